This design comes from an exercise in tuning for small area on the open sky130 flow, not from production work. RTL that was checked went through simulation tests only; none was proved equivalent to the original. The runs stand in the order in which they began. Some may have run side by side, so a run need not build on the results above it, and the first need not be the original design. Not every run is shown, and edits may drop behaviour that the tests do not exercise. Function not checked in run 3: the RTL went through the layout flow alone. Power and IR drop assume default switching activity.

## flow/design.v

```verilog
module font_rom (
    input      [5:0] code,
    input      [2:0] row,
    input      [2:0] col,
    output           bit_out
);
    reg [63:0] bitmap;
    assign bit_out = bitmap[{row, col}];
    always @(*) begin
        case (code)
            6'd1: bitmap = 64'h0033333F33331E0C;
            6'd2: bitmap = 64'h003F66663E66663F;
            6'd3: bitmap = 64'h003C66030303663C;
            6'd4: bitmap = 64'h001F36666666361F;
            6'd5: bitmap = 64'h007F46161E16467F;
            6'd6: bitmap = 64'h000F06161E16467F;
            6'd7: bitmap = 64'h007C66730303663C;
            6'd8: bitmap = 64'h003333333F333333;
            6'd9: bitmap = 64'h001E0C0C0C0C0C1E;
            6'd10: bitmap = 64'h001E333330303078;
            6'd11: bitmap = 64'h006766361E366667;
            6'd12: bitmap = 64'h007F66460606060F;
            6'd13: bitmap = 64'h0063636B7F7F7763;
            6'd14: bitmap = 64'h006363737B6F6763;
            6'd15: bitmap = 64'h001C36636363361C;
            6'd16: bitmap = 64'h000F06063E66663F;
            6'd17: bitmap = 64'h00381E3B3333331E;
            6'd18: bitmap = 64'h006766363E66663F;
            6'd19: bitmap = 64'h001E33380E07331E;
            6'd20: bitmap = 64'h001E0C0C0C0C2D3F;
            6'd21: bitmap = 64'h003F333333333333;
            6'd22: bitmap = 64'h000C1E3333333333;
            6'd23: bitmap = 64'h0063777F6B636363;
            6'd24: bitmap = 64'h0063361C1C366363;
            6'd25: bitmap = 64'h001E0C0C1E333333;
            6'd26: bitmap = 64'h007F664C1831637F;
            6'd27: bitmap = 64'h003E676F7B73633E;
            6'd28: bitmap = 64'h003F0C0C0C0C0E0C;
            6'd29: bitmap = 64'h003F33061C30331E;
            6'd30: bitmap = 64'h001E33301C30331E;
            6'd31: bitmap = 64'h0078307F33363C38;
            6'd32: bitmap = 64'h001E3330301F033F;
            6'd33: bitmap = 64'h001E33331F03061C;
            6'd34: bitmap = 64'h000C0C0C1830333F;
            6'd35: bitmap = 64'h001E33331E33331E;
            6'd36: bitmap = 64'h000E18303E33331E;
            6'd37: bitmap = 64'h000C0C0000000000;
            6'd38: bitmap = 64'h060C0C0000000000;
            6'd39: bitmap = 64'h000C000C1830331E;
            6'd40: bitmap = 64'h00180018183C3C18;
            6'd41: bitmap = 64'h000103060C183060;
            6'd42: bitmap = 64'h00406030180C0603;
            6'd43: bitmap = 64'h00FF000000000000;
            6'd44: bitmap = 64'h000000003F000000;
            6'd45: bitmap = 64'h0018181818181818;
            6'd46: bitmap = 64'h0000001E3333331E;
            6'd47: bitmap = 64'h000C0C00000C0C00;
            6'd48: bitmap = 64'h0000000000030606;
            default: bitmap = 64'h0;
        endcase
    end
endmodule
module svo_tmds (
	input clk, resetn, de,
	input [1:0] ctrl,
	input din,
	output reg [9:0] dout0,
	output reg [9:0] dout12
);
	reg signed [3:0] cnt;
	reg [3:0] q_out, dout_buf2, dout_code;
	wire neg = cnt[3];
	always @(posedge clk) begin
		if (!resetn) begin
			cnt <= 0;
			q_out <= 0;
		end else if (!de) begin
			cnt <= 0;
			q_out <= {2'b01, ctrl};
		end else begin
			cnt <= neg ? cnt + (din ? 4'sd3 : 4'sd5) : cnt - 4'sd4;
			q_out <= {2'b10, neg, din};
		end
		dout_buf2 <= q_out;
		dout_code <= dout_buf2;
	end
	reg [9:0] data_word;
	always @(*) begin
		case (dout_code[1:0])
			2'b00: data_word = 10'h100;
			2'b01: data_word = 10'h200;
			2'b10: data_word = 10'h3ff;
			2'b11: data_word = 10'h0ff;
		endcase
		if (dout_code[3]) begin
			dout0 = data_word;
			dout12 = data_word;
		end else if (dout_code[2]) begin
			case (dout_code[1:0])
				2'b00: dout0 = 10'b1101010100;
				2'b01: dout0 = 10'b0010101011;
				2'b10: dout0 = 10'b0101010100;
				2'b11: dout0 = 10'b1010101011;
			endcase
			dout12 = 10'b1101010100;
		end else begin
			dout0 = 10'b0;
			dout12 = 10'b0;
		end
	end
endmodule
`timescale 1ns / 1ps
module svo_enc (
	input clk, resetn,
	input in_axis_tvalid,
	output reg in_axis_tready,
	input in_axis_tdata,
	input in_axis_tuser,
	output reg out_axis_tdata,
	output reg [3:0] out_axis_tuser
);
	reg [10:0] hcursor;
	reg [9:0] vcursor;
	reg [3:0] ctrl_fifo [0:3];
	reg [1:0] ctrl_fifo_wraddr, ctrl_fifo_rdaddr;
	reg [1:0] pixel_fifo [0:7];
	reg [2:0] pixel_fifo_wraddr, pixel_fifo_rdaddr;
	reg [4:0] out_fifo [0:3];
	reg [1:0] out_fifo_wraddr, out_fifo_rdaddr;
	wire [1:0]  ctrl_fifo_fill =  ctrl_fifo_wraddr -  ctrl_fifo_rdaddr;
	wire [2:0] pixel_fifo_fill = pixel_fifo_wraddr - pixel_fifo_rdaddr;
	wire [1:0]   out_fifo_fill =   out_fifo_wraddr -   out_fifo_rdaddr;
	reg is_hsync, is_vsync, is_blank;
	always @(posedge clk) begin
		if (!resetn) begin
			ctrl_fifo_wraddr <= 0;
			hcursor = 0;
			vcursor = 0;
		end else if (ctrl_fifo_wraddr + 2'd1 != ctrl_fifo_rdaddr) begin
			is_blank = 0;
			is_hsync = 0;
			is_vsync = 0;
			if (hcursor < 64) begin
				is_blank = 1;
			end else if (hcursor < 64 + 128) begin
				is_blank = 1;
				is_hsync = 1;
			end else if (hcursor < 64 + 128 + 192) begin
				is_blank = 1;
			end
			if (vcursor < 3) begin
				is_blank = 1;
			end else if (vcursor < 3 + 5) begin
				is_blank = 1;
				is_vsync = 1;
			end else if (vcursor < 3 + 5 + 20) begin
				is_blank = 1;
			end
			ctrl_fifo[ctrl_fifo_wraddr] <= {is_blank, is_vsync, is_hsync, !hcursor && !vcursor};
			ctrl_fifo_wraddr <= ctrl_fifo_wraddr + 1;
			if (hcursor == 1664-1) begin
				hcursor = 0;
				vcursor = vcursor == 748-1 ? 0 : vcursor + 1;
			end else begin
				hcursor = hcursor + 1;
			end
		end
	end
	always @(posedge clk) begin
		if (!resetn) begin
			pixel_fifo_wraddr <= 0;
			in_axis_tready <= 0;
		end else begin
			if (in_axis_tvalid && in_axis_tready) begin
				pixel_fifo[pixel_fifo_wraddr] <= {in_axis_tuser, in_axis_tdata};
				pixel_fifo_wraddr <= pixel_fifo_wraddr + 1;
			end
			in_axis_tready <= pixel_fifo_wraddr + 3'd2 != pixel_fifo_rdaddr && pixel_fifo_wraddr + 3'd1 != pixel_fifo_rdaddr;
		end
	end
	always @(posedge clk) begin
		if (!resetn) begin
			ctrl_fifo_rdaddr <= 0;
			pixel_fifo_rdaddr <= 0;
			out_fifo_wraddr <= 0;
		end else begin
			if (ctrl_fifo_rdaddr != ctrl_fifo_wraddr && pixel_fifo_rdaddr != pixel_fifo_wraddr && out_fifo_wraddr + 2'd1 != out_fifo_rdaddr) begin
				if (ctrl_fifo[ctrl_fifo_rdaddr][0] && !pixel_fifo[pixel_fifo_rdaddr][1]) begin
					pixel_fifo_rdaddr <= pixel_fifo_rdaddr + 1;
				end else
				if (ctrl_fifo[ctrl_fifo_rdaddr][3]) begin
					out_fifo[out_fifo_wraddr] <= {ctrl_fifo[ctrl_fifo_rdaddr], 1'b0};
					out_fifo_wraddr <= out_fifo_wraddr + 1;
					ctrl_fifo_rdaddr <= ctrl_fifo_rdaddr + 1;
				end else begin
					out_fifo[out_fifo_wraddr] <= {ctrl_fifo[ctrl_fifo_rdaddr], pixel_fifo[pixel_fifo_rdaddr][0]};
					out_fifo_wraddr <= out_fifo_wraddr + 1;
					ctrl_fifo_rdaddr <= ctrl_fifo_rdaddr + 1;
					pixel_fifo_rdaddr <= pixel_fifo_rdaddr + 1;
				end
			end
		end
	end
	reg out_axis_tvalid;
	reg [1:0] next_out_fifo_rdaddr;
	reg [1:0] wait_for_fifos;
	always @(posedge clk) begin
		if (!resetn) begin
			wait_for_fifos <= 0;
			out_fifo_rdaddr <= 0;
			out_axis_tvalid <= 0;
			out_axis_tdata <= 0;
			out_axis_tuser <= 0;
		end else if (wait_for_fifos < 3 || out_fifo_fill == 0) begin
			if (ctrl_fifo_fill < 3 || pixel_fifo_fill < 6 || out_fifo_fill < 3)
				wait_for_fifos <= 0;
			else
				wait_for_fifos <= wait_for_fifos + 1;
		end else begin
			next_out_fifo_rdaddr = out_fifo_rdaddr;
			if (out_axis_tvalid)
				next_out_fifo_rdaddr = next_out_fifo_rdaddr + 1;
			out_axis_tvalid <= next_out_fifo_rdaddr != out_fifo_wraddr;
			{out_axis_tuser, out_axis_tdata} <= out_fifo[next_out_fifo_rdaddr];
			out_fifo_rdaddr <= next_out_fifo_rdaddr;
		end
	end
endmodule
`timescale 1ns / 1ps
module svo_canvas (
    input            clk,
    input            resetn,
    input            user_clk,
    input      [2:0] user_data_3,
    input            out_axis_tready,
    output reg       out_axis_tvalid,
    output reg       out_axis_tdata,
    output reg       out_axis_tuser
);
    localparam LEFT  = 64;
    localparam RIGHT = 64 + 1024;
    localparam BOT   = 512;
    reg [2:0] user_clk_q;
    wire user_clk_rise = user_clk_q[1] && !user_clk_q[2];
    wire user_clk_fall = !user_clk_q[1] && user_clk_q[2];
    reg       write_clk;
    reg       load_upper;
    reg [5:0] user_data_6;
    reg [6:0] last_pos;
    reg       any_wr;
    reg       two_wr;
    reg       enable_read_offset;
    reg [2:0] read_offset;
    wire       do_write = user_clk_rise && !write_clk;
    wire [6:0] wr_pos   = two_wr ? last_pos + 7'd1 : 7'd0;
    always @(posedge clk) begin
        if (!resetn) begin
            user_clk_q <= 0;
            write_clk <= 0;
            load_upper <= 0;
            user_data_6 <= 0;
            last_pos <= 0;
            any_wr <= 0;
            two_wr <= 0;
            enable_read_offset <= 0;
            read_offset <= 0;
        end else begin
            user_clk_q <= { user_clk_q[1:0], user_clk };
            if (user_clk_rise)
                write_clk <= !write_clk;
            if (user_clk_fall) begin
                load_upper <= !load_upper;
                if (load_upper)
                    user_data_6[5:3] <= user_data_3;
                else
                    user_data_6[2:0] <= user_data_3;
            end
            if (do_write) begin
                last_pos <= wr_pos;
                any_wr <= 1;
                two_wr <= any_wr;
                if (wr_pos == 7'd127)
                    enable_read_offset <= 1;
                if (enable_read_offset && wr_pos[3:0] == 0)
                    read_offset <= read_offset + 1;
            end
        end
    end
    reg [5:0] char_mem [0:127];
    always @(posedge clk) begin
        if (resetn && do_write)
            char_mem[wr_pos] <= user_data_6;
    end
    reg [10:0] screen_x;
    reg [9:0]  screen_y;
    reg [9:0]  display_x;
    reg [8:0]  display_y;
    reg [10:0] next_screen_x;
    reg [9:0]  next_screen_y;
    reg [9:0]  next_display_x;
    reg [8:0]  next_display_y;
    wire advance = !out_axis_tvalid || out_axis_tready;
    wire in_x = screen_x >= LEFT && screen_x < RIGHT;
    wire in_y = screen_y < BOT;
    always @(*) begin
        next_screen_x = screen_x;
        next_screen_y = screen_y;
        if (advance) begin
            if (screen_x == 1279) begin
                next_screen_x = 0;
                next_screen_y = (screen_y == 719) ? 10'd0 : screen_y + 10'd1;
            end else begin
                next_screen_x = screen_x + 11'd1;
            end
        end
    end
    always @(*) begin
        next_display_x = display_x;
        next_display_y = display_y;
        if (screen_x == RIGHT-1) begin
            next_display_x = 0;
            if (screen_y == BOT-1)
                next_display_y = 0;
            else if (in_y)
                next_display_y = display_y + 9'd1;
        end else if (in_x) begin
            next_display_x = display_x + 10'd1;
        end
    end
    wire [3:0] rd_col = next_display_x[9:6];
    wire [2:0] rd_row = next_display_y[8:6] + read_offset;
    wire [6:0] rd_pos = { rd_row, rd_col };
    wire [2:0] lw_row = last_pos[6:4];
    wire [3:0] lw_col = last_pos[3:0];
    wire rd_valid = any_wr && ((rd_row < lw_row) ||
                               (rd_row == lw_row && rd_col <= lw_col) ||
                               (enable_read_offset && rd_row > lw_row));
    reg  [5:0] char_code_q;
    reg        pix_q;
    wire       font_bit;
    font_rom font_bitmaps (
        .code(char_code_q),
        .row(display_y[5:3]),
        .col(display_x[5:3]),
        .bit_out(font_bit)
    );
    always @(posedge clk) begin
        if (!resetn) begin
            char_code_q <= 0;
            pix_q <= 0;
        end else begin
            char_code_q <= rd_valid ? char_mem[rd_pos] : 6'd0;
            pix_q <= font_bit;
        end
    end
    always @(posedge clk) begin
        if (!resetn) begin
            screen_x <= 0;
            screen_y <= 0;
            display_x <= 0;
            display_y <= 0;
            out_axis_tvalid <= 0;
            out_axis_tdata <= 0;
            out_axis_tuser <= 0;
        end else begin
            screen_x <= next_screen_x;
            screen_y <= next_screen_y;
            display_x <= next_display_x;
            display_y <= next_display_y;
            if (advance) begin
                out_axis_tvalid <= 1;
                out_axis_tdata <= pix_q && in_x && in_y;
                out_axis_tuser <= (screen_x == 0) && (screen_y == 0);
            end
        end
    end
endmodule
`timescale 1ns / 1ps
module hdmi_text_top (
	input clk,
	input resetn,
	input user_clk,
	input [2:0] user_data_3,
	output [9:0] tmds_ch0,
	output [9:0] tmds_ch1,
	output [9:0] tmds_ch2
);
	wire vdma_tvalid, vdma_tready, vdma_tdata, vdma_tuser;
	wire video_enc_tdata;
	wire [3:0] video_enc_tuser;
	reg [3:0] resetn_clk_pixel_q;
	always @(posedge clk)
		resetn_clk_pixel_q <= {resetn_clk_pixel_q, resetn};
	wire clk_pixel_resetn = resetn_clk_pixel_q[3];
	svo_canvas svo_canvas (
		.clk(clk),
		.resetn(resetn),
		.user_clk(user_clk),
		.user_data_3(user_data_3),
		.out_axis_tready(vdma_tready),
		.out_axis_tvalid(vdma_tvalid),
		.out_axis_tdata(vdma_tdata),
		.out_axis_tuser(vdma_tuser)
	);
	svo_enc svo_enc (
		.clk(clk),
		.resetn(clk_pixel_resetn),
		.in_axis_tvalid(vdma_tvalid),
		.in_axis_tready(vdma_tready),
		.in_axis_tdata(vdma_tdata),
		.in_axis_tuser(vdma_tuser),
		.out_axis_tdata(video_enc_tdata),
		.out_axis_tuser(video_enc_tuser)
	);
	wire [9:0] tmds_ch12;
	svo_tmds svo_tmds (
		.clk(clk),
		.resetn(clk_pixel_resetn),
		.de(!video_enc_tuser[3]),
		.ctrl(video_enc_tuser[2:1]),
		.din(video_enc_tdata),
		.dout0(tmds_ch0),
		.dout12(tmds_ch12)
	);
	assign tmds_ch1 = tmds_ch12;
	assign tmds_ch2 = tmds_ch12;
endmodule
```

## flow/run.sh

```bash
#!/bin/bash
# synth_recipe.tcl (not shown) runs the flow's synth.tcl, then flattens the netlist and writes it again
# the make line also repeats each setting of config.mk as NAME=value (left out here)
make -C /OpenROAD-flow-scripts/flow DESIGN_CONFIG=/design/flow/config.mk WORK_HOME=/design/flow/orfs CLKGATE_MAP_FILE= SYNTH_SCRIPT=/design/flow/synth_recipe.tcl finish
```

## flow/config.mk

```make
export PLATFORM = sky130hd
export DESIGN_NAME = hdmi_text_top
export DESIGN_NICKNAME = hdmi_text_top
export VERILOG_FILES = /design/flow/design.v
export SDC_FILE = /design/flow/constraint.sdc
export NUM_CORES = 4
export LEC_CHECK = 0
export CAP_MARGIN = 20
export CORE_MARGIN = 2
export CORE_UTILIZATION = 40
export SLEW_MARGIN = 20
```

## flow/constraint.sdc

```tcl
create_clock -name core_clock -period 10.0 [get_ports {clk}]
set_input_delay 2.0000 -clock core_clock [delete_from_list [all_inputs] [get_ports {clk}]]
set_output_delay 2.0000 -clock core_clock [all_outputs]
set_load 0.01 [all_outputs]
```

==> out/metrics.yaml, run 1 <==
outcome: "no timing/DRC/antenna violations"
synth-edff-count: 816
nNetsFinal: 3688
clkLatencyLatePin_ns: 0.70
max_freq_mhz: 168
hold_ws_ns: 0.324
seqPwrFrac_pct: 52.8
drive_gt1_share_pct: 6.60
area_growth_syn_to_layout_pct: 10.3
via_count: 29700
crit_arrival_ns: 6.57
yosys_warnings: 5
final_cell_mix: "816 x edfxtp_1, 663 x nand2_1, 266 x nor2_1, 212 x nand3_1, 164 x a21oi_1"
grt_usage_pct: 21.1
dpl.hpwl_um: 71600
core_um2: 107000
power_density_nw_per_um2: 174
start_util_pct: 40.2
die_h_um: 332
first_pass_iters: 6
cap_violations: 0
synth.area.top_cells: "edfxtp_1 57%, dfxtp_1 6.6%, nand2_1 5.8%"
p_switching_uw: 1770
ant_nets: 0
cts_made_buffers: 99
yosysTopAreaCell: "edfxtp_1"
synth-main-ff-cell: "edfxtp_1"
yosys.cell_types.count: 88
grt_pass1_wl_um: 179000
die-area_um2: 110000
antenna_cells: 0
finalCritPeriodShare_pct: 59.6
internal-power_uw: 6500
p_total_uw: 8270
post_cts_buffers: 0
fin_skew_ns: 0.0525
ir_drop_mv: 0.149
switching_share_pct: 21.3
tritoncts: "yes"
period_needed_ns: 5.96
post_drt_wl_per_cell_um: 23.3
ys_async_sr_fraction_pct: 0
ctsRootBufferMaster: "clkbuf_16"
clkTransAtPathRegs_ns: 0.06
drc_errors: 0
hold_buffers: 0
setup_violations: 0
cp_max_fo: 98
required_ns: 10.61
ioPinCount: 36
combPwrFrac_pct: 3.3
place_congestion: 0.937
cts.sinks: 958
chipWidth_um: 332
port_buffers: 35
placed_cells: 4919
worst_pin_slew_ns: 1.09
drtIter0Drc: 3868
std_cell_rows: 120
final_common_cell: "edfxtp_1"
end_kind: "register"
synth_top_area_share_pct: 57.0
yosysSeqAreaShare_pct: 63.6
synth_nets: 3757
synth_seq_cells: 958
tns_ns: 0
htreeDepth: 3
power.leakage_uw: 0.0158
final_cell_count_no_fill: 5100
cts_resized: 0
slew_headroom_pct: 26.8
rsz0062_at_grt: "false"
syn_area_um2: 43000
critical_path_class: "register to register"
antenna_found_initial: 0
vias_per_cell: 5.82
cts_buffer_depth: 3
netlist_instances: 3686
grt_pass1_vias: 28200
start_kind: "register"
synth.avg_cell_area_um2: 11.7
hold_viol: 0
routed_wl_um: 119000
grt_max_degree: 140
slew_viol_final: 0
grt-ovfl-total: 0
min_path_type: "register to register"
power.share.clock_pct: 43.9
sequential cells by signal, summed over array words and instances, names as in the netlist, 4 cells and up, named ones only:
register / cells
resetn_clk_pixel_q: 4
svo_canvas.char_code_q: 6
svo_canvas.char_mem: 768
svo_canvas.display_x: 10
svo_canvas.display_y: 9
svo_canvas.last_pos: 7
svo_canvas.screen_x: 11
svo_canvas.screen_y: 10
svo_canvas.user_data_6: 6
svo_enc.ctrl_fifo: 16
svo_enc.hcursor: 11
svo_enc.out_fifo: 16
svo_enc.pixel_fifo: 16
svo_enc.vcursor: 10
svo_tmds.cnt: 4
svo_tmds.dout_buf2: 4
svo_tmds.dout_code: 4
svo_tmds.q_out: 4
metal layers:
metal	share of wire (%)	up-vias	track usage, %
met3	8.5	235	3.44
met4	3.3	0	7.59
met1	44	14600	30.4
met5	0	-	0
li1	-	13400	-
met2	45	1391	32.1
critical path, stage by stage (launching register included):
cell,delay [ns]
dfxtp_1,0.50
nor4bb_2,0.51
nand3_1,0.33
o211ai_4,0.14
buf_4,0.54
nand2_8,0.58
inv_8,0.70
ha_1,0.26
nor2b_1,0.05
o21a_1,0.16
o21a_1,0.16
o21a_1,0.15
o21ai_0,0.28
nand4_1,0.40
a211oi_1,0.63
a21boi_1,0.20
a22oi_2,0.22
power groups by stage:
| stage | Combinational (µW) | Sequential (µW) | Clock, µW |
|---|---|---|---|
| final | 273 | 4370 | 3630 |
| after floorplan | 199 | 4450 | 0 |
| after global placement | 267 | 4450 | 0 |
| after global routing | 307 | 4370 | 3840 |
| after detailed placement | 272 | 4450 | 0 |
| after CTS | 273 | 4370 | 3680 |
logic make-up after synthesis:
logic type / count (synthesis) / synth area share [%]
xor+xnor: 81 / 1.67
buf+inv: 310 / 3.66
fa+ha+maj: 65 / 1.94
mux: 123 / 3.34
simple gates: 1502 / 15.9
compound gates: 647 / 9.89
flops: 958 / 63.6
synth_stat cells, drive strengths merged, types with 19 or more instances:
master and n:
xnor2 46, a21boi 20, mux2i 106, and2 57
edfxtp 816, nor2 271, and3 94, dfxtp 142
a22oi 26, a21oi 164, nand2 665, o21ai 109
a211oi 63, buf 149, nor3 41, a311oi 19
a31oi 82, ha 62, nor2b 34, o211ai 27
nand3 212, nand2b 25, inv 53, clkbuf 108
a221oi 20, nand4 37, xor2 35
worst paths after layout:
kind / start / to / slack, ns / cells after the start
min reg2reg: svo_tmds.q_out[2] / svo_tmds.dout_buf2[2] / 0.32 / 0
max: svo_canvas.screen_x[10] / svo_canvas.char_code_q[3] / 4.04 / 16
max reg2reg: svo_canvas.screen_x[10] / svo_canvas.char_code_q[3] / 4.04 / 16
min: svo_tmds.q_out[2] / svo_tmds.dout_buf2[2] / 0.32 / 0
layout make-up:
cell class | instances | area (µm²)
tap | 1403 | 1760
sequential | 958 | 27400
clock buffer | 137 | 2670
fill | 9795 | 59500
timing repair buffer | 87 | 761
clock inverter | 44 | 507
inverter | 53 | 211
multi-input combinational | 2418 | 14200
stage by stage:
step           worst slack (ns)  util, %  cell area, µm²
4_1_cts                    4.24     44.4           47400
3_3_place_gp               4.29     41.4           44300
3_5_place_dp               4.22     41.4           44300
6_report                   4.04     44.4           47400
5_1_grt                    3.71     44.4           47400
2_1_floorplan              5.54        -           43000
==> run 2: changes to the inputs <==
--- a/flow/design.v
+++ b/flow/design.v
@@ -286,11 +286,6 @@
             end
         end
     end
-    reg [5:0] char_mem [0:127];
-    always @(posedge clk) begin
-        if (resetn && do_write)
-            char_mem[wr_pos] <= user_data_6;
-    end
     reg [10:0] screen_x;
     reg [9:0]  screen_y;
     reg [9:0]  display_x;
@@ -332,9 +327,76 @@
     wire [6:0] rd_pos = { rd_row, rd_col };
     wire [2:0] lw_row = last_pos[6:4];
     wire [3:0] lw_col = last_pos[3:0];
-    wire rd_valid = any_wr && ((rd_row < lw_row) ||
+    wire rd_valid = two_wr && ((rd_row < lw_row) ||
                                (rd_row == lw_row && rd_col <= lw_col) ||
                                (enable_read_offset && rd_row > lw_row));
+    reg [3:0]  ph;
+    reg [95:0] ring [0:7];
+    reg        pa_v, pb_v;
+    reg [5:0]  pa_d, pb_d;
+    wire [6:0] pa_pos = last_pos;
+    wire [6:0] pb_pos = last_pos - 7'd1;
+    wire commit_a = pa_v && pa_pos[3:0] == ph;
+    wire commit_b = pb_v && pb_pos[3:0] == ph;
+    wire mem_write = do_write && any_wr;    
+    reg [5:0] ring_in [0:7];
+    integer r;
+    always @(*) begin
+        for (r = 0; r < 8; r = r + 1) begin
+            if (commit_a && pa_pos[6:4] == r)
+                ring_in[r] = pa_d;
+            else if (commit_b && pb_pos[6:4] == r)
+                ring_in[r] = pb_d;
+            else
+                ring_in[r] = ring[r][5:0];
+        end
+    end
+    always @(posedge clk) begin
+        for (r = 0; r < 8; r = r + 1)
+            ring[r] <= { ring_in[r], ring[r][95:6] };
+    end
+    always @(posedge clk) begin
+        if (!resetn) begin
+            ph <= 0;
+            pa_v <= 0;
+            pb_v <= 0;
+        end else begin
+            ph <= ph + 4'd1;
+            if (mem_write) begin
+                pa_v <= 1;
+                pa_d <= user_data_6;
+                pb_v <= pa_v && !commit_a;
+                pb_d <= pa_d;
+            end else begin
+                if (commit_a) pa_v <= 0;
+                if (commit_b) pb_v <= 0;
+            end
+        end
+    end
+    wire [3:0] c  = display_x[9:6];
+    wire [2:0] g  = display_y[8:6];
+    wire at_c  = ph == c;
+    wire at_c1 = ph == c + 4'd1;
+    wire [2:0] row_a = g + read_offset;
+    wire [2:0] row_b = row_a + 3'd1;
+    wire [5:0] tap_a = ring_in[row_a];
+    wire [5:0] tap_b = ring_in[row_b];
+    reg  [5:0] x00, x10, x01, x11;
+    wire [5:0] f00 = at_c  ? tap_a : x00;
+    wire [5:0] f10 = at_c  ? tap_b : x10;
+    wire [5:0] f01 = at_c1 ? tap_a : x01;
+    wire [5:0] f11 = at_c1 ? tap_b : x11;
+    wire colchg = rd_col != c;
+    wire scroll = do_write && enable_read_offset && wr_pos[3:0] == 0;
+    always @(posedge clk) begin
+        x00 <= scroll ? (colchg ? f11 : f10) : (colchg ? f01 : f00);
+        x10 <= colchg ? f11 : f10;
+        x01 <= scroll ? f11 : f01;
+        x11 <= f11;
+    end
+    wire [5:0] rd_data = (pa_v && rd_pos == pa_pos) ? pa_d :
+                         (pb_v && rd_pos == pb_pos) ? pb_d :
+                         colchg ? f01 : f00;
     reg  [5:0] char_code_q;
     reg        pix_q;
     wire       font_bit;
@@ -349,7 +411,7 @@
             char_code_q <= 0;
             pix_q <= 0;
         end else begin
-            char_code_q <= rd_valid ? char_mem[rd_pos] : 6'd0;
+            char_code_q <= rd_valid ? rd_data : 6'd0;
             pix_q <= font_bit;
         end
     end
==> out/metrics.yaml, run 2 <==
outcome: "no timing/DRC/antenna violations"
cts_buffer_depth: 3
required_ns: 10.54
yosys_warnings: 7
die_h_um: 291
yosysMostFrequentCell: "dfxtp_1"
post_cts_buffers: 0
area_growth_syn_to_layout_pct: 14.0
grt_usage_pct: 18.1
combPwrFrac_pct: 3.1
critical_path_class: "register to register"
grt-ovfl-total: 0
end_kind: "register"
ys_async_sr_fraction_pct: 0
synth.avg_cell_area_um2: 11.7
hold_buffers: 0
cts.sinks: 1045
vias_per_cell: 5.19
utilization_pct: 45.8
place_congestion: 1.00
internal-power_uw: 6560
tritoncts: "yes"
nNetsFinal: 2883
cp_max_fo: 23
final_cell_count_no_fill: 3964
routed_wl_um: 77600
synth-main-ff-cell: "dfxtp_1"
ioPinCount: 36
fin_area_um2: 37400
final_common_cell: "dfxtp_1"
max_freq_mhz: 128
slowest_stage: "ha_1"
cts_made_buffers: 98
synth_seq_cells: 1045
ir_drop_mv: 0.129
yosys.cell_types.count: 97
drive_gt1_share_pct: 9.33
p_switching_uw: 1770
seqPwrFrac_pct: 51.6
clkTransAtPathRegs_ns: 0.06
largest_register_ff_count: 768
grt_pass1_wl_um: 119000
slew_viol_final: 0
antenna_found_initial: 6
setup_violations: 0
finalCritPeriodShare_pct: 78.1
period_needed_ns: 7.81
rsz0062_at_grt: "false"
power.leakage_uw: 0.0144
start_kind: "register"
die-area_um2: 84400
worst_pin_slew_ns: 1.15
hold_viol: 0
path_common_cell: "nor3_1"
placed_cells: 3781
ctsRootBufferMaster: "clkbuf_16"
regMostFlops: "svo_canvas.ring"
min_path_type: "register to register"
htreeDepth: 3
yosysSeqAreaShare_pct: 65.5
tns_ns: 0
ant_nets: 0
drc_errors: 0
cap_violations: 0
yosys-top-cells-count: "985 x dfxtp_1, 240 x nor2_1, 180 x nand2_1, 139 x a21oi_1, 104 x o21ai_0"
via_count: 20600
std_cell_rows: 105
synth-edff-count: 60
fin_skew_ns: 0.0769
slew_headroom_pct: 23.1
chipWidth_um: 291
core_um2: 81700
start_util_pct: 40.2
final_cell_mix: "985 x dfxtp_1, 239 x nor2_1, 180 x nand2_1, 139 x a21oi_1, 104 x o21ai_0"
drtIter0Drc: 1593
crit_arrival_ns: 8.35
syn_area_um2: 32900
cts_resized: 0
synth.area.top_cells: "dfxtp_1 60%, edfxtp_1 5.5%, nor2_1 2.7%"
slowest_delay_ns: 0.92
grt_pass1_vias: 20000
dpl.hpwl_um: 52100
netlist_instances: 2809
power_density_nw_per_um2: 223
port_buffers: 35
grt_max_degree: 58
clkLatencyLatePin_ns: 0.67
hold_ws_ns: 0.305
first_pass_iters: 5
placed_area_um2: 34000
synth_nets: 2881
power.share.clock_pct: 45.3
post_drt_wl_per_cell_um: 19.6
synth_top_area_share_pct: 60.0
yosysTopAreaCell: "dfxtp_1"
switching_share_pct: 21.2
==> run 2: power groups by stage <==
stage | clock network (µW) | registers [µW] | logic, µW
detailed placement | 0 | 4400 | 259
global route | 4050 | 4310 | 289
global placement | 0 | 4390 | 249
finish | 3770 | 4300 | 258
floorplan | 0 | 4380 | 200
CTS | 3870 | 4300 | 261
==> run 2: through the flow <==
stage / total power, µW / setup WS, ns
CTS: 8440 / 2.28
detailed placement: 4650 / 2.32
finish: 8330 / 2.19
global placement: 4640 / 2.38
floorplan: 4580 / 3.65
global route: 8640 / 1.56
==> run 2: layer usage <==
metal,vias to the layer above,wire length [µm],global-route usage (%)
li1,9718,-,-
met1,9938,35600,25.2
met2,753,34300,28.3
met3,166,5070,3.06
met4,0,2550,6.99
met5,-,0,0
==> run 2: layout make-up <==
cell class                 count  area, µm²
fill                        7367      44300
clock inverter                38        508
multi-input combinational   1546      10400
clock buffer                 144       2930
antenna                        1       2.50
tap                         1070       1340
sequential                  1045      21500
inverter                      59        221
timing repair buffer          61        546
==> run 2: cells by family after synthesis <==
logic type | count (synthesis) | synth area share (%)
simple gates | 754 | 11.2
flops | 1045 | 65.5
fa+ha+maj | 66 | 2.60
compound gates | 482 | 9.33
buf+inv | 218 | 3.03
mux | 128 | 5.09
xor+xnor | 116 | 3.22
==> run 2: path summary, 6_finish.rpt <==
path,from,to,slack (ns),cells past startpoint
worst max-delay path,svo_canvas.screen_x[6],svo_canvas.font_bitmaps.bitmap[3],2.19,26
worst min-delay path,svo_canvas.ring[7][46],svo_canvas.ring[7][40],0.30,0
worst max register to register,svo_canvas.screen_x[6],svo_canvas.font_bitmaps.bitmap[3],2.19,26
worst min register to register,svo_canvas.ring[7][46],svo_canvas.ring[7][40],0.30,0
==> run 2: worst max-delay path, delay by kind of cell, from the launching register on <==
family / cells / cell delay [ns]
and+or+nand+nor: 13 / 3.24
xor gates and xnor gates: 2 / 0.41
DFF: 1 / 0.38
AOI/OAI and AO/OA: 4 / 1.01
muxes: 1 / 0.14
adders and majority gates: 3 / 1.72
buffers and inverters: 3 / 0.77
==> run 3: changes to the inputs <==
--- a/flow/design.v
+++ b/flow/design.v
@@ -1,64 +1,59 @@
 module font_rom (
-    input      [5:0] code,
-    input      [2:0] row,
-    input      [2:0] col,
-    output           bit_out
+    input  [5:0] code,
+    input  [2:0] row,
+    input  [2:0] col,
+    output       bit_out
 );
-    reg [63:0] bitmap;
+    wire [63:0] bitmap =
+        ({64{code == 6'd1}} & 64'h0033333F33331E0C) |
+        ({64{code == 6'd2}} & 64'h003F66663E66663F) |
+        ({64{code == 6'd3}} & 64'h003C66030303663C) |
+        ({64{code == 6'd4}} & 64'h001F36666666361F) |
+        ({64{code == 6'd5}} & 64'h007F46161E16467F) |
+        ({64{code == 6'd6}} & 64'h000F06161E16467F) |
+        ({64{code == 6'd7}} & 64'h007C66730303663C) |
+        ({64{code == 6'd8}} & 64'h003333333F333333) |
+        ({64{code == 6'd9}} & 64'h001E0C0C0C0C0C1E) |
+        ({64{code == 6'd10}} & 64'h001E333330303078) |
+        ({64{code == 6'd11}} & 64'h006766361E366667) |
+        ({64{code == 6'd12}} & 64'h007F66460606060F) |
+        ({64{code == 6'd13}} & 64'h0063636B7F7F7763) |
+        ({64{code == 6'd14}} & 64'h006363737B6F6763) |
+        ({64{code == 6'd15}} & 64'h001C36636363361C) |
+        ({64{code == 6'd16}} & 64'h000F06063E66663F) |
+        ({64{code == 6'd17}} & 64'h00381E3B3333331E) |
+        ({64{code == 6'd18}} & 64'h006766363E66663F) |
+        ({64{code == 6'd19}} & 64'h001E33380E07331E) |
+        ({64{code == 6'd20}} & 64'h001E0C0C0C0C2D3F) |
+        ({64{code == 6'd21}} & 64'h003F333333333333) |
+        ({64{code == 6'd22}} & 64'h000C1E3333333333) |
+        ({64{code == 6'd23}} & 64'h0063777F6B636363) |
+        ({64{code == 6'd24}} & 64'h0063361C1C366363) |
+        ({64{code == 6'd25}} & 64'h001E0C0C1E333333) |
+        ({64{code == 6'd26}} & 64'h007F664C1831637F) |
+        ({64{code == 6'd27}} & 64'h003E676F7B73633E) |
+        ({64{code == 6'd28}} & 64'h003F0C0C0C0C0E0C) |
+        ({64{code == 6'd29}} & 64'h003F33061C30331E) |
+        ({64{code == 6'd30}} & 64'h001E33301C30331E) |
+        ({64{code == 6'd31}} & 64'h0078307F33363C38) |
+        ({64{code == 6'd32}} & 64'h001E3330301F033F) |
+        ({64{code == 6'd33}} & 64'h001E33331F03061C) |
+        ({64{code == 6'd34}} & 64'h000C0C0C1830333F) |
+        ({64{code == 6'd35}} & 64'h001E33331E33331E) |
+        ({64{code == 6'd36}} & 64'h000E18303E33331E) |
+        ({64{code == 6'd37}} & 64'h000C0C0000000000) |
+        ({64{code == 6'd38}} & 64'h060C0C0000000000) |
+        ({64{code == 6'd39}} & 64'h000C000C1830331E) |
+        ({64{code == 6'd40}} & 64'h00180018183C3C18) |
+        ({64{code == 6'd41}} & 64'h000103060C183060) |
+        ({64{code == 6'd42}} & 64'h00406030180C0603) |
+        ({64{code == 6'd43}} & 64'h00FF000000000000) |
+        ({64{code == 6'd44}} & 64'h000000003F000000) |
+        ({64{code == 6'd45}} & 64'h0018181818181818) |
+        ({64{code == 6'd46}} & 64'h0000001E3333331E) |
+        ({64{code == 6'd47}} & 64'h000C0C00000C0C00) |
+        ({64{code == 6'd48}} & 64'h0000000000030606);
     assign bit_out = bitmap[{row, col}];
-    always @(*) begin
-        case (code)
-            6'd1: bitmap = 64'h0033333F33331E0C;
-            6'd2: bitmap = 64'h003F66663E66663F;
-            6'd3: bitmap = 64'h003C66030303663C;
-            6'd4: bitmap = 64'h001F36666666361F;
-            6'd5: bitmap = 64'h007F46161E16467F;
-            6'd6: bitmap = 64'h000F06161E16467F;
-            6'd7: bitmap = 64'h007C66730303663C;
-            6'd8: bitmap = 64'h003333333F333333;
-            6'd9: bitmap = 64'h001E0C0C0C0C0C1E;
-            6'd10: bitmap = 64'h001E333330303078;
-            6'd11: bitmap = 64'h006766361E366667;
-            6'd12: bitmap = 64'h007F66460606060F;
-            6'd13: bitmap = 64'h0063636B7F7F7763;
-            6'd14: bitmap = 64'h006363737B6F6763;
-            6'd15: bitmap = 64'h001C36636363361C;
-            6'd16: bitmap = 64'h000F06063E66663F;
-            6'd17: bitmap = 64'h00381E3B3333331E;
-            6'd18: bitmap = 64'h006766363E66663F;
-            6'd19: bitmap = 64'h001E33380E07331E;
-            6'd20: bitmap = 64'h001E0C0C0C0C2D3F;
-            6'd21: bitmap = 64'h003F333333333333;
-            6'd22: bitmap = 64'h000C1E3333333333;
-            6'd23: bitmap = 64'h0063777F6B636363;
-            6'd24: bitmap = 64'h0063361C1C366363;
-            6'd25: bitmap = 64'h001E0C0C1E333333;
-            6'd26: bitmap = 64'h007F664C1831637F;
-            6'd27: bitmap = 64'h003E676F7B73633E;
-            6'd28: bitmap = 64'h003F0C0C0C0C0E0C;
-            6'd29: bitmap = 64'h003F33061C30331E;
-            6'd30: bitmap = 64'h001E33301C30331E;
-            6'd31: bitmap = 64'h0078307F33363C38;
-            6'd32: bitmap = 64'h001E3330301F033F;
-            6'd33: bitmap = 64'h001E33331F03061C;
-            6'd34: bitmap = 64'h000C0C0C1830333F;
-            6'd35: bitmap = 64'h001E33331E33331E;
-            6'd36: bitmap = 64'h000E18303E33331E;
-            6'd37: bitmap = 64'h000C0C0000000000;
-            6'd38: bitmap = 64'h060C0C0000000000;
-            6'd39: bitmap = 64'h000C000C1830331E;
-            6'd40: bitmap = 64'h00180018183C3C18;
-            6'd41: bitmap = 64'h000103060C183060;
-            6'd42: bitmap = 64'h00406030180C0603;
-            6'd43: bitmap = 64'h00FF000000000000;
-            6'd44: bitmap = 64'h000000003F000000;
-            6'd45: bitmap = 64'h0018181818181818;
-            6'd46: bitmap = 64'h0000001E3333331E;
-            6'd47: bitmap = 64'h000C0C00000C0C00;
-            6'd48: bitmap = 64'h0000000000030606;
-            default: bitmap = 64'h0;
-        endcase
-    end
 endmodule
 module svo_tmds (
 	input clk, resetn, de,
--- a/flow/config.mk
+++ b/flow/config.mk
@@ -5,7 +5,9 @@
 export SDC_FILE = /design/flow/constraint.sdc
 export NUM_CORES = 4
 export LEC_CHECK = 0
+export ABC_AREA = 1
 export CAP_MARGIN = 20
 export CORE_MARGIN = 2
 export CORE_UTILIZATION = 40
+export CTS_BUF_LIST = sky130_fd_sc_hd__clkbuf_4
 export SLEW_MARGIN = 20
==> out/metrics.yaml, run 3 <==
outcome: "no timing/DRC/antenna violations"
end_kind: "output port"
clkTransAtPathRegs_ns: 0.06
chipWidth_um: 284
max_freq_mhz: 211
p_switching_uw: 1850
vias_per_cell: 4.78
ys_async_sr_fraction_pct: 0
drc_errors: 0
cap_violations: 0
ir_drop_mv: 0.152
critical_path_class: "register to output port"
grt-ovfl-total: 0
netlist_instances: 3148
cts_buffer_depth: 3
rsz0062_at_grt: "false"
placed_area_um2: 32600
hold_viol: 0
largest_register_ff_count: 768
power.share.clock_pct: 41.1
yosys_warnings: 6
syn_area_um2: 31300
synth_nets: 3207
period_needed_ns: 4.73
yosys-top-cells-count: "940 x dfxtp_1, 548 x nand2_1, 300 x inv_1, 284 x nor2_1, 242 x nand3_1"
place_congestion: 1.04
p_total_uw: 7790
grt.busiest_layer: "met2"
tns_ns: 0
synth_top_area_share_pct: 60.1
post_drt_wl_per_cell_um: 15.8
cts_made_buffers: 227
tritoncts: "yes"
core_um2: 77500
slowest_delay_ns: 0.55
die-area_um2: 80500
drive_gt1_share_pct: 13.9
cp_max_fo: 5
synth.avg_cell_area_um2: 9.95
antenna_found_initial: 1
required_ns: 8.00
dpl.hpwl_um: 51400
yosys.cell_types.count: 68
ioPinCount: 36
post_cts_buffers: 0
power.leakage_uw: 0.0158
synth-edff-count: 60
synth-main-ff-cell: "dfxtp_1"
seqPwrFrac_pct: 53.5
htreeDepth: 4
whs_path_depth: 0
slew_headroom_pct: 46.0
grt_max_degree: 38
crit_chain: "inv_1, ha_1, o21ai_0, o21ai_0, clkdlybuf4s50_1"
yosysSeqAreaShare_pct: 65.8
grt_pass1_vias: 21400
setup_violations: 0
nNetsFinal: 3413
fin_area_um2: 35700
first_pass_iters: 7
clkLatencyLatePin_ns: 1.04
internal-power_uw: 5940
via_count: 21900
slowest_stage: "clkdlybuf4s50_1"
final_common_cell: "dfxtp_1"
min_path_type: "register to register"
crit_arrival_ns: 2.73
utilization_pct: 46.1
combPwrFrac_pct: 5.4
grt_pass1_wl_um: 114000
synth_seq_cells: 1000
yosysTopAreaCell: "dfxtp_1"
r2r.worst_path.cells: 21
std_cell_rows: 102
ant_nets: 0
hold_buffers: 0
worst_pin_slew_ns: 0.803
gr-usage-met3_pct: 4.36
path_common_cell: "o21ai_0"
grt_use_met1_pct: 22.6
drtIter0Drc: 1476
ctsRootBufferMaster: "clkbuf_4"
start_kind: "register"
fin_skew_ns: 0.0931
grt_use_met2_pct: 28.5
final_cell_mix: "940 x dfxtp_1, 548 x nand2_1, 348 x clkbuf_4, 300 x inv_1, 283 x nor2_1"
start_util_pct: 40.4
slew_viol_final: 0
synth.area.top_cells: "dfxtp_1 60%, nand2_1 6.6%, edfxtp_1 5.8%"
switching_share_pct: 23.7
regMostFlops: "svo_canvas.ring"
power_density_nw_per_um2: 218
yosysMostFrequentCell: "dfxtp_1"
die_h_um: 284
area_growth_syn_to_layout_pct: 14.1
routed_wl_um: 72300
cts.sinks: 1000
finalCritPeriodShare_pct: 47.3
port_buffers: 35
cts_resized: 0
grt_usage_pct: 18.0
run 3: worst max-delay path, delay by kind of cell (launching register included):
kind | cells | cell delay (ns)
compound gates | 2 | 0.59
buf+inv | 2 | 0.62
flops | 1 | 0.39
fa+ha+maj | 1 | 0.18
run 3: cells by family after synthesis:
family	synth area share, %
AOI/OAI and AO/OA	5.83
xor gates and xnor gates	1.14
adders and majority gates	2.21
buffers and inverters	5.23
DFF	65.8
and+or+nand+nor	19.7
run 3: power by group through the flow:
stage,Combinational (µW),Clock [µW],Sequential (µW)
CTS,425,3350,4160
detailed placement,424,0,4250
finish,421,3200,4160
global route,487,3550,4170
global placement,420,0,4250
floorplan,329,0,4230
run 3: final cells by class:
class                      instances  area (µm²)
antenna                            2        5.00
sequential                      1000       20600
inverter                         321        1220
clock buffer                     348        2610
tap                             1040        1300
timing repair buffer              44         418
multi-input combinational       1760        9070
fill                            7393       41700
clock inverter                    63         472
run 3: routing by layer:
layer / part of all wire (%) / wire length (µm) / vias up
met5: 0 / 0 / -
met4: 4.1 / 2940 / 0
met3: 6.7 / 4840 / 192
met2: 45 / 32900 / 748
met1: 44 / 31700 / 10100
li1: - / - / 10800
run 3: final timing paths:
check        slack (ns)                   endpoint                   start
max                5.27                tmds_ch0[7]   svo_tmds.dout_code[0]
min                0.28     svo_canvas.ring[5][15]  svo_canvas.ring[5][21]
max reg2reg        5.37  svo_canvas.char_code_q[0]  svo_canvas.screen_x[0]
min reg2reg        0.28     svo_canvas.ring[5][15]  svo_canvas.ring[5][21]
run 3: through the flow:
stage	std cells	setup slack, ns	hold slack, ns
2_1_floorplan	3148	5.97	0.310
3_3_place_gp	4165	5.53	0.310
3_5_place_dp	4165	5.34	0.312
4_1_cts	4576	5.06	0.287
5_1_grt	4577	4.78	0.284
6_report	4578	5.27	0.278
==> run 4: changes to the inputs <==
--- a/flow/design.v
+++ b/flow/design.v
@@ -107,119 +107,42 @@
 `timescale 1ns / 1ps
 module svo_enc (
 	input clk, resetn,
-	input in_axis_tvalid,
-	output reg in_axis_tready,
-	input in_axis_tdata,
-	input in_axis_tuser,
-	output reg out_axis_tdata,
-	output reg [3:0] out_axis_tuser
+	output [9:0] disp_x,
+	output [8:0] disp_y,
+	output [3:0] rd_col,
+	output [2:0] rd_grid_y,
+	output de,
+	output [1:0] ctrl,    
+	output text           
 );
-	reg [10:0] hcursor;
-	reg [9:0] vcursor;
-	reg [3:0] ctrl_fifo [0:3];
-	reg [1:0] ctrl_fifo_wraddr, ctrl_fifo_rdaddr;
-	reg [1:0] pixel_fifo [0:7];
-	reg [2:0] pixel_fifo_wraddr, pixel_fifo_rdaddr;
-	reg [4:0] out_fifo [0:3];
-	reg [1:0] out_fifo_wraddr, out_fifo_rdaddr;
-	wire [1:0]  ctrl_fifo_fill =  ctrl_fifo_wraddr -  ctrl_fifo_rdaddr;
-	wire [2:0] pixel_fifo_fill = pixel_fifo_wraddr - pixel_fifo_rdaddr;
-	wire [1:0]   out_fifo_fill =   out_fifo_wraddr -   out_fifo_rdaddr;
-	reg is_hsync, is_vsync, is_blank;
+	reg [10:0] hx;
+	reg [9:0] ln;
 	always @(posedge clk) begin
 		if (!resetn) begin
-			ctrl_fifo_wraddr <= 0;
-			hcursor = 0;
-			vcursor = 0;
-		end else if (ctrl_fifo_wraddr + 2'd1 != ctrl_fifo_rdaddr) begin
-			is_blank = 0;
-			is_hsync = 0;
-			is_vsync = 0;
-			if (hcursor < 64) begin
-				is_blank = 1;
-			end else if (hcursor < 64 + 128) begin
-				is_blank = 1;
-				is_hsync = 1;
-			end else if (hcursor < 64 + 128 + 192) begin
-				is_blank = 1;
-			end
-			if (vcursor < 3) begin
-				is_blank = 1;
-			end else if (vcursor < 3 + 5) begin
-				is_blank = 1;
-				is_vsync = 1;
-			end else if (vcursor < 3 + 5 + 20) begin
-				is_blank = 1;
-			end
-			ctrl_fifo[ctrl_fifo_wraddr] <= {is_blank, is_vsync, is_hsync, !hcursor && !vcursor};
-			ctrl_fifo_wraddr <= ctrl_fifo_wraddr + 1;
-			if (hcursor == 1664-1) begin
-				hcursor = 0;
-				vcursor = vcursor == 748-1 ? 0 : vcursor + 1;
-			end else begin
-				hcursor = hcursor + 1;
-			end
-		end
-	end
-	always @(posedge clk) begin
-		if (!resetn) begin
-			pixel_fifo_wraddr <= 0;
-			in_axis_tready <= 0;
-		end else begin
-			if (in_axis_tvalid && in_axis_tready) begin
-				pixel_fifo[pixel_fifo_wraddr] <= {in_axis_tuser, in_axis_tdata};
-				pixel_fifo_wraddr <= pixel_fifo_wraddr + 1;
-			end
-			in_axis_tready <= pixel_fifo_wraddr + 3'd2 != pixel_fifo_rdaddr && pixel_fifo_wraddr + 3'd1 != pixel_fifo_rdaddr;
-		end
-	end
-	always @(posedge clk) begin
-		if (!resetn) begin
-			ctrl_fifo_rdaddr <= 0;
-			pixel_fifo_rdaddr <= 0;
-			out_fifo_wraddr <= 0;
+			hx <= 11'd1212;
+			ln <= 10'd720;
 		end else begin
-			if (ctrl_fifo_rdaddr != ctrl_fifo_wraddr && pixel_fifo_rdaddr != pixel_fifo_wraddr && out_fifo_wraddr + 2'd1 != out_fifo_rdaddr) begin
-				if (ctrl_fifo[ctrl_fifo_rdaddr][0] && !pixel_fifo[pixel_fifo_rdaddr][1]) begin
-					pixel_fifo_rdaddr <= pixel_fifo_rdaddr + 1;
-				end else
-				if (ctrl_fifo[ctrl_fifo_rdaddr][3]) begin
-					out_fifo[out_fifo_wraddr] <= {ctrl_fifo[ctrl_fifo_rdaddr], 1'b0};
-					out_fifo_wraddr <= out_fifo_wraddr + 1;
-					ctrl_fifo_rdaddr <= ctrl_fifo_rdaddr + 1;
-				end else begin
-					out_fifo[out_fifo_wraddr] <= {ctrl_fifo[ctrl_fifo_rdaddr], pixel_fifo[pixel_fifo_rdaddr][0]};
-					out_fifo_wraddr <= out_fifo_wraddr + 1;
-					ctrl_fifo_rdaddr <= ctrl_fifo_rdaddr + 1;
-					pixel_fifo_rdaddr <= pixel_fifo_rdaddr + 1;
-				end
-			end
-		end
-	end
-	reg out_axis_tvalid;
-	reg [1:0] next_out_fifo_rdaddr;
-	reg [1:0] wait_for_fifos;
-	always @(posedge clk) begin
-		if (!resetn) begin
-			wait_for_fifos <= 0;
-			out_fifo_rdaddr <= 0;
-			out_axis_tvalid <= 0;
-			out_axis_tdata <= 0;
-			out_axis_tuser <= 0;
-		end else if (wait_for_fifos < 3 || out_fifo_fill == 0) begin
-			if (ctrl_fifo_fill < 3 || pixel_fifo_fill < 6 || out_fifo_fill < 3)
-				wait_for_fifos <= 0;
-			else
-				wait_for_fifos <= wait_for_fifos + 1;
-		end else begin
-			next_out_fifo_rdaddr = out_fifo_rdaddr;
-			if (out_axis_tvalid)
-				next_out_fifo_rdaddr = next_out_fifo_rdaddr + 1;
-			out_axis_tvalid <= next_out_fifo_rdaddr != out_fifo_wraddr;
-			{out_axis_tuser, out_axis_tdata} <= out_fifo[next_out_fifo_rdaddr];
-			out_fifo_rdaddr <= next_out_fifo_rdaddr;
+			hx <= (hx == 11'd1663) ? 11'd0 : hx + 11'd1;
+			if (hx == 11'd1023)
+				ln <= (ln == 10'd747) ? 10'd0 : ln + 10'd1;
 		end
 	end
+	assign disp_x = hx[10] ? 10'd0 : hx[9:0];
+	assign disp_y = ln[9] ? 9'd0 : ln[8:0];
+	wire [10:0] hx_inc = hx + 11'd1;
+	assign rd_col = hx_inc[10] ? 4'd0 : hx_inc[9:6];
+	wire [9:0] ln_next = (hx == 11'd1023) ? ((ln == 10'd747) ? 10'd0 : ln + 10'd1) : ln;
+	assign rd_grid_y = ln_next[9] ? 3'd0 : ln_next[8:6];
+	wire late    = hx >= 11'd1024 && hx < 11'd1223;    
+	wire blank_h = hx >= 11'd1223 && hx < 11'd1607;
+	wire hsync   = hx >= 11'd1287 && hx < 11'd1415;
+	wire text_h  = hx >= 11'd7 && hx < 11'd1031;
+	wire blank_v = late ? (ln >= 10'd721 || ln == 10'd0) : (ln >= 10'd720);
+	wire vsync   = late ? (ln >= 10'd724 && ln < 10'd729) : (ln >= 10'd723 && ln < 10'd728);
+	wire text_v  = late ? (ln >= 10'd1 && ln < 10'd513) : (ln < 10'd512);
+	assign de = !(blank_h || blank_v);
+	assign ctrl = {vsync, hsync};
+	assign text = text_h && text_v;
 endmodule
 `timescale 1ns / 1ps
 module svo_canvas (
@@ -227,14 +150,12 @@
     input            resetn,
     input            user_clk,
     input      [2:0] user_data_3,
-    input            out_axis_tready,
-    output reg       out_axis_tvalid,
-    output reg       out_axis_tdata,
-    output reg       out_axis_tuser
+    input      [9:0] display_x,
+    input      [8:0] display_y,
+    input      [3:0] rd_col,
+    input      [2:0] rd_grid_y,
+    output           pixel
 );
-    localparam LEFT  = 64;
-    localparam RIGHT = 64 + 1024;
-    localparam BOT   = 512;
     reg [2:0] user_clk_q;
     wire user_clk_rise = user_clk_q[1] && !user_clk_q[2];
     wire user_clk_fall = !user_clk_q[1] && user_clk_q[2];
@@ -281,44 +202,7 @@
             end
         end
     end
-    reg [10:0] screen_x;
-    reg [9:0]  screen_y;
-    reg [9:0]  display_x;
-    reg [8:0]  display_y;
-    reg [10:0] next_screen_x;
-    reg [9:0]  next_screen_y;
-    reg [9:0]  next_display_x;
-    reg [8:0]  next_display_y;
-    wire advance = !out_axis_tvalid || out_axis_tready;
-    wire in_x = screen_x >= LEFT && screen_x < RIGHT;
-    wire in_y = screen_y < BOT;
-    always @(*) begin
-        next_screen_x = screen_x;
-        next_screen_y = screen_y;
-        if (advance) begin
-            if (screen_x == 1279) begin
-                next_screen_x = 0;
-                next_screen_y = (screen_y == 719) ? 10'd0 : screen_y + 10'd1;
-            end else begin
-                next_screen_x = screen_x + 11'd1;
-            end
-        end
-    end
-    always @(*) begin
-        next_display_x = display_x;
-        next_display_y = display_y;
-        if (screen_x == RIGHT-1) begin
-            next_display_x = 0;
-            if (screen_y == BOT-1)
-                next_display_y = 0;
-            else if (in_y)
-                next_display_y = display_y + 9'd1;
-        end else if (in_x) begin
-            next_display_x = display_x + 10'd1;
-        end
-    end
-    wire [3:0] rd_col = next_display_x[9:6];
-    wire [2:0] rd_row = next_display_y[8:6] + read_offset;
+    wire [2:0] rd_row = rd_grid_y + read_offset;
     wire [6:0] rd_pos = { rd_row, rd_col };
     wire [2:0] lw_row = last_pos[6:4];
     wire [3:0] lw_col = last_pos[3:0];
@@ -410,27 +294,10 @@
             pix_q <= font_bit;
         end
     end
-    always @(posedge clk) begin
-        if (!resetn) begin
-            screen_x <= 0;
-            screen_y <= 0;
-            display_x <= 0;
-            display_y <= 0;
-            out_axis_tvalid <= 0;
-            out_axis_tdata <= 0;
-            out_axis_tuser <= 0;
-        end else begin
-            screen_x <= next_screen_x;
-            screen_y <= next_screen_y;
-            display_x <= next_display_x;
-            display_y <= next_display_y;
-            if (advance) begin
-                out_axis_tvalid <= 1;
-                out_axis_tdata <= pix_q && in_x && in_y;
-                out_axis_tuser <= (screen_x == 0) && (screen_y == 0);
-            end
-        end
-    end
+    reg [6:0] pix_d;
+    always @(posedge clk)
+        pix_d <= { pix_d[5:0], pix_q };
+    assign pixel = pix_d[6];
 endmodule
 `timescale 1ns / 1ps
 module hdmi_text_top (
@@ -442,40 +309,45 @@
 	output [9:0] tmds_ch1,
 	output [9:0] tmds_ch2
 );
-	wire vdma_tvalid, vdma_tready, vdma_tdata, vdma_tuser;
-	wire video_enc_tdata;
-	wire [3:0] video_enc_tuser;
 	reg [3:0] resetn_clk_pixel_q;
 	always @(posedge clk)
 		resetn_clk_pixel_q <= {resetn_clk_pixel_q, resetn};
 	wire clk_pixel_resetn = resetn_clk_pixel_q[3];
+	wire [9:0] display_x;
+	wire [8:0] display_y;
+	wire [3:0] rd_col;
+	wire [2:0] rd_grid_y;
+	wire de, text, pixel;
+	wire [1:0] ctrl;
+	svo_enc svo_enc (
+		.clk(clk),
+		.resetn(clk_pixel_resetn),
+		.disp_x(display_x),
+		.disp_y(display_y),
+		.rd_col(rd_col),
+		.rd_grid_y(rd_grid_y),
+		.de(de),
+		.ctrl(ctrl),
+		.text(text)
+	);
 	svo_canvas svo_canvas (
 		.clk(clk),
 		.resetn(resetn),
 		.user_clk(user_clk),
 		.user_data_3(user_data_3),
-		.out_axis_tready(vdma_tready),
-		.out_axis_tvalid(vdma_tvalid),
-		.out_axis_tdata(vdma_tdata),
-		.out_axis_tuser(vdma_tuser)
-	);
-	svo_enc svo_enc (
-		.clk(clk),
-		.resetn(clk_pixel_resetn),
-		.in_axis_tvalid(vdma_tvalid),
-		.in_axis_tready(vdma_tready),
-		.in_axis_tdata(vdma_tdata),
-		.in_axis_tuser(vdma_tuser),
-		.out_axis_tdata(video_enc_tdata),
-		.out_axis_tuser(video_enc_tuser)
+		.display_x(display_x),
+		.display_y(display_y),
+		.rd_col(rd_col),
+		.rd_grid_y(rd_grid_y),
+		.pixel(pixel)
 	);
 	wire [9:0] tmds_ch12;
 	svo_tmds svo_tmds (
 		.clk(clk),
 		.resetn(clk_pixel_resetn),
-		.de(!video_enc_tuser[3]),
-		.ctrl(video_enc_tuser[2:1]),
-		.din(video_enc_tdata),
+		.de(de),
+		.ctrl(ctrl),
+		.din(text && pixel),
 		.dout0(tmds_ch0),
 		.dout12(tmds_ch12)
 	);
==> out/metrics.yaml, run 4 <==
nFillCells: 6232
ant_nets: 0
ctsRootBufferMaster: "clkbuf_4"
synth.avg_cell_area_um2: 9.98
yosysMostFrequentCell: "dfxtp_1"
ys_async_sr_fraction_pct: 0
htreeDepth: 4
post_cts_buffers: 0
period_needed_ns: 4.83
critical_path_class: "register to output port"
netlist_instances: 2642
via_count: 18600
switching_share_pct: 22.2
seqPwrFrac_pct: 55.5
synth-edff-count: 12
syn_area_um2: 26400
slowest_delay_ns: 0.65
synth_seq_cells: 889
synth-simple-area-share_pct: 20.7
area_growth_syn_to_layout_pct: 14.3
crit_arrival_ns: 2.83
synth-main-ff-cell: "dfxtp_1"
largest_register_ff_count: 768
synth.mux.area_fraction_pct: 0.0379
synth_top_family_by_area: "simple AND/OR/NAND/NOR gates"
drive_gt1_share_pct: 13.7
max_freq_mhz: 207
regMostFlops: "svo_canvas.ring"
p_switching_uw: 1440
finalCritPeriodShare_pct: 48.3
nNetsFinal: 2867
core_um2: 65500
synth_nets: 2678
post_drt_wl_per_cell_um: 17.8
p_total_uw: 6480
final_common_cell: "dfxtp_1"
synth_top_area_share_pct: 66.6
ir_drop_mv: 0.149
die-area_um2: 68000
internal-power_uw: 5050
grt-ovfl-total: 0
power_density_nw_per_um2: 215
synth_compound_area_share_pct: 4.34
slowest_stage: "clkdlybuf4s50_1"
clkTransAtPathRegs_ns: 0.06
worst_pin_slew_ns: 0.930
cts_resized: 0
yosysSeqAreaShare_pct: 67.9
synth.area.top_cells: "dfxtp_1 67%, nand2_1 7.8%, nand3_1 4.9%"
fin_ws_ns: 5.17
drtIter0Drc: 1445
outcome: "no timing/DRC/antenna violations"
start_kind: "register"
clkLatencyLatePin_ns: 0.99
crit_chain: "inv_1, ha_1, o31ai_1, clkdlybuf4s50_1"
tritoncts: "yes"
seq_area_um2: 17900
slew_headroom_pct: 37.4
yosys-top-cells-count: "877 x dfxtp_1, 550 x nand2_1, 256 x nand3_1, 228 x inv_1, 202 x nor2_1"
grt_pass1_vias: 17700
min_path_type: "register to register"
power.share.clock_pct: 41.5
chipWidth_um: 261
cts.sinks: 889
first_pass_iters: 5
hold_ws_ns: 0.291
cts_buffer_depth: 3
dpl.hpwl_um: 50100
synthAdderAreaFrac_pct: 1.51
grt_pass1_wl_um: 103000
grt_usage_pct: 20.3
std_cell_rows: 94
place_congestion: 0.972
die_h_um: 261
final_cell_mix: "877 x dfxtp_1, 550 x nand2_1, 300 x clkbuf_4, 256 x nand3_1, 228 x inv_1"
synth-xor-area-share_pct: 0.730
yosys.cell_types.count: 56
ioPinCount: 36
combPwrFrac_pct: 3.0
yosys_warnings: 6
power.leakage_uw: 0.0138
place_ws_ns: 5.24
cts_made_buffers: 203
fin_skew_ns: 0.0599
vias_per_cell: 4.82
routed_wl_um: 68500
setup_violations: 0
port_buffers: 35
start_util_pct: 40.3
end_kind: "output port"
hold_viol: 0
antenna_found_initial: 2
drc_errors: 0
slew_viol_final: 0
multi_input_area_um2: 7210
cp_max_fo: 5
yosysTopAreaCell: "dfxtp_1"
cap_violations: 0
grt_max_degree: 25
tns_ns: 0
required_ns: 8.00
hold_buffers: 0
rsz0062_at_grt: "false"
==> run 4: cell count changes after synthesis, sizes merged, moves of 10 or more <==
cell and change:
dfxtp -63, a21oi -49, xnor2 -11, inv -72, nand2 -10, nor3b -11, ha -22, edfxtp -48
o21ai -45, nand4 -15, nor2 -82, nor3 -34
==> run 4: cells by family after synthesis <==
kind of cell / Yosys count
DFF: 889
AOI/OAI and AO/OA: 198
xor gates and xnor gates: 22
adders and majority gates: 30
buffers and inverters: 303
and+or+nand+nor: 1199
muxes: 1
==> run 4: critical path, delay by kind of cell, from the launching register on <==
family	cells	cell delay, ns
buffers and inverters	2	0.73
adder cells (fa/ha/maj)	1	0.21
AO/OA/AOI/OAI	1	0.53
flip-flops	1	0.37
==> run 4: layout make-up <==
cell class | instances | area share (%)
diodes | 5 | 0.0415
inverters | 244 | 3.06
clock inverters | 55 | 1.11
flip-flops and latches | 889 | 59.4
well taps | 864 | 3.59
clock buffers | 300 | 7.47
repair buffers | 43 | 1.37
multi-input cells | 1450 | 23.9
==> run 4: final timing paths <==
path | from | to | slack (ns) | depth (start not counted)
worst max-delay path | svo_tmds.dout_code[0] | tmds_ch0[1] | 5.17 | 4
worst min-delay path | svo_canvas.ring[4][52] | svo_canvas.ring[4][46] | 0.29 | 0
worst min register to register | svo_canvas.ring[4][52] | svo_canvas.ring[4][46] | 0.29 | 0
worst max register to register | svo_enc.hx[0] | svo_canvas.char_code_q[5] | 5.19 | 23
==> run 4: per-layer routing <==
| layer | vias up | global-route usage (%) | part of all wire, % |
|---|---|---|---|
| met1 | 8638 | 28.5 | 47 |
| met3 | 127 | 4.85 | 7.1 |
| met5 | - | 0 | 0 |
| li1 | 9076 | - | - |
| met4 | 0 | 9.25 | 3.3 |
| met2 | 724 | 29.5 | 42 |
==> run 4: power groups by stage <==
stage | Clock, µW | Sequential (µW) | Combinational, µW
4_1_cts | 2810 | 3600 | 197
6_report | 2690 | 3600 | 196
3_5_place_dp | 0 | 3680 | 196
3_3_place_gp | 0 | 3670 | 189
5_1_grt | 3010 | 3600 | 215
2_1_floorplan | 0 | 3670 | 141
==> run 4: metrics by stage <==
stage | area (µm²) | utilization [%] | std cells
global route | 30100 | 46.0 | 3848
detailed placement | 27500 | 42.0 | 3489
finish | 30100 | 46.0 | 3850
global placement | 27500 | 42.0 | 3488
CTS | 30100 | 46.0 | 3844
floorplan | 26400 | - | 2642
==> run 5: changes to the inputs <==
==> flow/flow/run.sh (new file) <==
#!/bin/bash
set -euo pipefail
export CTS_ARGS="-sink_clustering_enable -repair_clock_nets -sink_clustering_size 18 -sink_clustering_max_diameter 50 -buf_list sky130_fd_sc_hd__clkbuf_8 -dont_use_dummy_load"
bash standard.sh > standard.log 2>&1
==> flow/standard.sh (new file) <==
#!/bin/bash
# synth_recipe.tcl (not shown) runs the flow's synth.tcl, then flattens the netlist and writes it again
# the make line also repeats each setting of config.mk as NAME=value (left out here)
make -C /OpenROAD-flow-scripts/flow DESIGN_CONFIG=/design/flow/config.mk WORK_HOME=/design/flow/orfs CLKGATE_MAP_FILE= SYNTH_SCRIPT=/design/flow/synth_recipe.tcl "${@:-finish}"
--- a/flow/config.mk
+++ b/flow/config.mk
@@ -9,5 +9,4 @@
 export CAP_MARGIN = 20
 export CORE_MARGIN = 2
 export CORE_UTILIZATION = 40
-export CTS_BUF_LIST = sky130_fd_sc_hd__clkbuf_4
 export SLEW_MARGIN = 20
removed: flow/run.sh
==> out/metrics.yaml, run 5 <==
cts_resized: 0
grt-ovfl-total: 0
cap_violations: 0
nFillCells: 6279
critPathBufInv: 2
start_kind: "register"
synth.area.top_cells: "dfxtp_1 67%, nand2_1 7.8%, nand3_1 4.9%"
placed_cells: 3489
hold_buffers: 0
netlist_instances: 2642
critical_path_class: "register to register"
final_cell_mix: "877 x dfxtp_1, 550 x nand2_1, 256 x nand3_1, 228 x inv_1, 200 x nor2_1"
required_ns: 10.50
worst_pin_slew_ns: 0.936
end_kind: "register"
htreeDepth: 3
grt_max_degree: 25
die-area_um2: 68000
fin_area_um2: 28500
slew_headroom_pct: 37.0
cts_buffer_depth: 3
internal-power_uw: 4270
seq_area_um2: 17900
r2r-end: "svo_canvas.char_code_q[5]"
routed_wl_um: 67100
cts_made_buffers: 69
drive_gt1_share_pct: 5.83
via_count: 17600
crit_cells: 22
drc_errors: 0
grt_pass1_vias: 16400
cts.sinks: 889
post_cts_buffers: 0
synth-edff-count: 12
switching_share_pct: 20.8
post_drt_wl_per_cell_um: 18.8
crit_chain: "ha_1, nand2_1, nor2_4, nand3_2, nor2_4, nand4_4, clkinv_2, nand4_1, nor2_1, nand2_1, o211ai_1, nor2_1, fa_1, xor2_1, nand3b_1, nand2_1, ha_1, nand3_1, nor3_1, inv_1, o21ai_0, a21oi_1"
power.leakage_uw: 0.0128
finalCritPeriodShare_pct: 47.6
largest_register_ff_count: 768
setup_violations: 0
whs_path_depth: 0
synth_top_area_share_pct: 66.6
antenna_found_initial: 1
yosysSeqAreaShare_pct: 67.9
power.share.clock_pct: 29.6
rsz0062_at_grt: "false"
slew_viol_final: 0
area_growth_syn_to_layout_pct: 8.01
cp_max_fo: 8
std_cell_rows: 94
yosysTopAreaCell: "dfxtp_1"
regMostFlops: "svo_canvas.ring"
hold_viol: 0
tritoncts: "yes"
ioPinCount: 36
placed_area_um2: 27500
vias_per_cell: 4.96
min_path_type: "register to register"
r2r.worst_path.cells: 22
final_common_cell: "dfxtp_1"
fin_skew_ns: 0.0886
ant_nets: 0
p_total_uw: 5380
slowest_delay_ns: 0.67
multi_input_area_um2: 7210
grt_pass1_wl_um: 99300
reg2reg_from: "svo_enc.hx[0]"
ir_drop_mv: 0.155
drtIter0Drc: 1542
start_util_pct: 40.3
crit_family: "simple AND/OR/NAND/NOR gates"
dpl.hpwl_um: 50100
yosys-top-cells-count: "877 x dfxtp_1, 550 x nand2_1, 256 x nand3_1, 228 x inv_1, 202 x nor2_1"
chipWidth_um: 261
final_cell_count_no_fill: 3560
holdCritStartpoint: "svo_canvas.ring[6][85]"
outcome: "no timing/DRC/antenna violations"
first_pass_iters: 6
yosys.cell_types.count: 56
tns_ns: 0
syn_area_um2: 26400
synth_seq_cells: 889
combPwrFrac_pct: 3.6
max_freq_mhz: 210
synth.avg_cell_area_um2: 9.98
holdPathEnd: "svo_canvas.ring[6][79]"
path_common_cell: "nand2_1"
yosysMostFrequentCell: "dfxtp_1"
clkTransAtPathRegs_ns: 0.10
reg2reg_slack_ns: 5.24
power_density_nw_per_um2: 189
nNetsFinal: 2733
synth-main-ff-cell: "dfxtp_1"
period_needed_ns: 4.76
synth_nets: 2678
yosys_warnings: 6
grt_usage_pct: 19.6
ys_async_sr_fraction_pct: 0
place_congestion: 0.972
seqPwrFrac_pct: 66.8
ctsRootBufferMaster: "clkbuf_8"
port_buffers: 35
core_um2: 65500
slowest_stage: "nor3_1"
crit_arrival_ns: 5.25
clkLatencyLatePin_ns: 0.67
die_h_um: 261
p_switching_uw: 1120
==> run 5: cell counts after synthesis <==
No cell type changed its count.
==> run 5: cells by family (layout without fill, tap and decap cells) <==
family | count (synthesis) | count (layout) | share of synthesized area, %
adders and majority gates | 30 | 30 | 1.51
xor gates and xnor gates | 22 | 22 | 0.730
buffers and inverters | 303 | 356 | 4.80
other | 0 | 1 | 0
AOI/OAI and AO/OA | 198 | 198 | 4.34
and+or+nand+nor | 1199 | 1199 | 20.7
muxes | 1 | 1 | 0.0379
DFF | 889 | 889 | 67.9
==> run 5: power by group through the flow <==
stage               combinational (µW)  sequential, µW  clock, µW
floorplan                          141            3670          0
global placement                   189            3670          0
detailed placement                 196            3680          0
CTS                                197            3590       1670
global route                       215            3600       1800
finish                             197            3590       1590
==> run 5: cell type report <==
cell class | count | area share (%)
clock buffers | 69 | 3.33
multi-input cells | 1450 | 25.3
repair buffers | 43 | 1.44
inverters | 244 | 3.24
diodes | 1 | 0.00878
flip-flops and latches | 889 | 62.9
well taps | 864 | 3.79
==> run 5: how the worst max path moves through the flow <==
stage	start	endpoint	slack (ns)
after floorplan	svo_enc.hx[0]	svo_canvas.char_code_q[0]	6.02
after global placement	svo_enc.hx[0]	svo_canvas.char_code_q[5]	5.40
after detailed placement	svo_enc.hx[0]	svo_canvas.char_code_q[5]	5.24
after CTS	svo_enc.hx[0]	svo_canvas.char_code_q[5]	5.24
after global routing	svo_enc.hx[0]	svo_canvas.char_code_q[5]	4.68
final	svo_enc.hx[0]	svo_canvas.char_code_q[5]	5.24
==> run 5: routing by layer <==
metal  global-route usage (%)  up-vias  routed length, µm
met1                     28.6     8287              32200
met5                        0        -                  0
met2                     28.6      655              27900
met3                     3.52      150               4630
li1                         -     8553                  -
met4                     7.73        0               2390
==> run 5: metrics by stage <==
| step | setup WS (ns) | hold slack (ns) | utilization (%) |
|---|---|---|---|
| after floorplan | 6.02 | 0.310 | - |
| after global placement | 5.40 | 0.310 | 42.0 |
| after detailed placement | 5.24 | 0.312 | 42.0 |
| after global routing | 4.68 | 0.283 | 43.5 |
| after CTS | 5.24 | 0.288 | 43.5 |
| final | 5.24 | 0.288 | 43.5 |
==> run 5: worst reg2reg max path, cell delays in order (launching register included) <==
cell	delay [ns]
dfxtp_1	0.37
ha_1	0.18
nand2_1	0.18
nor2_4	0.16
nand3_2	0.11
nor2_4	0.19
nand4_4	0.19
clkinv_2	0.15
nand4_1	0.12
nor2_1	0.15
nand2_1	0.11
o211ai_1	0.22
nor2_1	0.09
fa_1	0.41
xor2_1	0.17
nand3b_1	0.16
nand2_1	0.09
ha_1	0.32
nand3_1	0.13
nor3_1	0.67
inv_1	0.21
o21ai_0	0.22
a21oi_1	0.07
==> run 6: changes to the inputs <==
--- a/flow/design.v
+++ b/flow/design.v
@@ -4,56 +4,1115 @@
     input  [2:0] col,
     output       bit_out
 );
-    wire [63:0] bitmap =
-        ({64{code == 6'd1}} & 64'h0033333F33331E0C) |
-        ({64{code == 6'd2}} & 64'h003F66663E66663F) |
-        ({64{code == 6'd3}} & 64'h003C66030303663C) |
-        ({64{code == 6'd4}} & 64'h001F36666666361F) |
-        ({64{code == 6'd5}} & 64'h007F46161E16467F) |
-        ({64{code == 6'd6}} & 64'h000F06161E16467F) |
-        ({64{code == 6'd7}} & 64'h007C66730303663C) |
-        ({64{code == 6'd8}} & 64'h003333333F333333) |
-        ({64{code == 6'd9}} & 64'h001E0C0C0C0C0C1E) |
-        ({64{code == 6'd10}} & 64'h001E333330303078) |
-        ({64{code == 6'd11}} & 64'h006766361E366667) |
-        ({64{code == 6'd12}} & 64'h007F66460606060F) |
-        ({64{code == 6'd13}} & 64'h0063636B7F7F7763) |
-        ({64{code == 6'd14}} & 64'h006363737B6F6763) |
-        ({64{code == 6'd15}} & 64'h001C36636363361C) |
-        ({64{code == 6'd16}} & 64'h000F06063E66663F) |
-        ({64{code == 6'd17}} & 64'h00381E3B3333331E) |
-        ({64{code == 6'd18}} & 64'h006766363E66663F) |
-        ({64{code == 6'd19}} & 64'h001E33380E07331E) |
-        ({64{code == 6'd20}} & 64'h001E0C0C0C0C2D3F) |
-        ({64{code == 6'd21}} & 64'h003F333333333333) |
-        ({64{code == 6'd22}} & 64'h000C1E3333333333) |
-        ({64{code == 6'd23}} & 64'h0063777F6B636363) |
-        ({64{code == 6'd24}} & 64'h0063361C1C366363) |
-        ({64{code == 6'd25}} & 64'h001E0C0C1E333333) |
-        ({64{code == 6'd26}} & 64'h007F664C1831637F) |
-        ({64{code == 6'd27}} & 64'h003E676F7B73633E) |
-        ({64{code == 6'd28}} & 64'h003F0C0C0C0C0E0C) |
-        ({64{code == 6'd29}} & 64'h003F33061C30331E) |
-        ({64{code == 6'd30}} & 64'h001E33301C30331E) |
-        ({64{code == 6'd31}} & 64'h0078307F33363C38) |
-        ({64{code == 6'd32}} & 64'h001E3330301F033F) |
-        ({64{code == 6'd33}} & 64'h001E33331F03061C) |
-        ({64{code == 6'd34}} & 64'h000C0C0C1830333F) |
-        ({64{code == 6'd35}} & 64'h001E33331E33331E) |
-        ({64{code == 6'd36}} & 64'h000E18303E33331E) |
-        ({64{code == 6'd37}} & 64'h000C0C0000000000) |
-        ({64{code == 6'd38}} & 64'h060C0C0000000000) |
-        ({64{code == 6'd39}} & 64'h000C000C1830331E) |
-        ({64{code == 6'd40}} & 64'h00180018183C3C18) |
-        ({64{code == 6'd41}} & 64'h000103060C183060) |
-        ({64{code == 6'd42}} & 64'h00406030180C0603) |
-        ({64{code == 6'd43}} & 64'h00FF000000000000) |
-        ({64{code == 6'd44}} & 64'h000000003F000000) |
-        ({64{code == 6'd45}} & 64'h0018181818181818) |
-        ({64{code == 6'd46}} & 64'h0000001E3333331E) |
-        ({64{code == 6'd47}} & 64'h000C0C00000C0C00) |
-        ({64{code == 6'd48}} & 64'h0000000000030606);
-    assign bit_out = bitmap[{row, col}];
+    reg b;
+    always @(*) begin
+        case ({code, row, col})
+            12'd66: b = 1'b1;
+            12'd67: b = 1'b1;
+            12'd73: b = 1'b1;
+            12'd74: b = 1'b1;
+            12'd75: b = 1'b1;
+            12'd76: b = 1'b1;
+            12'd80: b = 1'b1;
+            12'd81: b = 1'b1;
+            12'd84: b = 1'b1;
+            12'd85: b = 1'b1;
+            12'd88: b = 1'b1;
+            12'd89: b = 1'b1;
+            12'd92: b = 1'b1;
+            12'd93: b = 1'b1;
+            12'd96: b = 1'b1;
+            12'd97: b = 1'b1;
+            12'd98: b = 1'b1;
+            12'd99: b = 1'b1;
+            12'd100: b = 1'b1;
+            12'd101: b = 1'b1;
+            12'd104: b = 1'b1;
+            12'd105: b = 1'b1;
+            12'd108: b = 1'b1;
+            12'd109: b = 1'b1;
+            12'd112: b = 1'b1;
+            12'd113: b = 1'b1;
+            12'd116: b = 1'b1;
+            12'd117: b = 1'b1;
+            12'd128: b = 1'b1;
+            12'd129: b = 1'b1;
+            12'd130: b = 1'b1;
+            12'd131: b = 1'b1;
+            12'd132: b = 1'b1;
+            12'd133: b = 1'b1;
+            12'd137: b = 1'b1;
+            12'd138: b = 1'b1;
+            12'd141: b = 1'b1;
+            12'd142: b = 1'b1;
+            12'd145: b = 1'b1;
+            12'd146: b = 1'b1;
+            12'd149: b = 1'b1;
+            12'd150: b = 1'b1;
+            12'd153: b = 1'b1;
+            12'd154: b = 1'b1;
+            12'd155: b = 1'b1;
+            12'd156: b = 1'b1;
+            12'd157: b = 1'b1;
+            12'd161: b = 1'b1;
+            12'd162: b = 1'b1;
+            12'd165: b = 1'b1;
+            12'd166: b = 1'b1;
+            12'd169: b = 1'b1;
+            12'd170: b = 1'b1;
+            12'd173: b = 1'b1;
+            12'd174: b = 1'b1;
+            12'd176: b = 1'b1;
+            12'd177: b = 1'b1;
+            12'd178: b = 1'b1;
+            12'd179: b = 1'b1;
+            12'd180: b = 1'b1;
+            12'd181: b = 1'b1;
+            12'd194: b = 1'b1;
+            12'd195: b = 1'b1;
+            12'd196: b = 1'b1;
+            12'd197: b = 1'b1;
+            12'd201: b = 1'b1;
+            12'd202: b = 1'b1;
+            12'd205: b = 1'b1;
+            12'd206: b = 1'b1;
+            12'd208: b = 1'b1;
+            12'd209: b = 1'b1;
+            12'd216: b = 1'b1;
+            12'd217: b = 1'b1;
+            12'd224: b = 1'b1;
+            12'd225: b = 1'b1;
+            12'd233: b = 1'b1;
+            12'd234: b = 1'b1;
+            12'd237: b = 1'b1;
+            12'd238: b = 1'b1;
+            12'd242: b = 1'b1;
+            12'd243: b = 1'b1;
+            12'd244: b = 1'b1;
+            12'd245: b = 1'b1;
+            12'd256: b = 1'b1;
+            12'd257: b = 1'b1;
+            12'd258: b = 1'b1;
+            12'd259: b = 1'b1;
+            12'd260: b = 1'b1;
+            12'd265: b = 1'b1;
+            12'd266: b = 1'b1;
+            12'd268: b = 1'b1;
+            12'd269: b = 1'b1;
+            12'd273: b = 1'b1;
+            12'd274: b = 1'b1;
+            12'd277: b = 1'b1;
+            12'd278: b = 1'b1;
+            12'd281: b = 1'b1;
+            12'd282: b = 1'b1;
+            12'd285: b = 1'b1;
+            12'd286: b = 1'b1;
+            12'd289: b = 1'b1;
+            12'd290: b = 1'b1;
+            12'd293: b = 1'b1;
+            12'd294: b = 1'b1;
+            12'd297: b = 1'b1;
+            12'd298: b = 1'b1;
+            12'd300: b = 1'b1;
+            12'd301: b = 1'b1;
+            12'd304: b = 1'b1;
+            12'd305: b = 1'b1;
+            12'd306: b = 1'b1;
+            12'd307: b = 1'b1;
+            12'd308: b = 1'b1;
+            12'd320: b = 1'b1;
+            12'd321: b = 1'b1;
+            12'd322: b = 1'b1;
+            12'd323: b = 1'b1;
+            12'd324: b = 1'b1;
+            12'd325: b = 1'b1;
+            12'd326: b = 1'b1;
+            12'd329: b = 1'b1;
+            12'd330: b = 1'b1;
+            12'd334: b = 1'b1;
+            12'd337: b = 1'b1;
+            12'd338: b = 1'b1;
+            12'd340: b = 1'b1;
+            12'd345: b = 1'b1;
+            12'd346: b = 1'b1;
+            12'd347: b = 1'b1;
+            12'd348: b = 1'b1;
+            12'd353: b = 1'b1;
+            12'd354: b = 1'b1;
+            12'd356: b = 1'b1;
+            12'd361: b = 1'b1;
+            12'd362: b = 1'b1;
+            12'd366: b = 1'b1;
+            12'd368: b = 1'b1;
+            12'd369: b = 1'b1;
+            12'd370: b = 1'b1;
+            12'd371: b = 1'b1;
+            12'd372: b = 1'b1;
+            12'd373: b = 1'b1;
+            12'd374: b = 1'b1;
+            12'd384: b = 1'b1;
+            12'd385: b = 1'b1;
+            12'd386: b = 1'b1;
+            12'd387: b = 1'b1;
+            12'd388: b = 1'b1;
+            12'd389: b = 1'b1;
+            12'd390: b = 1'b1;
+            12'd393: b = 1'b1;
+            12'd394: b = 1'b1;
+            12'd398: b = 1'b1;
+            12'd401: b = 1'b1;
+            12'd402: b = 1'b1;
+            12'd404: b = 1'b1;
+            12'd409: b = 1'b1;
+            12'd410: b = 1'b1;
+            12'd411: b = 1'b1;
+            12'd412: b = 1'b1;
+            12'd417: b = 1'b1;
+            12'd418: b = 1'b1;
+            12'd420: b = 1'b1;
+            12'd425: b = 1'b1;
+            12'd426: b = 1'b1;
+            12'd432: b = 1'b1;
+            12'd433: b = 1'b1;
+            12'd434: b = 1'b1;
+            12'd435: b = 1'b1;
+            12'd450: b = 1'b1;
+            12'd451: b = 1'b1;
+            12'd452: b = 1'b1;
+            12'd453: b = 1'b1;
+            12'd457: b = 1'b1;
+            12'd458: b = 1'b1;
+            12'd461: b = 1'b1;
+            12'd462: b = 1'b1;
+            12'd464: b = 1'b1;
+            12'd465: b = 1'b1;
+            12'd472: b = 1'b1;
+            12'd473: b = 1'b1;
+            12'd480: b = 1'b1;
+            12'd481: b = 1'b1;
+            12'd484: b = 1'b1;
+            12'd485: b = 1'b1;
+            12'd486: b = 1'b1;
+            12'd489: b = 1'b1;
+            12'd490: b = 1'b1;
+            12'd493: b = 1'b1;
+            12'd494: b = 1'b1;
+            12'd498: b = 1'b1;
+            12'd499: b = 1'b1;
+            12'd500: b = 1'b1;
+            12'd501: b = 1'b1;
+            12'd502: b = 1'b1;
+            12'd512: b = 1'b1;
+            12'd513: b = 1'b1;
+            12'd516: b = 1'b1;
+            12'd517: b = 1'b1;
+            12'd520: b = 1'b1;
+            12'd521: b = 1'b1;
+            12'd524: b = 1'b1;
+            12'd525: b = 1'b1;
+            12'd528: b = 1'b1;
+            12'd529: b = 1'b1;
+            12'd532: b = 1'b1;
+            12'd533: b = 1'b1;
+            12'd536: b = 1'b1;
+            12'd537: b = 1'b1;
+            12'd538: b = 1'b1;
+            12'd539: b = 1'b1;
+            12'd540: b = 1'b1;
+            12'd541: b = 1'b1;
+            12'd544: b = 1'b1;
+            12'd545: b = 1'b1;
+            12'd548: b = 1'b1;
+            12'd549: b = 1'b1;
+            12'd552: b = 1'b1;
+            12'd553: b = 1'b1;
+            12'd556: b = 1'b1;
+            12'd557: b = 1'b1;
+            12'd560: b = 1'b1;
+            12'd561: b = 1'b1;
+            12'd564: b = 1'b1;
+            12'd565: b = 1'b1;
+            12'd577: b = 1'b1;
+            12'd578: b = 1'b1;
+            12'd579: b = 1'b1;
+            12'd580: b = 1'b1;
+            12'd586: b = 1'b1;
+            12'd587: b = 1'b1;
+            12'd594: b = 1'b1;
+            12'd595: b = 1'b1;
+            12'd602: b = 1'b1;
+            12'd603: b = 1'b1;
+            12'd610: b = 1'b1;
+            12'd611: b = 1'b1;
+            12'd618: b = 1'b1;
+            12'd619: b = 1'b1;
+            12'd625: b = 1'b1;
+            12'd626: b = 1'b1;
+            12'd627: b = 1'b1;
+            12'd628: b = 1'b1;
+            12'd643: b = 1'b1;
+            12'd644: b = 1'b1;
+            12'd645: b = 1'b1;
+            12'd646: b = 1'b1;
+            12'd652: b = 1'b1;
+            12'd653: b = 1'b1;
+            12'd660: b = 1'b1;
+            12'd661: b = 1'b1;
+            12'd668: b = 1'b1;
+            12'd669: b = 1'b1;
+            12'd672: b = 1'b1;
+            12'd673: b = 1'b1;
+            12'd676: b = 1'b1;
+            12'd677: b = 1'b1;
+            12'd680: b = 1'b1;
+            12'd681: b = 1'b1;
+            12'd684: b = 1'b1;
+            12'd685: b = 1'b1;
+            12'd689: b = 1'b1;
+            12'd690: b = 1'b1;
+            12'd691: b = 1'b1;
+            12'd692: b = 1'b1;
+            12'd704: b = 1'b1;
+            12'd705: b = 1'b1;
+            12'd706: b = 1'b1;
+            12'd709: b = 1'b1;
+            12'd710: b = 1'b1;
+            12'd713: b = 1'b1;
+            12'd714: b = 1'b1;
+            12'd717: b = 1'b1;
+            12'd718: b = 1'b1;
+            12'd721: b = 1'b1;
+            12'd722: b = 1'b1;
+            12'd724: b = 1'b1;
+            12'd725: b = 1'b1;
+            12'd729: b = 1'b1;
+            12'd730: b = 1'b1;
+            12'd731: b = 1'b1;
+            12'd732: b = 1'b1;
+            12'd737: b = 1'b1;
+            12'd738: b = 1'b1;
+            12'd740: b = 1'b1;
+            12'd741: b = 1'b1;
+            12'd745: b = 1'b1;
+            12'd746: b = 1'b1;
+            12'd749: b = 1'b1;
+            12'd750: b = 1'b1;
+            12'd752: b = 1'b1;
+            12'd753: b = 1'b1;
+            12'd754: b = 1'b1;
+            12'd757: b = 1'b1;
+            12'd758: b = 1'b1;
+            12'd768: b = 1'b1;
+            12'd769: b = 1'b1;
+            12'd770: b = 1'b1;
+            12'd771: b = 1'b1;
+            12'd777: b = 1'b1;
+            12'd778: b = 1'b1;
+            12'd785: b = 1'b1;
+            12'd786: b = 1'b1;
+            12'd793: b = 1'b1;
+            12'd794: b = 1'b1;
+            12'd801: b = 1'b1;
+            12'd802: b = 1'b1;
+            12'd806: b = 1'b1;
+            12'd809: b = 1'b1;
+            12'd810: b = 1'b1;
+            12'd813: b = 1'b1;
+            12'd814: b = 1'b1;
+            12'd816: b = 1'b1;
+            12'd817: b = 1'b1;
+            12'd818: b = 1'b1;
+            12'd819: b = 1'b1;
+            12'd820: b = 1'b1;
+            12'd821: b = 1'b1;
+            12'd822: b = 1'b1;
+            12'd832: b = 1'b1;
+            12'd833: b = 1'b1;
+            12'd837: b = 1'b1;
+            12'd838: b = 1'b1;
+            12'd840: b = 1'b1;
+            12'd841: b = 1'b1;
+            12'd842: b = 1'b1;
+            12'd844: b = 1'b1;
+            12'd845: b = 1'b1;
+            12'd846: b = 1'b1;
+            12'd848: b = 1'b1;
+            12'd849: b = 1'b1;
+            12'd850: b = 1'b1;
+            12'd851: b = 1'b1;
+            12'd852: b = 1'b1;
+            12'd853: b = 1'b1;
+            12'd854: b = 1'b1;
+            12'd856: b = 1'b1;
+            12'd857: b = 1'b1;
+            12'd858: b = 1'b1;
+            12'd859: b = 1'b1;
+            12'd860: b = 1'b1;
+            12'd861: b = 1'b1;
+            12'd862: b = 1'b1;
+            12'd864: b = 1'b1;
+            12'd865: b = 1'b1;
+            12'd867: b = 1'b1;
+            12'd869: b = 1'b1;
+            12'd870: b = 1'b1;
+            12'd872: b = 1'b1;
+            12'd873: b = 1'b1;
+            12'd877: b = 1'b1;
+            12'd878: b = 1'b1;
+            12'd880: b = 1'b1;
+            12'd881: b = 1'b1;
+            12'd885: b = 1'b1;
+            12'd886: b = 1'b1;
+            12'd896: b = 1'b1;
+            12'd897: b = 1'b1;
+            12'd901: b = 1'b1;
+            12'd902: b = 1'b1;
+            12'd904: b = 1'b1;
+            12'd905: b = 1'b1;
+            12'd906: b = 1'b1;
+            12'd909: b = 1'b1;
+            12'd910: b = 1'b1;
+            12'd912: b = 1'b1;
+            12'd913: b = 1'b1;
+            12'd914: b = 1'b1;
+            12'd915: b = 1'b1;
+            12'd917: b = 1'b1;
+            12'd918: b = 1'b1;
+            12'd920: b = 1'b1;
+            12'd921: b = 1'b1;
+            12'd923: b = 1'b1;
+            12'd924: b = 1'b1;
+            12'd925: b = 1'b1;
+            12'd926: b = 1'b1;
+            12'd928: b = 1'b1;
+            12'd929: b = 1'b1;
+            12'd932: b = 1'b1;
+            12'd933: b = 1'b1;
+            12'd934: b = 1'b1;
+            12'd936: b = 1'b1;
+            12'd937: b = 1'b1;
+            12'd941: b = 1'b1;
+            12'd942: b = 1'b1;
+            12'd944: b = 1'b1;
+            12'd945: b = 1'b1;
+            12'd949: b = 1'b1;
+            12'd950: b = 1'b1;
+            12'd962: b = 1'b1;
+            12'd963: b = 1'b1;
+            12'd964: b = 1'b1;
+            12'd969: b = 1'b1;
+            12'd970: b = 1'b1;
+            12'd972: b = 1'b1;
+            12'd973: b = 1'b1;
+            12'd976: b = 1'b1;
+            12'd977: b = 1'b1;
+            12'd981: b = 1'b1;
+            12'd982: b = 1'b1;
+            12'd984: b = 1'b1;
+            12'd985: b = 1'b1;
+            12'd989: b = 1'b1;
+            12'd990: b = 1'b1;
+            12'd992: b = 1'b1;
+            12'd993: b = 1'b1;
+            12'd997: b = 1'b1;
+            12'd998: b = 1'b1;
+            12'd1001: b = 1'b1;
+            12'd1002: b = 1'b1;
+            12'd1004: b = 1'b1;
+            12'd1005: b = 1'b1;
+            12'd1010: b = 1'b1;
+            12'd1011: b = 1'b1;
+            12'd1012: b = 1'b1;
+            12'd1024: b = 1'b1;
+            12'd1025: b = 1'b1;
+            12'd1026: b = 1'b1;
+            12'd1027: b = 1'b1;
+            12'd1028: b = 1'b1;
+            12'd1029: b = 1'b1;
+            12'd1033: b = 1'b1;
+            12'd1034: b = 1'b1;
+            12'd1037: b = 1'b1;
+            12'd1038: b = 1'b1;
+            12'd1041: b = 1'b1;
+            12'd1042: b = 1'b1;
+            12'd1045: b = 1'b1;
+            12'd1046: b = 1'b1;
+            12'd1049: b = 1'b1;
+            12'd1050: b = 1'b1;
+            12'd1051: b = 1'b1;
+            12'd1052: b = 1'b1;
+            12'd1053: b = 1'b1;
+            12'd1057: b = 1'b1;
+            12'd1058: b = 1'b1;
+            12'd1065: b = 1'b1;
+            12'd1066: b = 1'b1;
+            12'd1072: b = 1'b1;
+            12'd1073: b = 1'b1;
+            12'd1074: b = 1'b1;
+            12'd1075: b = 1'b1;
+            12'd1089: b = 1'b1;
+            12'd1090: b = 1'b1;
+            12'd1091: b = 1'b1;
+            12'd1092: b = 1'b1;
+            12'd1096: b = 1'b1;
+            12'd1097: b = 1'b1;
+            12'd1100: b = 1'b1;
+            12'd1101: b = 1'b1;
+            12'd1104: b = 1'b1;
+            12'd1105: b = 1'b1;
+            12'd1108: b = 1'b1;
+            12'd1109: b = 1'b1;
+            12'd1112: b = 1'b1;
+            12'd1113: b = 1'b1;
+            12'd1116: b = 1'b1;
+            12'd1117: b = 1'b1;
+            12'd1120: b = 1'b1;
+            12'd1121: b = 1'b1;
+            12'd1123: b = 1'b1;
+            12'd1124: b = 1'b1;
+            12'd1125: b = 1'b1;
+            12'd1129: b = 1'b1;
+            12'd1130: b = 1'b1;
+            12'd1131: b = 1'b1;
+            12'd1132: b = 1'b1;
+            12'd1139: b = 1'b1;
+            12'd1140: b = 1'b1;
+            12'd1141: b = 1'b1;
+            12'd1152: b = 1'b1;
+            12'd1153: b = 1'b1;
+            12'd1154: b = 1'b1;
+            12'd1155: b = 1'b1;
+            12'd1156: b = 1'b1;
+            12'd1157: b = 1'b1;
+            12'd1161: b = 1'b1;
+            12'd1162: b = 1'b1;
+            12'd1165: b = 1'b1;
+            12'd1166: b = 1'b1;
+            12'd1169: b = 1'b1;
+            12'd1170: b = 1'b1;
+            12'd1173: b = 1'b1;
+            12'd1174: b = 1'b1;
+            12'd1177: b = 1'b1;
+            12'd1178: b = 1'b1;
+            12'd1179: b = 1'b1;
+            12'd1180: b = 1'b1;
+            12'd1181: b = 1'b1;
+            12'd1185: b = 1'b1;
+            12'd1186: b = 1'b1;
+            12'd1188: b = 1'b1;
+            12'd1189: b = 1'b1;
+            12'd1193: b = 1'b1;
+            12'd1194: b = 1'b1;
+            12'd1197: b = 1'b1;
+            12'd1198: b = 1'b1;
+            12'd1200: b = 1'b1;
+            12'd1201: b = 1'b1;
+            12'd1202: b = 1'b1;
+            12'd1205: b = 1'b1;
+            12'd1206: b = 1'b1;
+            12'd1217: b = 1'b1;
+            12'd1218: b = 1'b1;
+            12'd1219: b = 1'b1;
+            12'd1220: b = 1'b1;
+            12'd1224: b = 1'b1;
+            12'd1225: b = 1'b1;
+            12'd1228: b = 1'b1;
+            12'd1229: b = 1'b1;
+            12'd1232: b = 1'b1;
+            12'd1233: b = 1'b1;
+            12'd1234: b = 1'b1;
+            12'd1241: b = 1'b1;
+            12'd1242: b = 1'b1;
+            12'd1243: b = 1'b1;
+            12'd1251: b = 1'b1;
+            12'd1252: b = 1'b1;
+            12'd1253: b = 1'b1;
+            12'd1256: b = 1'b1;
+            12'd1257: b = 1'b1;
+            12'd1260: b = 1'b1;
+            12'd1261: b = 1'b1;
+            12'd1265: b = 1'b1;
+            12'd1266: b = 1'b1;
+            12'd1267: b = 1'b1;
+            12'd1268: b = 1'b1;
+            12'd1280: b = 1'b1;
+            12'd1281: b = 1'b1;
+            12'd1282: b = 1'b1;
+            12'd1283: b = 1'b1;
+            12'd1284: b = 1'b1;
+            12'd1285: b = 1'b1;
+            12'd1288: b = 1'b1;
+            12'd1290: b = 1'b1;
+            12'd1291: b = 1'b1;
+            12'd1293: b = 1'b1;
+            12'd1298: b = 1'b1;
+            12'd1299: b = 1'b1;
+            12'd1306: b = 1'b1;
+            12'd1307: b = 1'b1;
+            12'd1314: b = 1'b1;
+            12'd1315: b = 1'b1;
+            12'd1322: b = 1'b1;
+            12'd1323: b = 1'b1;
+            12'd1329: b = 1'b1;
+            12'd1330: b = 1'b1;
+            12'd1331: b = 1'b1;
+            12'd1332: b = 1'b1;
+            12'd1344: b = 1'b1;
+            12'd1345: b = 1'b1;
+            12'd1348: b = 1'b1;
+            12'd1349: b = 1'b1;
+            12'd1352: b = 1'b1;
+            12'd1353: b = 1'b1;
+            12'd1356: b = 1'b1;
+            12'd1357: b = 1'b1;
+            12'd1360: b = 1'b1;
+            12'd1361: b = 1'b1;
+            12'd1364: b = 1'b1;
+            12'd1365: b = 1'b1;
+            12'd1368: b = 1'b1;
+            12'd1369: b = 1'b1;
+            12'd1372: b = 1'b1;
+            12'd1373: b = 1'b1;
+            12'd1376: b = 1'b1;
+            12'd1377: b = 1'b1;
+            12'd1380: b = 1'b1;
+            12'd1381: b = 1'b1;
+            12'd1384: b = 1'b1;
+            12'd1385: b = 1'b1;
+            12'd1388: b = 1'b1;
+            12'd1389: b = 1'b1;
+            12'd1392: b = 1'b1;
+            12'd1393: b = 1'b1;
+            12'd1394: b = 1'b1;
+            12'd1395: b = 1'b1;
+            12'd1396: b = 1'b1;
+            12'd1397: b = 1'b1;
+            12'd1408: b = 1'b1;
+            12'd1409: b = 1'b1;
+            12'd1412: b = 1'b1;
+            12'd1413: b = 1'b1;
+            12'd1416: b = 1'b1;
+            12'd1417: b = 1'b1;
+            12'd1420: b = 1'b1;
+            12'd1421: b = 1'b1;
+            12'd1424: b = 1'b1;
+            12'd1425: b = 1'b1;
+            12'd1428: b = 1'b1;
+            12'd1429: b = 1'b1;
+            12'd1432: b = 1'b1;
+            12'd1433: b = 1'b1;
+            12'd1436: b = 1'b1;
+            12'd1437: b = 1'b1;
+            12'd1440: b = 1'b1;
+            12'd1441: b = 1'b1;
+            12'd1444: b = 1'b1;
+            12'd1445: b = 1'b1;
+            12'd1449: b = 1'b1;
+            12'd1450: b = 1'b1;
+            12'd1451: b = 1'b1;
+            12'd1452: b = 1'b1;
+            12'd1458: b = 1'b1;
+            12'd1459: b = 1'b1;
+            12'd1472: b = 1'b1;
+            12'd1473: b = 1'b1;
+            12'd1477: b = 1'b1;
+            12'd1478: b = 1'b1;
+            12'd1480: b = 1'b1;
+            12'd1481: b = 1'b1;
+            12'd1485: b = 1'b1;
+            12'd1486: b = 1'b1;
+            12'd1488: b = 1'b1;
+            12'd1489: b = 1'b1;
+            12'd1493: b = 1'b1;
+            12'd1494: b = 1'b1;
+            12'd1496: b = 1'b1;
+            12'd1497: b = 1'b1;
+            12'd1499: b = 1'b1;
+            12'd1501: b = 1'b1;
+            12'd1502: b = 1'b1;
+            12'd1504: b = 1'b1;
+            12'd1505: b = 1'b1;
+            12'd1506: b = 1'b1;
+            12'd1507: b = 1'b1;
+            12'd1508: b = 1'b1;
+            12'd1509: b = 1'b1;
+            12'd1510: b = 1'b1;
+            12'd1512: b = 1'b1;
+            12'd1513: b = 1'b1;
+            12'd1514: b = 1'b1;
+            12'd1516: b = 1'b1;
+            12'd1517: b = 1'b1;
+            12'd1518: b = 1'b1;
+            12'd1520: b = 1'b1;
+            12'd1521: b = 1'b1;
+            12'd1525: b = 1'b1;
+            12'd1526: b = 1'b1;
+            12'd1536: b = 1'b1;
+            12'd1537: b = 1'b1;
+            12'd1541: b = 1'b1;
+            12'd1542: b = 1'b1;
+            12'd1544: b = 1'b1;
+            12'd1545: b = 1'b1;
+            12'd1549: b = 1'b1;
+            12'd1550: b = 1'b1;
+            12'd1553: b = 1'b1;
+            12'd1554: b = 1'b1;
+            12'd1556: b = 1'b1;
+            12'd1557: b = 1'b1;
+            12'd1562: b = 1'b1;
+            12'd1563: b = 1'b1;
+            12'd1564: b = 1'b1;
+            12'd1570: b = 1'b1;
+            12'd1571: b = 1'b1;
+            12'd1572: b = 1'b1;
+            12'd1577: b = 1'b1;
+            12'd1578: b = 1'b1;
+            12'd1580: b = 1'b1;
+            12'd1581: b = 1'b1;
+            12'd1584: b = 1'b1;
+            12'd1585: b = 1'b1;
+            12'd1589: b = 1'b1;
+            12'd1590: b = 1'b1;
+            12'd1600: b = 1'b1;
+            12'd1601: b = 1'b1;
+            12'd1604: b = 1'b1;
+            12'd1605: b = 1'b1;
+            12'd1608: b = 1'b1;
+            12'd1609: b = 1'b1;
+            12'd1612: b = 1'b1;
+            12'd1613: b = 1'b1;
+            12'd1616: b = 1'b1;
+            12'd1617: b = 1'b1;
+            12'd1620: b = 1'b1;
+            12'd1621: b = 1'b1;
+            12'd1625: b = 1'b1;
+            12'd1626: b = 1'b1;
+            12'd1627: b = 1'b1;
+            12'd1628: b = 1'b1;
+            12'd1634: b = 1'b1;
+            12'd1635: b = 1'b1;
+            12'd1642: b = 1'b1;
+            12'd1643: b = 1'b1;
+            12'd1649: b = 1'b1;
+            12'd1650: b = 1'b1;
+            12'd1651: b = 1'b1;
+            12'd1652: b = 1'b1;
+            12'd1664: b = 1'b1;
+            12'd1665: b = 1'b1;
+            12'd1666: b = 1'b1;
+            12'd1667: b = 1'b1;
+            12'd1668: b = 1'b1;
+            12'd1669: b = 1'b1;
+            12'd1670: b = 1'b1;
+            12'd1672: b = 1'b1;
+            12'd1673: b = 1'b1;
+            12'd1677: b = 1'b1;
+            12'd1678: b = 1'b1;
+            12'd1680: b = 1'b1;
+            12'd1684: b = 1'b1;
+            12'd1685: b = 1'b1;
+            12'd1691: b = 1'b1;
+            12'd1692: b = 1'b1;
+            12'd1698: b = 1'b1;
+            12'd1699: b = 1'b1;
+            12'd1702: b = 1'b1;
+            12'd1705: b = 1'b1;
+            12'd1706: b = 1'b1;
+            12'd1709: b = 1'b1;
+            12'd1710: b = 1'b1;
+            12'd1712: b = 1'b1;
+            12'd1713: b = 1'b1;
+            12'd1714: b = 1'b1;
+            12'd1715: b = 1'b1;
+            12'd1716: b = 1'b1;
+            12'd1717: b = 1'b1;
+            12'd1718: b = 1'b1;
+            12'd1729: b = 1'b1;
+            12'd1730: b = 1'b1;
+            12'd1731: b = 1'b1;
+            12'd1732: b = 1'b1;
+            12'd1733: b = 1'b1;
+            12'd1736: b = 1'b1;
+            12'd1737: b = 1'b1;
+            12'd1741: b = 1'b1;
+            12'd1742: b = 1'b1;
+            12'd1744: b = 1'b1;
+            12'd1745: b = 1'b1;
+            12'd1748: b = 1'b1;
+            12'd1749: b = 1'b1;
+            12'd1750: b = 1'b1;
+            12'd1752: b = 1'b1;
+            12'd1753: b = 1'b1;
+            12'd1755: b = 1'b1;
+            12'd1756: b = 1'b1;
+            12'd1757: b = 1'b1;
+            12'd1758: b = 1'b1;
+            12'd1760: b = 1'b1;
+            12'd1761: b = 1'b1;
+            12'd1762: b = 1'b1;
+            12'd1763: b = 1'b1;
+            12'd1765: b = 1'b1;
+            12'd1766: b = 1'b1;
+            12'd1768: b = 1'b1;
+            12'd1769: b = 1'b1;
+            12'd1770: b = 1'b1;
+            12'd1773: b = 1'b1;
+            12'd1774: b = 1'b1;
+            12'd1777: b = 1'b1;
+            12'd1778: b = 1'b1;
+            12'd1779: b = 1'b1;
+            12'd1780: b = 1'b1;
+            12'd1781: b = 1'b1;
+            12'd1794: b = 1'b1;
+            12'd1795: b = 1'b1;
+            12'd1801: b = 1'b1;
+            12'd1802: b = 1'b1;
+            12'd1803: b = 1'b1;
+            12'd1810: b = 1'b1;
+            12'd1811: b = 1'b1;
+            12'd1818: b = 1'b1;
+            12'd1819: b = 1'b1;
+            12'd1826: b = 1'b1;
+            12'd1827: b = 1'b1;
+            12'd1834: b = 1'b1;
+            12'd1835: b = 1'b1;
+            12'd1840: b = 1'b1;
+            12'd1841: b = 1'b1;
+            12'd1842: b = 1'b1;
+            12'd1843: b = 1'b1;
+            12'd1844: b = 1'b1;
+            12'd1845: b = 1'b1;
+            12'd1857: b = 1'b1;
+            12'd1858: b = 1'b1;
+            12'd1859: b = 1'b1;
+            12'd1860: b = 1'b1;
+            12'd1864: b = 1'b1;
+            12'd1865: b = 1'b1;
+            12'd1868: b = 1'b1;
+            12'd1869: b = 1'b1;
+            12'd1876: b = 1'b1;
+            12'd1877: b = 1'b1;
+            12'd1882: b = 1'b1;
+            12'd1883: b = 1'b1;
+            12'd1884: b = 1'b1;
+            12'd1889: b = 1'b1;
+            12'd1890: b = 1'b1;
+            12'd1896: b = 1'b1;
+            12'd1897: b = 1'b1;
+            12'd1900: b = 1'b1;
+            12'd1901: b = 1'b1;
+            12'd1904: b = 1'b1;
+            12'd1905: b = 1'b1;
+            12'd1906: b = 1'b1;
+            12'd1907: b = 1'b1;
+            12'd1908: b = 1'b1;
+            12'd1909: b = 1'b1;
+            12'd1921: b = 1'b1;
+            12'd1922: b = 1'b1;
+            12'd1923: b = 1'b1;
+            12'd1924: b = 1'b1;
+            12'd1928: b = 1'b1;
+            12'd1929: b = 1'b1;
+            12'd1932: b = 1'b1;
+            12'd1933: b = 1'b1;
+            12'd1940: b = 1'b1;
+            12'd1941: b = 1'b1;
+            12'd1946: b = 1'b1;
+            12'd1947: b = 1'b1;
+            12'd1948: b = 1'b1;
+            12'd1956: b = 1'b1;
+            12'd1957: b = 1'b1;
+            12'd1960: b = 1'b1;
+            12'd1961: b = 1'b1;
+            12'd1964: b = 1'b1;
+            12'd1965: b = 1'b1;
+            12'd1969: b = 1'b1;
+            12'd1970: b = 1'b1;
+            12'd1971: b = 1'b1;
+            12'd1972: b = 1'b1;
+            12'd1987: b = 1'b1;
+            12'd1988: b = 1'b1;
+            12'd1989: b = 1'b1;
+            12'd1994: b = 1'b1;
+            12'd1995: b = 1'b1;
+            12'd1996: b = 1'b1;
+            12'd1997: b = 1'b1;
+            12'd2001: b = 1'b1;
+            12'd2002: b = 1'b1;
+            12'd2004: b = 1'b1;
+            12'd2005: b = 1'b1;
+            12'd2008: b = 1'b1;
+            12'd2009: b = 1'b1;
+            12'd2012: b = 1'b1;
+            12'd2013: b = 1'b1;
+            12'd2016: b = 1'b1;
+            12'd2017: b = 1'b1;
+            12'd2018: b = 1'b1;
+            12'd2019: b = 1'b1;
+            12'd2020: b = 1'b1;
+            12'd2021: b = 1'b1;
+            12'd2022: b = 1'b1;
+            12'd2028: b = 1'b1;
+            12'd2029: b = 1'b1;
+            12'd2035: b = 1'b1;
+            12'd2036: b = 1'b1;
+            12'd2037: b = 1'b1;
+            12'd2038: b = 1'b1;
+            12'd2048: b = 1'b1;
+            12'd2049: b = 1'b1;
+            12'd2050: b = 1'b1;
+            12'd2051: b = 1'b1;
+            12'd2052: b = 1'b1;
+            12'd2053: b = 1'b1;
+            12'd2056: b = 1'b1;
+            12'd2057: b = 1'b1;
+            12'd2064: b = 1'b1;
+            12'd2065: b = 1'b1;
+            12'd2066: b = 1'b1;
+            12'd2067: b = 1'b1;
+            12'd2068: b = 1'b1;
+            12'd2076: b = 1'b1;
+            12'd2077: b = 1'b1;
+            12'd2084: b = 1'b1;
+            12'd2085: b = 1'b1;
+            12'd2088: b = 1'b1;
+            12'd2089: b = 1'b1;
+            12'd2092: b = 1'b1;
+            12'd2093: b = 1'b1;
+            12'd2097: b = 1'b1;
+            12'd2098: b = 1'b1;
+            12'd2099: b = 1'b1;
+            12'd2100: b = 1'b1;
+            12'd2114: b = 1'b1;
+            12'd2115: b = 1'b1;
+            12'd2116: b = 1'b1;
+            12'd2121: b = 1'b1;
+            12'd2122: b = 1'b1;
+            12'd2128: b = 1'b1;
+            12'd2129: b = 1'b1;
+            12'd2136: b = 1'b1;
+            12'd2137: b = 1'b1;
+            12'd2138: b = 1'b1;
+            12'd2139: b = 1'b1;
+            12'd2140: b = 1'b1;
+            12'd2144: b = 1'b1;
+            12'd2145: b = 1'b1;
+            12'd2148: b = 1'b1;
+            12'd2149: b = 1'b1;
+            12'd2152: b = 1'b1;
+            12'd2153: b = 1'b1;
+            12'd2156: b = 1'b1;
+            12'd2157: b = 1'b1;
+            12'd2161: b = 1'b1;
+            12'd2162: b = 1'b1;
+            12'd2163: b = 1'b1;
+            12'd2164: b = 1'b1;
+            12'd2176: b = 1'b1;
+            12'd2177: b = 1'b1;
+            12'd2178: b = 1'b1;
+            12'd2179: b = 1'b1;
+            12'd2180: b = 1'b1;
+            12'd2181: b = 1'b1;
+            12'd2184: b = 1'b1;
+            12'd2185: b = 1'b1;
+            12'd2188: b = 1'b1;
+            12'd2189: b = 1'b1;
+            12'd2196: b = 1'b1;
+            12'd2197: b = 1'b1;
+            12'd2203: b = 1'b1;
+            12'd2204: b = 1'b1;
+            12'd2210: b = 1'b1;
+            12'd2211: b = 1'b1;
+            12'd2218: b = 1'b1;
+            12'd2219: b = 1'b1;
+            12'd2226: b = 1'b1;
+            12'd2227: b = 1'b1;
+            12'd2241: b = 1'b1;
+            12'd2242: b = 1'b1;
+            12'd2243: b = 1'b1;
+            12'd2244: b = 1'b1;
+            12'd2248: b = 1'b1;
+            12'd2249: b = 1'b1;
+            12'd2252: b = 1'b1;
+            12'd2253: b = 1'b1;
+            12'd2256: b = 1'b1;
+            12'd2257: b = 1'b1;
+            12'd2260: b = 1'b1;
+            12'd2261: b = 1'b1;
+            12'd2265: b = 1'b1;
+            12'd2266: b = 1'b1;
+            12'd2267: b = 1'b1;
+            12'd2268: b = 1'b1;
+            12'd2272: b = 1'b1;
+            12'd2273: b = 1'b1;
+            12'd2276: b = 1'b1;
+            12'd2277: b = 1'b1;
+            12'd2280: b = 1'b1;
+            12'd2281: b = 1'b1;
+            12'd2284: b = 1'b1;
+            12'd2285: b = 1'b1;
+            12'd2289: b = 1'b1;
+            12'd2290: b = 1'b1;
+            12'd2291: b = 1'b1;
+            12'd2292: b = 1'b1;
+            12'd2305: b = 1'b1;
+            12'd2306: b = 1'b1;
+            12'd2307: b = 1'b1;
+            12'd2308: b = 1'b1;
+            12'd2312: b = 1'b1;
+            12'd2313: b = 1'b1;
+            12'd2316: b = 1'b1;
+            12'd2317: b = 1'b1;
+            12'd2320: b = 1'b1;
+            12'd2321: b = 1'b1;
+            12'd2324: b = 1'b1;
+            12'd2325: b = 1'b1;
+            12'd2329: b = 1'b1;
+            12'd2330: b = 1'b1;
+            12'd2331: b = 1'b1;
+            12'd2332: b = 1'b1;
+            12'd2333: b = 1'b1;
+            12'd2340: b = 1'b1;
+            12'd2341: b = 1'b1;
+            12'd2347: b = 1'b1;
+            12'd2348: b = 1'b1;
+            12'd2353: b = 1'b1;
+            12'd2354: b = 1'b1;
+            12'd2355: b = 1'b1;
+            12'd2410: b = 1'b1;
+            12'd2411: b = 1'b1;
+            12'd2418: b = 1'b1;
+            12'd2419: b = 1'b1;
+            12'd2474: b = 1'b1;
+            12'd2475: b = 1'b1;
+            12'd2482: b = 1'b1;
+            12'd2483: b = 1'b1;
+            12'd2489: b = 1'b1;
+            12'd2490: b = 1'b1;
+            12'd2497: b = 1'b1;
+            12'd2498: b = 1'b1;
+            12'd2499: b = 1'b1;
+            12'd2500: b = 1'b1;
+            12'd2504: b = 1'b1;
+            12'd2505: b = 1'b1;
+            12'd2508: b = 1'b1;
+            12'd2509: b = 1'b1;
+            12'd2516: b = 1'b1;
+            12'd2517: b = 1'b1;
+            12'd2523: b = 1'b1;
+            12'd2524: b = 1'b1;
+            12'd2530: b = 1'b1;
+            12'd2531: b = 1'b1;
+            12'd2546: b = 1'b1;
+            12'd2547: b = 1'b1;
+            12'd2563: b = 1'b1;
+            12'd2564: b = 1'b1;
+            12'd2570: b = 1'b1;
+            12'd2571: b = 1'b1;
+            12'd2572: b = 1'b1;
+            12'd2573: b = 1'b1;
+            12'd2578: b = 1'b1;
+            12'd2579: b = 1'b1;
+            12'd2580: b = 1'b1;
+            12'd2581: b = 1'b1;
+            12'd2587: b = 1'b1;
+            12'd2588: b = 1'b1;
+            12'd2595: b = 1'b1;
+            12'd2596: b = 1'b1;
+            12'd2611: b = 1'b1;
+            12'd2612: b = 1'b1;
+            12'd2629: b = 1'b1;
+            12'd2630: b = 1'b1;
+            12'd2636: b = 1'b1;
+            12'd2637: b = 1'b1;
+            12'd2643: b = 1'b1;
+            12'd2644: b = 1'b1;
+            12'd2650: b = 1'b1;
+            12'd2651: b = 1'b1;
+            12'd2657: b = 1'b1;
+            12'd2658: b = 1'b1;
+            12'd2664: b = 1'b1;
+            12'd2665: b = 1'b1;
+            12'd2672: b = 1'b1;
+            12'd2688: b = 1'b1;
+            12'd2689: b = 1'b1;
+            12'd2697: b = 1'b1;
+            12'd2698: b = 1'b1;
+            12'd2706: b = 1'b1;
+            12'd2707: b = 1'b1;
+            12'd2715: b = 1'b1;
+            12'd2716: b = 1'b1;
+            12'd2724: b = 1'b1;
+            12'd2725: b = 1'b1;
+            12'd2733: b = 1'b1;
+            12'd2734: b = 1'b1;
+            12'd2742: b = 1'b1;
+            12'd2800: b = 1'b1;
+            12'd2801: b = 1'b1;
+            12'd2802: b = 1'b1;
+            12'd2803: b = 1'b1;
+            12'd2804: b = 1'b1;
+            12'd2805: b = 1'b1;
+            12'd2806: b = 1'b1;
+            12'd2807: b = 1'b1;
+            12'd2840: b = 1'b1;
+            12'd2841: b = 1'b1;
+            12'd2842: b = 1'b1;
+            12'd2843: b = 1'b1;
+            12'd2844: b = 1'b1;
+            12'd2845: b = 1'b1;
+            12'd2883: b = 1'b1;
+            12'd2884: b = 1'b1;
+            12'd2891: b = 1'b1;
+            12'd2892: b = 1'b1;
+            12'd2899: b = 1'b1;
+            12'd2900: b = 1'b1;
+            12'd2907: b = 1'b1;
+            12'd2908: b = 1'b1;
+            12'd2915: b = 1'b1;
+            12'd2916: b = 1'b1;
+            12'd2923: b = 1'b1;
+            12'd2924: b = 1'b1;
+            12'd2931: b = 1'b1;
+            12'd2932: b = 1'b1;
+            12'd2945: b = 1'b1;
+            12'd2946: b = 1'b1;
+            12'd2947: b = 1'b1;
+            12'd2948: b = 1'b1;
+            12'd2952: b = 1'b1;
+            12'd2953: b = 1'b1;
+            12'd2956: b = 1'b1;
+            12'd2957: b = 1'b1;
+            12'd2960: b = 1'b1;
+            12'd2961: b = 1'b1;
+            12'd2964: b = 1'b1;
+            12'd2965: b = 1'b1;
+            12'd2968: b = 1'b1;
+            12'd2969: b = 1'b1;
+            12'd2972: b = 1'b1;
+            12'd2973: b = 1'b1;
+            12'd2977: b = 1'b1;
+            12'd2978: b = 1'b1;
+            12'd2979: b = 1'b1;
+            12'd2980: b = 1'b1;
+            12'd3018: b = 1'b1;
+            12'd3019: b = 1'b1;
+            12'd3026: b = 1'b1;
+            12'd3027: b = 1'b1;
+            12'd3050: b = 1'b1;
+            12'd3051: b = 1'b1;
+            12'd3058: b = 1'b1;
+            12'd3059: b = 1'b1;
+            12'd3073: b = 1'b1;
+            12'd3074: b = 1'b1;
+            12'd3081: b = 1'b1;
+            12'd3082: b = 1'b1;
+            12'd3088: b = 1'b1;
+            12'd3089: b = 1'b1;
+            default: b = 1'b0;
+        endcase
+    end
+    assign bit_out = b;
 endmodule
 module svo_tmds (
 	input clk, resetn, de,
@@ -63,7 +1122,7 @@
 	output reg [9:0] dout12
 );
 	reg signed [3:0] cnt;
-	reg [3:0] q_out, dout_buf2, dout_code;
+	reg [3:0] q_out;
 	wire neg = cnt[3];
 	always @(posedge clk) begin
 		if (!resetn) begin
@@ -76,22 +1135,20 @@
 			cnt <= neg ? cnt + (din ? 4'sd3 : 4'sd5) : cnt - 4'sd4;
 			q_out <= {2'b10, neg, din};
 		end
-		dout_buf2 <= q_out;
-		dout_code <= dout_buf2;
 	end
 	reg [9:0] data_word;
 	always @(*) begin
-		case (dout_code[1:0])
+		case (q_out[1:0])
 			2'b00: data_word = 10'h100;
 			2'b01: data_word = 10'h200;
 			2'b10: data_word = 10'h3ff;
 			2'b11: data_word = 10'h0ff;
 		endcase
-		if (dout_code[3]) begin
+		if (q_out[3]) begin
 			dout0 = data_word;
 			dout12 = data_word;
-		end else if (dout_code[2]) begin
-			case (dout_code[1:0])
+		end else if (q_out[2]) begin
+			case (q_out[1:0])
 				2'b00: dout0 = 10'b1101010100;
 				2'b01: dout0 = 10'b0010101011;
 				2'b10: dout0 = 10'b0101010100;
@@ -119,7 +1176,7 @@
 	reg [9:0] ln;
 	always @(posedge clk) begin
 		if (!resetn) begin
-			hx <= 11'd1212;
+			hx <= 11'd1214;
 			ln <= 10'd720;
 		end else begin
 			hx <= (hx == 11'd1663) ? 11'd0 : hx + 11'd1;
@@ -133,10 +1190,10 @@
 	assign rd_col = hx_inc[10] ? 4'd0 : hx_inc[9:6];
 	wire [9:0] ln_next = (hx == 11'd1023) ? ((ln == 10'd747) ? 10'd0 : ln + 10'd1) : ln;
 	assign rd_grid_y = ln_next[9] ? 3'd0 : ln_next[8:6];
-	wire late    = hx >= 11'd1024 && hx < 11'd1223;    
-	wire blank_h = hx >= 11'd1223 && hx < 11'd1607;
-	wire hsync   = hx >= 11'd1287 && hx < 11'd1415;
-	wire text_h  = hx >= 11'd7 && hx < 11'd1031;
+	wire late    = hx >= 11'd1024 && hx < 11'd1225;
+	wire blank_h = hx >= 11'd1225 && hx < 11'd1609;
+	wire hsync   = hx >= 11'd1289 && hx < 11'd1417;
+	wire text_h  = hx >= 11'd9 && hx < 11'd1033;
 	wire blank_v = late ? (ln >= 10'd721 || ln == 10'd0) : (ln >= 10'd720);
 	wire vsync   = late ? (ln >= 10'd724 && ln < 10'd729) : (ln >= 10'd723 && ln < 10'd728);
 	wire text_v  = late ? (ln >= 10'd1 && ln < 10'd513) : (ln < 10'd512);
@@ -215,8 +1272,8 @@
     reg [5:0]  pa_d, pb_d;
     wire [6:0] pa_pos = last_pos;
     wire [6:0] pb_pos = last_pos - 7'd1;
-    wire commit_a = pa_v && pa_pos[3:0] == ph;
-    wire commit_b = pb_v && pb_pos[3:0] == ph;
+    wire commit_a = pa_v && (pa_pos[3:0] ^ {pa_pos[4], 3'b000}) == ph;
+    wire commit_b = pb_v && (pb_pos[3:0] ^ {pb_pos[4], 3'b000}) == ph;
     wire mem_write = do_write && any_wr;    
     reg [5:0] ring_in [0:7];
     integer r;
@@ -254,17 +1311,20 @@
     end
     wire [3:0] c  = display_x[9:6];
     wire [2:0] g  = display_y[8:6];
-    wire at_c  = ph == c;
-    wire at_c1 = ph == c + 4'd1;
-    wire [2:0] row_a = g + read_offset;
-    wire [2:0] row_b = row_a + 3'd1;
-    wire [5:0] tap_a = ring_in[row_a];
-    wire [5:0] tap_b = ring_in[row_b];
+    wire [2:0] r0 = g + read_offset;
+    wire [3:0] c1 = c + 4'd1;
+    wire odd = r0[0];
+    wire at_c   = ph == c;
+    wire at_c8  = ph == (c ^ 4'd8);
+    wire at_c1  = ph == c1;
+    wire at_c18 = ph == (c1 ^ 4'd8);
+    wire [2:0] row_sel = (odd == (at_c8 || at_c18)) ? r0 : r0 + 3'd1;
+    wire [5:0] tap = ring_in[row_sel];
     reg  [5:0] x00, x10, x01, x11;
-    wire [5:0] f00 = at_c  ? tap_a : x00;
-    wire [5:0] f10 = at_c  ? tap_b : x10;
-    wire [5:0] f01 = at_c1 ? tap_a : x01;
-    wire [5:0] f11 = at_c1 ? tap_b : x11;
+    wire [5:0] f00 = (odd ? at_c8  : at_c ) ? tap : x00;
+    wire [5:0] f10 = (odd ? at_c   : at_c8) ? tap : x10;
+    wire [5:0] f01 = (odd ? at_c18 : at_c1) ? tap : x01;
+    wire [5:0] f11 = (odd ? at_c1 : at_c18) ? tap : x11;
     wire colchg = rd_col != c;
     wire scroll = do_write && enable_read_offset && wr_pos[3:0] == 0;
     always @(posedge clk) begin
@@ -294,10 +1354,10 @@
             pix_q <= font_bit;
         end
     end
-    reg [6:0] pix_d;
+    reg [8:0] pix_d;
     always @(posedge clk)
-        pix_d <= { pix_d[5:0], pix_q };
-    assign pixel = pix_d[6];
+        pix_d <= { pix_d[7:0], pix_q };
+    assign pixel = pix_d[8];
 endmodule
 `timescale 1ns / 1ps
 module hdmi_text_top (
@@ -309,10 +1369,10 @@
 	output [9:0] tmds_ch1,
 	output [9:0] tmds_ch2
 );
-	reg [3:0] resetn_clk_pixel_q;
+	reg [5:0] resetn_clk_pixel_q;
 	always @(posedge clk)
 		resetn_clk_pixel_q <= {resetn_clk_pixel_q, resetn};
-	wire clk_pixel_resetn = resetn_clk_pixel_q[3];
+	wire clk_pixel_resetn = resetn_clk_pixel_q[5];
 	wire [9:0] display_x;
 	wire [8:0] display_y;
 	wire [3:0] rd_col;
==> out/metrics.yaml, run 6 <==
setup_violations: 0
cts.sinks: 885
reg2reg_from: "svo_enc.hx[0]"
rsz0062_at_grt: "false"
placed_area_um2: 26700
nFillCells: 5940
max_freq_mhz: 195
start_util_pct: 40.5
combPwrFrac_pct: 3.8
slew_headroom_pct: 35.5
synth-main-ff-cell: "dfxtp_1"
first_pass_iters: 7
cts_made_buffers: 69
core_um2: 63200
power_density_nw_per_um2: 195
post_cts_buffers: 0
tritoncts: "yes"
outcome: "no timing/DRC/antenna violations"
tns_ns: 0
slew_viol_final: 0
crit_family: "simple AND/OR/NAND/NOR gates"
holdCritStartpoint: "svo_canvas.ring[1][55]"
regMostFlops: "svo_canvas.ring"
die_h_um: 257
end_kind: "register"
yosys_warnings: 7
yosys.cell_types.count: 59
switching_share_pct: 20.8
grt-ovfl-total: 0
final_cell_mix: "873 x dfxtp_1, 431 x nand2_1, 193 x inv_1, 170 x nand3_1, 141 x nor2_1"
r2r.worst_path.cells: 28
min_path_type: "register to register"
ctsRootBufferMaster: "clkbuf_8"
period_needed_ns: 5.13
ant_nets: 0
drive_gt1_share_pct: 7.28
required_ns: 10.45
critPathBufInv: 5
synth.avg_cell_area_um2: 10.5
grt_pass1_wl_um: 84600
synth_nets: 2476
dpl.hpwl_um: 38700
seq_area_um2: 17800
std_cell_rows: 92
ioPinCount: 36
crit_arrival_ns: 5.58
slowest_delay_ns: 0.47
htreeDepth: 3
grt_max_degree: 40
cts_resized: 0
yosysMostFrequentCell: "dfxtp_1"
power.share.clock_pct: 29.6
multi_input_area_um2: 6530
seqPwrFrac_pct: 66.5
routed_wl_um: 54200
hold_buffers: 0
synth-edff-count: 12
yosysTopAreaCell: "dfxtp_1"
nNetsFinal: 2526
drc_errors: 0
cap_violations: 0
hold_viol: 0
final_common_cell: "dfxtp_1"
cp_max_fo: 9
largest_register_ff_count: 768
synth_seq_cells: 885
fin_area_um2: 27600
final_cell_count_no_fill: 3320
p_switching_uw: 1130
placed_cells: 3250
grt_pass1_vias: 15200
area_growth_syn_to_layout_pct: 8.09
critical_path_class: "register to register"
power.leakage_uw: 0.0116
fin_skew_ns: 0.0948
synth.area.top_cells: "dfxtp_1 68%, nand2_1 6.3%, nand3_1 3.3%"
clkLatencyLatePin_ns: 0.67
whs_path_depth: 0
yosysSeqAreaShare_pct: 69.7
cts_buffer_depth: 3
ys_async_sr_fraction_pct: 0
finalCritPeriodShare_pct: 51.3
port_buffers: 35
clkTransAtPathRegs_ns: 0.09
r2r-end: "svo_canvas.char_code_q[5]"
die-area_um2: 66000
holdPathEnd: "svo_canvas.ring[1][49]"
worst_pin_slew_ns: 0.963
synth_top_area_share_pct: 68.3
internal-power_uw: 4270
slowest_stage: "dfxtp_1"
reg2reg_slack_ns: 4.87
start_kind: "register"
post_drt_wl_per_cell_um: 16.3
netlist_instances: 2425
chipWidth_um: 257
vias_per_cell: 4.74
place_congestion: 0.949
drtIter0Drc: 1055
grt_usage_pct: 16.4
syn_area_um2: 25600
path_common_cell: "nand2_1"
via_count: 15700
ir_drop_mv: 0.0822
p_total_uw: 5400
yosys-top-cells-count: "873 x dfxtp_1, 431 x nand2_1, 193 x inv_1, 170 x nand3_1, 143 x nor2_1"
antenna_found_initial: 1
[run 6: cell types whose count changed after synthesis, sizes merged, moves of 30 or more]
cell and change:
a21oi +36, inv -30, nand2 -113, o21ai +32, nor2 -51, nand3 -80
[run 6: logic make-up after synthesis]
group | share of synthesized area [%]
DFF | 69.7
adders and majority gates | 2.29
muxes | 0.0391
AOI/OAI and AO/OA | 6.82
xor gates and xnor gates | 0.983
and+or+nand+nor | 15.4
buffers and inverters | 4.74
[run 6: worst register-to-register path, delay by kind of cell, from the launching register on]
family	cells	cell delay (ns)
compound gates	4	0.48
fa+ha+maj	3	0.95
flops	1	0.47
buf+inv	5	0.57
simple gates	15	2.40
xor+xnor	1	0.16
[run 6: through the flow]
stage | worst slack [ns] | util, % | hold WS [ns]
after floorplan | 5.73 | - | 0.310
after global placement | 5.29 | 42.2 | 0.310
after detailed placement | 4.99 | 42.2 | 0.312
after CTS | 4.89 | 43.7 | 0.277
after global routing | 4.11 | 43.7 | 0.286
final | 4.87 | 43.7 | 0.281
[run 6: layer usage]
layer / up-vias / part of all wire (%) / GRT usage [%]
li1: 7854 / - / -
met1: 7332 / 45 / 20.9
met2: 399 / 46 / 26.9
met3: 159 / 4.1 / 2.38
met4: 0 / 4.6 / 8.64
met5: - / 0 / 0
[run 6: worst max path at each step]
stage / from / end / depth (start not counted)
after detailed placement: svo_enc.hx[0] / svo_canvas.char_code_q[5] / 28
final: svo_enc.hx[0] / svo_canvas.char_code_q[5] / 28
after global routing: svo_enc.hx[0] / svo_canvas.char_code_q[5] / 28
after global placement: svo_enc.hx[0] / svo_canvas.char_code_q[1] / 28
after floorplan: svo_enc.hx[0] / svo_canvas.char_code_q[1] / 28
after CTS: svo_enc.hx[0] / svo_canvas.char_code_q[5] / 28
[run 6: power groups by stage]
stage               logic [µW]  clock network (µW)  registers (µW)
detailed placement         207                   0            3670
CTS                        209                1680            3590
floorplan                  153                   0            3660
global route               231                1800            3600
global placement           203                   0            3670
finish                     207                1600            3590
[run 6: cell type report]
cell class	instances	area share (%)
Inverter	213	2.93
Tap cell	846	3.83
Sequential cell	885	64.5
Timing Repair Buffer	49	1.65
Antenna cell	1	0.00905
Clock buffer	69	3.44
Multi-Input combinational cell	1257	23.6
==> run 7: changes to the inputs <==
==> flow/flow/run.sh (replaced) <==
#!/bin/bash
set -euo pipefail
export CTS_ARGS="-sink_clustering_enable -repair_clock_nets -sink_clustering_size 24 -sink_clustering_max_diameter 40 -buf_list sky130_fd_sc_hd__clkbuf_8 -dont_use_dummy_load"
bash standard.sh > standard.log 2>&1
==> out/metrics.yaml, run 7 <==
netlist_instances: 2425
rsz0062_at_grt: "false"
grt.busiest_layer: "met2"
port_buffers: 35
placed_cells: 3250
cts_buffer_depth: 3
hold_viol: 0
drc_errors: 0
final_common_cell: "dfxtp_1"
post_cts_buffers: 0
grt_pass1_vias: 15500
cts_resized: 0
area_growth_syn_to_layout_pct: 9.17
p_total_uw: 5600
required_ns: 10.51
fin_skew_ns: 0.0964
ys_async_sr_fraction_pct: 0
drive_gt1_share_pct: 8.02
period_needed_ns: 5.13
synth_top_area_share_pct: 68.3
grt-ovfl-total: 0
routed_wl_um: 54400
cts_made_buffers: 89
grt_pass1_wl_um: 84900
ioPinCount: 36
vias_per_cell: 4.75
largest_register_ff_count: 768
yosys.cell_types.count: 59
hold_buffers: 0
post_drt_wl_per_cell_um: 16.3
slew_headroom_pct: 35.8
std_cell_rows: 92
final_cell_mix: "873 x dfxtp_1, 431 x nand2_1, 193 x inv_1, 170 x nand3_1, 141 x nor2_1"
synth.avg_cell_area_um2: 10.5
slowest_delay_ns: 0.47
critical_path_class: "register to register"
ir_drop_mv: 0.0852
synth-edff-count: 12
start_util_pct: 40.5
yosys-top-cells-count: "873 x dfxtp_1, 431 x nand2_1, 193 x inv_1, 170 x nand3_1, 143 x nor2_1"
yosysMostFrequentCell: "dfxtp_1"
cp_max_fo: 9
crit_arrival_ns: 5.64
clkTransAtPathRegs_ns: 0.10
yosysTopAreaCell: "dfxtp_1"
max_freq_mhz: 195
die_h_um: 257
path_common_cell: "nand2_1"
grt_use_met2_pct: 27.0
worst_pin_slew_ns: 0.959
first_pass_iters: 6
tns_ns: 0
syn_area_um2: 25600
gr-usage-met3_pct: 2.83
ant_nets: 0
grt_usage_pct: 16.4
yosysSeqAreaShare_pct: 69.7
core_um2: 63200
antenna_found_initial: 1
slew_viol_final: 0
htreeDepth: 3
synth_seq_cells: 885
final_cell_count_no_fill: 3340
power.leakage_uw: 0.0118
via_count: 15900
clkLatencyLatePin_ns: 0.70
grt_use_met1_pct: 20.7
ctsRootBufferMaster: "clkbuf_8"
finalCritPeriodShare_pct: 51.3
drtIter0Drc: 948
tritoncts: "yes"
grt_max_degree: 40
slowest_stage: "dfxtp_1"
end_kind: "register"
start_kind: "register"
yosys_warnings: 7
min_path_type: "register to register"
regMostFlops: "svo_canvas.ring"
power_density_nw_per_um2: 201
chipWidth_um: 257
die-area_um2: 66000
cts.sinks: 885
nNetsFinal: 2546
place_congestion: 0.949
cap_violations: 0
synth.area.top_cells: "dfxtp_1 68%, nand2_1 6.3%, nand3_1 3.3%"
setup_violations: 0
synth_nets: 2476
dpl.hpwl_um: 38700
outcome: "no timing/DRC/antenna violations"
synth-main-ff-cell: "dfxtp_1"
==> run 7: cell counts after synthesis <==
Identical to the previous run, type by type.
==> run 7: layer usage <==
layer	routed length [µm]	up-vias
li1	-	7897
met1	24400	7410
met2	25200	420
met3	2410	143
met4	2400	0
met5	0	-
==> run 7: worst max-delay path, delay by kind of cell (launching register included) <==
kind	cells	cell delay [ns]
buffers and inverters	5	0.57
AND/OR/NAND/NOR	15	2.38
AO/OA/AOI/OAI	4	0.48
XOR/XNOR	1	0.16
flip-flops	1	0.47
adder cells (fa/ha/maj)	3	0.94
==> run 7: final timing paths <==
path                                             start                   endpoint  slack [ns]  cells past startpoint
worst max register to register           svo_enc.hx[0]  svo_canvas.char_code_q[5]        4.87                     28
worst min-delay path            svo_canvas.ring[7][94]     svo_canvas.ring[7][88]        0.23                      0
worst min register to register  svo_canvas.ring[7][94]     svo_canvas.ring[7][88]        0.23                      0
worst max-delay path                     svo_enc.hx[0]  svo_canvas.char_code_q[5]        4.87                     28
==> run 7: cells by family after synthesis <==
kind of cell / synth area share (%)
simple gates: 15.4
buf+inv: 4.74
mux: 0.0391
flops: 69.7
xor+xnor: 0.983
fa+ha+maj: 2.29
compound gates: 6.82
==> run 7: through the flow <==
stage               cell area (µm²)  utilization [%]  worst slack, ns  hold slack [ns]
CTS                           27900             44.2             4.89            0.224
detailed placement            26700             42.2             4.99            0.312
global placement              26700             42.2             5.29            0.310
global route                  27900             44.2             4.10            0.227
floorplan                     25600                -             5.73            0.310
finish                        27900             44.2             4.87            0.232
==> run 7: cell type report <==
type | instances | area, µm²
Fill cell | 5920 | 35300
Sequential cell | 885 | 17800
Multi-Input combinational cell | 1257 | 6530
Clock buffer | 89 | 1220
Tap cell | 846 | 1060
Inverter | 213 | 810
Timing Repair Buffer | 49 | 455
Antenna cell | 1 | 2.50
==> run 7: power breakdown <==
part	leakage, µW	internal (µW)	switching, µW
registers	0.00716	3570	25.2
clock network	0.000640	788	1020
logic	0.00395	87.4	120
==> run 8: changes to the inputs <==
==> flow/flow/run.sh (replaced) <==
#!/bin/bash
set -euo pipefail
export CTS_ARGS="-sink_clustering_enable -repair_clock_nets -sink_clustering_size 40 -sink_clustering_max_diameter 60 -buf_list sky130_fd_sc_hd__clkbuf_16 -dont_use_dummy_load"
bash standard.sh > standard.log 2>&1
==> out/metrics.yaml, run 8 <==
outcome: "no timing/DRC/antenna violations"
ioPinCount: 36
synth-edff-count: 12
antenna_found_initial: 0
yosys-top-cells-count: "873 x dfxtp_1, 431 x nand2_1, 193 x inv_1, 170 x nand3_1, 143 x nor2_1"
die-area_um2: 66000
synth_top_area_share_pct: 68.3
synth-main-ff-cell: "dfxtp_1"
holdCritStartpoint: "svo_canvas.ring[1][55]"
synth.area.top_cells: "dfxtp_1 68%, nand2_1 6.3%, nand3_1 3.3%"
routed_wl_um: 53900
slowest_delay_ns: 0.46
placed_cells: 3250
drive_gt1_share_pct: 6.26
grt_pass1_vias: 15000
critical_path_class: "register to register"
nNetsFinal: 2499
yosysTopAreaCell: "dfxtp_1"
regMostFlops: "svo_canvas.ring"
place_congestion: 0.949
hold_viol: 0
critPathBufInv: 5
fin_skew_ns: 0.0845
hold_buffers: 0
first_pass_iters: 7
yosys.cell_types.count: 59
final_cell_mix: "873 x dfxtp_1, 431 x nand2_1, 193 x inv_1, 170 x nand3_1, 141 x nor2_1"
cts_buffer_depth: 3
ant_nets: 0
required_ns: 10.41
start_kind: "register"
final_cell_count_no_fill: 3292
finalCritPeriodShare_pct: 51.3
end_kind: "register"
cts_made_buffers: 42
cp_max_fo: 9
antenna_cells: 0
min_path_type: "register to register"
crit_cells: 28
htreeDepth: 2
chipWidth_um: 257
grt_max_degree: 41
crit_family: "simple AND/OR/NAND/NOR gates"
synth.avg_cell_area_um2: 10.5
cts_resized: 0
drtIter0Drc: 1000
path_common_cell: "nand2_1"
setup_violations: 0
clkTransAtPathRegs_ns: 0.12
synth_nets: 2476
dpl.hpwl_um: 38700
ir_drop_mv: 0.113
yosysMostFrequentCell: "dfxtp_1"
period_needed_ns: 5.13
cap_violations: 0
netlist_instances: 2425
largest_register_ff_count: 768
cts.sinks: 885
yosys_warnings: 7
ys_async_sr_fraction_pct: 0
worstSetupStartpoint: "svo_enc.hx[0]"
power_density_nw_per_um2: 199
slew_headroom_pct: 34.8
start_util_pct: 40.5
final_common_cell: "dfxtp_1"
whs_path_depth: 0
vias_per_cell: 4.76
via_count: 15700
syn_area_um2: 25600
yosysSeqAreaShare_pct: 69.7
tritoncts: "yes"
core_um2: 63200
worst_pin_slew_ns: 0.975
area_growth_syn_to_layout_pct: 8.48
power.leakage_uw: 0.0116
die_h_um: 257
post_cts_buffers: 0
drc_errors: 0
clkLatencyLatePin_ns: 0.61
port_buffers: 35
grt_pass1_wl_um: 83900
reg2reg_from: "svo_enc.hx[0]"
grt-ovfl-total: 0
slowest_stage: "dfxtp_1"
synth_seq_cells: 885
rsz0062_at_grt: "false"
max_freq_mhz: 195
ctsRootBufferMaster: "clkbuf_16"
std_cell_rows: 92
slew_viol_final: 0
r2r.worst_path.cells: 28
post_drt_wl_per_cell_um: 16.4
tns_ns: 0
grt_usage_pct: 16.1
crit_arrival_ns: 5.54
[run 8: changes by cell type in the layout (fill, tap and decap cells not counted), sizes merged]
cell	previous run	this run
clkbuf	89	42
diode	1	0
[run 8: cells by family (layout without fill, tap and decap cells)]
family                     Yosys count  in the layout  share of synthesized area [%]
buffers and inverters              283            304                           4.74
adders and majority gates           45             45                           2.29
muxes                                1              1                         0.0391
DFF                                885            885                           69.7
and+or+nand+nor                    881            881                           15.4
AOI/OAI and AO/OA                  303            303                           6.82
xor gates and xnor gates            27             27                          0.983
[run 8: worst paths after layout]
check                           slack, ns                   endpoint
worst min-delay path                 0.23     svo_canvas.ring[1][49]
worst max register to register       4.87  svo_canvas.char_code_q[5]
worst max-delay path                 4.87  svo_canvas.char_code_q[5]
worst min register to register       0.23     svo_canvas.ring[1][49]
[run 8: layout make-up]
type | instances | area (µm²)
Tap cell | 846 | 1060
Multi-Input combinational cell | 1257 | 6530
Sequential cell | 885 | 17800
Fill cell | 5921 | 35500
Inverter | 213 | 810
Timing Repair Buffer | 49 | 455
Clock buffer | 42 | 1050
[run 8: metal layers]
layer	global-route usage (%)	wire, µm	vias up
li1	-	-	7804
met1	20.9	24600	7354
met2	26.9	24800	366
met3	2.34	2180	144
met4	7.09	2320	0
met5	0	0	-
[run 8: metrics by stage]
stage / utilization (%) / hold slack [ns] / setup WS [ns] / cell area, µm² / total power [µW]
final: 43.9 / 0.234 / 4.87 / 27700 / 5530
after floorplan: - / 0.310 / 5.73 / 25600 / 3820
after global routing: 43.9 / 0.234 / 4.13 / 27700 / 5740
after global placement: 42.2 / 0.310 / 5.29 / 26700 / 3870
after detailed placement: 42.2 / 0.312 / 4.99 / 26700 / 3880
after CTS: 43.9 / 0.238 / 4.91 / 27700 / 5590
[run 8: where the power goes]
part | switching (µW) | internal (µW) | total, µW | leakage [µW]
clock | 978 | 751 | 1730 | 0.000518
sequential | 25.4 | 3570 | 3590 | 0.00716
combinational | 120 | 87.4 | 207 | 0.00395
total | 1120 | 4410 | 5530 | 0.0116
==> run 9: changes to the inputs <==
==> flow/flow/run.sh (replaced) <==
#!/bin/bash
set -euo pipefail
export CTS_ARGS="-sink_clustering_enable -repair_clock_nets -sink_clustering_size 20 -sink_clustering_max_diameter 40 -buf_list sky130_fd_sc_hd__clkbuf_8 -dont_use_dummy_load"
export BUFFER_PORTS_ARGS="-buffer_cell sky130_fd_sc_hd__buf_1"
bash standard.sh > standard.log 2>&1
--- a/flow/config.mk
+++ b/flow/config.mk
@@ -8,5 +8,6 @@
 export ABC_AREA = 1
 export CAP_MARGIN = 20
 export CORE_MARGIN = 2
-export CORE_UTILIZATION = 40
+export CORE_UTILIZATION = 65
+export GPL_TIMING_DRIVEN = 0
 export SLEW_MARGIN = 20
==> out/metrics.yaml, run 9 <==
nFillCells: 2538
cts_buffer_depth: 3
hold_viol: 0
port_buffers: 35
slowest_delay_ns: 0.50
antenna_found_initial: 2
grt_max_degree: 21
grt_pass1_wl_um: 97100
core_um2: 38700
place_congestion: 0.990
path_common_cell: "nand2_1"
synth_nets: 2476
start_util_pct: 66.0
post_cts_buffers: 0
antenna_cells: 0
yosys_warnings: 7
hold_ws_ns: 0.264
die_h_um: 202
worst_pin_slew_ns: 0.998
post_drt_wl_per_cell_um: 20.9
synth.area.top_cells: "dfxtp_1 68%, nand2_1 6.3%, nand3_1 3.3%"
yosysTopAreaCell: "dfxtp_1"
grt.busiest_layer: "met2"
power.leakage_uw: 0.0117
max_freq_mhz: 186
critical_path_class: "register to register"
regMostFlops: "svo_canvas.ring"
dpl.hpwl_um: 42200
clkLatencyLatePin_ns: 0.68
yosysSeqAreaShare_pct: 69.7
cap_violations: 0
cts_made_buffers: 73
area_growth_syn_to_layout_pct: 6.99
die-area_um2: 40900
cp_max_fo: 9
start_kind: "register"
yosys.cell_types.count: 59
syn_area_um2: 25600
chipWidth_um: 202
tns_ns: 0
gr-usage-met3_pct: 5.50
synth-edff-count: 12
finalCritPeriodShare_pct: 53.8
via_count: 17400
slowest_stage: "nor3_1"
drc_errors: 0
required_ns: 10.45
synth_seq_cells: 885
synth-main-ff-cell: "dfxtp_1"
fin_skew_ns: 0.132
rsz0062_at_grt: "false"
ant_nets: 0
synth_top_area_share_pct: 68.3
grt-ovfl-total: 0
slew_headroom_pct: 33.2
grt_usage_pct: 31.2
hold_buffers: 0
yosys-top-cells-count: "873 x dfxtp_1, 431 x nand2_1, 193 x inv_1, 170 x nand3_1, 143 x nor2_1"
final_cell_mix: "873 x dfxtp_1, 431 x nand2_1, 193 x inv_1, 170 x nand3_1, 142 x nor2_1"
setup_violations: 0
htreeDepth: 3
cts.sinks: 885
ir_drop_mv: 0.130
std_cell_rows: 72
vias_per_cell: 5.71
synth.avg_cell_area_um2: 10.5
min_path_type: "register to register"
drive_gt1_share_pct: 8.21
ys_async_sr_fraction_pct: 0
period_needed_ns: 5.38
grt_pass1_vias: 17000
grt_use_met2_pct: 49.6
slew_viol_final: 0
nNetsFinal: 2586
drtIter0Drc: 1888
clkTransAtPathRegs_ns: 0.11
yosysMostFrequentCell: "dfxtp_1"
largest_register_ff_count: 768
first_pass_iters: 10
ioPinCount: 36
ctsRootBufferMaster: "clkbuf_8"
crit_arrival_ns: 5.83
end_kind: "register"
outcome: "no timing/DRC/antenna violations"
final_common_cell: "dfxtp_1"
tritoncts: "yes"
routed_wl_um: 63900
grt_use_met1_pct: 40.5
power_density_nw_per_um2: 201
cts_resized: 0
netlist_instances: 2425
[run 9: cell counts after synthesis]
Identical to the previous run, type by type.
[run 9: final cells by class]
class                      instances  area [µm²]  share of cell area (%)
clock buffer                      73        1000                    3.67
tap                              518         648                    2.37
multi-input combinational       1257        6530                    23.9
sequential                       885       17800                    65.2
buffer                            70         402                    1.47
inverter                         213         810                    2.96
timing repair buffer              35         131                   0.480
[run 9: critical path: cells and delay by family (launching register included)]
kind	cells	cell delay [ns]
simple gates	15	2.51
fa+ha+maj	3	0.93
buf+inv	5	0.65
compound gates	4	0.49
flops	1	0.47
xor+xnor	1	0.17
[run 9: worst paths after layout]
| kind | from | end | slack (ns) | cells after the start |
|---|---|---|---|---|
| worst max-delay path | svo_enc.hx[0] | svo_canvas.char_code_q[5] | 4.62 | 28 |
| worst min register to register | svo_canvas.ring[4][61] | svo_canvas.ring[4][55] | 0.26 | 0 |
| worst max register to register | svo_enc.hx[0] | svo_canvas.char_code_q[5] | 4.62 | 28 |
| worst min-delay path | svo_canvas.ring[4][61] | svo_canvas.ring[4][55] | 0.26 | 0 |
[run 9: cells by family after synthesis]
family | count (synthesis) | synth area share, %
compound gates | 303 | 6.82
flops | 885 | 69.7
fa+ha+maj | 45 | 2.29
xor+xnor | 27 | 0.983
simple gates | 881 | 15.4
buf+inv | 283 | 4.74
mux | 1 | 0.0391
[run 9: report_power, final]
part	leakage (µW)	switching, µW	internal (µW)
combinational	0.00403	130	78.6
clock	0.000525	1040	654
sequential	0.00716	25.5	3570
[run 9: through the flow]
step	cell area (µm²)	utilization (%)	setup slack [ns]	instances	power, µW
2_1_floorplan	25600	-	5.73	2425	3820
3_3_place_gp	26400	68.0	4.85	2978	3860
3_5_place_dp	26400	68.0	4.78	2978	3870
4_1_cts	27400	70.6	4.73	3051	5520
5_1_grt	27400	70.6	4.08	3051	5670
6_report	27400	70.6	4.62	3051	5500
[run 9: routing by layer]
| layer | up-vias | share of wire (%) |
|---|---|---|
| met5 | - | 0 |
| met4 | 0 | 6.3 |
| met3 | 327 | 8.3 |
| met2 | 1051 | 45 |
| met1 | 8081 | 40 |
| li1 | 7965 | - |
==> run 10: changes to the inputs <==
--- a/flow/design.v
+++ b/flow/design.v
@@ -1275,17 +1275,14 @@
     wire commit_a = pa_v && (pa_pos[3:0] ^ {pa_pos[4], 3'b000}) == ph;
     wire commit_b = pb_v && (pb_pos[3:0] ^ {pb_pos[4], 3'b000}) == ph;
     wire mem_write = do_write && any_wr;    
+    wire [5:0] commit_d = commit_a ? pa_d : pb_d;
+    wire [2:0] commit_row = commit_a ? pa_pos[6:4] : pb_pos[6:4];
+    wire       commit = commit_a || commit_b;
     reg [5:0] ring_in [0:7];
     integer r;
     always @(*) begin
-        for (r = 0; r < 8; r = r + 1) begin
-            if (commit_a && pa_pos[6:4] == r)
-                ring_in[r] = pa_d;
-            else if (commit_b && pb_pos[6:4] == r)
-                ring_in[r] = pb_d;
-            else
-                ring_in[r] = ring[r][5:0];
-        end
+        for (r = 0; r < 8; r = r + 1)
+            ring_in[r] = (commit && commit_row == r) ? commit_d : ring[r][5:0];
     end
     always @(posedge clk) begin
         for (r = 0; r < 8; r = r + 1)
@@ -1319,7 +1316,14 @@
     wire at_c1  = ph == c1;
     wire at_c18 = ph == (c1 ^ 4'd8);
     wire [2:0] row_sel = (odd == (at_c8 || at_c18)) ? r0 : r0 + 3'd1;
-    wire [5:0] tap = ring_in[row_sel];
+    reg  [5:0] ring_tap;
+    always @(*) begin
+        ring_tap = ring[0][5:0];
+        for (r = 1; r < 8; r = r + 1)
+            if (row_sel == r)
+                ring_tap = ring[r][5:0];
+    end
+    wire [5:0] tap = (commit && commit_row == row_sel) ? commit_d : ring_tap;
     reg  [5:0] x00, x10, x01, x11;
     wire [5:0] f00 = (odd ? at_c8  : at_c ) ? tap : x00;
     wire [5:0] f10 = (odd ? at_c   : at_c8) ? tap : x10;
@@ -1327,15 +1331,17 @@
     wire [5:0] f11 = (odd ? at_c1 : at_c18) ? tap : x11;
     wire colchg = rd_col != c;
     wire scroll = do_write && enable_read_offset && wr_pos[3:0] == 0;
+    wire [5:0] cur   = colchg ? f01 : f00;    
+    wire [5:0] below = colchg ? f11 : f10;    
     always @(posedge clk) begin
-        x00 <= scroll ? (colchg ? f11 : f10) : (colchg ? f01 : f00);
-        x10 <= colchg ? f11 : f10;
+        x00 <= scroll ? below : cur;
+        x10 <= below;
         x01 <= scroll ? f11 : f01;
         x11 <= f11;
     end
     wire [5:0] rd_data = (pa_v && rd_pos == pa_pos) ? pa_d :
                          (pb_v && rd_pos == pb_pos) ? pb_d :
-                         colchg ? f01 : f00;
+                         cur;
     reg  [5:0] char_code_q;
     reg        pix_q;
     wire       font_bit;
==> flow/flow/run.sh (replaced) <==
#!/bin/bash
set -euo pipefail
export CTS_ARGS="-sink_clustering_enable -repair_clock_nets -sink_clustering_size 18 -sink_clustering_max_diameter 50 -buf_list sky130_fd_sc_hd__clkbuf_8 -dont_use_dummy_load"
export BUFFER_PORTS_ARGS="-buffer_cell sky130_fd_sc_hd__buf_1"
bash standard.sh > standard.log 2>&1
--- a/flow/config.mk
+++ b/flow/config.mk
@@ -8,6 +8,5 @@
 export ABC_AREA = 1
 export CAP_MARGIN = 20
 export CORE_MARGIN = 2
-export CORE_UTILIZATION = 65
-export GPL_TIMING_DRIVEN = 0
+export CORE_UTILIZATION = 40
 export SLEW_MARGIN = 20
==> out/metrics.yaml, run 10 <==
tritoncts: "yes"
grt-ovfl-total: 0
start_util_pct: 40.5
ctsRootBufferMaster: "clkbuf_8"
grt_pass1_wl_um: 78400
port_buffers: 35
reg2reg_slack_ns: 5.37
place_congestion: 0.896
routed_wl_um: 50200
ys_async_sr_fraction_pct: 0
period_needed_ns: 4.63
ir_drop_mv: 0.144
nFillCells: 5833
finalCritPeriodShare_pct: 46.3
cap_violations: 0
post_cts_buffers: 0
synth.avg_cell_area_um2: 10.8
setup_violations: 0
cts_buffer_depth: 3
drc_errors: 0
slowest_stage: "nor3_1"
antenna_found_initial: 0
die-area_um2: 64600
synth-edff-count: 12
final_cell_count_no_fill: 3207
antenna_cells: 0
largest_register_ff_count: 768
crit_end: "svo_canvas.char_code_q[4]"
via_count: 15100
placed_cells: 3135
clkLatencyLatePin_ns: 0.68
netlist_instances: 2325
critical_path_class: "register to register"
first_pass_iters: 7
final_cell_mix: "873 x dfxtp_1, 380 x nand2_1, 183 x inv_1, 165 x nor2_1, 145 x o21ai_0"
die_h_um: 254
yosysSeqAreaShare_pct: 71.2
hold_buffers: 0
r2r.worst_path.cells: 25
max_freq_mhz: 216
cts.sinks: 885
crit_arrival_ns: 5.14
core_um2: 61800
final_common_cell: "dfxtp_1"
hold_viol: 0
ioPinCount: 36
ant_nets: 0
worst_pin_slew_ns: 0.919
std_cell_rows: 91
slew_viol_final: 0
reg2reg_from: "svo_enc.hx[0]"
nNetsFinal: 2423
start_kind: "register"
yosys_warnings: 7
slew_headroom_pct: 38.6
yosysMostFrequentCell: "dfxtp_1"
synth-main-ff-cell: "dfxtp_1"
grt_max_degree: 26
synth_seq_cells: 885
area_growth_syn_to_layout_pct: 7.40
min_path_type: "register to register"
regMostFlops: "svo_canvas.ring"
clkTransAtPathRegs_ns: 0.11
yosys-top-cells-count: "873 x dfxtp_1, 380 x nand2_1, 183 x inv_1, 165 x nor2_1, 145 x o21ai_0"
cp_max_fo: 9
post_drt_wl_per_cell_um: 15.7
synth_top_area_share_pct: 69.8
chipWidth_um: 254
slowest_delay_ns: 0.49
vias_per_cell: 4.70
rsz0062_at_grt: "false"
yosys.cell_types.count: 60
grt_usage_pct: 15.7
required_ns: 10.51
worstSetupStartpoint: "svo_enc.hx[0]"
fin_skew_ns: 0.104
htreeDepth: 3
tns_ns: 0
dpl.hpwl_um: 34900
outcome: "no timing/DRC/antenna violations"
r2r-end: "svo_canvas.char_code_q[4]"
utilization_pct: 43.5
cts_resized: 0
synth.area.top_cells: "dfxtp_1 70%, nand2_1 5.7%, o21ai_0 2.9%"
drtIter0Drc: 1202
power_density_nw_per_um2: 202
grt_pass1_vias: 14400
cts_made_buffers: 70
synth_nets: 2376
syn_area_um2: 25000
power.leakage_uw: 0.0110
drive_gt1_share_pct: 5.61
end_kind: "register"
yosysTopAreaCell: "dfxtp_1"
-- run 10: changes by cell type after synthesis, sizes merged, moves of 11 or more --
cell	change
nand3	-78
a21oi	-20
a31oi	-11
inv	-18
o21ai	+43
clkbuf	+12
nand2	-61
nor3	+16
-- run 10: worst min path at each step --
stage                                 startpoint                     end  slack (ns)  depth (start not counted)
after floorplan            resetn_clk_pixel_q[0]   resetn_clk_pixel_q[1]        0.31                          0
after global placement    svo_canvas.ring[5][48]  svo_canvas.ring[5][42]        0.31                          0
after detailed placement  svo_canvas.ring[6][90]  svo_canvas.ring[6][84]        0.31                          0
after CTS                 svo_canvas.ring[0][36]  svo_canvas.ring[0][30]        0.25                          0
after global routing      svo_canvas.ring[0][36]  svo_canvas.ring[0][30]        0.23                          0
final                     svo_canvas.ring[0][36]  svo_canvas.ring[0][30]        0.24                          0
-- run 10: stage by stage --
stage               area [µm²]  hold WS (ns)  power, µW  setup slack (ns)
CTS                      26900         0.252       5510              5.32
detailed placement       25900         0.312       3890              5.34
finish                   26900         0.244       5440              5.37
global route             26900         0.233       5660              4.72
global placement         25900         0.309       3890              5.42
floorplan                25000         0.310       3850              6.16
-- run 10: area by class of cell --
type | count | area [µm²] | area share (%)
multi-input combinational | 1171 | 6080 | 22.6
timing repair buffer | 49 | 234 | 0.870
inverter | 195 | 734 | 2.73
sequential | 885 | 17800 | 66.3
clock buffer | 70 | 963 | 3.58
tap | 837 | 1050 | 3.89
-- run 10: cell families (layout without fill, tap and decap cells) --
kind of cell | after synthesis | count (layout) | synth area share (%)
AOI/OAI and AO/OA | 320 | 320 | 7.38
xor gates and xnor gates | 31 | 31 | 1.08
adders and majority gates | 45 | 45 | 2.34
buffers and inverters | 269 | 314 | 4.50
DFF | 885 | 885 | 71.2
muxes | 1 | 1 | 0.0400
and+or+nand+nor | 774 | 774 | 13.4
-- run 10: per-layer routing --
metal | share of wire, % | global-route usage (%) | vias up
li1 | - | - | 7531
met1 | 48 | 21.2 | 6986
met2 | 43 | 24.3 | 443
met3 | 5.6 | 3.31 | 125
met4 | 3.7 | 6.79 | 0
met5 | 0 | 0 | -
-- run 10: critical path: cells and delay by family (launching register included) --
kind,cells,cell delay (ns)
AOI/OAI and AO/OA,2,0.18
xor gates and xnor gates,2,0.42
adders and majority gates,4,1.04
buffers and inverters,5,0.61
DFF,1,0.40
and+or+nand+nor,12,1.82
-- run 10: power by group --
| part | internal [µW] | switching, µW |
|---|---|---|
| clock | 628 | 998 |
| combinational | 74.0 | 131 |
| sequential | 3580 | 27.9 |
==> run 11: changes to the inputs <==
==> flow/design.v (replaced) <==
module font_rom(code, row, col, bit_out);
  input [5:0] code;
  wire [5:0] code;
  input [2:0] row;
  wire [2:0] row;
  input [2:0] col;
  wire [2:0] col;
  output bit_out;
  wire bit_out;
  wire _000_;
  wire _001_;
  wire _002_;
  wire _003_;
  wire _004_;
  wire _005_;
  wire _006_;
  wire _007_;
  wire _008_;
  wire _009_;
  wire _010_;
  wire _011_;
  wire _012_;
  wire _013_;
  wire _014_;
  wire _015_;
  wire _016_;
  wire _017_;
  wire _018_;
  wire _019_;
  wire _020_;
  wire _021_;
  wire _022_;
  wire _023_;
  wire _024_;
  wire _025_;
  wire _026_;
  wire _027_;
  wire _028_;
  wire _029_;
  wire _030_;
  wire _031_;
  wire _032_;
  wire _033_;
  wire _034_;
  wire _035_;
  wire _036_;
  wire _037_;
  wire _038_;
  wire _039_;
  wire _040_;
  wire _041_;
  wire _042_;
  wire _043_;
  wire _044_;
  wire _045_;
  wire _046_;
  wire _047_;
  wire _048_;
  wire _049_;
  wire _050_;
  wire _051_;
  wire _052_;
  wire _053_;
  wire _054_;
  wire _055_;
  wire _056_;
  wire _057_;
  wire _058_;
  wire _059_;
  wire _060_;
  wire _061_;
  wire _062_;
  wire _063_;
  wire _064_;
  wire _065_;
  wire _066_;
  wire _067_;
  wire _068_;
  wire _069_;
  wire _070_;
  wire _071_;
  wire _072_;
  wire _073_;
  wire _074_;
  wire _075_;
  wire _076_;
  wire _077_;
  wire _078_;
  wire _079_;
  wire _080_;
  wire _081_;
  wire _082_;
  wire _083_;
  wire _084_;
  wire _085_;
  wire _086_;
  wire _087_;
  wire _088_;
  wire _089_;
  wire _090_;
  wire _091_;
  wire _092_;
  wire _093_;
  wire _094_;
  wire _095_;
  wire _096_;
  wire _097_;
  wire _098_;
  wire _099_;
  wire _100_;
  wire _101_;
  wire _102_;
  wire _103_;
  wire _104_;
  wire _105_;
  wire _106_;
  wire _107_;
  wire _108_;
  wire _109_;
  wire _110_;
  wire _111_;
  wire _112_;
  wire _113_;
  wire _114_;
  wire _115_;
  wire _116_;
  wire _117_;
  wire _118_;
  wire _119_;
  wire _120_;
  wire _121_;
  wire _122_;
  wire _123_;
  wire _124_;
  wire _125_;
  wire _126_;
  wire _127_;
  wire _128_;
  wire _129_;
  wire _130_;
  wire _131_;
  wire _132_;
  wire _133_;
  wire _134_;
  wire _135_;
  wire _136_;
  wire _137_;
  wire _138_;
  wire _139_;
  wire _140_;
  wire _141_;
  wire _142_;
  wire _143_;
  wire _144_;
  wire _145_;
  wire _146_;
  wire _147_;
  wire _148_;
  wire _149_;
  wire _150_;
  wire _151_;
  wire _152_;
  wire _153_;
  wire _154_;
  wire _155_;
  wire _156_;
  wire _157_;
  wire _158_;
  wire _159_;
  wire _160_;
  wire _161_;
  wire _162_;
  wire _163_;
  wire _164_;
  wire _165_;
  wire _166_;
  wire _167_;
  wire _168_;
  wire _169_;
  wire _170_;
  wire _171_;
  wire _172_;
  wire _173_;
  wire _174_;
  wire _175_;
  wire _176_;
  wire _177_;
  wire _178_;
  wire _179_;
  wire _180_;
  wire _181_;
  wire _182_;
  wire _183_;
  wire _184_;
  wire _185_;
  wire _186_;
  wire _187_;
  wire _188_;
  wire _189_;
  wire _190_;
  wire _191_;
  wire _192_;
  wire _193_;
  wire _194_;
  wire _195_;
  wire _196_;
  wire _197_;
  wire _198_;
  wire _199_;
  wire _200_;
  wire _201_;
  wire _202_;
  wire _203_;
  wire _204_;
  wire _205_;
  wire _206_;
  wire _207_;
  wire _208_;
  wire _209_;
  wire _210_;
  wire _211_;
  wire _212_;
  wire _213_;
  wire _214_;
  wire _215_;
  wire _216_;
  wire _217_;
  wire _218_;
  wire _219_;
  wire _220_;
  wire _221_;
  wire _222_;
  wire _223_;
  wire _224_;
  wire _225_;
  wire _226_;
  wire _227_;
  wire _228_;
  wire _229_;
  wire _230_;
  wire _231_;
  wire _232_;
  wire _233_;
  wire _234_;
  wire _235_;
  wire _236_;
  wire _237_;
  wire _238_;
  wire _239_;
  wire _240_;
  wire _241_;
  wire _242_;
  wire _243_;
  wire _244_;
  wire _245_;
  wire _246_;
  wire _247_;
  wire _248_;
  wire _249_;
  wire _250_;
  wire _251_;
  wire _252_;
  wire _253_;
  wire _254_;
  wire _255_;
  wire _256_;
  wire _257_;
  wire _258_;
  wire _259_;
  wire _260_;
  wire _261_;
  wire _262_;
  wire _263_;
  wire _264_;
  wire _265_;
  wire _266_;
  wire _267_;
  wire _268_;
  wire _269_;
  wire _270_;
  wire _271_;
  wire _272_;
  wire _273_;
  wire _274_;
  wire _275_;
  wire _276_;
  wire _277_;
  wire _278_;
  wire _279_;
  wire _280_;
  wire _281_;
  wire _282_;
  wire _283_;
  wire _284_;
  wire _285_;
  wire _286_;
  wire _287_;
  wire _288_;
  wire _289_;
  wire _290_;
  wire _291_;
  wire _292_;
  wire _293_;
  wire _294_;
  wire _295_;
  wire _296_;
  wire _297_;
  wire _298_;
  wire _299_;
  wire _300_;
  wire _301_;
  wire _302_;
  wire _303_;
  wire _304_;
  wire _305_;
  wire _306_;
  wire _307_;
  wire _308_;
  wire _309_;
  wire _310_;
  wire _311_;
  wire _312_;
  wire _313_;
  wire _314_;
  wire _315_;
  wire _316_;
  wire _317_;
  wire _318_;
  wire _319_;
  wire _320_;
  wire _321_;
  wire _322_;
  wire _323_;
  wire _324_;
  wire _325_;
  wire _326_;
  wire _327_;
  wire _328_;
  wire _329_;
  wire _330_;
  wire _331_;
  wire _332_;
  wire _333_;
  wire _334_;
  wire _335_;
  wire _336_;
  wire _337_;
  wire _338_;
  wire _339_;
  wire _340_;
  wire _341_;
  wire _342_;
  wire _343_;
  wire _344_;
  wire _345_;
  wire _346_;
  wire _347_;
  wire _348_;
  wire _349_;
  wire _350_;
  wire _351_;
  wire _352_;
  wire _353_;
  wire _354_;
  wire _355_;
  wire _356_;
  wire _357_;
  wire _358_;
  wire _359_;
  wire _360_;
  wire _361_;
  wire _362_;
  wire _363_;
  wire _364_;
  wire _365_;
  wire _366_;
  wire _367_;
  wire _368_;
  wire _369_;
  wire _370_;
  wire _371_;
  wire _372_;
  wire _373_;
  wire _374_;
  wire _375_;
  wire _376_;
  wire _377_;
  wire _378_;
  wire _379_;
  wire _380_;
  wire _381_;
  wire _382_;
  wire _383_;
  wire _384_;
  wire _385_;
  wire _386_;
  wire _387_;
  wire _388_;
  wire _389_;
  wire _390_;
  wire _391_;
  wire _392_;
  wire _393_;
  wire _394_;
  wire _395_;
  wire _396_;
  wire _397_;
  wire _398_;
  wire _399_;
  wire _400_;
  wire _401_;
  wire _402_;
  wire _403_;
  wire _404_;
  wire _405_;
  wire _406_;
  wire _407_;
  wire _408_;
  wire _409_;
  wire _410_;
  wire _411_;
  wire _412_;
  wire _413_;
  wire _414_;
  wire _415_;
  wire _416_;
  wire _417_;
  wire _418_;
  wire _419_;
  wire _420_;
  wire _421_;
  wire _422_;
  wire _423_;
  wire _424_;
  wire _425_;
  wire _426_;
  wire _427_;
  wire _428_;
  wire _429_;
  wire _430_;
  wire _431_;
  wire _432_;
  wire _433_;
  wire b;
  assign _040_ = ~code[1];
  assign _051_ = ~col[2];
  assign _062_ = ~row[0];
  assign _073_ = ~(row[1] | row[2]);
  assign _084_ = row[1] & row[2];
  assign _095_ = ~(_084_ | _073_);
  assign _106_ = _062_ & ~(_095_);
  assign _117_ = col[0] & ~(col[1]);
  assign _128_ = row[1] & row[0];
  assign _139_ = _117_ & ~(_128_);
  assign _150_ = ~_139_;
  assign _161_ = _150_ & ~(_106_);
  assign _172_ = col[1] & ~(col[0]);
  assign _183_ = _172_ & ~(_084_);
  assign _194_ = _161_ & ~(_183_);
  assign _205_ = _051_ & ~(_194_);
  assign _216_ = _172_ & _073_;
  assign _227_ = ~(row[1] | col[1]);
  assign _238_ = row[0] | row[2];
  assign _249_ = _227_ & ~(_238_);
  assign _260_ = _249_ | _216_;
  assign _271_ = ~(col[2] | row[2]);
  assign _282_ = ~(_128_ & col[0]);
  assign _293_ = _271_ & ~(_282_);
  assign _304_ = col[2] & ~(col[0]);
  assign _315_ = _304_ & ~(col[1]);
  assign _326_ = row[1] ? row[2] : row[0];
  assign _337_ = _315_ & ~(_326_);
  assign _348_ = ~(_337_ | _293_);
  assign _359_ = _260_ | ~(_348_);
  assign _370_ = ~(_359_ | _205_);
  assign _379_ = ~col[1];
  assign _380_ = row[0] & ~(row[1]);
  assign _381_ = _380_ & ~(_379_);
  assign _382_ = code[0] & ~(_381_);
  assign _383_ = col[2] & ~(_382_);
  assign _384_ = _383_ | _106_;
  assign _385_ = _370_ & ~(_384_);
  assign _386_ = ~code[0];
  assign _387_ = ~(_172_ | _117_);
  assign _388_ = row[1] & ~(row[2]);
  assign _389_ = ~_388_;
  assign _390_ = _387_ & ~(_389_);
  assign _391_ = code[0] | ~(code[1]);
  assign _392_ = code[2] & ~(_391_);
  assign _393_ = col[2] & ~(col[1]);
  assign _394_ = row[2] & ~(row[1]);
  assign _395_ = _394_ & _393_;
  assign _396_ = _392_ & ~(_395_);
  assign _397_ = code[2] & ~(code[1]);
  assign _398_ = _386_ & ~(_128_);
  assign _399_ = col[0] & ~(col[2]);
  assign _400_ = col[1] & ~(col[2]);
  assign _401_ = ~_400_;
  assign _402_ = _401_ & ~(_315_);
  assign _403_ = _402_ & ~(_399_);
  assign _404_ = _401_ & ~(_106_);
  assign _405_ = _404_ | _403_;
  assign _406_ = _398_ & ~(_405_);
  assign _407_ = _397_ & ~(_406_);
  assign _408_ = ~(_407_ | _396_);
  assign _409_ = _062_ ? _095_ : _389_;
  assign _410_ = ~(_409_ | _401_);
  assign _411_ = ~_394_;
  assign _412_ = ~(row[1] | row[0]);
  assign _413_ = ~(_412_ | _128_);
  assign _414_ = _413_ & ~(row[2]);
  assign _415_ = ~(row[0] & row[2]);
  assign _416_ = ~(_399_ | _304_);
  assign _417_ = _415_ & ~(_416_);
  assign _418_ = _417_ | _414_;
  assign _419_ = _411_ & ~(_418_);
  assign _420_ = _379_ & ~(_419_);
  assign _421_ = ~(_420_ | _410_);
  assign _422_ = row[1] & ~(col[2]);
  assign _423_ = _422_ | row[2];
  assign _424_ = col[0] & col[1];
  assign _425_ = code[0] & ~(code[2]);
  assign _426_ = _425_ | _424_;
  assign _427_ = _423_ & ~(_426_);
  assign _428_ = ~(_427_ | _421_);
  assign _429_ = ~_227_;
  assign _430_ = ~(col[0] | row[0]);
  assign _431_ = ~_430_;
  assign _432_ = row[1] & col[1];
  assign _433_ = ~(_432_ | _227_);
  assign _000_ = ~_433_;
  assign _001_ = _431_ ? _429_ : _000_;
  assign _002_ = row[1] ? col[2] : row[0];
  assign _003_ = _002_ & ~(_001_);
  assign _004_ = _051_ & ~(_387_);
  assign _005_ = row[1] & ~(col[1]);
  assign _006_ = _005_ & ~(_392_);
  assign _007_ = _006_ | _004_;
  assign _008_ = row[2] & ~(_412_);
  assign _009_ = _392_ & ~(_008_);
  assign _010_ = row[2] & ~(row[0]);
  assign _011_ = _009_ | ~(_010_);
  assign _012_ = _007_ & ~(_011_);
  assign _013_ = _012_ | _003_;
  assign _014_ = _013_ | _428_;
  assign _015_ = ~(_014_ | _408_);
  assign _016_ = _387_ | ~(_073_);
  assign _017_ = _016_ | ~(_015_);
  assign _018_ = _017_ & ~(_390_);
  assign _019_ = _386_ & ~(_018_);
  assign _020_ = ~_397_;
  assign _021_ = row[2] & ~(code[0]);
  assign _022_ = _021_ | _424_;
  assign _023_ = ~(_022_ & _001_);
  assign _024_ = _405_ & ~(_023_);
  assign _025_ = _024_ | _020_;
  assign _026_ = _025_ | _019_;
  assign _027_ = code[1] & ~(code[2]);
  assign _028_ = col[1] & col[2];
  assign _029_ = _028_ & ~(_413_);
  assign _030_ = _413_ & _387_;
  assign _031_ = code[0] | row[2];
  assign _032_ = _031_ | _030_;
  assign _033_ = _032_ | _029_;
  assign _034_ = _027_ & ~(_033_);
  assign _035_ = _026_ & ~(_034_);
  assign _036_ = _035_ | _385_;
  assign _037_ = code[0] & ~(col[1]);
  assign _038_ = _037_ & ~(col[2]);
  assign _039_ = _038_ & _095_;
  assign _041_ = _380_ & ~(col[1]);
  assign _042_ = _422_ | _380_;
  assign _043_ = ~(col[1] ^ row[2]);
  assign _044_ = _042_ & ~(_043_);
  assign _045_ = _040_ & ~(_044_);
  assign _046_ = ~(_045_ | _041_);
  assign _047_ = _046_ & _039_;
  assign _048_ = ~(code[0] & row[0]);
  assign _049_ = _021_ & ~(code[2]);
  assign _050_ = _048_ & ~(_049_);
  assign _052_ = ~(_050_ | _387_);
  assign _053_ = row[1] | ~(code[1]);
  assign _054_ = _052_ & ~(_053_);
  assign _055_ = _054_ | _047_;
  assign _056_ = _392_ & ~(_370_);
  assign _057_ = _056_ | _055_;
  assign _058_ = _036_ & ~(_057_);
  assign _059_ = ~(code[0] | col[2]);
  assign _060_ = ~_059_;
  assign _061_ = _060_ | _058_;
  assign _063_ = ~_424_;
  assign _064_ = _402_ & ~(_386_);
  assign _065_ = col[0] & ~(_415_);
  assign _066_ = _021_ & ~(_227_);
  assign _067_ = _066_ | _065_;
  assign _068_ = _067_ | _064_;
  assign _069_ = col[0] & row[2];
  assign _070_ = row[0] & ~(col[0]);
  assign _071_ = _070_ | row[1];
  assign _072_ = ~(_071_ | _069_);
  assign _074_ = _008_ | _386_;
  assign _075_ = ~(_074_ | _072_);
  assign _076_ = _068_ ? _063_ : _075_;
  assign _077_ = _061_ & ~(_076_);
  assign _078_ = _040_ & ~(_077_);
  assign _079_ = _379_ & ~(_399_);
  assign _080_ = _073_ & ~(_304_);
  assign _081_ = _080_ & _079_;
  assign _082_ = ~(code[2] | code[1]);
  assign _083_ = _082_ & ~(_432_);
  assign _085_ = _083_ & ~(_081_);
  assign _086_ = _249_ | _386_;
  assign _087_ = _085_ & ~(_086_);
  assign _088_ = _038_ | _040_;
  assign _089_ = _106_ & ~(_088_);
  assign _090_ = _089_ | _087_;
  assign _091_ = _415_ & ~(_028_);
  assign _092_ = _429_ & ~(_091_);
  assign _093_ = col[1] | ~(code[2]);
  assign _094_ = _084_ & ~(_093_);
  assign _096_ = _094_ | _092_;
  assign _097_ = _090_ & ~(_096_);
  assign _098_ = _058_ & ~(_097_);
  assign _099_ = ~(_098_ & _051_);
  assign _100_ = ~code[2];
  assign _101_ = code[1] & code[0];
  assign _102_ = _101_ & ~(_100_);
  assign _103_ = ~col[0];
  assign _104_ = _028_ & ~(_103_);
  assign _105_ = _102_ & ~(_104_);
  assign _107_ = _106_ | ~(_402_);
  assign _108_ = _106_ & ~(_402_);
  assign _109_ = _108_ | _380_;
  assign _110_ = _109_ | ~(_107_);
  assign _111_ = ~(_110_ & _105_);
  assign _112_ = _099_ & ~(_111_);
  assign _113_ = _381_ & ~(col[0]);
  assign _114_ = _370_ & ~(_113_);
  assign _115_ = code[0] & ~(_114_);
  assign _116_ = ~(code[0] | col[1]);
  assign _118_ = _116_ | ~(_161_);
  assign _119_ = _118_ | _115_;
  assign _120_ = _101_ & _315_;
  assign _121_ = _023_ & ~(_120_);
  assign _122_ = _059_ | _388_;
  assign _123_ = _121_ ? _060_ : _122_;
  assign _124_ = _411_ & ~(_123_);
  assign _125_ = _124_ | code[2];
  assign _126_ = _119_ & ~(_125_);
  assign _127_ = ~(_400_ | _393_);
  assign _129_ = _127_ | _062_;
  assign _130_ = ~(_129_ | _348_);
  assign _131_ = ~(col[2] & row[2]);
  assign _132_ = _271_ | ~(_131_);
  assign _133_ = ~(_380_ | _227_);
  assign _134_ = _133_ | _030_;
  assign _135_ = _238_ & ~(_430_);
  assign _136_ = _432_ & ~(_135_);
  assign _137_ = _134_ & ~(_136_);
  assign _138_ = _132_ & ~(_137_);
  assign _140_ = ~(_138_ | _130_);
  assign _141_ = col[1] & ~(_304_);
  assign _142_ = ~(_141_ | _315_);
  assign _143_ = _140_ & ~(_142_);
  assign _144_ = _392_ & ~(_143_);
  assign _145_ = _144_ | _082_;
  assign _146_ = _145_ | _126_;
  assign _147_ = _146_ | _112_;
  assign _148_ = _147_ | _078_;
  assign _149_ = _405_ | _398_;
  assign _151_ = _116_ | ~(_082_);
  assign _152_ = _149_ & ~(_151_);
  assign _153_ = _084_ & ~(_062_);
  assign _154_ = code[4] | ~(code[3]);
  assign _155_ = _154_ | _153_;
  assign _156_ = _102_ & _383_;
  assign _157_ = _156_ | _155_;
  assign _158_ = _157_ | _152_;
  assign _159_ = _148_ & ~(_158_);
  assign _160_ = ~(code[4] | code[3]);
  assign _162_ = _131_ | row[0];
  assign _163_ = _105_ & ~(_162_);
  assign _164_ = _098_ & ~(_163_);
  assign _165_ = _160_ & ~(_164_);
  assign _166_ = _059_ & ~(_370_);
  assign _167_ = col[2] & ~(_391_);
  assign _168_ = _167_ | _166_;
  assign _169_ = _418_ & ~(_127_);
  assign _170_ = _386_ & ~(_169_);
  assign _171_ = code[1] ? _140_ : _170_;
  assign _173_ = col[0] ? col[1] : col[2];
  assign _174_ = _271_ | ~(_173_);
  assign _175_ = _171_ & ~(_174_);
  assign _176_ = _168_ & ~(_175_);
  assign _177_ = ~(_388_ & _062_);
  assign _178_ = _424_ & ~(_177_);
  assign _179_ = ~(_178_ | _403_);
  assign _180_ = _040_ & ~(_415_);
  assign _181_ = _180_ | col[1];
  assign _182_ = _370_ & ~(_181_);
  assign _184_ = ~(_182_ | _179_);
  assign _185_ = _010_ & _172_;
  assign _186_ = _185_ | _386_;
  assign _187_ = _186_ | _046_;
  assign _188_ = row[1] ? _079_ : _051_;
  assign _189_ = ~(_424_ | _271_);
  assign _190_ = _062_ & ~(_189_);
  assign _191_ = _430_ & ~(_131_);
  assign _192_ = _191_ | _190_;
  assign _193_ = _188_ & ~(_192_);
  assign _195_ = _101_ & ~(_193_);
  assign _196_ = _195_ | ~(_187_);
  assign _197_ = _196_ & ~(_184_);
  assign _198_ = col[2] & ~(_033_);
  assign _199_ = _198_ | code[2];
  assign _200_ = _199_ | _197_;
  assign _201_ = _200_ | _176_;
  assign _202_ = _405_ | code[0];
  assign _203_ = _400_ & _084_;
  assign _204_ = _037_ | ~(_397_);
  assign _206_ = _204_ | _203_;
  assign _207_ = _206_ | _081_;
  assign _208_ = _202_ & ~(_207_);
  assign _209_ = _416_ & ~(_062_);
  assign _210_ = _209_ | _429_;
  assign _211_ = ~_412_;
  assign _212_ = ~(_400_ & row[2]);
  assign _213_ = _211_ & ~(_212_);
  assign _214_ = col[1] | row[2];
  assign _215_ = ~(_392_ & _214_);
  assign _217_ = _215_ | _213_;
  assign _218_ = _210_ & ~(_217_);
  assign _219_ = row[1] | col[2];
  assign _220_ = _010_ & ~(_219_);
  assign _221_ = _102_ & ~(_220_);
  assign _222_ = _128_ & ~(col[2]);
  assign _223_ = _222_ | _063_;
  assign _224_ = _103_ & ~(_394_);
  assign _225_ = _224_ & ~(_127_);
  assign _226_ = _223_ & ~(_225_);
  assign _228_ = _221_ & ~(_226_);
  assign _229_ = code[3] | ~(code[4]);
  assign _230_ = _229_ | _153_;
  assign _231_ = _230_ | _228_;
  assign _232_ = _231_ | _218_;
  assign _233_ = _232_ | _208_;
  assign _234_ = _201_ & ~(_233_);
  assign _235_ = ~(_400_ & _388_);
  assign _236_ = row[0] & ~(_235_);
  assign _237_ = ~row[2];
  assign _239_ = _237_ & ~(_128_);
  assign _240_ = _239_ | ~(_403_);
  assign _241_ = row[2] ? _429_ : _037_;
  assign _242_ = code[0] & ~(_153_);
  assign _243_ = _242_ | _412_;
  assign _244_ = ~(_243_ & _241_);
  assign _245_ = _240_ & ~(_244_);
  assign _246_ = _082_ & ~(_245_);
  assign _247_ = _304_ & _095_;
  assign _248_ = _413_ & ~(_103_);
  assign _250_ = _010_ & _422_;
  assign _251_ = _250_ | _080_;
  assign _252_ = _251_ | _248_;
  assign _253_ = _252_ | _247_;
  assign _254_ = ~_172_;
  assign _255_ = _398_ & ~(_254_);
  assign _256_ = _253_ ? _116_ : _255_;
  assign _257_ = _256_ | ~(_246_);
  assign _258_ = _257_ & ~(_015_);
  assign _259_ = _258_ | _236_;
  assign _261_ = row[0] ? row[1] : code[0];
  assign _262_ = ~(_261_ | _424_);
  assign _263_ = _127_ & ~(_262_);
  assign _264_ = _348_ & ~(_129_);
  assign _265_ = _394_ & ~(_424_);
  assign _266_ = ~(_177_ | _079_);
  assign _267_ = _266_ | _265_;
  assign _268_ = _267_ | _264_;
  assign _269_ = _268_ | _263_;
  assign _270_ = _388_ & ~(_141_);
  assign _272_ = _150_ & ~(_270_);
  assign _273_ = code[0] & ~(_272_);
  assign _274_ = ~(_380_ & _117_);
  assign _275_ = ~(_274_ & _027_);
  assign _276_ = _397_ & _117_;
  assign _277_ = _275_ & ~(_276_);
  assign _278_ = _254_ & ~(_038_);
  assign _279_ = _394_ & ~(_278_);
  assign _280_ = _279_ | _277_;
  assign _281_ = _280_ | _273_;
  assign _283_ = _269_ & ~(_281_);
  assign _284_ = _260_ | col[2];
  assign _285_ = _390_ | ~(_190_);
  assign _286_ = _285_ | _284_;
  assign _287_ = ~(_433_ & row[0]);
  assign _288_ = _091_ & ~(_287_);
  assign _289_ = _393_ & ~(_128_);
  assign _290_ = ~(_289_ | _191_);
  assign _291_ = ~(_290_ & _221_);
  assign _292_ = _291_ | _288_;
  assign _294_ = _286_ & ~(_292_);
  assign _295_ = _070_ | ~(_238_);
  assign _296_ = ~(_116_ & _397_);
  assign _297_ = _295_ & ~(_296_);
  assign _298_ = ~(code[4] & code[3]);
  assign _299_ = _298_ | _297_;
  assign _300_ = _299_ | _294_;
  assign _301_ = _300_ | _283_;
  assign _302_ = _259_ & ~(_301_);
  assign _303_ = _302_ | code[5];
  assign _305_ = _303_ | _234_;
  assign _306_ = _305_ | _165_;
  assign _307_ = _306_ | _159_;
  assign _308_ = _084_ | code[0];
  assign _309_ = _393_ & ~(_308_);
  assign _310_ = _184_ | ~(_309_);
  assign _311_ = _059_ & ~(_394_);
  assign _312_ = _311_ & ~(_421_);
  assign _313_ = _413_ & ~(_212_);
  assign _314_ = _313_ & ~(_076_);
  assign _316_ = _314_ | _020_;
  assign _317_ = _316_ | _312_;
  assign _318_ = _310_ & ~(_317_);
  assign _319_ = _059_ & ~(_424_);
  assign _320_ = row[0] & ~(_319_);
  assign _321_ = code[2] & ~(_320_);
  assign _322_ = _321_ | _398_;
  assign _323_ = _282_ & ~(_081_);
  assign _324_ = _386_ & ~(_323_);
  assign _325_ = _212_ & ~(_324_);
  assign _327_ = _322_ & ~(_325_);
  assign _328_ = code[1] & ~(_327_);
  assign _329_ = _328_ & ~(_428_);
  assign _330_ = _038_ | _386_;
  assign _331_ = _413_ ? _237_ : _330_;
  assign _332_ = _331_ | _421_;
  assign _333_ = _381_ | ~(_398_);
  assign _334_ = _333_ & ~(_052_);
  assign _335_ = _271_ & ~(_334_);
  assign _336_ = _413_ & ~(_430_);
  assign _338_ = _309_ & ~(_336_);
  assign _339_ = _039_ | ~(_082_);
  assign _340_ = _339_ | _338_;
  assign _341_ = _340_ | _335_;
  assign _342_ = _332_ & ~(_341_);
  assign _343_ = _009_ | ~(_160_);
  assign _344_ = _343_ | _342_;
  assign _345_ = _344_ | _329_;
  assign _346_ = _345_ | _318_;
  assign _347_ = ~(_403_ & _412_);
  assign _349_ = _101_ & _084_;
  assign _350_ = _100_ & ~(_349_);
  assign _351_ = _413_ & ~(_401_);
  assign _352_ = _102_ & ~(_351_);
  assign _353_ = _352_ | _350_;
  assign _354_ = _347_ & ~(_353_);
  assign _355_ = _132_ | _001_;
  assign _356_ = _431_ & ~(_235_);
  assign _357_ = _356_ | _386_;
  assign _358_ = _355_ & ~(_357_);
  assign _360_ = _101_ | code[2];
  assign _361_ = ~(_360_ | _358_);
  assign _362_ = _361_ & ~(_171_);
  assign _363_ = _362_ | _354_;
  assign _364_ = _173_ | _386_;
  assign _365_ = _028_ | _398_;
  assign _366_ = _364_ & ~(_365_);
  assign _367_ = _397_ & ~(_366_);
  assign _368_ = _211_ & ~(_215_);
  assign _369_ = _368_ | _155_;
  assign _371_ = _369_ | _367_;
  assign _372_ = _363_ & ~(_371_);
  assign _373_ = _239_ & ~(_229_);
  assign _374_ = ~(_373_ & _319_);
  assign _375_ = _374_ | ~(_085_);
  assign _376_ = ~(_375_ & code[5]);
  assign _377_ = _376_ | _372_;
  assign _378_ = _346_ & ~(_377_);
  assign bit_out = _307_ & ~(_378_);
  assign b = bit_out;
endmodule
module svo_tmds (
	input clk, resetn, de,
	input [1:0] ctrl,
	input din,
	output reg [9:0] dout0,
	output reg [9:0] dout12
);
	reg signed [3:0] cnt;
	reg [3:0] q_out;
	wire neg = cnt[3];
	always @(posedge clk) begin
		if (!resetn) begin
			cnt <= 0;
			q_out <= 0;
		end else if (!de) begin
			cnt <= 0;
			q_out <= {2'b01, ctrl};
		end else begin
			cnt <= neg ? cnt + (din ? 4'sd3 : 4'sd5) : cnt - 4'sd4;
			q_out <= {2'b10, neg, din};
		end
	end
	reg [9:0] data_word;
	always @(*) begin
		case (q_out[1:0])
			2'b00: data_word = 10'h100;
			2'b01: data_word = 10'h200;
			2'b10: data_word = 10'h3ff;
			2'b11: data_word = 10'h0ff;
		endcase
		if (q_out[3]) begin
			dout0 = data_word;
			dout12 = data_word;
		end else if (q_out[2]) begin
			case (q_out[1:0])
				2'b00: dout0 = 10'b1101010100;
				2'b01: dout0 = 10'b0010101011;
				2'b10: dout0 = 10'b0101010100;
				2'b11: dout0 = 10'b1010101011;
			endcase
			dout12 = 10'b1101010100;
		end else begin
			dout0 = 10'b0;
			dout12 = 10'b0;
		end
	end
endmodule
`timescale 1ns / 1ps
module svo_enc (
	input clk, resetn,
	output [9:0] disp_x,
	output [8:0] disp_y,
	output [3:0] rd_col,
	output [2:0] rd_grid_y,
	output de,
	output [1:0] ctrl,    
	output text           
);
	reg [10:0] hx;
	reg [9:0] ln;
	always @(posedge clk) begin
		if (!resetn) begin
			hx <= 11'd1214;
			ln <= 10'd720;
		end else begin
			hx <= (hx == 11'd1663) ? 11'd0 : hx + 11'd1;
			if (hx == 11'd1023)
				ln <= (ln == 10'd747) ? 10'd0 : ln + 10'd1;
		end
	end
	assign disp_x = hx[10] ? 10'd0 : hx[9:0];
	assign disp_y = ln[9] ? 9'd0 : ln[8:0];
	wire [10:0] hx_inc = hx + 11'd1;
	assign rd_col = hx_inc[10] ? 4'd0 : hx_inc[9:6];
	wire [9:0] ln_next = (hx == 11'd1023) ? ((ln == 10'd747) ? 10'd0 : ln + 10'd1) : ln;
	assign rd_grid_y = ln_next[9] ? 3'd0 : ln_next[8:6];
	wire late    = hx >= 11'd1024 && hx < 11'd1225;
	wire blank_h = hx >= 11'd1225 && hx < 11'd1609;
	wire hsync   = hx >= 11'd1289 && hx < 11'd1417;
	wire text_h  = hx >= 11'd9 && hx < 11'd1033;
	wire blank_v = late ? (ln >= 10'd721 || ln == 10'd0) : (ln >= 10'd720);
	wire vsync   = late ? (ln >= 10'd724 && ln < 10'd729) : (ln >= 10'd723 && ln < 10'd728);
	wire text_v  = late ? (ln >= 10'd1 && ln < 10'd513) : (ln < 10'd512);
	assign de = !(blank_h || blank_v);
	assign ctrl = {vsync, hsync};
	assign text = text_h && text_v;
endmodule
`timescale 1ns / 1ps
module svo_canvas (
    input            clk,
    input            resetn,
    input            user_clk,
    input      [2:0] user_data_3,
    input      [9:0] display_x,
    input      [8:0] display_y,
    input      [3:0] rd_col,
    input      [2:0] rd_grid_y,
    output           pixel
);
    reg [2:0] user_clk_q;
    wire user_clk_rise = user_clk_q[1] && !user_clk_q[2];
    wire user_clk_fall = !user_clk_q[1] && user_clk_q[2];
    reg       write_clk;
    reg       load_upper;
    reg [5:0] user_data_6;
    reg [6:0] last_pos;
    reg       any_wr;
    reg       two_wr;
    reg       enable_read_offset;
    reg [2:0] read_offset;
    wire       do_write = user_clk_rise && !write_clk;
    wire [6:0] wr_pos   = two_wr ? last_pos + 7'd1 : 7'd0;
    always @(posedge clk) begin
        if (!resetn) begin
            user_clk_q <= 0;
            write_clk <= 0;
            load_upper <= 0;
            user_data_6 <= 0;
            last_pos <= 0;
            any_wr <= 0;
            two_wr <= 0;
            enable_read_offset <= 0;
            read_offset <= 0;
        end else begin
            user_clk_q <= { user_clk_q[1:0], user_clk };
            if (user_clk_rise)
                write_clk <= !write_clk;
            if (user_clk_fall) begin
                load_upper <= !load_upper;
                if (load_upper)
                    user_data_6[5:3] <= user_data_3;
                else
                    user_data_6[2:0] <= user_data_3;
            end
            if (do_write) begin
                last_pos <= wr_pos;
                any_wr <= 1;
                two_wr <= any_wr;
                if (wr_pos == 7'd127)
                    enable_read_offset <= 1;
                if (enable_read_offset && wr_pos[3:0] == 0)
                    read_offset <= read_offset + 1;
            end
        end
    end
    wire [2:0] rd_row = rd_grid_y + read_offset;
    wire [6:0] rd_pos = { rd_row, rd_col };
    wire [2:0] lw_row = last_pos[6:4];
    wire [3:0] lw_col = last_pos[3:0];
    wire rd_valid = two_wr && ((rd_row < lw_row) ||
                               (rd_row == lw_row && rd_col <= lw_col) ||
                               (enable_read_offset && rd_row > lw_row));
    reg [3:0]  ph;
    reg [95:0] ring [0:7];
    reg        pa_v, pb_v;
    reg [5:0]  pa_d, pb_d;
    wire [6:0] pa_pos = last_pos;
    wire [6:0] pb_pos = last_pos - 7'd1;
    wire commit_a = pa_v && (pa_pos[3:0] ^ {pa_pos[4], 3'b000}) == ph;
    wire commit_b = pb_v && (pb_pos[3:0] ^ {pb_pos[4], 3'b000}) == ph;
    wire mem_write = do_write && any_wr;    
    wire [5:0] commit_d = commit_a ? pa_d : pb_d;
    wire [2:0] commit_row = commit_a ? pa_pos[6:4] : pb_pos[6:4];
    wire       commit = commit_a || commit_b;
    reg [5:0] ring_in [0:7];
    integer r;
    always @(*) begin
        for (r = 0; r < 8; r = r + 1)
            ring_in[r] = (commit && commit_row == r) ? commit_d : ring[r][5:0];
    end
    always @(posedge clk) begin
        for (r = 0; r < 8; r = r + 1)
            ring[r] <= { ring_in[r], ring[r][95:6] };
    end
    always @(posedge clk) begin
        if (!resetn) begin
            ph <= 0;
            pa_v <= 0;
            pb_v <= 0;
        end else begin
            ph <= ph + 4'd1;
            if (mem_write) begin
                pa_v <= 1;
                pa_d <= user_data_6;
                pb_v <= pa_v && !commit_a;
                pb_d <= pa_d;
            end else begin
                if (commit_a) pa_v <= 0;
                if (commit_b) pb_v <= 0;
            end
        end
    end
    wire [3:0] c  = display_x[9:6];
    wire [2:0] g  = display_y[8:6];
    wire [2:0] r0 = g + read_offset;
    wire [3:0] c1 = c + 4'd1;
    wire odd = r0[0];
    wire at_c   = ph == c;
    wire at_c8  = ph == (c ^ 4'd8);
    wire at_c1  = ph == c1;
    wire at_c18 = ph == (c1 ^ 4'd8);
    wire [2:0] row_sel = (odd == (at_c8 || at_c18)) ? r0 : r0 + 3'd1;
    reg  [5:0] ring_tap;
    always @(*) begin
        ring_tap = ring[0][5:0];
        for (r = 1; r < 8; r = r + 1)
            if (row_sel == r)
                ring_tap = ring[r][5:0];
    end
    wire [5:0] tap = (commit && commit_row == row_sel) ? commit_d : ring_tap;
    reg  [5:0] x00, x10, x01, x11;
    wire [5:0] f00 = (odd ? at_c8  : at_c ) ? tap : x00;
    wire [5:0] f10 = (odd ? at_c   : at_c8) ? tap : x10;
    wire [5:0] f01 = (odd ? at_c18 : at_c1) ? tap : x01;
    wire [5:0] f11 = (odd ? at_c1 : at_c18) ? tap : x11;
    wire colchg = rd_col != c;
    wire scroll = do_write && enable_read_offset && wr_pos[3:0] == 0;
    wire [5:0] cur   = colchg ? f01 : f00;    
    wire [5:0] below = colchg ? f11 : f10;    
    always @(posedge clk) begin
        x00 <= scroll ? below : cur;
        x10 <= below;
        x01 <= scroll ? f11 : f01;
        x11 <= f11;
    end
    wire [5:0] rd_data = (pa_v && rd_pos == pa_pos) ? pa_d :
                         (pb_v && rd_pos == pb_pos) ? pb_d :
                         cur;
    reg  [5:0] char_code_q;
    reg        pix_q;
    wire       font_bit;
    font_rom font_bitmaps (
        .code(char_code_q),
        .row(display_y[5:3]),
        .col(display_x[5:3]),
        .bit_out(font_bit)
    );
    always @(posedge clk) begin
        if (!resetn) begin
            char_code_q <= 0;
            pix_q <= 0;
        end else begin
            char_code_q <= rd_valid ? rd_data : 6'd0;
            pix_q <= font_bit;
        end
    end
    reg [8:0] pix_d;
    always @(posedge clk)
        pix_d <= { pix_d[7:0], pix_q };
    assign pixel = pix_d[8];
endmodule
`timescale 1ns / 1ps
module hdmi_text_top (
	input clk,
	input resetn,
	input user_clk,
	input [2:0] user_data_3,
	output [9:0] tmds_ch0,
	output [9:0] tmds_ch1,
	output [9:0] tmds_ch2
);
	reg [5:0] resetn_clk_pixel_q;
	always @(posedge clk)
		resetn_clk_pixel_q <= {resetn_clk_pixel_q, resetn};
	wire clk_pixel_resetn = resetn_clk_pixel_q[5];
	wire [9:0] display_x;
	wire [8:0] display_y;
	wire [3:0] rd_col;
	wire [2:0] rd_grid_y;
	wire de, text, pixel;
	wire [1:0] ctrl;
	svo_enc svo_enc (
		.clk(clk),
		.resetn(clk_pixel_resetn),
		.disp_x(display_x),
		.disp_y(display_y),
		.rd_col(rd_col),
		.rd_grid_y(rd_grid_y),
		.de(de),
		.ctrl(ctrl),
		.text(text)
	);
	svo_canvas svo_canvas (
		.clk(clk),
		.resetn(resetn),
		.user_clk(user_clk),
		.user_data_3(user_data_3),
		.display_x(display_x),
		.display_y(display_y),
		.rd_col(rd_col),
		.rd_grid_y(rd_grid_y),
		.pixel(pixel)
	);
	wire [9:0] tmds_ch12;
	svo_tmds svo_tmds (
		.clk(clk),
		.resetn(clk_pixel_resetn),
		.de(de),
		.ctrl(ctrl),
		.din(text && pixel),
		.dout0(tmds_ch0),
		.dout12(tmds_ch12)
	);
	assign tmds_ch1 = tmds_ch12;
	assign tmds_ch2 = tmds_ch12;
endmodule
==> out/metrics.yaml, run 11 <==
outcome: "no timing/DRC/antenna violations"
slew_viol_final: 0
grt_pass1_vias: 14000
ctsRootBufferMaster: "clkbuf_8"
start_kind: "register"
power.share.clock_pct: 29.4
slew_headroom_pct: 29.0
critical_path_class: "register to register"
end_kind: "register"
min_path_type: "register to register"
die_h_um: 253
ant_nets: 0
drc_errors: 0
std_cell_rows: 91
synth-edff-count: 12
dpl.hpwl_um: 34400
routed_wl_um: 48500
crit_arrival_ns: 5.90
cts.sinks: 885
yosysSeqAreaShare_pct: 72.0
crit_family: "simple AND/OR/NAND/NOR gates"
worst_pin_slew_ns: 1.06
final_cell_count_no_fill: 3051
clkLatencyLatePin_ns: 0.65
slowest_stage: "nor4_1"
placed_area_um2: 25600
yosysMostFrequentCell: "dfxtp_1"
final_cell_mix: "873 x dfxtp_1, 338 x nand2_1, 175 x inv_1, 138 x nor2_1, 131 x o21ai_0"
p_switching_uw: 1140
core_um2: 61500
rsz0062_at_grt: "false"
final_common_cell: "dfxtp_1"
area_growth_syn_to_layout_pct: 7.16
grt_max_degree: 21
via_count: 14300
clkTransAtPathRegs_ns: 0.10
fin_area_um2: 26500
cts_buffer_depth: 3
hold_viol: 0
grt_pass1_wl_um: 76500
p_total_uw: 5410
tns_ns: 0
yosys.cell_types.count: 59
netlist_instances: 2209
cts_resized: 0
ioPinCount: 36
power.leakage_uw: 0.0109
placed_cells: 2983
slowest_delay_ns: 0.88
start_util_pct: 40.3
grt-ovfl-total: 0
vias_per_cell: 4.70
switching_share_pct: 21.1
drtIter0Drc: 1081
chipWidth_um: 253
yosysTopAreaCell: "dfxtp_1"
cap_violations: 0
synth.area.top_cells: "dfxtp_1 71%, nand2_1 5.1%, o21ai_0 2.7%"
critPathBufInv: 7
seqPwrFrac_pct: 66.8
yosys_warnings: 6
period_needed_ns: 5.40
cp_max_fo: 7
regMostFlops: "svo_canvas.ring"
first_pass_iters: 6
syn_area_um2: 24800
drive_gt1_share_pct: 6.32
hold_buffers: 0
synth.avg_cell_area_um2: 11.2
synth-main-ff-cell: "dfxtp_1"
post_cts_buffers: 0
fin_skew_ns: 0.0777
setup_violations: 0
yosys-top-cells-count: "873 x dfxtp_1, 338 x nand2_1, 175 x inv_1, 138 x nor2_1, 132 x o21ai_0"
synth_top_area_share_pct: 70.6
power_density_nw_per_um2: 204
antenna_found_initial: 0
required_ns: 10.49
combPwrFrac_pct: 3.8
nFillCells: 5767
max_freq_mhz: 185
largest_register_ff_count: 768
post_drt_wl_per_cell_um: 15.9
internal-power_uw: 4270
port_buffers: 35
place_congestion: 0.911
cts_made_buffers: 68
synth_seq_cells: 885
nNetsFinal: 2324
die-area_um2: 63900
tritoncts: "yes"
finalCritPeriodShare_pct: 54.0
antenna_cells: 0
htreeDepth: 3
path_common_cell: "inv_1"
grt_usage_pct: 15.5
synth_nets: 2270
ys_async_sr_fraction_pct: 0
ir_drop_mv: 0.153
-- run 11: cell count changes in the layout (fill, tap and decap cells not counted), moves of 8 or more --
cell and delta:
ha_1 +10, nand3_1 -9, inv_1 -8, nor3_1 -18, nor2_1 -27, nand2_1 -42, o21ai_0 -14
-- run 11: path summary, 6_finish.rpt --
path                                             start                        end  slack, ns  cells after the start
worst max register to register           svo_enc.hx[0]  svo_canvas.char_code_q[5]       4.60                     26
worst min register to register  svo_canvas.ring[3][90]     svo_canvas.ring[3][84]       0.26                      0
worst max-delay path                     svo_enc.hx[0]  svo_canvas.char_code_q[5]       4.60                     26
worst min-delay path            svo_canvas.ring[3][90]     svo_canvas.ring[3][84]       0.26                      0
-- run 11: cell families (layout without fill, tap and decap cells) --
| family | count (synthesis) | after routing | share of synthesized area [%] |
|---|---|---|---|
| compound gates | 302 | 302 | 7.34 |
| fa+ha+maj | 55 | 55 | 2.87 |
| simple gates | 686 | 686 | 12.3 |
| flops | 885 | 885 | 72.0 |
| buf+inv | 249 | 301 | 4.33 |
| xor+xnor | 32 | 32 | 1.13 |
-- run 11: power groups by stage --
| stage | Combinational, µW | Clock [µW] | Sequential (µW) |
|---|---|---|---|
| detailed placement | 208 | 0 | 3700 |
| finish | 208 | 1590 | 3610 |
| global route | 237 | 1810 | 3620 |
| floorplan | 177 | 0 | 3680 |
| CTS | 209 | 1670 | 3620 |
| global placement | 201 | 0 | 3690 |
-- run 11: layout make-up --
cell class | instances | area [µm²] | share of cell area (%)
inverter | 187 | 704 | 2.65
clock buffer | 68 | 936 | 3.53
timing repair buffer | 46 | 214 | 0.806
tap | 790 | 988 | 3.72
multi-input combinational | 1075 | 5870 | 22.1
sequential | 885 | 17800 | 67.2
-- run 11: stage by stage --
stage	worst slack, ns	utilization, %	hold slack [ns]
5_1_grt	4.04	43.2	0.254
4_1_cts	4.67	43.2	0.265
2_1_floorplan	5.52	-	0.310
3_5_place_dp	4.72	41.6	0.312
3_3_place_gp	4.96	41.6	0.310
6_report	4.60	43.2	0.264
-- run 11: routing by layer --
metal	track usage, %	vias to the layer above	share of wire, %
met3	2.97	105	4.8
met4	6.37	0	3.4
met2	24.3	337	44
met5	0	-	0
met1	20.9	6730	48
li1	-	7177	-
==> run 12: changes to the inputs <==
==> flow/flow/run.sh (replaced) <==
#!/bin/bash
set -euo pipefail
export CTS_ARGS="-sink_clustering_enable -repair_clock_nets -sink_clustering_size 22 -sink_clustering_max_diameter 50 -buf_list sky130_fd_sc_hd__clkbuf_8 -dont_use_dummy_load"
export BUFFER_PORTS_ARGS="-buffer_cell sky130_fd_sc_hd__buf_1"
bash standard.sh > standard.log 2>&1
==> out/metrics.yaml, run 12 <==
outcome: "no timing/DRC/antenna violations"
utilization_pct: 43.0
vias_per_cell: 4.69
antenna_cells: 0
period_needed_ns: 5.40
drtIter0Drc: 1008
tritoncts: "yes"
cts.sinks: 885
nNetsFinal: 2316
hold_viol: 0
area_growth_syn_to_layout_pct: 6.72
clkLatencyLatePin_ns: 0.70
setup_violations: 0
synth.area.top_cells: "dfxtp_1 71%, nand2_1 5.1%, o21ai_0 2.7%"
p_total_uw: 5320
die_h_um: 253
first_pass_iters: 6
synth-main-ff-cell: "dfxtp_1"
tns_ns: 0
holdCritStartpoint: "svo_canvas.ring[4][91]"
netlist_instances: 2209
yosysTopAreaCell: "dfxtp_1"
yosysSeqAreaShare_pct: 72.0
yosys.cell_types.count: 59
routed_wl_um: 48300
start_util_pct: 40.3
std_cell_rows: 91
finalCritPeriodShare_pct: 54.0
placed_cells: 2983
holdPathEnd: "svo_canvas.ring[4][85]"
worst_pin_slew_ns: 1.06
antenna_found_initial: 0
dpl.hpwl_um: 34400
post_cts_buffers: 0
grt_usage_pct: 15.3
yosysMostFrequentCell: "dfxtp_1"
slowest_delay_ns: 0.88
ant_nets: 0
max_freq_mhz: 185
die-area_um2: 63900
cp_max_fo: 7
synth-edff-count: 12
syn_area_um2: 24800
grt_pass1_wl_um: 76100
rsz0062_at_grt: "false"
post_drt_wl_per_cell_um: 15.9
critical_path_class: "register to register"
r2r-end: "svo_canvas.char_code_q[5]"
ctsRootBufferMaster: "clkbuf_8"
chipWidth_um: 253
port_buffers: 35
path_common_cell: "inv_1"
cts_resized: 0
slew_viol_final: 0
yosys-top-cells-count: "873 x dfxtp_1, 338 x nand2_1, 175 x inv_1, 138 x nor2_1, 132 x o21ai_0"
power_density_nw_per_um2: 201
fin_skew_ns: 0.120
final_cell_count_no_fill: 3043
min_path_type: "register to register"
required_ns: 10.52
regMostFlops: "svo_canvas.ring"
synth_top_area_share_pct: 70.6
cts_made_buffers: 60
place_congestion: 0.911
yosys_warnings: 6
grt_max_degree: 23
ys_async_sr_fraction_pct: 0
reg2reg_from: "svo_enc.hx[0]"
clkTransAtPathRegs_ns: 0.11
final_cell_mix: "873 x dfxtp_1, 338 x nand2_1, 175 x inv_1, 138 x nor2_1, 131 x o21ai_0"
cts_buffer_depth: 3
final_common_cell: "dfxtp_1"
crit_arrival_ns: 5.92
drc_errors: 0
synth_seq_cells: 885
power.leakage_uw: 0.0109
grt-ovfl-total: 0
r2r.worst_path.cells: 26
ir_drop_mv: 0.152
grt_pass1_vias: 13900
synth.avg_cell_area_um2: 11.2
whs_path_depth: 0
core_um2: 61500
hold_ws_ns: 0.241
slowest_stage: "nor4_1"
end_kind: "register"
htreeDepth: 2
drive_gt1_share_pct: 5.99
cap_violations: 0
start_kind: "register"
reg2reg_slack_ns: 4.60
hold_buffers: 0
synth_nets: 2270
slew_headroom_pct: 28.6
ioPinCount: 36
via_count: 14300
largest_register_ff_count: 768
==> run 12: how the worst max path moves through the flow <==
stage	startpoint	end	slack (ns)	cells after the start
6_report	svo_enc.hx[0]	svo_canvas.char_code_q[5]	4.60	26
4_1_cts	svo_enc.hx[0]	svo_canvas.char_code_q[5]	4.70	26
3_5_place_dp	svo_enc.hx[0]	svo_canvas.char_code_q[5]	4.72	26
2_1_floorplan	svo_enc.hx[0]	svo_canvas.char_code_q[0]	5.52	26
3_3_place_gp	svo_enc.hx[0]	svo_canvas.char_code_q[4]	4.96	26
5_1_grt	svo_enc.hx[0]	svo_canvas.char_code_q[5]	4.07	26
==> run 12: layout make-up <==
cell class	count	area, µm²
clock buffers	60	826
fillers	5772	35000
inverters	187	704
multi-input cells	1075	5870
flip-flops and latches	885	17800
well taps	790	988
repair buffers	46	214
==> run 12: cells by family (layout without fill, tap and decap cells) <==
logic type               Yosys count  after routing  share of synthesized area, %
flip-flops                       885            885                          72.0
AND/OR/NAND/NOR                  686            686                          12.3
AO/OA/AOI/OAI                    302            302                          7.34
buffers and inverters            249            293                          4.33
adder cells (fa/ha/maj)           55             55                          2.87
XOR/XNOR                          32             32                          1.13
==> run 12: stage by stage <==
step                area [µm²]  setup WS [ns]
floorplan                24800           5.52
global placement         25600           4.96
detailed placement       25600           4.72
CTS                      26400           4.70
global route             26400           4.07
finish                   26400           4.60
==> run 12: report_power, final <==
part | switching (µW) | internal (µW) | total, µW
clock | 959 | 535 | 1490
sequential | 32.7 | 3580 | 3620
combinational | 130 | 78.3 | 208
total | 1120 | 4200 | 5320
==> run 12: layer usage <==
metal | track usage, % | wire (µm) | vias up
met2 | 24.4 | 21300 | 335
met3 | 2.80 | 2200 | 95
met4 | 5.70 | 1640 | 0
met5 | 0 | 0 | -
li1 | - | - | 7157
met1 | 20.7 | 23200 | 6687
==> run 12: critical path: cells and delay by family (launching register included) <==
family          cells  cell delay, ns
simple gates       12            2.57
fa+ha+maj           3            0.91
buf+inv             7            0.75
flops               1            0.41
xor+xnor            1            0.16
compound gates      3            0.47
## Run 13: large edit since run 12, in outline
flow/design.v: 1187 -> 4175 lines; modules unchanged: 0
  hdmi_text_top: edited, 54 -> 4175 lines, shown in part
  removed: font_rom, svo_tmds, svo_enc, svo_canvas
  code outside the modules changed too, not shown
==> module hdmi_text_top, changes in run 13, first 83 of 4229 lines <==
@@ -1,54 +1,4175 @@
-module hdmi_text_top (
-	input clk,
-	input resetn,
-	input user_clk,
-	input [2:0] user_data_3,
-	output [9:0] tmds_ch0,
-	output [9:0] tmds_ch1,
-	output [9:0] tmds_ch2
-);
-	reg [5:0] resetn_clk_pixel_q;
-	always @(posedge clk)
-		resetn_clk_pixel_q <= {resetn_clk_pixel_q, resetn};
-	wire clk_pixel_resetn = resetn_clk_pixel_q[5];
-	wire [9:0] display_x;
-	wire [8:0] display_y;
-	wire [3:0] rd_col;
-	wire [2:0] rd_grid_y;
-	wire de, text, pixel;
-	wire [1:0] ctrl;
-	svo_enc svo_enc (
-		.clk(clk),
-		.resetn(clk_pixel_resetn),
-		.disp_x(display_x),
-		.disp_y(display_y),
-		.rd_col(rd_col),
-		.rd_grid_y(rd_grid_y),
-		.de(de),
-		.ctrl(ctrl),
-		.text(text)
-	);
-	svo_canvas svo_canvas (
-		.clk(clk),
-		.resetn(resetn),
-		.user_clk(user_clk),
-		.user_data_3(user_data_3),
-		.display_x(display_x),
-		.display_y(display_y),
-		.rd_col(rd_col),
-		.rd_grid_y(rd_grid_y),
-		.pixel(pixel)
-	);
-	wire [9:0] tmds_ch12;
-	svo_tmds svo_tmds (
-		.clk(clk),
-		.resetn(clk_pixel_resetn),
-		.de(de),
-		.ctrl(ctrl),
-		.din(text && pixel),
-		.dout0(tmds_ch0),
-		.dout12(tmds_ch12)
-	);
-	assign tmds_ch1 = tmds_ch12;
-	assign tmds_ch2 = tmds_ch12;
+module hdmi_text_top(clk, resetn, user_clk, user_data_3, tmds_ch0, tmds_ch1, tmds_ch2);
+  input clk;
+  wire clk;
+  input resetn;
+  wire resetn;
+  input user_clk;
+  wire user_clk;
+  input [2:0] user_data_3;
+  wire [2:0] user_data_3;
+  output [9:0] tmds_ch0;
+  wire [9:0] tmds_ch0;
+  output [9:0] tmds_ch1;
+  wire [9:0] tmds_ch1;
+  output [9:0] tmds_ch2;
+  wire [9:0] tmds_ch2;
+  wire gw0000;
+  wire gw0001;
+  wire gw0002;
+  wire gw0003;
+  wire gw0004;
+  wire gw0005;
+  wire gw0006;
+  wire gw0007;
+  wire gw0008;
+  wire gw0009;
+  wire gw0010;
+  wire gw0011;
+  wire gw0012;
+  wire gw0013;
==> flow/flow/run.sh (replaced) <==
#!/bin/bash
set -euo pipefail
export CTS_ARGS="-sink_clustering_enable -repair_clock_nets -sink_clustering_size 20 -sink_clustering_max_diameter 50 -buf_list sky130_fd_sc_hd__clkbuf_8 -dont_use_dummy_load"
export BUFFER_PORTS_ARGS="-buffer_cell sky130_fd_sc_hd__buf_1"
bash standard.sh > standard.log 2>&1
==> out/metrics.yaml, run 13 <==
outcome: "no timing/DRC/antenna violations"
clkLatencyLatePin_ns: 0.70
rsz0062_at_grt: "false"
slew_viol_final: 0
final_common_cell: "dfxtp_1"
synth_top_area_share_pct: 72.3
core_um2: 60000
synth_seq_cells: 885
cp_max_fo: 12
yosysMostFrequentCell: "dfxtp_1"
ant_nets: 0
die_h_um: 250
r2r-end: "svo_canvas_char_code_q[4]"
slew_headroom_pct: 34.3
reg2reg_from: "svo_enc_hx[0]"
cts.sinks: 885
grt_usage_pct: 16.1
hold_buffers: 0
synth-main-ff-cell: "dfxtp_1"
hold_viol: 0
r2r.worst_path.cells: 29
yosys_warnings: 1
antenna_found_initial: 0
cts_resized: 0
final_cell_count_no_fill: 2984
slowest_delay_ns: 0.33
finalCritPeriodShare_pct: 45.4
cts_buffer_depth: 3
area_growth_syn_to_layout_pct: 7.41
chipWidth_um: 250
tritoncts: "yes"
drive_gt1_share_pct: 7.36
whs_path_depth: 0
port_buffers: 35
ys_async_sr_fraction_pct: 0
holdPathEnd: "svo_canvas_ring_4_[65]"
ctsRootBufferMaster: "clkbuf_8"
max_freq_mhz: 220
htreeDepth: 3
dpl.hpwl_um: 36100
syn_area_um2: 24200
std_cell_rows: 90
min_path_type: "register to register"
drtIter0Drc: 774
yosysSeqAreaShare_pct: 73.8
routed_wl_um: 49800
start_util_pct: 40.3
power.leakage_uw: 0.0108
yosys-top-cells-count: "873 x dfxtp_1, 318 x nand2_1, 209 x inv_1, 120 x o21ai_0, 119 x nor2_1"
end_kind: "register"
holdCritStartpoint: "svo_canvas_ring_4_[71]"
grt_pass1_wl_um: 76900
worst_pin_slew_ns: 0.982
post_drt_wl_per_cell_um: 16.7
synth.area.top_cells: "dfxtp_1 72%, nand2_1 4.9%, inv_1 3.2%"
slowest_stage: "dfxtp_1"
first_pass_iters: 5
vias_per_cell: 4.66
synth.avg_cell_area_um2: 11.3
grt_pass1_vias: 13600
critical_path_class: "register to register"
reg2reg_slack_ns: 5.46
netlist_instances: 2144
placed_cells: 2913
setup_violations: 0
cts_made_buffers: 70
nNetsFinal: 2249
start_kind: "register"
crit_arrival_ns: 5.08
clkTransAtPathRegs_ns: 0.10
die-area_um2: 62400
worstSetupStartpoint: "svo_enc_hx[0]"
drc_errors: 0
ir_drop_mv: 0.157
post_cts_buffers: 0
yosysTopAreaCell: "dfxtp_1"
place_congestion: 0.913
synth_nets: 2190
utilization_pct: 43.2
grt-ovfl-total: 0
power_density_nw_per_um2: 207
period_needed_ns: 4.54
grt_max_degree: 21
synth-edff-count: 12
ioPinCount: 36
required_ns: 10.54
fin_skew_ns: 0.0896
cap_violations: 0
tns_ns: 0
via_count: 13900
final_cell_mix: "873 x dfxtp_1, 318 x nand2_1, 209 x inv_1, 120 x o21ai_0, 119 x nor2_1"
yosys.cell_types.count: 56
-- run 13: cell types whose count changed after synthesis, moves of 13 or more --
cell and change:
nand2_1 -20, nand3_1 -13, inv_1 +34, nor2_1 -19, xor2_1 -18
-- run 13: cell families (layout without fill, tap and decap cells) --
logic type               Yosys count  after routing  share of synthesized area (%)
AND/OR/NAND/NOR                  639            639                           11.9
XOR/XNOR                           6              6                          0.217
other                              0              1                              0
flip-flops                       885            885                           73.8
AO/OA/AOI/OAI                    290            290                           6.99
adder cells (fa/ha/maj)           40             40                           2.07
buffers and inverters            283            340                           4.95
multiplexers                       1              1                         0.0414
-- run 13: how the worst max path moves through the flow --
stage	end	slack, ns	cells after the start
after detailed placement	svo_canvas_char_code_q[4]	5.41	29
final	svo_canvas_char_code_q[4]	5.46	29
after CTS	svo_canvas_char_code_q[4]	5.40	29
after floorplan	svo_canvas_char_code_q[1]	6.27	29
after global routing	svo_canvas_char_code_q[4]	4.88	29
after global placement	svo_canvas_char_code_q[4]	5.59	29
-- run 13: power breakdown --
part           internal, µW  switching, µW  total [µW]
combinational          51.4            110         162
clock                   627            987        1610
sequential             3580           24.4        3600
total                  4260           1120        5380
-- run 13: stage by stage --
| stage | hold WS, ns | worst slack, ns | area, µm² | power (µW) |
|---|---|---|---|---|
| after floorplan | 0.310 | 6.27 | 24200 | 3800 |
| after global placement | 0.310 | 5.59 | 25000 | 3840 |
| after detailed placement | 0.312 | 5.41 | 25000 | 3840 |
| after CTS | 0.260 | 5.40 | 26000 | 5460 |
| after global routing | 0.255 | 4.88 | 26000 | 5610 |
| final | 0.261 | 5.46 | 26000 | 5380 |
-- run 13: critical path: cells and delay by family (launching register included) --
family                   cells  cell delay, ns
AO/OA/AOI/OAI                5            0.62
AND/OR/NAND/NOR              9            1.27
buffers and inverters        7            0.58
XOR/XNOR                     1            0.24
flip-flops                   1            0.33
adder cells (fa/ha/maj)      7            1.42
-- run 13: routing by layer --
layer | track usage [%] | part of all wire [%] | vias up
met2 | 25.3 | 44 | 336
met1 | 21.2 | 47 | 6525
li1 | - | - | 6920
met3 | 2.84 | 4.0 | 136
met4 | 8.76 | 5.1 | 0
met5 | 0 | 0 | -
-- run 13: cell type report --
| cell class | count | area, µm² |
|---|---|---|
| flip-flops and latches | 885 | 17800 |
| clock buffers | 70 | 963 |
| fillers | 5627 | 34100 |
| inverters | 228 | 858 |
| repair buffers | 42 | 184 |
| well taps | 782 | 978 |
| diodes | 1 | 2.50 |
| multi-input cells | 976 | 5130 |
==> run 14: changes to the inputs <==
==> flow/flow/run.sh (replaced) <==
#!/bin/bash
set -euo pipefail
export CTS_ARGS="-sink_clustering_enable -repair_clock_nets -sink_clustering_size 22 -sink_clustering_max_diameter 50 -buf_list sky130_fd_sc_hd__clkbuf_8 -dont_use_dummy_load"
export BUFFER_PORTS_ARGS="-buffer_cell sky130_fd_sc_hd__buf_1"
bash standard.sh > standard.log 2>&1
==> out/metrics.yaml, run 14 <==
outcome: "no timing/DRC/antenna violations"
ir_drop_mv: 0.159
drtIter0Drc: 840
synth.area.top_cells: "dfxtp_1 72%, nand2_1 4.9%, inv_1 3.2%"
cts.sinks: 885
yosysTopAreaCell: "dfxtp_1"
tritoncts: "yes"
reg2reg_from: "svo_enc_hx[0]"
end_kind: "register"
synth.avg_cell_area_um2: 11.3
clkTransAtPathRegs_ns: 0.11
cts_resized: 0
yosys-top-cells-count: "873 x dfxtp_1, 318 x nand2_1, 209 x inv_1, 120 x o21ai_0, 119 x nor2_1"
synth_top_area_share_pct: 72.3
yosysMostFrequentCell: "dfxtp_1"
final_common_cell: "dfxtp_1"
final_cell_count_no_fill: 2982
max_freq_mhz: 219
yosys.cell_types.count: 56
drc_errors: 0
slew_viol_final: 0
post_cts_buffers: 0
ctsRootBufferMaster: "clkbuf_8"
grt_pass1_vias: 13500
port_buffers: 35
hold_buffers: 0
hold_ws_ns: 0.249
routed_wl_um: 49900
dpl.hpwl_um: 36100
whs_path_depth: 0
cts_buffer_depth: 3
place_ws_ns: 5.41
grt.busiest_layer: "met2"
hold_viol: 0
synth-main-ff-cell: "dfxtp_1"
power.leakage_uw: 0.0108
slowest_delay_ns: 0.33
placed_cells: 2913
nFillCells: 5631
grt_use_met1_pct: 21.3
grt-ovfl-total: 0
setup_violations: 0
gr-usage-met3_pct: 2.84
yosys_warnings: 1
ys_async_sr_fraction_pct: 0
grt_max_degree: 23
nNetsFinal: 2247
power_density_nw_per_um2: 207
reg2reg_slack_ns: 5.42
r2r.worst_path.cells: 29
finalCritPeriodShare_pct: 45.8
antenna_found_initial: 0
place_congestion: 0.913
ioPinCount: 36
std_cell_rows: 90
syn_area_um2: 24200
clkLatencyLatePin_ns: 0.66
cap_violations: 0
multi_input_area_um2: 5130
chipWidth_um: 250
tns_ns: 0
holdPathEnd: "svo_canvas_ring_0_[68]"
crit_arrival_ns: 5.10
area_growth_syn_to_layout_pct: 7.30
holdCritStartpoint: "svo_canvas_ring_0_[74]"
fin_skew_ns: 0.0714
min_path_type: "register to register"
required_ns: 10.53
rsz0062_at_grt: "false"
synth_nets: 2190
htreeDepth: 3
start_util_pct: 40.3
die-area_um2: 62400
cp_max_fo: 12
final_cell_mix: "873 x dfxtp_1, 318 x nand2_1, 209 x inv_1, 120 x o21ai_0, 119 x nor2_1"
fin_ws_ns: 5.42
critical_path_class: "register to register"
via_count: 13900
slew_headroom_pct: 34.5
cts_made_buffers: 68
ant_nets: 0
start_kind: "register"
synth-edff-count: 12
p_total_uw: 5360
synth_seq_cells: 885
drive_gt1_share_pct: 7.28
die_h_um: 250
core_um2: 60000
grt_pass1_wl_um: 77000
netlist_instances: 2144
grt_usage_pct: 16.1
r2r-end: "svo_canvas_char_code_q[4]"
seq_area_um2: 17800
yosysSeqAreaShare_pct: 73.8
grt_use_met2_pct: 25.3
worst_pin_slew_ns: 0.979
vias_per_cell: 4.67
first_pass_iters: 5
period_needed_ns: 4.58
slowest_stage: "dfxtp_1"
post_drt_wl_per_cell_um: 16.7
run 14: worst max-delay path by stage:
stage / slack [ns] / endpoint / startpoint
final: 5.42 / svo_canvas_char_code_q[4] / svo_enc_hx[0]
after detailed placement: 5.41 / svo_canvas_char_code_q[4] / svo_enc_hx[0]
after floorplan: 6.27 / svo_canvas_char_code_q[1] / svo_enc_hx[0]
after global routing: 4.88 / svo_canvas_char_code_q[4] / svo_enc_hx[0]
after global placement: 5.59 / svo_canvas_char_code_q[4] / svo_enc_hx[0]
after CTS: 5.40 / svo_canvas_char_code_q[4] / svo_enc_hx[0]
run 14: where the power goes:
part | switching (µW) | internal (µW)
Combinational | 110 | 51.4
Clock | 985 | 610
Sequential | 24.5 | 3580
Total | 1120 | 4240
run 14: worst max-delay path, delay by kind of cell, from the launching register on:
family                   cells  cell delay, ns
adder cells (fa/ha/maj)      7            1.43
AND/OR/NAND/NOR              9            1.28
AO/OA/AOI/OAI                5            0.62
buffers and inverters        7            0.58
flip-flops                   1            0.33
XOR/XNOR                     1            0.25
run 14: final cells by class:
class / count / share of cell area, %
flip-flops and latches: 885 / 68.8
multi-input cells: 976 / 19.8
well taps: 782 / 3.77
clock buffers: 68 / 3.61
inverters: 228 / 3.31
repair buffers: 42 / 0.709
diodes: 1 / 0.00965
run 14: metrics by stage:
stage	utilization (%)	instance area [µm²]
after detailed placement	41.6	25000
after floorplan	-	24200
after global routing	43.2	25900
after CTS	43.2	25900
final	43.2	25900
after global placement	41.6	25000
run 14: kinds of logic (layout without fill, tap and decap cells):
group / after synthesis / in the layout / share of synthesized area (%)
AOI/OAI and AO/OA: 290 / 290 / 6.99
xor gates and xnor gates: 6 / 6 / 0.217
adders and majority gates: 40 / 40 / 2.07
buffers and inverters: 283 / 338 / 4.95
DFF: 885 / 885 / 73.8
muxes: 1 / 1 / 0.0414
other: 0 / 1 / 0
and+or+nand+nor: 639 / 639 / 11.9
run 14: routing by layer:
metal  part of all wire [%]  up-vias
li1                       -     6911
met1                     47     6564
met2                     44      346
met3                    4.0      118
met4                    4.7        0
met5                      0        -

[port drivers added, routing unchanged]
The results above use ideal ports. As a check the final layouts listed here were re-extracted and re-timed, cells and wires unchanged.
Step 1, drivers: a clkbuf_16 drives clk and a buf_2 each remaining input, both assumed.
Step 2, shift: input delay + t, output delay - t, t = (earliest + latest rising clock arrival at the registers) / 2. This alone moves slack from input paths to output paths.
a / b / c = no drivers / after step 1 / after step 2; a / b = the first two.
run | t (ns) | setup slack, ns | cell pins on the clock port's net
run 1 | 0.746 | 4.039 / 4.039 / 4.039 | 1
run 2 | 0.694 | 2.188 / 2.188 / 2.188 | 1
run 3 | 1.055 | 5.267 / 5.207 / 5.373 | 1
run 4 | 1.017 | 5.172 / 5.117 / 5.185 | 1
run 5 | 0.683 | 5.243 / 5.243 / 5.243 | 1
run 6 | 0.675 | 4.871 / 4.871 / 4.871 | 1
run 7 | 0.705 | 4.867 / 4.867 / 4.867 | 1
run 8 | 0.618 | 4.870 / 4.870 / 4.870 | 1
run 9 | 0.652 | 4.617 / 4.617 / 4.617 | 1
run 10 | 0.673 | 5.371 / 5.371 / 5.371 | 1
run 11 | 0.668 | 4.595 / 4.595 / 4.595 | 1
run 12 | 0.700 | 4.601 / 4.601 / 4.601 | 1
run 13 | 0.703 | 5.455 / 5.455 / 5.455 | 1
run 14 | 0.680 | 5.424 / 5.424 / 5.424 | 1
After both steps setup and hold are still met in every run listed.
